What follows belongs to an exercise in optimizing a design on an open flow for small area; a production flow would make more cautious choices.
At most, simulation tests tie the RTL to the original design; equivalence was not proved.
Order is by start time. A run may have started before the one above it ended, and the first run may already hold edits.
Not every run is shown, and edits may drop behaviour that the tests do not exercise.
Function not checked in run 8: the RTL went through the layout flow alone. No driver is modelled on the clock port, so clocking that relies on it looks cheaper here than on a real chip.

==> config.mk <==
export PLATFORM = sky130hd
export DESIGN_NAME = ws2812_top
export DESIGN_NICKNAME = ws2812_top
export VERILOG_FILES = /design/flow/design.v
export SDC_FILE = /design/flow/constraint.sdc
export NUM_CORES = 4
export LEC_CHECK = 0
export CAP_MARGIN = 20
export CORE_MARGIN = 2
export CORE_UTILIZATION = 45
export PLACE_DENSITY = 0.6
export SLEW_MARGIN = 20
==> constraint.sdc <==
create_clock -name core_clock -period 48.9 [get_ports {clk}]
set_input_delay 9.7800 -clock core_clock [delete_from_list [all_inputs] [get_ports {clk}]]
set_output_delay 9.7800 -clock core_clock [all_outputs]
set_load 0.01 [all_outputs]
==> design.v <==
module bit_fifo #(parameter DEPTH = 768) (
	input clk,
	input reset,
	input din,
	input wr_en,
	input rd_en,
	output reg q,
	output empty,
	output full
);
	localparam AW = $clog2(DEPTH);
	localparam CW = $clog2(DEPTH+1);
	reg mem [0:DEPTH-1];
	reg [AW-1:0] wr_ptr;
	reg [AW-1:0] rd_ptr;
	reg [CW-1:0] count;
	wire do_wr = wr_en & ~full;
	wire do_rd = rd_en & ~empty;
	assign empty = (count == 0);
	assign full = (count == DEPTH);
	always @(posedge clk) begin
		if (do_wr)
			mem[wr_ptr] <= din;
	end
	always @(posedge clk) begin
		if (reset) begin
			wr_ptr <= 0;
			rd_ptr <= 0;
			count <= 0;
			q <= 0;
		end else begin
			if (do_wr)
				wr_ptr <= (wr_ptr == DEPTH-1) ? {AW{1'b0}} : wr_ptr + 1'b1;
			if (do_rd) begin
				q <= mem[rd_ptr];
				rd_ptr <= (rd_ptr == DEPTH-1) ? {AW{1'b0}} : rd_ptr + 1'b1;
			end
			if (do_wr & ~do_rd)
				count <= count + 1'b1;
			else if (do_rd & ~do_wr)
				count <= count - 1'b1;
		end
	end
endmodule
module ledDriver(input clk, input reset, output reg led, input data, input lastBit, input start, output finish, output reg read);
	reg running;
	reg resCounting;
	reg[4:0] count;
	always @(posedge clk) begin
		if (reset || ~running) begin
			count<=0;
		end else begin
			if (count!=24) begin
				count <= count + 1;
			end else begin
			 count <=0;
			end
		end
	end
  reg firstbit;
	always @(posedge clk) begin
	  if (reset) begin
	    running <= 0;
	    firstbit <= 1;	   
		read <= 0;
		resCounting <= 0;
	  end else begin
	    if (~running & start) begin
	      running <= 1;
	      firstbit <= 1;
	    end else if (running) begin
	      firstbit<=0;
	      if (lastBit && count==24) begin
	        running <= 0;
	        resCounting <= 1;	 
			read <= 0;
	      end else if (count==0 && ~firstbit) begin
			read <= 1;
	      end else read <= 0;
	    end else if (resCounting && finish) begin
	      resCounting <= 0;
	    end
	  end
	end
	always @(posedge clk) begin
		if (reset || ~running) begin
			led <= 0;
		end else begin
			if (count==0) begin
				led <= 1;
			end else if ( (count==8 && ~data) || (count==16 && data)) begin
				led<=0;
			end
		end
	end
	reg [10:0] resCounter;
	always @(posedge clk) begin
	  if (reset || ~resCounting) begin
	    resCounter<=0;
	  end else begin
	    resCounter <= resCounter+1;
	  end
	end
	assign finish = resCounter==11'h7FF;
endmodule
module ws2812_top(input clk, input reset, input spi_valid, input spi_data, output led);
	parameter NUM_LEDS = 32;
	localparam NUM_BITS = NUM_LEDS*24;
	reg switch;
	wire q1,q2;
	reg[12:0] writeCount;
	wire read;	
	wire write ;		   	   
	wire empty1, empty2;
	reg justSwitched;
	bit_fifo #(.DEPTH(NUM_BITS)) fifo1(
		.clk(clk),
		.reset(reset),
		.din(spi_data),
		.wr_en(spi_valid & ~switch & write),
		.rd_en(read & switch),
		.q(q1),
		.empty(empty1),
		.full()
	);	   
	bit_fifo #(.DEPTH(NUM_BITS)) fifo2(
		.clk(clk),
		.reset(reset),
		.din(spi_data),
		.wr_en(spi_valid & switch & write),
		.rd_en(read & ~switch),
		.q(q2),
		.empty(empty2),
		.full()
	);		  
	wire readData;
	assign readData = switch ? q1 : q2;
	wire empty;
	assign empty = switch ? empty1 : empty2;
	wire ledFinished;  
	wire readDriver;
	assign read = readDriver | justSwitched;
	ledDriver ledDriver_inst(
		.clk(clk),
		.reset(reset),
		.led(led),
		.data(readData),   
		.lastBit(empty),
		.start(justSwitched),
		.finish(ledFinished),
		.read(readDriver)				  
	);
	reg ledRealFinished;
	reg firstRun;
	always @(posedge clk) begin
		if (reset) begin
			firstRun <= 1;		 
			ledRealFinished <= 1;
		end else begin
			if (justSwitched) begin
				firstRun <= 0;				
			end
			if (ledFinished)
				ledRealFinished <= 1;
			else if (justSwitched)
				ledRealFinished <= 0;
		end
	end
	reg spiFinished;
	reg seenSwitch;
	assign write = ~spiFinished | (seenSwitch!=switch);	
	wire spiRealFinished;
	assign spiRealFinished = spiFinished & (seenSwitch==switch);
	always @(posedge clk) begin
		if (reset) begin 
			writeCount <= 0;
			spiFinished <= 0;
			seenSwitch <= 0;
		end else if (spi_valid) begin
			if (writeCount==NUM_BITS-1) begin   
				if (seenSwitch!=switch) begin
					writeCount <= 1;  
					spiFinished <= 0;
				end else begin
					spiFinished <= 1;
				end
			end else begin
				writeCount <= writeCount + 1;
				spiFinished <= 0;		 
				seenSwitch <= switch;
			end
		end
	end			 
	always @(posedge clk) begin
		if (reset) begin
			switch <= 0;			  
			justSwitched <= 0;
		end else begin	
			if ((firstRun | ledRealFinished) & spiRealFinished) begin
				switch <= ~switch;
				justSwitched <= 1;
			end else
				justSwitched <= 0;
		end
	end	
endmodule
==> run.sh <==
#!/bin/bash
# synth_recipe.tcl (not shown) runs the flow's synth.tcl, then flattens the netlist and writes it again
# the make line also repeats each setting of config.mk as NAME=value (left out here)
make -C /OpenROAD-flow-scripts/flow DESIGN_CONFIG=/design/flow/config.mk WORK_HOME=/design/flow/orfs CLKGATE_MAP_FILE= SYNTH_SCRIPT=/design/flow/synth_recipe.tcl finish
==> impl_metrics.csv, run 1 <==
group,metric,value,unit
run_status,status,"no timing/DRC/antenna violations",
worst_setup_path,ff2ff_setup_slack,44050,ps
yosys,mappedNetlistNets,5219,
grt,grt_antenna_before_repair,3,
die,start_util,0.452,
timing,hold_viol,0,
yosys,synthFlopType,"edfxtp_1",
placed_design,gp_congestion,0.843,
clocking,cts.sinks,1638,
yosys,synth-async-reset-ratio,0,
timing,slew_viol_final,0,
worst_setup_path,crit_family,"compound AO/OA/AOI/OAI gates",
detailed_routing,routed_wl,182000,um
timing,hold_ws,444,ps
timing,max_freq,74.4,MHz
detailed_routing,ant_nets,0,
die,dieArea,0.162,sq mm
clocking,max-clock-path-buffers,3,
yosys,ys_types,70,
worst_setup_path,max_stage_delay,730,ps
clocking,clk_latency,830,ps
timing,finalSetupViolCount,0,
timing,relSlewSlack,0.190,
run,maxCapViolCount,0,
timing,rsz0062_at_grt,"no",
detailed_routing,wl_per_cell,25.2,um
grt,grt_pass1_vias,41200,
cells_and_area,fillers,13500,
worst_setup_path,critPathRequiredTime,49630,ps
worst_setup_path,cp_data_arrival_time,14170,ps
worst_setup_path,end_kind,"register",
die,die_h,402,um
clocking,clk_pin_slew_worst_paths,60,ps
yosys,synth_edf_count,1536,
clocking,ctsRootBufferMaster,"clkbuf_16",
yosys,yosys_warnings,3,
die,die_w,402,um
yosys,ys_ff_latch,1638,
detailed_routing,drtPass1Iterations,5,
worst_setup_path,worstPathCellList,"clkdlybuf4s50_1, o21ai_0, nor3_2, ha_1, inv_1, ha_1, nor2b_1, o21ai_0, a21boi_0, o21ai_0, a21boi_0, o21a_1, o21ai_0, or3b_2, a21oi_1",
die,io-pin-count,5,
timing,min_period,13440,ps
grt,grt_pass1_wl,269000,um
timing,tns,0,ps
detailed_routing,drt_iter0_markers,4968,
cells_and_area,nets,5090,
detailed_routing,vias_per_cell,5.87,
die,core_area,0.158,sq mm
clocking,h-tree-depth,4,
worst_setup_path,path_max_fanout,10,
cells_and_area,drive_above_1_share,0.148,
yosys,syn_area,0.0715,sq mm
worst_setup_path,critPathMostFrequentCell,"o21ai_0",
grt,grt_max_degree,276,
placed_design,dp_hpwl,103000,um
yosys,yosysSeqAreaShare,0.674,
worst_setup_path,cp-start-kind,"input port",
cells_and_area,finish.utilization,0.498,
yosys,syn_area_per_cell,13.8,sq um
timing,tightest_slew,1210,ps
grt,overflow,0,
clocking,ctsHoldBuffers,0,
detailed_routing,vias,42600,
clocking,cts_tree,"done",
cells_and_area,antenna_cells,0,
cells_and_area,area.growth.synth_to_final,10.1,%
yosys,netlist_instances,5181,
detailed_routing,drc,0,
worst_setup_path,cpMaxStageDelayCell,"nor3_2",
worst_setup_path,critical_path_class,"input port to register",
grt,grt_use_total,0.224,
placed_design,io_buffer_count,4,
die,rows,146,
worst_hold_path,hp-class,"register to register",
worst_setup_path,cp_num_buf_inv,2,
clocking,post_cts_resize_count,0,
clocking,cts_setup_buffers,0,
timing,post-route-period-util,0.275,
clocking,cts_made_buffers,172,
timing,finClkSkew,69.0,ps
==> cell usage after synthesis, drive strengths merged (8+ instances only) <==
cell type	instances	area share
nor2	1679	0.088
edfxtp	1536	0.65
clkbuf	356	0.019
mux4	352	0.11
nand2	232	0.012
mux2i	152	0.021
dfxtp	102	0.029
buf	99	0.0094
a21oi	79	0.0055
o21ai	61	0.0043
nor3	45	0.0032
nand3	43	0.0030
inv	37	0.0019
ha	32	0.0056
xnor2	29	0.0036
a221oi	26	0.0032
xor2	26	0.0032
a211oi	22	0.0023
and2	18	0.0016
o221ai	18	0.0022
a22o	16	0.0020
and3	16	0.0014
nor2b	15	0.0013
o22ai	15	0.0013
nor3b	14	0.0015
a22oi	13	0.0014
nor4	13	0.0011
a221o	11	0.0015
o211ai	10	0.0011
and3b	9	0.0011
nand2b	8	0.00070
nand4	8	0.00070
or2	8	0.00070
or3	8	0.00070
==> metal layers <==
| layer | vias to the layer above | GRT usage | wire [um] |
|---|---|---|---|
| met4 | 2 | 0.0763 | 6160 |
| met3 | 330 | 0.0416 | 13700 |
| met5 | - | 0 | 20 |
| met1 | 22100 | 0.308 | 75500 |
| li1 | 18600 | - | - |
| met2 | 1566 | 0.358 | 87100 |
==> final timing paths <==
path                                 from                      endpoint  cells after the start
min reg2reg  ledDriver_inst.resCounter[0]  ledDriver_inst.resCounter[0]                      1
min          ledDriver_inst.resCounter[0]  ledDriver_inst.resCounter[0]                      1
max reg2reg               fifo2.rd_ptr[1]                       fifo2.q                     11
max                             spi_valid                fifo1.count[8]                     15
==> cell families after synthesis <==
family / share of synthesized area
and+or+nand+nor: 0.119
DFF: 0.674
muxes: 0.133
buffers and inverters: 0.0301
AOI/OAI and AO/OA: 0.0308
xor gates and xnor gates: 0.00674
adders and majority gates: 0.00616
==> worst register-to-register path: stages, from the launching register on <==
cell and delay (ps):
dfxtp_4 930, buf_4 710, buf_4 660, mux4_2 430, a22o_1 260, a221oi_1 430
o22ai_1 260, or4_1 510, o311ai_1 120, o311ai_1 150, o311ai_1 110, a41oi_1 160
==> flip-flops by register name, indices dropped and copies added (netlist names), 5 cells and up <==
register	count
fifo1.mem	768
fifo2.rd_ptr	10
writeCount	13
ledDriver_inst.count	5
fifo1.wr_ptr	10
fifo2.count	10
ledDriver_inst.resCounter	11
fifo2.mem	768
fifo1.count	10
fifo1.rd_ptr	10
fifo2.wr_ptr	10
==> cell usage in the layout (no fill, tap or decap), types with 43 or more instances in the layout <==
master	instances
clkbuf_1	54
mux2i_1	152
nand2_1	213
dfxtp_1	95
buf_4	138
a21oi_1	79
edfxtp_1	1536
mux4_2	352
clkbuf_16	173
nor3_1	44
o21ai_0	59
nor2_1	1679
nand3_1	43
==> metrics by stage <==
step	setup slack, ps	instance area, sq um	cells
3_5_place_dp	34670	73300	6949
5_1_grt	35060	78700	7254
6_report	35460	78700	7254
2_1_floorplan	35840	71500	5181
4_1_cts	35520	78600	7253
3_3_place_gp	34610	73200	6947
==> cell type report <==
| cell class | count | area (sq um) | share of cell area |
|---|---|---|---|
| clock buffer | 230 | 4570 | 0.0581 |
| clock inverter | 74 | 769 | 0.00978 |
| inverter | 37 | 139 | 0.00176 |
| multi-input combinational | 3051 | 21200 | 0.269 |
| sequential | 1638 | 48200 | 0.612 |
| tap | 2072 | 2590 | 0.0329 |
| timing repair buffer | 152 | 1260 | 0.0160 |
Power of run 1 is not shown: the default activity estimate is doubtful for this run.
==> run 2, diff against run 1 <==
==> design.v (replaced) <==
module ws2812_top(input clk, input reset, input spi_valid, input spi_data, output reg led);
	localparam D = 24;           
	localparam NL = 63;          
	localparam QD = 23;          
	reg [4:0] ph;
	always @(posedge clk)
		if (reset || ph == D-1) ph <= 0;
		else ph <= ph + 1'b1;
	reg [9:0] writeCount;
	reg spiFinished;
	reg pend;                    
	reg ledRealFinished;
	reg justSwitched;
	wire swcond = ledRealFinished & spiFinished & ~pend;
	wire accept = spi_valid & (~spiFinished | pend);
	wire wcLast = (writeCount == 10'd767);
	always @(posedge clk) begin
		if (reset) begin
			writeCount <= 0;
			spiFinished <= 0;
			pend <= 0;
		end else begin
			if (spi_valid) begin
				if (wcLast) begin
					if (pend) begin
						writeCount <= 1;
						spiFinished <= 0;
					end else
						spiFinished <= 1;
				end else begin
					writeCount <= writeCount + 1'b1;
					spiFinished <= 0;
				end
			end
			if (swcond)
				pend <= 1;
			else if (spi_valid & ~wcLast)
				pend <= 0;
		end
	end
	reg [QD-1:0] q;
	reg [4:0] qc;
	reg [4:0] cs;
	reg [5:0] cl;
	wire atc = (ph == cs);
	wire qne = (qc != 0);
	wire commit = atc & (qne | accept);
	wire shin = accept & ~(atc & ~qne);
	wire pop = atc & qne;
	wire cdata = qne ? q[qc-1'b1] : spi_data;
	always @(posedge clk)
		if (shin) q <= {q[QD-2:0], spi_data};
	always @(posedge clk) begin
		if (reset) begin
			qc <= 0;
			cs <= 0;
			cl <= 0;
		end else begin
			if (shin & ~pop) qc <= qc + 1'b1;
			else if (pop & ~shin) qc <= qc - 1'b1;
			if (commit) begin
				if (cs == D-1) begin
					cs <= 0;
					cl <= (cl == NL-1) ? 6'd0 : cl + 1'b1;
				end else
					cs <= cs + 1'b1;
			end
		end
	end
	reg [NL-1:0] ring [0:D-1];
	wire [NL-1:0] tap = ring[D-1];
	integer i;
	always @(posedge clk) begin
		for (i = D-1; i > 0; i = i - 1)
			ring[i] <= ring[i-1];
	end
	genvar g;
	generate for (g = 0; g < NL; g = g + 1) begin : lane
		always @(posedge clk)
			ring[0][g] <= (commit && cl == g) ? cdata : tap[g];
	end endgenerate
	reg running;
	reg resCounting;
	reg [4:0] count;
	reg [10:0] resCounter;
	wire finish = (resCounter == 11'h7FF);
	reg [4:0] rs;
	reg [5:0] rl;
	reg [4:0] rk;
	reg got;
	reg d;
	wire atr = (ph == rs);
	wire fetch = atr & (~running | ~got);
	wire use8 = running & (count == 8);
	wire lastBit = (rs == 0) & (rk == 0);
	always @(posedge clk)
		if (fetch) d <= tap[rl];
	always @(posedge clk) begin
		if (reset) begin
			rs <= 0;
			rl <= 0;
			rk <= 0;
			got <= 0;
		end else begin
			if (use8) begin
				got <= 0;
				if (rs == D-1) begin
					rs <= 0;
					rk <= rk + 1'b1;
					rl <= (rl == NL-1) ? 6'd0 : rl + 1'b1;
				end else
					rs <= rs + 1'b1;
			end else if (fetch)
				got <= 1;
		end
	end
	always @(posedge clk) begin
		if (reset || ~running)
			count <= 0;
		else if (count != 24)
			count <= count + 1'b1;
		else
			count <= 0;
	end
	always @(posedge clk) begin
		if (reset) begin
			running <= 0;
			resCounting <= 0;
		end else begin
			if (~running & justSwitched)
				running <= 1;
			else if (running) begin
				if (lastBit && count == 24) begin
					running <= 0;
					resCounting <= 1;
				end
			end else if (resCounting && finish)
				resCounting <= 0;
		end
	end
	always @(posedge clk) begin
		if (reset || ~running)
			led <= 0;
		else if (count == 0)
			led <= 1;
		else if ((count == 8 && ~d) || count == 16)
			led <= 0;
	end
	always @(posedge clk) begin
		if (reset || ~resCounting)
			resCounter <= 0;
		else
			resCounter <= resCounter + 1'b1;
	end
	always @(posedge clk) begin
		if (reset) begin
			ledRealFinished <= 1;
			justSwitched <= 0;
		end else begin
			if (finish)
				ledRealFinished <= 1;
			else if (justSwitched)
				ledRealFinished <= 0;
			justSwitched <= swcond;
		end
	end
endmodule
==> impl_metrics.csv, run 2 <==
group,metric,value,unit
worst_setup_path,cp_data_arrival_time,1600,ps
grt,grt_pass1_wl,79100,um
clocking,ctsRootBufferMaster,"clkbuf_16",
worst_setup_path,worstPathCellList,"clkdlybuf4s50_1",
die,dieArea,0.0839,sq mm
run_status,status,"no timing/DRC/antenna violations",
cells_and_area,mostFrequentLayoutCells,"1583 x dfxtp_1, 145 x clkbuf_16, 63 x a21oi_1",
timing,tightest_slew,769,ps
yosys,synthMuxAreaShare,0.0196,
detailed_routing,wl_met3,2310,um
cells_and_area,layout_commonest_cell,"dfxtp_1",
yosys,yosysMostFrequentCell,"dfxtp_1",
clocking,ctsHoldBuffers,0,
detailed_routing,wl_per_cell,13.9,um
yosys,synth.area.top_cells,"dfxtp_1 86%, edfxtp_1 2.0%, a21oi_1 0.86%",
die,rows,104,
yosys,syn_area_per_cell,16.3,sq um
detailed_routing,m1WireLength,24200,um
clocking,cts.sinks,1607,
grt,grt_use_total,0.121,
cells_and_area,reg.largest.list,"ring (1512), q (23), resCounter (11)",
timing,hold_ws,313,ps
detailed_routing,drtPass1Iterations,7,
yosys,ys_types,70,
yosys,yosys_warnings,2,
run,maxCapViolCount,0,
detailed_routing,highest_layer,"met4",
worst_setup_path,crit_family,"buffers and inverters",
die,die_w,290,um
clocking,cts_tree,"done",
grt,overflow,0,
yosys,synthXorXnorAreaFrac,0.00835,
worst_setup_path,end_kind,"primary output",
yosys,synth_fa_ha_area_frac,0.00613,
detailed_routing,drt_iter0_markers,866,
cells_and_area,fillers,6403,
timing,min_period,11380,ps
cells_and_area,finish.utilization,0.529,
detailed_routing,ant_nets,0,
yosys,ys_ff_latch,1607,
detailed_routing,routed-wl-met2,20900,um
detailed_routing,vias_per_cell,4.36,
timing,hold_viol,0,
yosys,synth-async-reset-ratio,0,
placed_design,dpl.cell_count,3261,
clocking,cts_made_buffers,144,
yosys,yosys.area.top_type,"dfxtp_1",
yosys,synth_top_area_frac,0.863,
cells_and_area,drive_above_1_share,0.112,
yosys,mappedNetlistNets,2275,
detailed_routing,vias,15400,
clocking,cts_setup_buffers,0,
timing,finClkSkew,27.6,ps
yosys,synth-simple-area-share,0.0374,
yosys,synth_top_family_by_area,"simple AND/OR/NAND/NOR gates",
die,core_area,0.0807,sq mm
grt,grt_max_degree,64,
timing,slew_viol_final,0,
clocking,clk_latency,720,ps
cells_and_area,fin_cells,3529,
timing,finalSetupViolCount,0,
clocking,clk_pin_slew_worst_paths,60,ps
clocking,h-tree-depth,4,
yosys,syn_area,0.0367,sq mm
yosys,netlist_top_cells_count,"1583 x dfxtp_1, 63 x a21oi_1, 54 x nor2_1, 49 x a31oi_1, 47 x nand3_1",
placed_design,dp_hpwl,28300,um
clocking,max-clock-path-buffers,3,
timing,relSlewSlack,0.486,
yosys,synth_edf_count,24,
worst_setup_path,max_stage_delay,550,ps
yosys,yosysSeqAreaShare,0.882,
worst_setup_path,critPathRequiredTime,39120,ps
worst_setup_path,cpMaxStageDelayCell,"clkdlybuf4s50_1",
die,io-pin-count,5,
detailed_routing,routed_wl,49200,um
worst_hold_path,hp-class,"register to register",
worst_setup_path,cp_num_buf_inv,1,
timing,max_freq,87.9,MHz
clocking,post_cts_resize_count,0,
yosys,synth_compound_area_frac,0.0315,
cells_and_area,nets,2369,
timing,tns,0,ps
timing,rsz0062_at_grt,"no",
worst_setup_path,cp-start-kind,"register",
yosys,synthFlopType,"dfxtp_1",
cells_and_area,area.growth.synth_to_final,16.1,%
timing,post-route-period-util,0.233,
worst_setup_path,critical_path_class,"register to primary output",
placed_design,io_buffer_count,4,
grt,grt_pass1_vias,15500,
die,die_h,290,um
worst_setup_path,path_max_fanout,2,
cells_and_area,largest_reg_flops,1512,
placed_design,gp_congestion,0.785,
grt,grt_antenna_before_repair,3,
die,start_util,0.455,
yosys,netlist_instances,2253,
cells_and_area,largest_register,"ring",
detailed_routing,drc,0,
==> run 2: through the flow <==
stage	setup slack, ps	instance area [sq um]
final	37520	42700
after global routing	37430	42600
after CTS	37370	42600
after detailed placement	36600	37800
after global placement	36780	37800
after floorplan	36220	36700
==> run 2: cell families after synthesis <==
family	count (synthesis)
buffers and inverters	112
multiplexers	50
AND/OR/NAND/NOR	253
flip-flops	1607
AO/OA/AOI/OAI	178
XOR/XNOR	35
adder cells (fa/ha/maj)	18
==> run 2: cell type report <==
class	instances	area, sq um	share of cell area
diodes	2	5.00	0.000117
clock buffers	210	4160	0.0976
clock inverters	56	643	0.0151
inverters	45	169	0.00396
multi-input cells	534	3820	0.0895
flip-flops and latches	1607	32400	0.760
well taps	1060	1330	0.0311
repair buffers	15	118	0.00276
==> run 2: worst paths after layout <==
check	from	endpoint	slack (ps)	cells after the start
setup reg to reg	qc[0]	ring[0][50]	45380	8
setup / recovery	led	led	37520	1
hold reg to reg	ring[17][11]	ring[18][11]	310	0
hold / removal	ring[17][11]	ring[18][11]	310	0
==> run 2: metal layers <==
layer / up-vias / GRT usage
li1: 7598 / -
met1: 7309 / 0.163
met2: 323 / 0.177
met3: 142 / 0.0337
met4: 0 / 0.0671
met5: - / 0
Power of run 2 is not shown: the default activity estimate is doubtful for this run.
==> run 3, diff against run 2 <==
--- a/config.mk
+++ b/config.mk
@@ -6,7 +6,10 @@
 export NUM_CORES = 4
 export LEC_CHECK = 0
+export ABC_AREA = 1
 export CAP_MARGIN = 20
 export CORE_MARGIN = 2
-export CORE_UTILIZATION = 45
-export PLACE_DENSITY = 0.6
+export CORE_UTILIZATION = 60
+export CTS_BUF_LIST = sky130_fd_sc_hd__clkbuf_8
+export CTS_CLUSTER_SIZE = 30
+export PLACE_DENSITY = 0.75
 export SLEW_MARGIN = 20
==> impl_metrics.csv, run 3 <==
group,metric,value,unit
worst_setup_path,cp-start-kind,"input port",
worst_setup_path,critical_path_class,"input port to register",
yosys,syn_area,0.0371,sq mm
die,die_h,253,um
detailed_routing,routed_wl,54300,um
die,die_w,253,um
detailed_routing,vias,17300,
yosys,netlist_instances,2653,
yosys,synth-async-reset-ratio,0,
detailed_routing,drt_iter0_markers,1012,
yosys,syn_area_per_cell,14.0,sq um
die,rows,91,
yosys,yosysSeqAreaShare,0.872,
timing,max_freq,85.2,MHz
grt,grt_max_degree,133,
timing,slew_viol_final,0,
worst_setup_path,end_kind,"register",
yosys,ys_types,38,
grt,grt_use_total,0.177,
detailed_routing,vias_per_cell,4.59,
timing,finClkSkew,35.7,ps
clocking,ctsHoldBuffers,0,
cells_and_area,layout_commonest_cell,"dfxtp_1",
clocking,clk_latency,820,ps
grt,grt_antenna_before_repair,2,
worst_setup_path,cp_data_arrival_time,12470,ps
cells_and_area,largest_reg_flops,1512,
run_status,status,"no timing/DRC/antenna violations",
die,dieArea,0.0639,sq mm
placed_design,placed_cell_area,0.0379,sq mm
timing,rsz0062_at_grt,"no",
timing,hold_viol,0,
clocking,cts_made_buffers,211,
die,core_area,0.0615,sq mm
cells_and_area,drive_above_1_share,0.111,
cells_and_area,nets,2851,
cells_and_area,reg.largest.list,"ring (1512), q (23), resCounter (11)",
clocking,max-clock-path-buffers,3,
yosys,synth_edf_count,24,
placed_design,gp_congestion,0.895,
cells_and_area,seq_area,0.0324,sq mm
grt,grt_pass1_vias,17900,
worst_hold_path,hp-class,"register to register",
yosys,yosys.area.top_type,"dfxtp_1",
placed_design,dp_hpwl,31200,um
cells_and_area,largest_register,"ring",
worst_setup_path,path_max_fanout,29,
cells_and_area,final_cell_area,0.0423,sq mm
clocking,cts_tree,"done",
cells_and_area,area.growth.synth_to_final,14.0,%
cells_and_area,fillers,3879,
yosys,netlist_top_cells_count,"1583 x dfxtp_1, 383 x nand2_1, 177 x nor2_1, 121 x inv_1, 89 x o21ai_0",
detailed_routing,drc,0,
yosys,synth.area.top_cells,"dfxtp_1 85%, nand2_1 3.9%, edfxtp_1 1.9%",
worst_setup_path,critPathRequiredTime,49640,ps
die,io-pin-count,5,
timing,tns,0,ps
detailed_routing,ant_nets,0,
detailed_routing,drtPass1Iterations,8,
clocking,clk_pin_slew_worst_paths,60,ps
clocking,h-tree-depth,4,
yosys,ys_ff_latch,1607,
grt,grt_pass1_wl,88000,um
yosys,synthFlopType,"dfxtp_1",
clocking,ctsRootBufferMaster,"clkbuf_8",
yosys,yosysMostFrequentCell,"dfxtp_1",
cells_and_area,mostFrequentLayoutCells,"1583 x dfxtp_1, 383 x nand2_1, 268 x clkbuf_8",
run,maxCapViolCount,0,
yosys,yosys_warnings,2,
clocking,cts.sinks,1607,
placed_design,io_buffer_count,4,
timing,relSlewSlack,0.372,
timing,finalSetupViolCount,0,
timing,tightest_slew,940,ps
grt,overflow,0,
yosys,synth_top_area_frac,0.853,
die,start_util,0.604,
clocking,post_cts_resize_count,0,
cells_and_area,multi_input_area,0.00401,sq mm
clocking,cts_setup_buffers,0,
timing,min_period,11740,ps
detailed_routing,wl_per_cell,14.4,um
timing,post-route-period-util,0.240,
yosys,mappedNetlistNets,2675,
## run 3: worst paths after layout
path              slack, ps             to         from  cells past startpoint
hold reg to reg         300   ring[10][36]  ring[9][36]                      0
setup reg to reg      45750    ring[0][11]        qc[0]                     11
hold / removal          300   ring[10][36]  ring[9][36]                      0
setup / recovery      37160  resCounter[3]        reset                      6
## run 3: per-stage QoR
step	cells	hold WS, ps	setup slack (ps)	utilization
after floorplan	2653	310	36890	-
after detailed placement	3406	312	36400	0.617
after CTS	3778	299	37280	0.688
after global routing	3779	303	36950	0.689
final	3781	302	37160	0.689
after global placement	3406	310	36490	0.617
## run 3: layout make-up
type	count	area share
repair buffers	7	0.00148
clock inverters	104	0.0166
multi-input cells	876	0.0946
well taps	790	0.0233
inverters	126	0.0112
clock buffers	268	0.0871
flip-flops and latches	1607	0.765
diodes	3	0.000177
## run 3: layer usage
layer	track usage	up-vias	wire length, um
li1	-	8696	-
met1	0.229	8085	25400
met2	0.274	431	24600
met3	0.0466	136	2480
met4	0.0943	0	1870
met5	0	-	0
## run 3: worst max-delay path: stages
cell	delay, ps
clkdlybuf4s50_1	890
inv_1	950
nand2_1	350
inv_1	240
o21ai_0	130
a21oi_1	120
## run 3: cell families (layout without fill, tap and decap cells)
group                    Yosys count  in the layout  share of synthesized area
AO/OA/AOI/OAI                    155            155                     0.0220
XOR/XNOR                          15             15                    0.00354
adder cells (fa/ha/maj)           18             18                    0.00606
buffers and inverters            170            505                     0.0203
flip-flops                      1607           1607                      0.872
other                              0              3                          0
AND/OR/NAND/NOR                  688            688                     0.0756
Power of run 3 is not shown: the default activity estimate is doubtful for this run.
==> run 4, diff against run 3 <==
--- a/design.v
+++ b/design.v
@@ -10,7 +10,7 @@
 	reg spiFinished;
 	reg pend;                    
-	reg ledRealFinished;
-	reg justSwitched;
-	wire swcond = ledRealFinished & spiFinished & ~pend;
+	reg running;
+	reg resCounting;
+	wire swcond = ~running & ~resCounting & spiFinished & ~pend;
 	wire accept = spi_valid & (~spiFinished | pend);
 	wire wcLast = (writeCount == 10'd767);
@@ -80,46 +80,49 @@
 			ring[0][g] <= (commit && cl == g) ? cdata : tap[g];
 	end endgenerate
-	reg running;
-	reg resCounting;
 	reg [4:0] count;
-	reg [10:0] resCounter;
-	wire finish = (resCounter == 11'h7FF);
 	reg [4:0] rs;
 	reg [5:0] rl;
 	reg [4:0] rk;
-	reg got;
+	reg x;
 	reg d;
-	wire atr = (ph == rs);
-	wire fetch = atr & (~running | ~got);
 	wire use8 = running & (count == 8);
+	wire rwrap = use8 & (rs == D-1);
 	wire lastBit = (rs == 0) & (rk == 0);
+	wire gapCarry = resCounting & (count == 5'd31);
+	wire finish = gapCarry & x & (rk == 5'd31);
 	always @(posedge clk)
-		if (fetch) d <= tap[rl];
+		if (ph == rs) d <= tap[rl];
 	always @(posedge clk) begin
 		if (reset) begin
 			rs <= 0;
 			rl <= 0;
-			rk <= 0;
-			got <= 0;
-		end else begin
-			if (use8) begin
-				got <= 0;
-				if (rs == D-1) begin
-					rs <= 0;
-					rk <= rk + 1'b1;
-					rl <= (rl == NL-1) ? 6'd0 : rl + 1'b1;
-				end else
-					rs <= rs + 1'b1;
-			end else if (fetch)
-				got <= 1;
+		end else if (use8) begin
+			if (rs == D-1) begin
+				rs <= 0;
+				rl <= (rl == NL-1) ? 6'd0 : rl + 1'b1;
+			end else
+				rs <= rs + 1'b1;
 		end
 	end
 	always @(posedge clk) begin
-		if (reset || ~running)
+		if (reset) begin
+			rk <= 0;
+			x <= 0;
+		end else begin
+			if (rwrap | gapCarry)
+				rk <= rk + 1'b1;
+			if (gapCarry & (rk == 5'd31))
+				x <= ~x;
+		end
+	end
+	always @(posedge clk) begin
+		if (reset)
 			count <= 0;
-		else if (count != 24)
+		else if (swcond)
+			count <= 5'd31;
+		else if (running & (count == 24))
+			count <= 0;
+		else if (running | resCounting)
 			count <= count + 1'b1;
-		else
-			count <= 0;
 	end
 	always @(posedge clk) begin
@@ -128,5 +131,5 @@
 			resCounting <= 0;
 		end else begin
-			if (~running & justSwitched)
+			if (swcond)
 				running <= 1;
 			else if (running) begin
@@ -135,5 +138,5 @@
 					resCounting <= 1;
 				end
-			end else if (resCounting && finish)
+			end else if (finish)
 				resCounting <= 0;
 		end
@@ -147,21 +150,3 @@
 			led <= 0;
 	end
-	always @(posedge clk) begin
-		if (reset || ~resCounting)
-			resCounter <= 0;
-		else
-			resCounter <= resCounter + 1'b1;
-	end
-	always @(posedge clk) begin
-		if (reset) begin
-			ledRealFinished <= 1;
-			justSwitched <= 0;
-		end else begin
-			if (finish)
-				ledRealFinished <= 1;
-			else if (justSwitched)
-				ledRealFinished <= 0;
-			justSwitched <= swcond;
-		end
-	end
 endmodule
--- a/config.mk
+++ b/config.mk
@@ -6,10 +6,9 @@
 export NUM_CORES = 4
 export LEC_CHECK = 0
-export ABC_AREA = 1
 export CAP_MARGIN = 20
 export CORE_MARGIN = 2
 export CORE_UTILIZATION = 60
-export CTS_BUF_LIST = sky130_fd_sc_hd__clkbuf_8
-export CTS_CLUSTER_SIZE = 30
+export CTS_CLUSTER_DIAMETER = 70
+export CTS_CLUSTER_SIZE = 36
 export PLACE_DENSITY = 0.75
 export SLEW_MARGIN = 20
==> impl_metrics.csv, run 4 <==
group,metric,value,unit
yosys,synth_top_family_by_area,"multiplexers",
worst_setup_path,max_stage_delay,900,ps
die,die_w,250,um
yosys,yosysSeqAreaShare,0.885,
cells_and_area,multi_input_area,0.00389,sq mm
yosys,syn_area,0.0363,sq mm
timing,max_freq,81.6,MHz
yosys,ys_ff_latch,1594,
yosys,synthXorXnorAreaFrac,0.00748,
cells_and_area,seq_area,0.0322,sq mm
yosys,synthFlopType,"dfxtp_1",
yosys,synthMuxAreaShare,0.0429,
worst_setup_path,end_kind,"register",
clocking,ctsRootBufferMaster,"clkbuf_16",
grt,grt_max_degree,64,
yosys,synth_compound_area_frac,0.0151,
worst_setup_path,path_max_fanout,16,
clocking,ctsHoldBuffers,0,
clocking,post_cts_resize_count,0,
yosys,yosys_warnings,2,
clocking,clk_pin_slew_worst_paths,120,ps
worst_setup_path,cp_num_buf_inv,2,
grt,grt_use_total,0.147,
timing,rsz0062_at_grt,"no",
yosys,synth.area.top_cells,"dfxtp_1 87%, mux2_4 2.5%, edfxtp_1 2.0%",
cells_and_area,reg.largest.list,"ring (1512), q (23), writeCount (10)",
timing,finClkSkew,19.9,ps
timing,post-route-period-util,0.251,
grt,grt_pass1_wl,72200,um
timing,hold_viol,0,
detailed_routing,vias_per_cell,4.64,
detailed_routing,m1WireLength,23300,um
timing,tns,0,ps
die,core_area,0.0601,sq mm
clocking,max-clock-path-buffers,3,
yosys,synth-async-reset-ratio,0,
cells_and_area,largest_register,"ring",
timing,tightest_slew,1140,ps
yosys,netlist_top_cells_count,"1570 x dfxtp_1, 116 x nor2_1, 60 x mux2_4, 41 x nand2_1, 26 x inv_1",
grt,grt_pass1_vias,13600,
clocking,cts.sinks,1594,
detailed_routing,ant_nets,0,
die,dieArea,0.0625,sq mm
detailed_routing,drtPass1Iterations,5,
die,die_h,250,um
detailed_routing,highest_layer,"met4",
worst_setup_path,critPathRequiredTime,49440,ps
cells_and_area,layout_commonest_cell,"dfxtp_1",
die,start_util,0.604,
grt,overflow,0,
cells_and_area,area.growth.synth_to_final,6.51,%
detailed_routing,wl_per_cell,15.5,um
worst_setup_path,cpMaxStageDelayCell,"nand4_1",
cells_and_area,finish.utilization,0.643,
run_status,status,"no timing/DRC/antenna violations",
timing,relSlewSlack,0.241,
timing,finalSetupViolCount,0,
timing,min_period,12250,ps
detailed_routing,drt_iter0_markers,782,
yosys,synth_fa_ha_area_frac,0.00655,
yosys,synth_edf_count,24,
worst_setup_path,cp_data_arrival_time,12800,ps
die,io-pin-count,5,
placed_design,io_buffer_count,4,
timing,slew_viol_final,0,
worst_setup_path,crit_family,"simple AND/OR/NAND/NOR gates",
yosys,ys_types,63,
yosys,mappedNetlistNets,2162,
detailed_routing,drc,0,
clocking,cts_setup_buffers,0,
grt,grt_antenna_before_repair,4,
yosys,syn_area_per_cell,17.0,sq um
detailed_routing,wl_met3,1560,um
clocking,h-tree-depth,2,
worst_setup_path,cp-start-kind,"input port",
detailed_routing,routed_wl,46000,um
worst_setup_path,worstPathCellList,"clkdlybuf4s50_1, inv_1, o21ai_1, nand4_1, nor2_1, mux2_4",
yosys,synth_top_area_frac,0.865,
cells_and_area,largest_reg_flops,1512,
cells_and_area,fillers,4037,
run,maxCapViolCount,0,
yosys,netlist_instances,2139,
detailed_routing,routed-wl-met2,20000,um
yosys,yosys.area.top_type,"dfxtp_1",
placed_design,gp_congestion,0.801,
placed_design,dp_hpwl,28000,um
yosys,yosysMostFrequentCell,"dfxtp_1",
clocking,cts_tree,"done",
detailed_routing,vias,13700,
worst_hold_path,hp-class,"register to register",
cells_and_area,nets,2189,
worst_setup_path,critical_path_class,"input port to register",
clocking,cts_made_buffers,52,
die,rows,90,
cells_and_area,mostFrequentLayoutCells,"1570 x dfxtp_1, 116 x nor2_1, 60 x mux2_4",
yosys,synth-simple-area-share,0.0344,
cells_and_area,drive_above_1_share,0.0753,
clocking,clk_latency,650,ps
[run 4: metal layers]
layer  vias up  global-route usage
li1       6897                   -
met1      6549               0.214
met5         -                   0
met4         0              0.0489
met2       217               0.228
met3        83              0.0229
[run 4: final timing paths]
kind	cells past startpoint	startpoint	slack, ps	endpoint
min reg2reg	0	ring[12][5]	330	ring[13][5]
max	6	spi_valid	36650	ring[0][1]
min	0	ring[12][5]	330	ring[13][5]
max reg2reg	8	qc[0]	45310	ring[0][58]
[run 4: metrics by stage]
stage	worst slack (ps)	hold WS, ps	instance area [sq um]	cells
global route	36540	325	38700	2961
CTS	36720	325	38700	2961
global placement	36110	310	37200	2894
floorplan	37200	310	36300	2139
detailed placement	36040	312	37200	2894
finish	36650	327	38700	2963
[run 4: layout make-up]
class                           count  share of cell area
Antenna cell                        2            0.000129
Clock inverter                     10             0.00330
Tap cell                          782              0.0253
Timing Repair Buffer                7             0.00162
Sequential cell                  1594               0.831
Multi-Input combinational cell    485               0.101
Clock buffer                       57              0.0355
Inverter                           26             0.00252
[run 4: logic make-up (layout without fill, tap and decap cells)]
kind of cell | Yosys count | after routing
DFF | 1594 | 1594
adders and majority gates | 19 | 19
xor gates and xnor gates | 31 | 31
AOI/OAI and AO/OA | 77 | 77
other | 0 | 2
buffers and inverters | 60 | 100
and+or+nand+nor | 260 | 260
muxes | 98 | 98
Power of run 4 is not shown: the default activity estimate is doubtful for this run.
==> run 5, diff against run 4 <==
--- a/config.mk
+++ b/config.mk
@@ -8,7 +8,7 @@
 export CAP_MARGIN = 20
 export CORE_MARGIN = 2
-export CORE_UTILIZATION = 60
-export CTS_CLUSTER_DIAMETER = 70
-export CTS_CLUSTER_SIZE = 36
-export PLACE_DENSITY = 0.75
+export CORE_UTILIZATION = 45
+export CTS_CLUSTER_DIAMETER = 100
+export CTS_CLUSTER_SIZE = 30
+export PLACE_DENSITY = 0.6
 export SLEW_MARGIN = 20
==> impl_metrics.csv, run 5 <==
group,metric,value,unit
yosys,synth.area.top_cells,"dfxtp_1 87%, mux2_4 2.5%, edfxtp_1 2.0%",
detailed_routing,drt_iter0_markers,707,
grt,grt_pass1_wl,71000,um
cells_and_area,area.growth.synth_to_final,7.69,%
timing,rsz0062_at_grt,"no",
yosys,synth-async-reset-ratio,0,
worst_setup_path,path_max_fanout,16,
yosys,yosys_warnings,2,
detailed_routing,vias_per_cell,4.26,
clocking,cts_tree,"done",
clocking,ctsHoldBuffers,0,
detailed_routing,wl_met3,1660,um
cells_and_area,layout_commonest_cell,"dfxtp_1",
worst_setup_path,worstReg2RegEnd,"ring[0][60]",
clocking,cts_setup_buffers,0,
grt,grt_antenna_before_repair,5,
die,die_w,288,um
worst_setup_path,ff2ff_setup_slack,45260,ps
cells_and_area,multi_input_area,0.00389,sq mm
yosys,synthMuxAreaShare,0.0429,
grt,grt_max_degree,64,
detailed_routing,drc,0,
yosys,synth-simple-area-share,0.0344,
detailed_routing,m1WireLength,23600,um
cells_and_area,largest_reg_flops,1512,
timing,post-route-period-util,0.250,
placed_design,dpl.cell_count,3172,
yosys,synth_edf_count,24,
yosys,mappedNetlistNets,2162,
yosys,synth_fa_ha_area_frac,0.00655,
clocking,max-clock-path-buffers,3,
worst_hold_path,hold_path_depth,0,
cells_and_area,nets,2196,
cells_and_area,mostFrequentLayoutCells,"1570 x dfxtp_1, 116 x nor2_1, 61 x clkbuf_16",
detailed_routing,routed-wl-met2,18200,um
yosys,synthFlopType,"dfxtp_1",
worst_setup_path,cp_data_arrival_time,12750,ps
cells_and_area,fin_cells,3242,
timing,max_freq,81.9,MHz
placed_design,dp_hpwl,27800,um
die,start_util,0.453,
grt,grt_pass1_vias,13600,
detailed_routing,highest_layer,"met4",
timing,relSlewSlack,0.251,
die,io-pin-count,5,
yosys,yosys.area.top_type,"dfxtp_1",
timing,finClkSkew,25.4,ps
die,core_area,0.0802,sq mm
timing,finalSetupViolCount,0,
yosys,syn_area_per_cell,17.0,sq um
yosys,synth_compound_area_frac,0.0151,
detailed_routing,ant_nets,0,
cells_and_area,largest_register,"ring",
yosys,syn_area,0.0363,sq mm
worst_hold_path,hp-class,"register to register",
clocking,clk_pin_slew_worst_paths,120,ps
worst_setup_path,r2r_cells,8,
grt,overflow,0,
clocking,h-tree-depth,2,
worst_setup_path,end_kind,"register",
yosys,synth_top_area_frac,0.865,
cells_and_area,drive_above_1_share,0.0743,
yosys,synth_top_family_by_area,"multiplexers",
worst_setup_path,critical_path_class,"input port to register",
yosys,yosysMostFrequentCell,"dfxtp_1",
clocking,cts.sinks,1594,
yosys,yosysSeqAreaShare,0.885,
yosys,ys_ff_latch,1594,
detailed_routing,routed_wl,44900,um
worst_setup_path,cp-start-kind,"input port",
detailed_routing,wl_per_cell,13.9,um
yosys,netlist_instances,2139,
detailed_routing,drtPass1Iterations,5,
timing,tightest_slew,1120,ps
detailed_routing,vias,13800,
timing,hold_viol,0,
placed_design,io_buffer_count,4,
die,die_h,288,um
die,rows,104,
worst_hold_path,worstHoldStart,"ring[21][14]",
clocking,ctsRootBufferMaster,"clkbuf_16",
worst_setup_path,r2r_start,"qc[0]",
timing,min_period,12220,ps
clocking,clk_latency,650,ps
yosys,netlist_top_cells_count,"1570 x dfxtp_1, 116 x nor2_1, 60 x mux2_4, 41 x nand2_1, 26 x inv_1",
cells_and_area,fillers,6712,
worst_hold_path,worstHoldEndpoint,"ring[22][14]",
yosys,synthXorXnorAreaFrac,0.00748,
cells_and_area,reg.largest.list,"ring (1512), q (23), writeCount (10)",
cells_and_area,seq_area,0.0322,sq mm
clocking,cts_made_buffers,59,
grt,grt_use_total,0.109,
run,maxCapViolCount,0,
timing,tns,0,ps
die,dieArea,0.0830,sq mm
worst_setup_path,critPathRequiredTime,49430,ps
clocking,post_cts_resize_count,0,
run_status,status,"no timing/DRC/antenna violations",
yosys,ys_types,63,
placed_design,gp_congestion,0.780,
timing,slew_viol_final,0,
[run 5: worst max-delay path by stage]
stage,start,to,slack [ps],cells past startpoint
2_1_floorplan,spi_valid,q[0],37200,3
3_3_place_gp,spi_valid,ring[0][1],36100,6
3_5_place_dp,spi_valid,ring[0][49],36040,6
4_1_cts,spi_valid,ring[0][49],36770,6
5_1_grt,spi_valid,ring[0][5],36530,6
6_report,spi_valid,ring[0][49],36680,6
[run 5: cells by family after synthesis]
group                    after synthesis
XOR/XNOR                              31
multiplexers                          98
buffers and inverters                 60
AND/OR/NAND/NOR                      260
adder cells (fa/ha/maj)               19
flip-flops                          1594
AO/OA/AOI/OAI                         77
[run 5: routing by layer]
layer / GRT usage / up-vias
li1: - / 6918
met2: 0.158 / 239
met4: 0.0446 / 0
met3: 0.0199 / 99
met1: 0.162 / 6570
met5: 0 / -
[run 5: critical path, stage by stage]
cell and delay, ps:
clkdlybuf4s50_1 690, inv_1 210, o21ai_1 500, nand4_1 840, nor2_1 400, mux2_4 320
[run 5: area by class of cell]
type                    count  area share
multi-input cells         485      0.0996
repair buffers              7     0.00160
flip-flops and latches   1594       0.822
diodes                      3    0.000192
clock inverters             2    0.000736
inverters                  26     0.00250
clock buffers              65      0.0394
well taps                1060      0.0339
[run 5: per-stage QoR]
step	instance area (sq um)	hold slack, ps	util	worst slack, ps
global placement	37500	310	0.468	36100
detailed placement	37500	312	0.468	36040
global route	39100	334	0.488	36530
finish	39100	323	0.488	36680
floorplan	36300	310	-	37200
CTS	39100	326	0.488	36770
Power of run 5 is not shown: the default activity estimate is doubtful for this run.
==> run 6, diff against run 5 <==
--- a/config.mk
+++ b/config.mk
@@ -8,7 +8,8 @@
 export CAP_MARGIN = 20
 export CORE_MARGIN = 2
-export CORE_UTILIZATION = 45
-export CTS_CLUSTER_DIAMETER = 100
-export CTS_CLUSTER_SIZE = 30
-export PLACE_DENSITY = 0.6
+export CORE_UTILIZATION = 65
+export CTS_BUF_LIST = sky130_fd_sc_hd__clkbuf_8
+export CTS_CLUSTER_DIAMETER = 40
+export CTS_CLUSTER_SIZE = 20
+export PLACE_DENSITY = 0.8
 export SLEW_MARGIN = 20
==> impl_metrics.csv, run 6 <==
group,metric,value,unit
timing,hold_viol,0,
worst_setup_path,cp_data_arrival_time,12960,ps
yosys,netlist_instances,2139,
cells_and_area,reg.largest.list,"ring (1512), q (23), writeCount (10)",
cells_and_area,fillers,3091,
die,io-pin-count,5,
cells_and_area,layout_commonest_cell,"dfxtp_1",
worst_setup_path,critPathRequiredTime,49540,ps
grt,grt_max_degree,64,
grt,grt_pass1_wl,81300,um
run,maxCapViolCount,0,
die,dieArea,0.0578,sq mm
cells_and_area,nets,2255,
clocking,clk_pin_slew_worst_paths,110,ps
grt,overflow,0,
placed_design,gp_congestion,0.819,
worst_setup_path,worstPathCellList,"clkdlybuf4s50_1, inv_1, o21ai_1, nand4_1, nor2_1, mux2_4",
clocking,ctsRootBufferMaster,"clkbuf_8",
yosys,netlist_top_cells_count,"1570 x dfxtp_1, 116 x nor2_1, 60 x mux2_4, 41 x nand2_1, 26 x inv_1",
clocking,ctsHoldBuffers,0,
die,rows,86,
detailed_routing,drtPass1Iterations,5,
timing,rsz0062_at_grt,"no",
grt,grt_use_total,0.186,
worst_setup_path,cpMaxStageDelayCell,"nand4_1",
detailed_routing,vias_per_cell,4.69,
detailed_routing,drc,0,
worst_setup_path,max_stage_delay,920,ps
yosys,syn_area_per_cell,17.0,sq um
detailed_routing,ant_nets,0,
worst_setup_path,path_max_fanout,16,
timing,post-route-period-util,0.252,
clocking,cts_tree,"done",
cells_and_area,mostFrequentLayoutCells,"1569 x dfxtp_1, 132 x clkbuf_8, 116 x nor2_1",
grt,grt_pass1_vias,15100,
cells_and_area,drive_above_1_share,0.135,
die,core_area,0.0552,sq mm
yosys,synth-async-reset-ratio,0,
detailed_routing,drt_iter0_markers,851,
yosys,mappedNetlistNets,2162,
yosys,ys_ff_latch,1594,
worst_hold_path,hp-class,"register to register",
placed_design,dp_hpwl,29900,um
yosys,synth.area.top_cells,"dfxtp_1 87%, mux2_4 2.5%, edfxtp_1 2.0%",
clocking,max-clock-path-buffers,3,
worst_setup_path,end_kind,"register",
placed_design,io_buffer_count,4,
yosys,synth_edf_count,24,
timing,slew_viol_final,0,
timing,finalSetupViolCount,0,
clocking,clk_latency,740,ps
timing,tns,0,ps
yosys,yosysSeqAreaShare,0.885,
yosys,syn_area,0.0363,sq mm
worst_setup_path,cp-start-kind,"input port",
yosys,yosys_warnings,2,
yosys,synth_top_area_frac,0.865,
worst_setup_path,critical_path_class,"input port to register",
worst_setup_path,ff2ff_setup_slack,45370,ps
clocking,cts_setup_buffers,0,
clocking,cts_made_buffers,118,
die,start_util,0.658,
clocking,post_cts_resize_count,0,
timing,relSlewSlack,0.228,
clocking,h-tree-depth,3,
yosys,yosys.area.top_type,"dfxtp_1",
die,die_w,240,um
detailed_routing,routed_wl,52300,um
timing,min_period,12320,ps
run_status,status,"no timing/DRC/antenna violations",
cells_and_area,largest_register,"ring",
clocking,cts.sinks,1594,
yosys,synthFlopType,"dfxtp_1",
grt,grt_antenna_before_repair,2,
timing,tightest_slew,1150,ps
yosys,ys_types,63,
yosys,yosysMostFrequentCell,"dfxtp_1",
timing,finClkSkew,33.5,ps
cells_and_area,largest_reg_flops,1512,
timing,max_freq,81.1,MHz
die,die_h,240,um
cells_and_area,area.growth.synth_to_final,10.2,%
detailed_routing,vias,14500,
detailed_routing,wl_per_cell,17.0,um
run 6: cell count changes in the layout (fill, tap and decap cells not counted), sizes merged:
cell,previous run,this run
bufinv,0,11
clkbuf,65,132
clkinv,0,34
clkinvlp,0,21
diode,3,2
inv,28,50
run 6: cell families after synthesis:
kind of cell,after synthesis,synth area share
xor gates and xnor gates,31,0.00748
muxes,98,0.0429
adders and majority gates,19,0.00655
buffers and inverters,60,0.00834
and+or+nand+nor,260,0.0344
DFF,1594,0.885
AOI/OAI and AO/OA,77,0.0151
run 6: cell type report:
class                           instances  area, sq um  area share
Clock buffer                          132         1820      0.0454
Timing Repair Buffer                    7         62.6     0.00156
Antenna cell                            2         5.00    0.000125
Inverter                               26         97.6     0.00244
Clock inverter                         90         1060      0.0266
Tap cell                              748          936      0.0234
Multi-Input combinational cell        485         3880      0.0969
Sequential cell                      1594        32200       0.804
run 6: path summary, 6_finish.rpt:
check,depth (start not counted),startpoint,end
worst max-delay path,6,spi_valid,ring[0][29]
worst min-delay path,0,ring[17][28],ring[18][28]
worst max register to register,7,qc[0],ring[0][29]
worst min register to register,0,ring[17][28],ring[18][28]
run 6: per-stage QoR:
stage	instances	area (sq um)	util	setup slack [ps]	hold WS (ps)
after floorplan	2139	36300	-	37200	310
after global placement	2860	37100	0.672	36140	310
after detailed placement	2860	37100	0.673	36020	312
after CTS	3082	40000	0.725	36730	317
after global routing	3083	40000	0.725	36580	316
final	3084	40000	0.725	36580	316
run 6: critical path, delay by kind of cell:
family	cells	cell delay (ps)
mux	1	340
compound gates	1	500
buf+inv	2	930
simple gates	2	1410
run 6: metal layers:
| layer | routed length (um) | up-vias | share of wire | GRT usage |
|---|---|---|---|---|
| met5 | 0 | - | 0 | 0 |
| met4 | 1410 | 0 | 0.027 | 0.0653 |
| met3 | 1940 | 120 | 0.037 | 0.0359 |
| met2 | 24700 | 299 | 0.47 | 0.310 |
| met1 | 24200 | 6938 | 0.46 | 0.246 |
| li1 | - | 7115 | - | - |
Power of run 6 is not shown: the default activity estimate is doubtful for this run.
==> run 7, diff against run 6 <==
==> config.mk (replaced) <==
export PLATFORM = sky130hd
export DESIGN_NAME = ws2812_top
export DESIGN_NICKNAME = ws2812_top
export VERILOG_FILES = /design/flow/design.v
export SDC_FILE = /design/flow/constraint.sdc
export NUM_CORES = 4
export LEC_CHECK = 0
export ABC_CLOCK_PERIOD_IN_PS = 48900
export CAP_MARGIN = 20
export CORE_MARGIN = 2
export CORE_UTILIZATION = 45
export CTS_CLUSTER_DIAMETER = 100
export CTS_CLUSTER_SIZE = 30
export PLACE_DENSITY = 0.6
export SLEW_MARGIN = 20
==> impl_metrics.csv, run 7 <==
group,metric,value,unit
worst_setup_path,worstPathCellList,"clkdlybuf4s50_1, inv_1, o21ai_1, nand4_1, nor2_1, mux2_4",
cells_and_area,area.growth.synth_to_final,7.69,%
cells_and_area,largest_reg_flops,1512,
timing,hold_ws,323,ps
timing,tns,0,ps
die,die_w,288,um
yosys,yosysSeqAreaShare,0.885,
clocking,max-clock-path-buffers,3,
die,die_h,288,um
clocking,cts_setup_buffers,0,
clocking,ctsHoldBuffers,0,
cells_and_area,largest_register,"ring",
timing,finClkSkew,25.4,ps
worst_setup_path,cp-start-kind,"input port",
run_status,status,"no timing/DRC/antenna violations",
die,start_util,0.453,
worst_setup_path,end_kind,"register",
timing,slew_viol_final,0,
cells_and_area,finish.utilization,0.488,
timing,min_period,12220,ps
detailed_routing,vias,13800,
worst_setup_path,cpMaxStageDelayCell,"nand4_1",
clocking,h-tree-depth,2,
grt,grt_pass1_vias,13600,
grt,grt_pass1_wl,71000,um
clocking,post_cts_resize_count,0,
yosys,synth_top_area_frac,0.865,
cells_and_area,layout_commonest_cell,"dfxtp_1",
cells_and_area,nets,2196,
detailed_routing,wl_met3,1660,um
worst_setup_path,cp_num_buf_inv,2,
timing,relSlewSlack,0.251,
placed_design,io_buffer_count,4,
die,io-pin-count,5,
detailed_routing,drt_iter0_markers,707,
detailed_routing,routed_wl,44900,um
clocking,ctsRootBufferMaster,"clkbuf_16",
clocking,clk_latency,650,ps
cells_and_area,seq_area,0.0322,sq mm
yosys,netlist_instances,2139,
cells_and_area,multi_input_area,0.00389,sq mm
yosys,synth-async-reset-ratio,0,
worst_setup_path,critPathRequiredTime,49430,ps
worst_setup_path,critical_path_class,"input port to register",
run,maxCapViolCount,0,
cells_and_area,fillers,6712,
detailed_routing,wl_per_cell,13.9,um
timing,max_freq,81.9,MHz
clocking,cts.sinks,1594,
yosys,yosys_warnings,2,
worst_setup_path,cp_data_arrival_time,12750,ps
yosys,yosysMostFrequentCell,"dfxtp_1",
timing,post-route-period-util,0.250,
die,rows,104,
worst_setup_path,max_stage_delay,840,ps
yosys,synth_edf_count,24,
die,core_area,0.0802,sq mm
clocking,cts_tree,"done",
yosys,syn_area,0.0363,sq mm
grt,grt_max_degree,64,
cells_and_area,final_cell_area,0.0391,sq mm
placed_design,gp_congestion,0.780,
timing,tightest_slew,1120,ps
placed_design,dp_hpwl,27800,um
detailed_routing,m1WireLength,23600,um
die,dieArea,0.0830,sq mm
placed_design,placed_cell_area,0.0375,sq mm
yosys,netlist_top_cells_count,"1570 x dfxtp_1, 116 x nor2_1, 60 x mux2_4, 41 x nand2_1, 26 x inv_1",
yosys,synth.area.top_cells,"dfxtp_1 87%, mux2_4 2.5%, edfxtp_1 2.0%",
clocking,cts_made_buffers,59,
detailed_routing,highest_layer,"met4",
yosys,mappedNetlistNets,2162,
detailed_routing,ant_nets,0,
yosys,ys_types,63,
yosys,ys_ff_latch,1594,
clocking,clk_pin_slew_worst_paths,120,ps
detailed_routing,drtPass1Iterations,5,
worst_setup_path,path_max_fanout,16,
timing,hold_viol,0,
detailed_routing,vias_per_cell,4.26,
cells_and_area,drive_above_1_share,0.0743,
grt,grt_use_total,0.109,
worst_setup_path,crit_family,"simple AND/OR/NAND/NOR gates",
cells_and_area,reg.largest.list,"ring (1512), q (23), writeCount (10)",
yosys,synthFlopType,"dfxtp_1",
detailed_routing,routed-wl-met2,18200,um
grt,grt_antenna_before_repair,5,
grt,overflow,0,
timing,rsz0062_at_grt,"no",
cells_and_area,mostFrequentLayoutCells,"1570 x dfxtp_1, 116 x nor2_1, 61 x clkbuf_16",
yosys,syn_area_per_cell,17.0,sq um
yosys,yosys.area.top_type,"dfxtp_1",
detailed_routing,drc,0,
timing,finalSetupViolCount,0,
worst_hold_path,hp-class,"register to register",
-- run 7: layer usage --
layer | vias to the layer above | GRT usage
met4 | 0 | 0.0446
met5 | - | 0
met1 | 6570 | 0.162
met3 | 99 | 0.0199
met2 | 239 | 0.158
li1 | 6918 | -
-- run 7: final cells by class --
class	count	area share
sequential	1594	0.822
multi-input combinational	485	0.0996
clock buffer	65	0.0394
tap	1060	0.0339
inverter	26	0.00250
timing repair buffer	7	0.00160
clock inverter	2	0.000736
antenna	3	0.000192
-- run 7: logic make-up after synthesis --
logic type / count (synthesis) / synth area share
mux: 98 / 0.0429
flops: 1594 / 0.885
compound gates: 77 / 0.0151
buf+inv: 60 / 0.00834
fa+ha+maj: 19 / 0.00655
simple gates: 260 / 0.0344
xor+xnor: 31 / 0.00748
-- run 7: path summary, 6_finish.rpt --
path / start / end / slack, ps / depth (start not counted)
hold reg to reg: ring[21][14] / ring[22][14] / 320 / 0
setup / recovery: spi_valid / ring[0][49] / 36680 / 6
hold / removal: ring[21][14] / ring[22][14] / 320 / 0
setup reg to reg: qc[0] / ring[0][60] / 45260 / 8
-- run 7: metrics by stage --
stage | instances | worst slack, ps
global route | 3239 | 36530
detailed placement | 3172 | 36040
floorplan | 2139 | 37200
CTS | 3239 | 36770
finish | 3242 | 36680
global placement | 3172 | 36100
Power of run 7 is not shown: the default activity estimate is doubtful for this run.
==> run 8, diff against run 7 <==
--- a/design.v
+++ b/design.v
@@ -2,72 +2,49 @@
 	localparam D = 24;           
 	localparam NL = 63;          
-	localparam QD = 23;          
 	reg [4:0] ph;
 	always @(posedge clk)
 		if (reset || ph == D-1) ph <= 0;
 		else ph <= ph + 1'b1;
-	reg [9:0] writeCount;
+	reg [4:0] ms;
+	reg [4:0] mk;
+	reg [5:0] ml;
 	reg spiFinished;
-	reg pend;                    
+	reg pend;
 	reg running;
 	reg resCounting;
 	wire swcond = ~running & ~resCounting & spiFinished & ~pend;
 	wire accept = spi_valid & (~spiFinished | pend);
-	wire wcLast = (writeCount == 10'd767);
+	wire msLast = (ms == D-1);
 	always @(posedge clk) begin
 		if (reset) begin
-			writeCount <= 0;
+			ms <= 0;
+			mk <= 0;
+			ml <= 0;
 			spiFinished <= 0;
 			pend <= 0;
 		end else begin
-			if (spi_valid) begin
-				if (wcLast) begin
-					if (pend) begin
-						writeCount <= 1;
-						spiFinished <= 0;
-					end else
-						spiFinished <= 1;
-				end else begin
-					writeCount <= writeCount + 1'b1;
-					spiFinished <= 0;
-				end
+			if (accept) begin
+				spiFinished <= msLast & (mk == 5'd31);
+				if (msLast) begin
+					ms <= 0;
+					mk <= mk + 1'b1;
+					ml <= (ml == NL-1) ? 6'd0 : ml + 1'b1;
+				end else
+					ms <= ms + 1'b1;
 			end
 			if (swcond)
 				pend <= 1;
-			else if (spi_valid & ~wcLast)
+			else if (spi_valid & ~spiFinished)
 				pend <= 0;
 		end
 	end
-	reg [QD-1:0] q;
-	reg [4:0] qc;
-	reg [4:0] cs;
-	reg [5:0] cl;
-	wire atc = (ph == cs);
-	wire qne = (qc != 0);
-	wire commit = atc & (qne | accept);
-	wire shin = accept & ~(atc & ~qne);
-	wire pop = atc & qne;
-	wire cdata = qne ? q[qc-1'b1] : spi_data;
+	reg [D-1:0] w;
 	always @(posedge clk)
-		if (shin) q <= {q[QD-2:0], spi_data};
-	always @(posedge clk) begin
-		if (reset) begin
-			qc <= 0;
-			cs <= 0;
-			cl <= 0;
-		end else begin
-			if (shin & ~pop) qc <= qc + 1'b1;
-			else if (pop & ~shin) qc <= qc - 1'b1;
-			if (commit) begin
-				if (cs == D-1) begin
-					cs <= 0;
-					cl <= (cl == NL-1) ? 6'd0 : cl + 1'b1;
-				end else
-					cs <= cs + 1'b1;
-			end
-		end
-	end
+		if (accept) w[ms] <= spi_data;
 	reg [NL-1:0] ring [0:D-1];
 	wire [NL-1:0] tap = ring[D-1];
+	wire [5:0] mlp = (ml == 0) ? NL-1 : ml - 1'b1;
+	wire [5:0] cl = (ph < ms) ? ml : mlp;
+	wire cdata = w[ph];
 	integer i;
 	always @(posedge clk) begin
@@ -78,5 +55,5 @@
 	generate for (g = 0; g < NL; g = g + 1) begin : lane
 		always @(posedge clk)
-			ring[0][g] <= (commit && cl == g) ? cdata : tap[g];
+			ring[0][g] <= (cl == g) ? cdata : tap[g];
 	end endgenerate
 	reg [4:0] count;
==> impl_metrics.csv, run 8 <==
group,metric,value,unit
run_status,status,"no timing/DRC/antenna violations",
cells_and_area,largest_reg_flops,1512,
yosys,synthMuxAreaShare,0.0444,
yosys,synthXorXnorAreaFrac,0.00819,
clocking,cts_made_buffers,59,
clocking,max-clock-path-buffers,3,
timing,finalSetupViolCount,0,
worst_setup_path,critical_path_class,"input port to register",
cells_and_area,mostFrequentLayoutCells,"1560 x dfxtp_1, 101 x nand2_1, 75 x mux2_2",
timing,min_period,11700,ps
cells_and_area,largest_register,"ring",
yosys,netlist_instances,2168,
clocking,clk_pin_slew_worst_paths,110,ps
die,io-pin-count,5,
timing,tightest_slew,1060,ps
cells_and_area,area.growth.synth_to_final,7.68,%
yosys,mappedNetlistNets,2197,
yosys,synth-simple-area-share,0.0344,
yosys,ys_types,65,
yosys,synth_top_area_frac,0.859,
worst_setup_path,critPathRequiredTime,49440,ps
worst_setup_path,cp-start-kind,"input port",
worst_setup_path,path_max_fanout,30,
timing,finClkSkew,24.1,ps
yosys,yosysMostFrequentCell,"dfxtp_1",
yosys,syn_area_per_cell,16.8,sq um
detailed_routing,ant_nets,0,
timing,tns,0,ps
yosys,yosys_warnings,2,
clocking,clk_latency,650,ps
die,rows,104,
clocking,h-tree-depth,2,
cells_and_area,fillers,6611,
yosys,synth.area.top_cells,"dfxtp_1 86%, mux2_2 2.3%, edfxtp_1 2.1%",
die,die_w,288,um
run,maxCapViolCount,0,
detailed_routing,routed_wl,46000,um
yosys,syn_area,0.0364,sq mm
yosys,synth_fa_ha_area_frac,0.00860,
grt,grt_max_degree,64,
yosys,yosys.area.top_type,"dfxtp_1",
cells_and_area,drive_above_1_share,0.0884,
worst_setup_path,cp_data_arrival_time,12240,ps
timing,relSlewSlack,0.289,
die,dieArea,0.0831,sq mm
worst_setup_path,end_kind,"register",
yosys,synthFlopType,"dfxtp_1",
yosys,netlist_top_cells_count,"1560 x dfxtp_1, 101 x nand2_1, 75 x mux2_2, 62 x nor2_1, 26 x nor3_1",
grt,grt_pass1_vias,13800,
detailed_routing,drt_iter0_markers,632,
cells_and_area,reg.largest.list,"ring (1512), w (24)",
grt,grt_antenna_before_repair,2,
clocking,cts.sinks,1585,
clocking,ctsRootBufferMaster,"clkbuf_16",
die,die_h,288,um
cells_and_area,fin_cells,3270,
detailed_routing,drc,0,
cells_and_area,seq_area,0.0320,sq mm
yosys,synth_top_family_by_area,"multiplexers",
die,start_util,0.453,
grt,grt_pass1_wl,74000,um
timing,max_freq,85.4,MHz
timing,slew_viol_final,0,
die,core_area,0.0803,sq mm
grt,grt_use_total,0.113,
placed_design,io_buffer_count,4,
clocking,cts_setup_buffers,0,
cells_and_area,multi_input_area,0.00406,sq mm
clocking,ctsHoldBuffers,0,
yosys,synth-async-reset-ratio,0,
yosys,synth_compound_area_frac,0.0159,
worst_hold_path,hp-class,"register to register",
yosys,ys_ff_latch,1585,
timing,post-route-period-util,0.239,
clocking,post_cts_resize_count,0,
placed_design,dp_hpwl,28000,um
placed_design,gp_congestion,0.772,
detailed_routing,vias_per_cell,4.26,
placed_design,dpl.cell_count,3198,
timing,rsz0062_at_grt,"no",
detailed_routing,vias,13900,
yosys,yosysSeqAreaShare,0.879,
yosys,synth_edf_count,25,
grt,overflow,0,
detailed_routing,wl_per_cell,14.1,um
detailed_routing,drtPass1Iterations,5,
timing,hold_viol,0,
cells_and_area,layout_commonest_cell,"dfxtp_1",
clocking,cts_tree,"done",
cells_and_area,nets,2229,
## run 8: cell count changes in the layout (fill, tap and decap cells not counted), sizes merged, moves of 6 or more
cell and delta:
dfxtp -10, nand2 +60, mux2 +14, a22oi -6
nor3 +13, nor2b -7, ha +6, nand3 -6
nor2 -54, o21ai +8, o2bb2ai +6
## run 8: critical path: stages
cell	delay (ps)
clkdlybuf4s50_1	490
nand2_1	100
inv_2	500
nand3_1	240
nor3_2	420
buf_4	270
nand4_1	150
xnor2_1	200
nor2_1	70
## run 8: routing by layer
metal,global-route usage,vias to the layer above,share of wire
met2,0.168,166,0.42
met3,0.0199,85,0.031
met4,0.0399,0,0.030
li1,-,7014,-
met5,0,-,0
met1,0.165,6657,0.52
## run 8: final timing paths
kind / from / to / slack (ps) / cells past startpoint
worst max-delay path: spi_valid / ml[4] / 37200 / 9
worst min-delay path: ring[19][53] / ring[20][53] / 310 / 0
worst max register to register: ms[4] / ring[0][45] / 45190 / 9
worst min register to register: ring[19][53] / ring[20][53] / 310 / 0
## run 8: final cells by class
type / instances / share of cell area
Inverter: 24 / 0.00230
Timing Repair Buffer: 10 / 0.00217
Sequential cell: 1585 / 0.816
Multi-Input combinational cell: 520 / 0.104
Clock inverter: 5 / 0.00214
Antenna cell: 3 / 0.000192
Clock buffer: 63 / 0.0392
Tap cell: 1060 / 0.0339
## run 8: cell families (layout without fill, tap and decap cells)
| kind of cell | after synthesis | after routing |
|---|---|---|
| flops | 1585 | 1585 |
| simple gates | 262 | 262 |
| mux | 118 | 118 |
| compound gates | 81 | 81 |
| buf+inv | 63 | 102 |
| xor+xnor | 34 | 34 |
| fa+ha+maj | 25 | 25 |
| other cells | 0 | 3 |
## run 8: stage by stage
step	hold WS [ps]	worst slack [ps]	area (sq um)	util
after floorplan	310	37270	36400	-
after global placement	310	36250	37500	0.468
after detailed placement	312	36100	37500	0.468
after CTS	320	36810	39200	0.488
after global routing	321	37010	39200	0.488
final	315	37200	39200	0.488
Power of run 8 is not shown: the default activity estimate is doubtful for this run.
==> run 9, diff against run 8 <==
--- a/design.v
+++ b/design.v
@@ -2,49 +2,72 @@
 	localparam D = 24;           
 	localparam NL = 63;          
+	localparam QD = 23;          
 	reg [4:0] ph;
 	always @(posedge clk)
 		if (reset || ph == D-1) ph <= 0;
-		else ph <= ph + 1'b1;
-	reg [4:0] ms;
-	reg [4:0] mk;
-	reg [5:0] ml;
+		else ph <= (ph ^ {&ph[3:0], &ph[2:0], &ph[1:0], ph[0], 1'b1});
+	reg [9:0] writeCount;
 	reg spiFinished;
-	reg pend;
+	reg pend;                    
 	reg running;
 	reg resCounting;
 	wire swcond = ~running & ~resCounting & spiFinished & ~pend;
 	wire accept = spi_valid & (~spiFinished | pend);
-	wire msLast = (ms == D-1);
+	wire wcLast = (writeCount == 10'd767);
 	always @(posedge clk) begin
 		if (reset) begin
-			ms <= 0;
-			mk <= 0;
-			ml <= 0;
+			writeCount <= 0;
 			spiFinished <= 0;
 			pend <= 0;
 		end else begin
-			if (accept) begin
-				spiFinished <= msLast & (mk == 5'd31);
-				if (msLast) begin
-					ms <= 0;
-					mk <= mk + 1'b1;
-					ml <= (ml == NL-1) ? 6'd0 : ml + 1'b1;
-				end else
-					ms <= ms + 1'b1;
+			if (spi_valid) begin
+				if (wcLast) begin
+					if (pend) begin
+						writeCount <= 1;
+						spiFinished <= 0;
+					end else
+						spiFinished <= 1;
+				end else begin
+					writeCount <= (writeCount ^ {&writeCount[8:0], &writeCount[7:0], &writeCount[6:0], &writeCount[5:0], &writeCount[4:0], &writeCount[3:0], &writeCount[2:0], &writeCount[1:0], writeCount[0], 1'b1});
+					spiFinished <= 0;
+				end
 			end
 			if (swcond)
 				pend <= 1;
-			else if (spi_valid & ~spiFinished)
+			else if (spi_valid & ~wcLast)
 				pend <= 0;
 		end
 	end
-	reg [D-1:0] w;
+	reg [QD-1:0] q;
+	reg [4:0] qc;
+	reg [4:0] cs;
+	reg [5:0] cl;
+	wire atc = (ph == cs);
+	wire qne = (qc != 0);
+	wire commit = atc & (qne | accept);
+	wire shin = accept & ~(atc & ~qne);
+	wire pop = atc & qne;
+	wire cdata = qne ? q[(qc ^ {~|qc[3:0], ~|qc[2:0], ~|qc[1:0], ~qc[0], 1'b1})] : spi_data;
 	always @(posedge clk)
-		if (accept) w[ms] <= spi_data;
+		if (shin) q <= {q[QD-2:0], spi_data};
+	always @(posedge clk) begin
+		if (reset) begin
+			qc <= 0;
+			cs <= 0;
+			cl <= 0;
+		end else begin
+			if (shin & ~pop) qc <= (qc ^ {&qc[3:0], &qc[2:0], &qc[1:0], qc[0], 1'b1});
+			else if (pop & ~shin) qc <= (qc ^ {~|qc[3:0], ~|qc[2:0], ~|qc[1:0], ~qc[0], 1'b1});
+			if (commit) begin
+				if (cs == D-1) begin
+					cs <= 0;
+					cl <= (cl == NL-1) ? 6'd0 : (cl ^ {&cl[4:0], &cl[3:0], &cl[2:0], &cl[1:0], cl[0], 1'b1});
+				end else
+					cs <= (cs ^ {&cs[3:0], &cs[2:0], &cs[1:0], cs[0], 1'b1});
+			end
+		end
+	end
 	reg [NL-1:0] ring [0:D-1];
 	wire [NL-1:0] tap = ring[D-1];
-	wire [5:0] mlp = (ml == 0) ? NL-1 : ml - 1'b1;
-	wire [5:0] cl = (ph < ms) ? ml : mlp;
-	wire cdata = w[ph];
 	integer i;
 	always @(posedge clk) begin
@@ -55,5 +78,5 @@
 	generate for (g = 0; g < NL; g = g + 1) begin : lane
 		always @(posedge clk)
-			ring[0][g] <= (cl == g) ? cdata : tap[g];
+			ring[0][g] <= (commit && cl == g) ? cdata : tap[g];
 	end endgenerate
 	reg [4:0] count;
@@ -77,7 +100,7 @@
 			if (rs == D-1) begin
 				rs <= 0;
-				rl <= (rl == NL-1) ? 6'd0 : rl + 1'b1;
+				rl <= (rl == NL-1) ? 6'd0 : (rl ^ {&rl[4:0], &rl[3:0], &rl[2:0], &rl[1:0], rl[0], 1'b1});
 			end else
-				rs <= rs + 1'b1;
+				rs <= (rs ^ {&rs[3:0], &rs[2:0], &rs[1:0], rs[0], 1'b1});
 		end
 	end
@@ -88,5 +111,5 @@
 		end else begin
 			if (rwrap | gapCarry)
-				rk <= rk + 1'b1;
+				rk <= (rk ^ {&rk[3:0], &rk[2:0], &rk[1:0], rk[0], 1'b1});
 			if (gapCarry & (rk == 5'd31))
 				x <= ~x;
@@ -101,5 +124,5 @@
 			count <= 0;
 		else if (running | resCounting)
-			count <= count + 1'b1;
+			count <= (count ^ {&count[3:0], &count[2:0], &count[1:0], count[0], 1'b1});
 	end
 	always @(posedge clk) begin
--- a/config.mk
+++ b/config.mk
@@ -6,5 +6,4 @@
 export NUM_CORES = 4
 export LEC_CHECK = 0
-export ABC_CLOCK_PERIOD_IN_PS = 48900
 export CAP_MARGIN = 20
 export CORE_MARGIN = 2
==> impl_metrics.csv, run 9 <==
group,metric,value,unit
worst_hold_path,hp-class,"register to register",
worst_setup_path,worstReg2RegEnd,"ring[0][13]",
grt,grt_max_degree,40,
cells_and_area,layout_commonest_cell,"dfxtp_1",
worst_setup_path,path_max_fanout,18,
clocking,cts_setup_buffers,0,
worst_hold_path,worstHoldStart,"ring[22][37]",
timing,finClkSkew,49.6,ps
clocking,ctsHoldBuffers,0,
detailed_routing,drc,0,
worst_setup_path,cp_num_cells,6,
timing,tns,0,ps
cells_and_area,mostFrequentLayoutCells,"1568 x dfxtp_1, 107 x o21ai_0, 59 x clkbuf_16",
yosys,ys_types,62,
detailed_routing,drt_iter0_markers,762,
timing,post-route-period-util,0.253,
clocking,max-clock-path-buffers,3,
die,die_w,287,um
worst_setup_path,ff2ff_setup_slack,45440,ps
worst_setup_path,cp_num_buf_inv,2,
worst_setup_path,end_kind,"register",
clocking,cts.sinks,1594,
die,rows,103,
detailed_routing,wl_per_cell,14.1,um
worst_setup_path,crit_family,"compound AO/OA/AOI/OAI gates",
detailed_routing,drtPass1Iterations,5,
grt,grt_use_total,0.112,
clocking,cts_tree,"done",
grt,grt_pass1_wl,72100,um
yosys,ys_ff_latch,1594,
die,die_h,287,um
cells_and_area,largest_register,"ring",
yosys,yosysMostFrequentCell,"dfxtp_1",
yosys,yosysSeqAreaShare,0.893,
cells_and_area,nets,2228,
timing,max_freq,80.9,MHz
yosys,synth_top_area_frac,0.873,
yosys,yosys_warnings,2,
cells_and_area,final_cell_area,0.0388,sq mm
worst_setup_path,max_stage_delay,870,ps
grt,grt_antenna_before_repair,5,
grt,overflow,0,
worst_setup_path,r2r_start,"qc[0]",
placed_design,gp_congestion,0.812,
cells_and_area,finish.utilization,0.490,
timing,min_period,12360,ps
worst_hold_path,worstHoldEndpoint,"ring[23][37]",
yosys,mappedNetlistNets,2193,
cells_and_area,area.growth.synth_to_final,7.80,%
yosys,synthFlopType,"dfxtp_1",
clocking,h-tree-depth,2,
yosys,syn_area,0.0360,sq mm
yosys,syn_area_per_cell,16.7,sq um
timing,hold_ws,304,ps
yosys,synth_edf_count,24,
cells_and_area,fillers,6639,
timing,finalSetupViolCount,0,
timing,tightest_slew,858,ps
detailed_routing,vias_per_cell,4.30,
clocking,post_cts_resize_count,0,
timing,rsz0062_at_grt,"no",
cells_and_area,reg.largest.list,"ring (1512), q (23), writeCount (10)",
worst_hold_path,hold_path_depth,0,
placed_design,io_buffer_count,4,
cells_and_area,largest_reg_flops,1512,
detailed_routing,routed_wl,45700,um
placed_design,placed_cell_area,0.0372,sq mm
timing,hold_viol,0,
cells_and_area,drive_above_1_share,0.0547,
yosys,synth.area.top_cells,"dfxtp_1 87%, edfxtp_1 2.0%, o21ai_0 1.5%",
grt,grt_pass1_vias,13400,
detailed_routing,vias,14000,
yosys,netlist_top_cells_count,"1570 x dfxtp_1, 107 x o21ai_0, 57 x nand2_1, 38 x nor2_1, 37 x a21oi_1",
run,maxCapViolCount,0,
die,io-pin-count,5,
run_status,status,"no timing/DRC/antenna violations",
clocking,cts_made_buffers,59,
timing,slew_viol_final,0,
worst_setup_path,r2r_cells,8,
worst_setup_path,worstPathCellList,"clkdlybuf4s50_1, inv_1, o21ai_1, nand4_1, o21bai_2, o21ai_0",
clocking,clk_latency,690,ps
clocking,clk_pin_slew_worst_paths,110,ps
placed_design,dp_hpwl,28600,um
worst_setup_path,cp_data_arrival_time,12950,ps
detailed_routing,ant_nets,0,
worst_setup_path,cp-start-kind,"input port",
worst_setup_path,cpMaxStageDelayCell,"clkdlybuf4s50_1",
yosys,synth-async-reset-ratio,0,
yosys,netlist_instances,2155,
die,core_area,0.0791,sq mm
clocking,ctsRootBufferMaster,"clkbuf_16",
worst_setup_path,critPathRequiredTime,49480,ps
die,start_util,0.455,
die,dieArea,0.0823,sq mm
timing,relSlewSlack,0.428,
yosys,yosys.area.top_type,"dfxtp_1",
worst_setup_path,critical_path_class,"input port to register",
==> run 9: cell type report <==
type / count / area (sq um) / share of cell area
flip-flops and latches: 1594 / 32200 / 0.829
multi-input cells: 493 / 3550 / 0.0915
clock buffers: 62 / 1500 / 0.0386
well taps: 1050 / 1310 / 0.0339
inverters: 36 / 135 / 0.00348
clock inverters: 4 / 82.6 / 0.00213
repair buffers: 6 / 55.1 / 0.00142
diodes: 4 / 10.0 / 0.000258
==> run 9: worst max path at each step <==
stage               from           to  slack (ps)
6_report       spi_valid  ring[0][13]       36540
5_1_grt        spi_valid  ring[0][13]       36310
4_1_cts        spi_valid  ring[0][13]       36560
3_5_place_dp   spi_valid  ring[0][13]       35860
3_3_place_gp   spi_valid  ring[0][15]       36040
2_1_floorplan  spi_valid         q[0]       37230
==> run 9: per-layer routing <==
metal,up-vias,track usage,part of all wire
met1,6647,0.168,0.53
met4,0,0.0432,0.030
li1,7023,-,-
met3,91,0.0187,0.038
met5,-,0,0
met2,200,0.161,0.40
==> run 9: cells by family (layout without fill, tap and decap cells) <==
kind of cell    count (synthesis)  count (layout)  share of synthesized area
mux                            34              34                     0.0171
other cells                     0               4                          0
buf+inv                        68             108                    0.00862
compound gates                217             217                     0.0380
fa+ha+maj                      34              34                     0.0118
flops                        1594            1594                      0.893
xor+xnor                       21              21                    0.00511
simple gates                  187             187                     0.0259
==> run 9: worst reg2reg max path, stage by stage, from the launching register on <==
cell and delay, ps:
dfxtp_1 610, inv_1 160, ha_1 240, nor3b_1 140, ha_1 300, o21ai_1 250
nand4_1 720, o21bai_2 680, o21ai_0 270
==> run 9: metrics by stage <==
| step | cells | setup WS (ps) |
|---|---|---|
| floorplan | 2155 | 37230 |
| global placement | 3179 | 36040 |
| detailed placement | 3179 | 35860 |
| CTS | 3245 | 36560 |
| global route | 3245 | 36310 |
| finish | 3249 | 36540 |
Power of run 9 is not shown: the default activity estimate is doubtful for this run.
==> run 10, diff against run 9 <==
==> flow/run.sh (new file) <==
#!/bin/bash
# The standard layout (standard.sh, all ORFS steps to finish) with one change:
# ABC maps the logic with an area-oriented script (flow/abc.script) in place
# of ORFS's abc_speed.script. Everything else, including the register mapping,
# is ORFS's own, from an unmodified copy of its scripts folder.
set -euo pipefail
here=$(pwd)
rm -rf "$here/scripts"
cp -r "$FLOW_HOME/scripts" "$here/scripts"
cp "$here/flow/abc.script" "$here/scripts/abc_speed.script"
bash standard.sh SCRIPTS_DIR="$here/scripts" finish > "$here/orfs_flow.log" 2>&1
==> flow/abc.script (new file) <==
strash
dch
amap
topo
==> standard.sh (new file) <==
#!/bin/bash
# synth_recipe.tcl (not shown) runs the flow's synth.tcl, then flattens the netlist and writes it again
# the make line also repeats each setting of config.mk as NAME=value (left out here)
make -C /OpenROAD-flow-scripts/flow DESIGN_CONFIG=/design/flow/config.mk WORK_HOME=/design/flow/orfs CLKGATE_MAP_FILE= SYNTH_SCRIPT=/design/flow/synth_recipe.tcl "${@:-finish}"
removed: run.sh
==> impl_metrics.csv, run 10 <==
group,metric,value,unit
run_status,status,"no timing/DRC/antenna violations",
die,die_h,285,um
cells_and_area,final_cell_area,0.0384,sq mm
worst_setup_path,path_max_fanout,35,
clocking,ctsRootBufferMaster,"clkbuf_16",
detailed_routing,vias,14300,
timing,rsz0062_at_grt,"no",
grt,grt_antenna_before_repair,5,
clocking,h-tree-depth,2,
yosys,ys_ff_latch,1594,
worst_hold_path,hp-class,"register to register",
detailed_routing,drtPass1Iterations,5,
timing,finClkSkew,17.1,ps
yosys,synth_fa_ha_area_frac,0.0120,
yosys,yosysMostFrequentCell,"dfxtp_1",
placed_design,io_buffer_count,4,
detailed_routing,wl_per_cell,13.6,um
placed_design,placed_cell_area,0.0368,sq mm
die,dieArea,0.0810,sq mm
yosys,synth_top_family_by_area,"compound AO/OA/AOI/OAI gates",
grt,grt_pass1_wl,72000,um
yosys,synth_edf_count,24,
timing,min_period,12400,ps
yosys,yosys.area.top_type,"dfxtp_1",
die,start_util,0.456,
yosys,netlist_top_cells_count,"1570 x dfxtp_1, 150 x nor2_1, 87 x a21oi_1, 58 x clkinv_1, 45 x nor3_1",
worst_setup_path,worstPathCellList,"clkdlybuf4s50_1, nand2_1, a21oi_1, inv_2, nor3_1, nand2_1, clkinv_1, nor2_1, clkinv_1, o21ai_0, o311a_1",
timing,tightest_slew,857,ps
yosys,synth_top_area_frac,0.887,
yosys,ys_types,36,
worst_setup_path,critPathRequiredTime,49450,ps
timing,hold_viol,0,
clocking,cts.sinks,1594,
timing,finalSetupViolCount,0,
worst_setup_path,cp-startpoint,"spi_valid",
yosys,syn_area,0.0354,sq mm
placed_design,gp_congestion,0.855,
cells_and_area,area.growth.synth_to_final,8.38,%
worst_setup_path,cpMaxStageDelayCell,"a21oi_1",
yosys,synthFlopType,"dfxtp_1",
yosys,synthMuxAreaShare,0,
worst_setup_path,r2r_cells,13,
clocking,cts_made_buffers,59,
timing,fin_ws,36500,ps
yosys,mappedNetlistNets,2220,
grt,overflow,0,
worst_setup_path,cp_num_buf_inv,4,
detailed_routing,routed_wl,45000,um
cells_and_area,reg.largest.list,"ring (1512), q (23), writeCount (10)",
clocking,cts_setup_buffers,0,
cells_and_area,mostFrequentLayoutCells,"1570 x dfxtp_1, 150 x nor2_1, 86 x a21oi_1",
die,io-pin-count,5,
worst_setup_path,end_kind,"register",
placed_design,dp_hpwl,27800,um
worst_setup_path,r2r_start,"qc[0]",
grt,grt_pass1_vias,13800,
detailed_routing,ant_nets,0,
yosys,synth_compound_area_frac,0.0424,
clocking,clk_latency,660,ps
cells_and_area,largest_register,"ring",
worst_setup_path,cp-start-kind,"input port",
yosys,yosysSeqAreaShare,0.907,
detailed_routing,drc,0,
grt,grt_max_degree,64,
worst_setup_path,critical_path_class,"input port to register",
worst_setup_path,cp_data_arrival_time,12940,ps
yosys,synth.area.top_cells,"dfxtp_1 89%, edfxtp_1 2.0%, nor2_1 1.6%",
clocking,clk_pin_slew_worst_paths,110,ps
cells_and_area,nets,2289,
clocking,max-clock-path-buffers,3,
worst_setup_path,max_stage_delay,680,ps
timing,hold_ws,317,ps
cells_and_area,largest_reg_flops,1512,
yosys,synth-async-reset-ratio,0,
cells_and_area,drive_above_1_share,0.0319,
clocking,post_cts_resize_count,0,
die,die_w,285,um
yosys,netlist_instances,2182,
timing,tns,0,ps
detailed_routing,vias_per_cell,4.32,
placed_design,dp_worst_setup_slack,35090,ps
die,rows,102,
grt,grt_use_total,0.112,
worst_setup_path,cp_num_cells,11,
timing,relSlewSlack,0.423,
worst_hold_path,worstHoldStart,"ring[22][49]",
timing,slew_viol_final,0,
run,maxCapViolCount,0,
timing,max_freq,80.7,MHz
worst_hold_path,hold_path_depth,0,
cells_and_area,layout_commonest_cell,"dfxtp_1",
yosys,syn_area_per_cell,16.2,sq um
yosys,yosys_warnings,2,
clocking,ctsHoldBuffers,0,
detailed_routing,drt_iter0_markers,779,
die,core_area,0.0777,sq mm
worst_setup_path,crit_family,"buffers and inverters",
timing,post-route-period-util,0.253,
yosys,synth-simple-area-share,0.0323,
clocking,cts_tree,"done",
yosys,synthXorXnorAreaFrac,0,
run 10: changes by cell type after synthesis, moves of 27 or more:
cell,delta
nor2_1,+112
o21ai_0,-90
clkinv_1,+58
a21oi_1,+50
a22oi_1,+37
inv_1,-36
nor3_1,+36
nand2_1,-34
o22ai_1,+27
run 10: layout make-up:
class,instances,area [sq um]
clock inverter,5,60.1
fill,6446,39300
timing repair buffer,8,70.1
tap,1040,1300
antenna,2,5.00
multi-input combinational,530,3100
sequential,1594,32200
inverter,58,218
clock buffer,63,1510
run 10: through the flow:
step	util	instances
after floorplan	-	2182
after global placement	0.474	3230
after detailed placement	0.474	3230
after CTS	0.494	3298
after global routing	0.494	3298
final	0.494	3300
run 10: path summary, 6_finish.rpt:
| check | endpoint | slack, ps |
|---|---|---|
| worst min register to register | ring[23][49] | 320 |
| worst max-delay path | cl[5] | 36500 |
| worst min-delay path | ring[23][49] | 320 |
| worst max register to register | cl[5] | 44370 |
run 10: logic make-up (layout without fill, tap and decap cells):
group / Yosys count / in the layout
DFF: 1594 / 1594
and+or+nand+nor: 265 / 265
adders and majority gates: 34 / 34
buffers and inverters: 58 / 134
AOI/OAI and AO/OA: 231 / 231
other: 0 / 2
run 10: worst register-to-register path: cells and delay by family, from the launching register on:
kind / cells / cell delay (ps)
AND/OR/NAND/NOR: 4 / 780
buffers and inverters: 4 / 1270
flip-flops: 1 / 670
AO/OA/AOI/OAI: 3 / 1040
adder cells (fa/ha/maj): 2 / 670
run 10: per-layer routing:
layer  GRT usage  share of wire  vias up
li1            -              -     7241
met1       0.161           0.52     6699
met2       0.162           0.40      212
met3      0.0222          0.040       98
met4      0.0505          0.041        0
met5           0              0        -
Power of run 10 is not shown: the default activity estimate is doubtful for this run.
==> run 11, diff against run 10 <==
--- a/config.mk
+++ b/config.mk
@@ -10,5 +10,5 @@
 export CORE_UTILIZATION = 45
 export CTS_CLUSTER_DIAMETER = 100
-export CTS_CLUSTER_SIZE = 30
+export CTS_CLUSTER_SIZE = 34
 export PLACE_DENSITY = 0.6
 export SLEW_MARGIN = 20
==> impl_metrics.csv, run 11 <==
group,metric,value,unit
timing,hold_viol,0,
yosys,netlist_instances,2182,
grt,grt_antenna_before_repair,2,
die,rows,102,
cells_and_area,nets,2283,
worst_setup_path,worstPathCellList,"clkdlybuf4s50_1, nand2_1, a21oi_1, inv_2, nor3_1, nand2_1, clkinv_1, nor2_1, clkinv_1, o21ai_0, o311a_1",
cells_and_area,drive_above_1_share,0.0293,
grt,grtUsageMet3,0.0231,
timing,relSlewSlack,0.421,
clocking,h-tree-depth,2,
yosys,synth_top_family_by_area,"compound AO/OA/AOI/OAI gates",
placed_design,dpl.cell_count,3230,
die,core_area,0.0777,sq mm
clocking,max-clock-path-buffers,3,
yosys,synth_edf_count,24,
detailed_routing,drtPass1Iterations,6,
timing,tightest_slew,860,ps
detailed_routing,drc,0,
detailed_routing,wl_per_cell,13.6,um
yosys,synth.area.top_cells,"dfxtp_1 89%, edfxtp_1 2.0%, nor2_1 1.6%",
yosys,synth_compound_area_frac,0.0424,
yosys,synthMuxAreaShare,0,
worst_setup_path,end_kind,"register",
die,die_h,285,um
yosys,synth-async-reset-ratio,0,
run,maxCapViolCount,0,
clocking,ctsRootBufferMaster,"clkbuf_16",
run_status,status,"no timing/DRC/antenna violations",
clocking,cts_setup_buffers,0,
detailed_routing,routed_wl,44900,um
cells_and_area,layout_commonest_cell,"dfxtp_1",
yosys,ys_ff_latch,1594,
grt,grt_pass1_wl,71700,um
grt,grt_use_met1,0.161,
yosys,syn_area,0.0354,sq mm
cells_and_area,largest_register,"ring",
yosys,ys_types,36,
die,die_w,285,um
die,start_util,0.456,
worst_setup_path,crit_family,"buffers and inverters",
grt,overflow,0,
detailed_routing,drt_iter0_markers,806,
detailed_routing,ant_nets,0,
clocking,cts_tree,"done",
yosys,yosys.area.top_type,"dfxtp_1",
worst_setup_path,path_max_fanout,35,
grt,grt_max_degree,64,
yosys,yosysSeqAreaShare,0.907,
timing,min_period,12380,ps
worst_hold_path,hp-class,"register to register",
grt,grt_use_total,0.111,
worst_setup_path,critPathRequiredTime,49450,ps
worst_setup_path,max_stage_delay,670,ps
timing,tns,0,ps
yosys,synth-simple-area-share,0.0323,
yosys,synth_top_area_frac,0.887,
yosys,mappedNetlistNets,2220,
grt,grt_pass1_vias,13800,
die,dieArea,0.0810,sq mm
worst_setup_path,cp_num_buf_inv,4,
die,io-pin-count,5,
cells_and_area,fin_cells,3294,
worst_setup_path,critical_path_class,"input port to register",
placed_design,gp_congestion,0.855,
timing,rsz0062_at_grt,"no",
timing,finClkSkew,32.1,ps
cells_and_area,seq_area,0.0322,sq mm
timing,max_freq,80.8,MHz
placed_design,dp_hpwl,27800,um
cells_and_area,area.growth.synth_to_final,8.04,%
clocking,cts.sinks,1594,
worst_setup_path,cp_data_arrival_time,12930,ps
cells_and_area,largest_reg_flops,1512,
cells_and_area,reg.largest.list,"ring (1512), q (23), writeCount (10)",
clocking,cts_made_buffers,53,
clocking,clk_latency,660,ps
timing,finalSetupViolCount,0,
cells_and_area,mostFrequentLayoutCells,"1570 x dfxtp_1, 150 x nor2_1, 86 x a21oi_1",
yosys,synthXorXnorAreaFrac,0,
yosys,yosysMostFrequentCell,"dfxtp_1",
yosys,yosys_warnings,2,
cells_and_area,multi_input_area,0.00310,sq mm
clocking,ctsHoldBuffers,0,
worst_setup_path,cp-start-kind,"input port",
placed_design,io_buffer_count,4,
timing,slew_viol_final,0,
cells_and_area,fillers,6442,
grt,use_met2,0.162,
yosys,synth_fa_ha_area_frac,0.0120,
worst_setup_path,cpMaxStageDelayCell,"a21oi_1",
detailed_routing,vias_per_cell,4.31,
yosys,syn_area_per_cell,16.2,sq um
clocking,post_cts_resize_count,0,
detailed_routing,vias,14200,
clocking,clk_pin_slew_worst_paths,120,ps
timing,post-route-period-util,0.253,
yosys,netlist_top_cells_count,"1570 x dfxtp_1, 150 x nor2_1, 87 x a21oi_1, 58 x clkinv_1, 45 x nor3_1",
grt,grt_busiest_layer,"met2",
yosys,synthFlopType,"dfxtp_1",
-- run 11: path summary, 6_finish.rpt --
kind,startpoint,to,slack (ps),cells after the start
hold reg to reg,ring[20][29],ring[21][29],310,0
hold / removal,ring[20][29],ring[21][29],310,0
setup reg to reg,qc[0],cl[5],44380,13
setup / recovery,spi_valid,cl[5],36520,11
-- run 11: through the flow --
step	hold WS, ps	utilization	worst slack (ps)	instance area, sq um
final	307	0.493	36520	38300
after global placement	310	0.474	35360	36800
after global routing	304	0.493	36250	38300
after detailed placement	312	0.474	35090	36800
after floorplan	310	-	36500	35400
after CTS	306	0.492	35780	38300
-- run 11: cells by family after synthesis --
logic type,after synthesis
AND/OR/NAND/NOR,265
buffers and inverters,58
AO/OA/AOI/OAI,231
adder cells (fa/ha/maj),34
flip-flops,1594
-- run 11: cell type report --
| class | count | area share |
|---|---|---|
| well taps | 1040 | 0.0340 |
| clock buffers | 55 | 0.0348 |
| clock inverters | 6 | 0.00297 |
| diodes | 3 | 0.000196 |
| multi-input cells | 530 | 0.0808 |
| inverters | 58 | 0.00569 |
| flip-flops and latches | 1594 | 0.840 |
| repair buffers | 8 | 0.00183 |
-- run 11: worst reg2reg max path, cell delays in order (launching register included) --
cell and delay, ps:
dfxtp_1 680, clkinv_1 490, ha_1 370, nor3b_1 150, ha_1 300, a21oi_1 660
inv_2 520, nor3_1 340, nand2_1 230, clkinv_1 130, nor2_1 60, clkinv_1 150
o21ai_0 180, o311a_1 180
-- run 11: layer usage --
| layer | vias up | part of all wire |
|---|---|---|
| met3 | 76 | 0.038 |
| met4 | 0 | 0.035 |
| met2 | 215 | 0.40 |
| li1 | 7223 | - |
| met5 | - | 0 |
| met1 | 6669 | 0.52 |
Power of run 11 is not shown: the default activity estimate is doubtful for this run.
==> run 12, diff against run 11 <==
--- a/config.mk
+++ b/config.mk
@@ -8,7 +8,7 @@
 export CAP_MARGIN = 20
 export CORE_MARGIN = 2
-export CORE_UTILIZATION = 45
-export CTS_CLUSTER_DIAMETER = 100
-export CTS_CLUSTER_SIZE = 34
-export PLACE_DENSITY = 0.6
+export CORE_UTILIZATION = 55
+export CTS_CLUSTER_DIAMETER = 80
+export CTS_CLUSTER_SIZE = 36
+export PLACE_DENSITY = 0.7
 export SLEW_MARGIN = 20
==> impl_metrics.csv, run 12 <==
group,metric,value,unit
detailed_routing,drc,0,
clocking,clk_latency,650,ps
grt,grt_max_degree,64,
timing,tightest_slew,887,ps
timing,slew_viol_final,0,
yosys,syn_area,0.0354,sq mm
worst_setup_path,worstPathCellList,"clkdlybuf4s50_1, nand2_1, a21oi_1, clkinv_1, buf_8, nor3_1, nand2_1, clkinv_1, nor2_1, clkinv_1, o21ai_0, o221a_1",
yosys,yosys_warnings,2,
worst_setup_path,path_max_fanout,18,
die,core_area,0.0641,sq mm
timing,hold_viol,0,
clocking,cts_setup_buffers,0,
worst_setup_path,r2r_cells,14,
clocking,max-clock-path-buffers,3,
grt,grt_antenna_before_repair,2,
timing,rsz0062_at_grt,"no",
grt,grt_pass1_wl,73100,um
worst_setup_path,cpMaxStageDelayCell,"clkinv_1",
yosys,yosysSeqAreaShare,0.907,
yosys,netlist_instances,2182,
worst_setup_path,cp-start-kind,"input port",
clocking,h-tree-depth,2,
detailed_routing,routed_wl,46000,um
detailed_routing,vias,14300,
cells_and_area,finish.utilization,0.593,
yosys,ys_ff_latch,1594,
worst_setup_path,end_kind,"register",
detailed_routing,drtPass1Iterations,5,
die,start_util,0.553,
clocking,post_cts_resize_count,0,
detailed_routing,highest_layer,"met4",
detailed_routing,vias_per_cell,4.59,
cells_and_area,largest_reg_flops,1512,
yosys,synthFlopType,"dfxtp_1",
yosys,synth_top_area_frac,0.887,
detailed_routing,wl_per_cell,14.8,um
timing,finClkSkew,26.6,ps
run_status,status,"no timing/DRC/antenna violations",
worst_setup_path,critPathMostFrequentCell,"clkinv_1",
timing,hold_ws,322,ps
worst_setup_path,critPathRequiredTime,49440,ps
run,maxCapViolCount,0,
worst_hold_path,hp-class,"register to register",
die,die_w,258,um
cells_and_area,largest_register,"ring",
detailed_routing,drt_iter0_markers,1037,
cells_and_area,nets,2282,
yosys,ys_types,36,
worst_setup_path,cp_num_cells,12,
worst_hold_path,hold_path_depth,0,
detailed_routing,wl_met3,1610,um
grt,overflow,0,
clocking,clk_pin_slew_worst_paths,120,ps
yosys,mappedNetlistNets,2220,
timing,tns,0,ps
cells_and_area,area.growth.synth_to_final,7.31,%
yosys,synth-async-reset-ratio,0,
die,rows,93,
cells_and_area,reg.largest.list,"ring (1512), q (23), writeCount (10)",
clocking,cts_tree,"done",
clocking,ctsRootBufferMaster,"clkbuf_16",
die,io-pin-count,5,
worst_setup_path,cp_num_buf_inv,5,
clocking,cts.sinks,1594,
yosys,netlist_top_cells_count,"1570 x dfxtp_1, 150 x nor2_1, 87 x a21oi_1, 58 x clkinv_1, 45 x nor3_1",
cells_and_area,fillers,4676,
yosys,synth_edf_count,24,
timing,finalSetupViolCount,0,
worst_setup_path,critical_path_class,"input port to register",
timing,min_period,12820,ps
grt,grt_pass1_vias,14100,
worst_setup_path,max_stage_delay,740,ps
clocking,cts_made_buffers,51,
yosys,syn_area_per_cell,16.2,sq um
detailed_routing,ant_nets,0,
detailed_routing,m1WireLength,23400,um
detailed_routing,routed-wl-met2,19200,um
die,die_h,258,um
grt,grt_use_total,0.139,
placed_design,gp_congestion,0.861,
timing,post-route-period-util,0.262,
die,dieArea,0.0665,sq mm
cells_and_area,drive_above_1_share,0.0297,
yosys,yosysMostFrequentCell,"dfxtp_1",
cells_and_area,mostFrequentLayoutCells,"1570 x dfxtp_1, 150 x nor2_1, 86 x a21oi_1",
cells_and_area,layout_commonest_cell,"dfxtp_1",
yosys,yosys.area.top_type,"dfxtp_1",
worst_setup_path,crit_family,"buffers and inverters",
yosys,synth.area.top_cells,"dfxtp_1 89%, edfxtp_1 2.0%, nor2_1 1.6%",
timing,relSlewSlack,0.402,
timing,max_freq,78.0,MHz
placed_design,dp_hpwl,28300,um
worst_setup_path,cp_data_arrival_time,13360,ps
clocking,ctsHoldBuffers,0,
placed_design,io_buffer_count,4,
## run 12: cell counts after synthesis
Identical to the previous run, type by type.
## run 12: layer usage
metal | up-vias | track usage
met5 | - | 0
met4 | 0 | 0.0592
met3 | 100 | 0.0264
met2 | 232 | 0.208
met1 | 6723 | 0.201
li1 | 7234 | -
## run 12: metrics by stage
stage | std cells | setup WS [ps] | cell area [sq um]
after floorplan | 2182 | 36500 | 35400
after global placement | 3045 | 35450 | 36600
after detailed placement | 3045 | 35250 | 36600
after CTS | 3107 | 35930 | 38000
after global routing | 3108 | 35880 | 38000
final | 3110 | 36080 | 38000
## run 12: cell type report
class	instances	area, sq um	share of cell area
inverters	58	218	0.00572
diodes	2	5.00	0.000132
clock buffers	54	1310	0.0344
flip-flops and latches	1594	32200	0.845
repair buffers	9	85.1	0.00224
multi-input cells	530	3100	0.0814
well taps	855	1070	0.0281
clock inverters	8	100	0.00263
## run 12: worst register-to-register path, stage by stage, from the launching register on
cell and delay, ps:
dfxtp_1 680, clkinv_1 480, ha_1 360, nor3b_1 150, ha_1 300, a21oi_1 620
clkinv_1 740, buf_8 380, nor3_1 200, nand2_1 210, clkinv_1 120, nor2_1 60
clkinv_1 140, o21ai_0 190, o221a_1 190
## run 12: final timing paths
path,from,end,slack (ps)
setup reg to reg,qc[0],cl[0],43980
hold / removal,ring[21][16],ring[22][16],320
hold reg to reg,ring[21][16],ring[22][16],320
setup / recovery,spi_valid,cl[0],36080
## run 12: cell families after synthesis
kind of cell    after synthesis  synth area share
flops                      1594             0.907
simple gates                265            0.0323
compound gates              231            0.0424
buf+inv                      58           0.00614
fa+ha+maj                    34            0.0120
Power of run 12 is not shown: the default activity estimate is doubtful for this run.
==> run 13, diff against run 12 <==
--- a/design.v
+++ b/design.v
@@ -42,5 +42,4 @@
 	reg [4:0] qc;
 	reg [4:0] cs;
-	reg [5:0] cl;
 	wire atc = (ph == cs);
 	wire qne = (qc != 0);
@@ -55,15 +54,9 @@
 			qc <= 0;
 			cs <= 0;
-			cl <= 0;
 		end else begin
 			if (shin & ~pop) qc <= (qc ^ {&qc[3:0], &qc[2:0], &qc[1:0], qc[0], 1'b1});
 			else if (pop & ~shin) qc <= (qc ^ {~|qc[3:0], ~|qc[2:0], ~|qc[1:0], ~qc[0], 1'b1});
-			if (commit) begin
-				if (cs == D-1) begin
-					cs <= 0;
-					cl <= (cl == NL-1) ? 6'd0 : (cl ^ {&cl[4:0], &cl[3:0], &cl[2:0], &cl[1:0], cl[0], 1'b1});
-				end else
-					cs <= (cs ^ {&cs[3:0], &cs[2:0], &cs[1:0], cs[0], 1'b1});
-			end
+			if (commit)
+				cs <= (cs == D-1) ? 5'd0 : (cs ^ {&cs[3:0], &cs[2:0], &cs[1:0], cs[0], 1'b1});
 		end
 	end
@@ -74,10 +67,6 @@
 		for (i = D-1; i > 0; i = i - 1)
 			ring[i] <= ring[i-1];
+		ring[0] <= commit ? {tap[NL-2:0], cdata} : tap;
 	end
-	genvar g;
-	generate for (g = 0; g < NL; g = g + 1) begin : lane
-		always @(posedge clk)
-			ring[0][g] <= (commit && cl == g) ? cdata : tap[g];
-	end endgenerate
 	reg [4:0] count;
 	reg [4:0] rs;
@@ -93,14 +82,16 @@
 	always @(posedge clk)
 		if (ph == rs) d <= tap[rl];
+	wire [4:0] rsn = (rs == D-1) ? 5'd0 : (rs ^ {&rs[3:0], &rs[2:0], &rs[1:0], rs[0], 1'b1});
 	always @(posedge clk) begin
 		if (reset) begin
 			rs <= 0;
-			rl <= 0;
-		end else if (use8) begin
-			if (rs == D-1) begin
-				rs <= 0;
-				rl <= (rl == NL-1) ? 6'd0 : (rl ^ {&rl[4:0], &rl[3:0], &rl[2:0], &rl[1:0], rl[0], 1'b1});
-			end else
-				rs <= (rs ^ {&rs[3:0], &rs[2:0], &rs[1:0], rs[0], 1'b1});
+			rl <= 6'h3F;
+		end else begin
+			if (use8)
+				rs <= rsn;
+			if (commit & ~use8 & (cs == rs))
+				rl <= (rl ^ {&rl[4:0], &rl[3:0], &rl[2:0], &rl[1:0], rl[0], 1'b1});
+			else if (use8 & ~commit & (rsn == cs))
+				rl <= (rl ^ {~|rl[4:0], ~|rl[3:0], ~|rl[2:0], ~|rl[1:0], ~rl[0], 1'b1});
 		end
 	end
==> flow/abc.script (replaced) <==
strash
&get -n
&st
&syn3
&dch
&put
amap
topo
--- a/config.mk
+++ b/config.mk
@@ -10,5 +10,5 @@
 export CORE_UTILIZATION = 55
 export CTS_CLUSTER_DIAMETER = 80
-export CTS_CLUSTER_SIZE = 36
+export CTS_CLUSTER_SIZE = 32
 export PLACE_DENSITY = 0.7
 export SLEW_MARGIN = 20
==> impl_metrics.csv, run 13 <==
group,metric,value,unit
run_status,status,"no timing/DRC/antenna violations",
clocking,cts.sinks,1588,
cells_and_area,area.growth.synth_to_final,7.68,%
worst_setup_path,ff2ff_setup_slack,44570,ps
detailed_routing,ant_nets,0,
yosys,yosys_warnings,2,
timing,post-route-period-util,0.264,
worst_setup_path,cpMaxStageDelayCell,"o41ai_1",
worst_setup_path,cp_num_cells,10,
clocking,post_cts_resize_count,0,
yosys,syn_area,0.0349,sq mm
timing,tightest_slew,919,ps
detailed_routing,wl_per_cell,14.6,um
yosys,synth_edf_count,24,
yosys,synth.area.top_cells,"dfxtp_1 90%, edfxtp_1 2.1%, o22ai_1 1.8%",
cells_and_area,layout_commonest_cell,"dfxtp_1",
worst_setup_path,critPathRequiredTime,49430,ps
worst_setup_path,critical_path_class,"input port to register",
timing,min_period,12900,ps
clocking,cts_tree,"done",
clocking,ctsHoldBuffers,0,
yosys,mappedNetlistNets,2106,
timing,tns,0,ps
cells_and_area,fillers,4634,
worst_setup_path,path_max_fanout,69,
detailed_routing,vias_per_cell,4.62,
die,io-pin-count,5,
worst_setup_path,r2r_start,"qc[0]",
detailed_routing,vias,13900,
die,die_w,256,um
worst_setup_path,crit_family,"compound AO/OA/AOI/OAI gates",
timing,hold_viol,0,
yosys,ys_types,38,
timing,relSlewSlack,0.380,
clocking,ctsRootBufferMaster,"clkbuf_16",
clocking,cts_made_buffers,56,
worst_setup_path,end_kind,"register",
yosys,yosys.area.top_type,"dfxtp_1",
worst_setup_path,worstPathCellList,"clkdlybuf4s50_1, nand2_1, nand2_1, nand2_2, buf_4, inv_2, o41ai_1, o221ai_1, a21oi_1, o21ai_0",
yosys,syn_area_per_cell,16.8,sq um
die,start_util,0.555,
worst_setup_path,max_stage_delay,940,ps
timing,slew_viol_final,0,
cells_and_area,drive_above_1_share,0.0339,
yosys,netlist_top_cells_count,"1564 x dfxtp_1, 116 x clkinv_1, 101 x o22ai_1, 43 x nor2_1, 26 x a21oi_1",
grt,grt_max_degree,70,
cells_and_area,mostFrequentLayoutCells,"1564 x dfxtp_1, 115 x clkinv_1, 101 x o22ai_1",
clocking,clk_latency,660,ps
detailed_routing,routed_wl,43800,um
worst_hold_path,worstHoldStart,"ring[6][23]",
clocking,cts_setup_buffers,0,
die,rows,92,
timing,finalSetupViolCount,0,
worst_hold_path,hold_path_depth,0,
yosys,synth_top_area_frac,0.897,
cells_and_area,nets,2176,
worst_setup_path,r2r_cells,12,
timing,rsz0062_at_grt,"no",
yosys,yosysSeqAreaShare,0.918,
die,core_area,0.0629,sq mm
yosys,netlist_instances,2078,
worst_setup_path,cp_num_buf_inv,3,
grt,overflow,0,
cells_and_area,largest_reg_flops,1512,
run,maxCapViolCount,0,
grt,grt_use_total,0.134,
grt,grt_pass1_wl,70800,um
placed_design,gp_congestion,0.806,
worst_hold_path,hp-class,"register to register",
placed_design,io_buffer_count,4,
clocking,clk_pin_slew_worst_paths,120,ps
die,dieArea,0.0655,sq mm
cells_and_area,largest_register,"ring",
worst_setup_path,cp_data_arrival_time,13440,ps
yosys,yosysMostFrequentCell,"dfxtp_1",
clocking,max-clock-path-buffers,3,
timing,max_freq,77.5,MHz
grt,grt_antenna_before_repair,1,
worst_setup_path,worstReg2RegEnd,"rl[5]",
timing,finClkSkew,29.1,ps
worst_setup_path,cp-start-kind,"input port",
detailed_routing,drt_iter0_markers,995,
worst_setup_path,critPathMostFrequentCell,"nand2_1",
grt,grt_pass1_vias,13800,
worst_hold_path,worstHoldEndpoint,"ring[7][23]",
detailed_routing,drc,0,
detailed_routing,drtPass1Iterations,6,
die,die_h,256,um
clocking,h-tree-depth,2,
cells_and_area,reg.largest.list,"ring (1512), q (23), writeCount (10)",
yosys,ys_ff_latch,1588,
placed_design,dp_hpwl,25000,um
yosys,synthFlopType,"dfxtp_1",
yosys,synth-async-reset-ratio,0,
[run 13: cells by family (layout without fill, tap and decap cells)]
logic type | count (synthesis) | count (layout) | share of synthesized area
other | 0 | 7 | 0
adders and majority gates | 24 | 24 | 0.00861
and+or+nand+nor | 111 | 111 | 0.0147
AOI/OAI and AO/OA | 239 | 239 | 0.0463
buffers and inverters | 116 | 193 | 0.0125
DFF | 1588 | 1588 | 0.918
[run 13: through the flow]
stage	std cells	hold slack [ps]	worst slack, ps	util	instance area, sq um
after floorplan	2078	310	34800	-	34900
after global placement	2936	310	35860	0.574	36100
after detailed placement	2936	312	35520	0.574	36100
after CTS	3001	318	36240	0.598	37600
after global routing	3001	329	35840	0.598	37600
final	3008	318	36000	0.598	37600
[run 13: area by class of cell]
type	instances	area, sq um	area share
Inverter	116	435	0.0116
Sequential cell	1588	32000	0.853
Tap cell	846	1060	0.0282
Clock inverter	6	67.6	0.00180
Multi-Input combinational cell	374	2430	0.0646
Timing Repair Buffer	12	100	0.00266
Antenna cell	7	17.5	0.000466
Clock buffer	59	1430	0.0382
[run 13: worst max-delay path by stage]
stage,from,end
finish,spi_valid,rl[5]
global route,spi_valid,rl[5]
CTS,spi_valid,rl[5]
detailed placement,spi_valid,rl[5]
global placement,spi_valid,rl[5]
floorplan,spi_valid,rl[5]
[run 13: metal layers]
metal	track usage	wire length, um	up-vias
met5	0	0	-
met1	0.193	22300	6644
met2	0.204	18700	247
li1	-	-	6913
met3	0.0269	1730	80
met4	0.0429	1140	0
Power of run 13 is not shown: the default activity estimate is doubtful for this run.
==> run 14, diff against run 13 <==
--- a/design.v
+++ b/design.v
@@ -47,5 +47,6 @@
 	wire shin = accept & ~(atc & ~qne);
 	wire pop = atc & qne;
-	wire cdata = qne ? q[(qc ^ {~|qc[3:0], ~|qc[2:0], ~|qc[1:0], ~qc[0], 1'b1})] : spi_data;
+	wire [31:0] qx = {{(32-QD){1'b0}}, q};     
+	wire cdata = qne ? qx[(qc ^ {~|qc[3:0], ~|qc[2:0], ~|qc[1:0], ~qc[0], 1'b1})] : spi_data;
 	always @(posedge clk)
 		if (shin) q <= {q[QD-2:0], spi_data};
@@ -63,9 +64,14 @@
 	reg [NL-1:0] ring [0:D-1];
 	wire [NL-1:0] tap = ring[D-1];
+	wire [63:0] tapx = {{(64-NL){1'b0}}, tap};   
+	reg rpar;
+	always @(posedge clk)
+		if (reset) rpar <= 0;
+		else if (ph == D-1) rpar <= ~rpar;
 	integer i;
 	always @(posedge clk) begin
 		for (i = D-1; i > 0; i = i - 1)
 			ring[i] <= ring[i-1];
-		ring[0] <= commit ? {tap[NL-2:0], cdata} : tap;
+		ring[0] <= ~(commit ? {tap[NL-2:0], cdata ^ rpar} : tap);
 	end
 	reg [4:0] count;
@@ -81,5 +87,5 @@
 	wire finish = gapCarry & x & (rk == 5'd31);
 	always @(posedge clk)
-		if (ph == rs) d <= tap[rl];
+		if (ph == rs) d <= tapx[rl] ^ rpar;
 	wire [4:0] rsn = (rs == D-1) ? 5'd0 : (rs ^ {&rs[3:0], &rs[2:0], &rs[1:0], rs[0], 1'b1});
 	always @(posedge clk) begin
==> impl_metrics.csv, run 14 <==
group,metric,value,unit
detailed_routing,routed_wl,43300,um
detailed_routing,drt_iter0_markers,846,
clocking,h-tree-depth,2,
placed_design,gp_congestion,0.766,
die,dieArea,0.0651,sq mm
yosys,yosysMostFrequentCell,"dfxtp_1",
die,core_area,0.0627,sq mm
worst_setup_path,critPathRequiredTime,49460,ps
die,rows,92,
timing,slew_viol_final,0,
cells_and_area,layout_commonest_cell,"dfxtp_1",
detailed_routing,drc,0,
worst_hold_path,hp-class,"register to register",
run_status,status,"no timing/DRC/antenna violations",
grt,grt_use_total,0.135,
worst_setup_path,cp_data_arrival_time,13260,ps
detailed_routing,wl_per_cell,14.6,um
detailed_routing,ant_nets,0,
cells_and_area,drive_above_1_share,0.0342,
clocking,ctsRootBufferMaster,"clkbuf_16",
grt,grt_max_degree,70,
run,maxCapViolCount,0,
clocking,post_cts_resize_count,0,
cells_and_area,largest_reg_flops,1512,
detailed_routing,vias,13600,
yosys,mappedNetlistNets,2058,
die,io-pin-count,5,
grt,grt_antenna_before_repair,1,
clocking,cts_tree,"done",
yosys,synth_top_area_frac,0.903,
worst_setup_path,path_max_fanout,69,
placed_design,io_buffer_count,4,
die,start_util,0.553,
grt,grt_pass1_vias,13500,
die,die_h,255,um
timing,hold_viol,0,
timing,max_freq,78.7,MHz
yosys,synth-async-reset-ratio,0,
grt,grt_pass1_wl,69600,um
yosys,synth_edf_count,24,
yosys,syn_area_per_cell,17.1,sq um
timing,tns,0,ps
clocking,cts_setup_buffers,0,
clocking,clk_pin_slew_worst_paths,110,ps
detailed_routing,drtPass1Iterations,6,
timing,min_period,12700,ps
yosys,ys_ff_latch,1589,
worst_setup_path,critical_path_class,"input port to register",
timing,rsz0062_at_grt,"no",
cells_and_area,reg.largest.list,"ring (1512), q (23), writeCount (10)",
yosys,syn_area,0.0347,sq mm
clocking,ctsHoldBuffers,0,
cells_and_area,mostFrequentLayoutCells,"1565 x dfxtp_1, 93 x o22ai_1, 57 x nor2_1, 57 x clkbuf_16, 56 x clkinv_1",
yosys,synthFlopType,"dfxtp_1",
grt,overflow,0,
cells_and_area,largest_register,"ring",
cells_and_area,area.growth.synth_to_final,7.80,%
detailed_routing,vias_per_cell,4.60,
clocking,clk_latency,650,ps
worst_setup_path,cp-start-kind,"input port",
timing,finClkSkew,26.0,ps
die,die_w,255,um
yosys,netlist_instances,2030,
timing,relSlewSlack,0.408,
timing,post-route-period-util,0.260,
clocking,max-clock-path-buffers,3,
timing,tightest_slew,882,ps
worst_setup_path,ff2ff_setup_slack,44400,ps
timing,finalSetupViolCount,0,
clocking,cts_made_buffers,56,
yosys,yosys.area.top_type,"dfxtp_1",
worst_setup_path,end_kind,"register",
yosys,yosysSeqAreaShare,0.923,
yosys,netlist_top_cells_count,"1565 x dfxtp_1, 93 x o22ai_1, 57 x clkinv_1, 57 x nor2_1",
yosys,yosys_warnings,2,
cells_and_area,nets,2126,
clocking,cts.sinks,1589,
placed_design,dp_hpwl,24800,um
yosys,ys_types,36,
yosys,synth.area.top_cells,"dfxtp_1 90%, edfxtp_1 2.1%, o22ai_1 1.7%",
[run 14: cell type report]
type | instances | area [sq um]
tap | 846 | 1060
clock inverter | 6 | 92.6
multi-input combinational | 384 | 2470
antenna | 4 | 10.0
fill | 4486 | 25300
clock buffer | 60 | 1440
timing repair buffer | 10 | 85.1
sequential | 1589 | 32100
inverter | 57 | 214
[run 14: kinds of logic (layout without fill, tap and decap cells)]
| group | Yosys count | after routing | synth area share |
|---|---|---|---|
| buffers and inverters | 57 | 133 | 0.00616 |
| and+or+nand+nor | 124 | 124 | 0.0160 |
| AOI/OAI and AO/OA | 236 | 236 | 0.0458 |
| other | 0 | 4 | 0 |
| DFF | 1589 | 1589 | 0.923 |
| adders and majority gates | 24 | 24 | 0.00865 |
[run 14: worst max-delay path, stage by stage]
cell and delay, ps:
clkdlybuf4s50_1 530, nand2_1 170, clkinv_1 130, o21ai_4 50, buf_4 350, inv_2 130, buf_4 610, nand3_1 340
o41ai_1 260, clkinv_1 270, a211oi_1 330, clkinv_1 120, o221ai_1 180
[run 14: worst paths after layout]
check | depth (start not counted) | end | start
setup / recovery | 13 | rl[1] | spi_valid
hold / removal | 0 | ring[3][14] | ring[2][14]
setup reg to reg | 15 | rl[1] | qc[0]
hold reg to reg | 0 | ring[3][14] | ring[2][14]
[run 14: metrics by stage]
stage / hold WS (ps) / setup WS, ps / std cells / utilization / area, sq um
floorplan: 310 / 30870 / 2030 / - / 34700
global placement: 310 / 35780 / 2886 / 0.572 / 35900
detailed placement: 312 / 35630 / 2886 / 0.572 / 35900
CTS: 306 / 36310 / 2952 / 0.596 / 37400
global route: 300 / 35990 / 2952 / 0.596 / 37400
finish: 305 / 36200 / 2956 / 0.596 / 37400
[run 14: metal layers]
layer,routed length [um],up-vias,share of wire,GRT usage
met1,22400,6481,0.52,0.199
met5,0,-,0,0
li1,-,6809,-,-
met4,921,0,0.021,0.0414
met3,1670,74,0.039,0.0242
met2,18300,245,0.42,0.204
Power of run 14 is not shown: the default activity estimate is doubtful for this run.
==> run 15, diff against run 14 <==
--- a/config.mk
+++ b/config.mk
@@ -10,5 +10,5 @@
 export CORE_UTILIZATION = 55
 export CTS_CLUSTER_DIAMETER = 80
-export CTS_CLUSTER_SIZE = 32
+export CTS_CLUSTER_SIZE = 35
 export PLACE_DENSITY = 0.7
 export SLEW_MARGIN = 20
==> impl_metrics.csv, run 15 <==
group,metric,value,unit
run_status,status,"no timing/DRC/antenna violations",
cells_and_area,mostFrequentLayoutCells,"1565 x dfxtp_1, 93 x o22ai_1, 57 x nor2_1",
yosys,yosysMostFrequentCell,"dfxtp_1",
run,maxCapViolCount,0,
worst_setup_path,critPathRequiredTime,49460,ps
yosys,netlist_instances,2030,
clocking,cts_made_buffers,53,
yosys,synth_edf_count,24,
clocking,ctsHoldBuffers,0,
die,dieArea,0.0651,sq mm
clocking,clk_latency,650,ps
timing,hold_viol,0,
clocking,h-tree-depth,2,
worst_setup_path,critical_path_class,"input port to register",
die,rows,92,
timing,tightest_slew,886,ps
yosys,synth-async-reset-ratio,0,
worst_setup_path,ff2ff_setup_slack,44410,ps
worst_setup_path,end_kind,"register",
yosys,syn_area,0.0347,sq mm
timing,tns,0,ps
clocking,cts.sinks,1589,
cells_and_area,drive_above_1_share,0.0347,
timing,slew_viol_final,0,
placed_design,dp_hpwl,24800,um
worst_hold_path,hp-class,"register to register",
cells_and_area,nets,2123,
timing,post-route-period-util,0.260,
grt,grt_use_total,0.134,
cells_and_area,largest_reg_flops,1512,
yosys,syn_area_per_cell,17.1,sq um
cells_and_area,layout_commonest_cell,"dfxtp_1",
yosys,yosys.area.top_type,"dfxtp_1",
grt,grt_pass1_vias,13400,
die,die_h,255,um
clocking,max-clock-path-buffers,3,
die,io-pin-count,5,
clocking,post_cts_resize_count,0,
grt,grt_max_degree,70,
yosys,mappedNetlistNets,2058,
clocking,clk_pin_slew_worst_paths,120,ps
yosys,synthFlopType,"dfxtp_1",
cells_and_area,fillers,4509,
yosys,yosys_warnings,2,
placed_design,placed_cell_area,0.0359,sq mm
yosys,synth.area.top_cells,"dfxtp_1 90%, edfxtp_1 2.1%, o22ai_1 1.7%",
worst_setup_path,path_max_fanout,69,
placed_design,io_buffer_count,4,
yosys,netlist_top_cells_count,"1565 x dfxtp_1, 93 x o22ai_1, 57 x clkinv_1, 57 x nor2_1",
detailed_routing,drc,0,
cells_and_area,largest_register,"ring",
die,start_util,0.553,
grt,grt_antenna_before_repair,3,
detailed_routing,drt_iter0_markers,919,
detailed_routing,ant_nets,0,
cells_and_area,reg.largest.list,"ring (1512), q (23), writeCount (10)",
detailed_routing,vias_per_cell,4.59,
detailed_routing,wl_per_cell,14.6,um
clocking,ctsRootBufferMaster,"clkbuf_16",
timing,max_freq,78.6,MHz
die,die_w,255,um
worst_setup_path,cp_data_arrival_time,13280,ps
timing,min_period,12720,ps
yosys,synth_top_area_frac,0.903,
die,core_area,0.0627,sq mm
grt,overflow,0,
detailed_routing,routed_wl,43200,um
grt,grt_pass1_wl,69300,um
detailed_routing,drtPass1Iterations,5,
yosys,yosysSeqAreaShare,0.923,
cells_and_area,area.growth.synth_to_final,7.84,%
yosys,ys_types,36,
timing,rsz0062_at_grt,"no",
timing,finalSetupViolCount,0,
timing,relSlewSlack,0.406,
worst_setup_path,cp-start-kind,"input port",
yosys,ys_ff_latch,1589,
detailed_routing,vias,13600,
timing,finClkSkew,40.4,ps
cells_and_area,final_cell_area,0.0374,sq mm
placed_design,gp_congestion,0.766,
clocking,cts_setup_buffers,0,
clocking,cts_tree,"done",
[run 15: cell count changes in the layout (fill, tap and decap cells not counted)]
cell,before,now
clkbuf_16,57,55
inv_8,0,1
clkinv_8,0,4
clkbuf_1,3,1
clkinv_4,1,0
inv_16,2,1
inv_4,1,0
inv_6,0,1
bufinv_16,0,1
clkinvlp_4,1,0
[run 15: kinds of logic after synthesis]
| kind of cell | count (synthesis) | synth area share |
|---|---|---|
| adder cells (fa/ha/maj) | 24 | 0.00865 |
| buffers and inverters | 57 | 0.00616 |
| flip-flops | 1589 | 0.923 |
| AND/OR/NAND/NOR | 124 | 0.0160 |
| AO/OA/AOI/OAI | 236 | 0.0458 |
[run 15: path summary, 6_finish.rpt]
check,from,endpoint,cells past startpoint
worst max-delay path,spi_valid,rl[1],13
worst min-delay path,ring[3][15],ring[4][15],0
worst max register to register,qc[0],rl[1],15
worst min register to register,ring[3][15],ring[4][15],0
[run 15: worst max-delay path, stage by stage]
cell             delay, ps
clkdlybuf4s50_1        530
nand2_1                170
clkinv_1               130
o21ai_4                 50
buf_4                  350
inv_2                  130
buf_4                  610
nand3_1                340
o41ai_1                260
clkinv_1               280
a211oi_1               330
clkinv_1               120
o221ai_1               180
[run 15: final cells by class]
cell class	count	area [sq um]	area share
sequential	1589	32100	0.856
tap	846	1060	0.0283
multi-input combinational	384	2470	0.0659
clock buffer	56	1380	0.0369
clock inverter	9	165	0.00441
inverter	57	214	0.00572
antenna	4	10.0	0.000267
timing repair buffer	10	85.1	0.00227
[run 15: layer usage]
layer	GRT usage	up-vias	wire length, um
li1	-	6808	-
met1	0.197	6429	22200
met2	0.202	264	18100
met3	0.0304	77	1930
met4	0.0363	0	853
met5	0	-	0
[run 15: through the flow]
stage | setup slack, ps | cells | hold WS, ps | utilization
3_3_place_gp | 35780 | 2886 | 310 | 0.572
3_5_place_dp | 35630 | 2886 | 312 | 0.572
4_1_cts | 36310 | 2951 | 285 | 0.596
2_1_floorplan | 30870 | 2030 | 310 | -
6_report | 36180 | 2955 | 284 | 0.597
5_1_grt | 35980 | 2951 | 280 | 0.597
Power of run 15 is not shown: the default activity estimate is doubtful for this run.
==> run 16, diff against run 15 <==
--- a/config.mk
+++ b/config.mk
@@ -9,6 +9,7 @@
 export CORE_MARGIN = 2
 export CORE_UTILIZATION = 55
-export CTS_CLUSTER_DIAMETER = 80
-export CTS_CLUSTER_SIZE = 35
+export CTS_BUF_LIST = sky130_fd_sc_hd__clkbuf_8
+export CTS_CLUSTER_DIAMETER = 60
+export CTS_CLUSTER_SIZE = 20
 export PLACE_DENSITY = 0.7
 export SLEW_MARGIN = 20
==> impl_metrics.csv, run 16 <==
group,metric,value,unit
run_status,status,"no timing/DRC/antenna violations",
clocking,cts_made_buffers,91,
yosys,synth.area.top_cells,"dfxtp_1 90%, edfxtp_1 2.1%, o22ai_1 1.7%",
yosys,syn_area_per_cell,17.1,sq um
worst_setup_path,cp_data_arrival_time,13300,ps
yosys,yosysMostFrequentCell,"dfxtp_1",
timing,finClkSkew,35.7,ps
cells_and_area,layout_commonest_cell,"dfxtp_1",
timing,min_period,12680,ps
worst_setup_path,end_kind,"register",
placed_design,gp_congestion,0.766,
timing,post-route-period-util,0.259,
die,core_area,0.0627,sq mm
clocking,max-clock-path-buffers,3,
yosys,mappedNetlistNets,2058,
cells_and_area,fillers,4511,
timing,relSlewSlack,0.403,
placed_design,io_buffer_count,4,
cells_and_area,reg.largest.list,"ring (1512), q (23), writeCount (10)",
timing,hold_viol,0,
worst_setup_path,critPathMostFrequentCell,"clkinv_1",
cells_and_area,seq_area,0.0321,sq mm
clocking,cts_setup_buffers,0,
worst_setup_path,cp-startpoint,"spi_valid",
yosys,synth_top_area_frac,0.903,
die,rows,92,
detailed_routing,drtPass1Iterations,5,
clocking,cts.sinks,1589,
timing,rsz0062_at_grt,"no",
detailed_routing,drc,0,
run,maxCapViolCount,0,
worst_setup_path,path_max_fanout,69,
worst_setup_path,ff2ff_setup_slack,44410,ps
yosys,yosysSeqAreaShare,0.923,
yosys,yosys.area.top_type,"dfxtp_1",
cells_and_area,nets,2161,
die,die_h,255,um
worst_setup_path,worstReg2RegEnd,"rl[1]",
cells_and_area,largest_reg_flops,1512,
worst_setup_path,critPathRequiredTime,49520,ps
clocking,post_cts_resize_count,0,
timing,slew_viol_final,0,
yosys,netlist_top_cells_count,"1565 x dfxtp_1, 93 x o22ai_1, 57 x clkinv_1, 57 x nor2_1",
yosys,ys_ff_latch,1589,
timing,max_freq,78.9,MHz
yosys,synth_edf_count,24,
detailed_routing,routed_wl,43100,um
die,io-pin-count,5,
worst_setup_path,cp-start-kind,"input port",
worst_setup_path,r2r_start,"qc[0]",
worst_hold_path,worstHoldEndpoint,"ring[9][45]",
grt,grt_max_degree,70,
cells_and_area,largest_register,"ring",
detailed_routing,drt_iter0_markers,854,
yosys,ys_types,36,
cells_and_area,multi_input_area,0.00247,sq mm
detailed_routing,vias_per_cell,4.62,
worst_setup_path,cpMaxStageDelayCell,"buf_4",
detailed_routing,vias,13900,
die,die_w,255,um
yosys,yosys_warnings,2,
timing,tns,0,ps
clocking,cts_tree,"done",
cells_and_area,area.growth.synth_to_final,7.53,%
grt,grt_antenna_before_repair,3,
clocking,h-tree-depth,3,
yosys,syn_area,0.0347,sq mm
timing,tightest_slew,890,ps
worst_hold_path,hold_path_depth,0,
grt,grt_pass1_vias,13800,
detailed_routing,ant_nets,0,
clocking,clk_latency,700,ps
grt,grt_use_total,0.135,
grt,overflow,0,
worst_hold_path,hp-class,"register to register",
yosys,netlist_instances,2030,
worst_setup_path,worstPathCellList,"clkdlybuf4s50_1, nand2_1, clkinv_1, o21ai_4, buf_4, inv_2, buf_4, nand3_1, o41ai_1, clkinv_1, a211oi_1, clkinv_1, o221ai_1",
grt,grt_pass1_wl,69600,um
clocking,ctsHoldBuffers,0,
timing,finalSetupViolCount,0,
worst_setup_path,max_stage_delay,610,ps
die,start_util,0.553,
clocking,clk_pin_slew_worst_paths,120,ps
clocking,ctsRootBufferMaster,"clkbuf_8",
cells_and_area,drive_above_1_share,0.0531,
die,dieArea,0.0651,sq mm
worst_hold_path,worstHoldStart,"ring[8][45]",
detailed_routing,wl_per_cell,14.4,um
worst_setup_path,r2r_cells,15,
placed_design,dp_hpwl,24800,um
cells_and_area,mostFrequentLayoutCells,"1565 x dfxtp_1, 95 x clkbuf_8, 93 x o22ai_1",
worst_setup_path,critical_path_class,"input port to register",
yosys,synth-async-reset-ratio,0,
yosys,synthFlopType,"dfxtp_1",
run 16: cell counts after synthesis:
Identical to the previous run, type by type.
run 16: worst max-delay path by stage:
stage,to,slack [ps]
finish,rl[1],36220
global route,rl[5],36040
CTS,rl[1],36390
detailed placement,rl[1],35630
global placement,rl[1],35780
floorplan,rl[1],30870
run 16: final cells by class:
cell class | instances | share of cell area
diodes | 4 | 0.000268
clock buffers | 95 | 0.0350
clock inverters | 13 | 0.00349
inverters | 57 | 0.00573
multi-input cells | 384 | 0.0661
flip-flops and latches | 1589 | 0.859
well taps | 846 | 0.0284
repair buffers | 10 | 0.00228
run 16: worst max-delay path: cells and delay by family:
kind                   cells  cell delay (ps)
AOI/OAI and AO/OA          4              830
buffers and inverters      7             2140
and+or+nand+nor            2              510
run 16: layer usage:
layer | vias up | global-route usage | wire (um)
met5 | - | 0 | 0
li1 | 6880 | - | -
met4 | 0 | 0.0468 | 1190
met2 | 290 | 0.201 | 18000
met3 | 106 | 0.0327 | 1840
met1 | 6586 | 0.196 | 22100
run 16: kinds of logic (layout without fill, tap and decap cells):
group,count (synthesis),after routing,share of synthesized area
adder cells (fa/ha/maj),24,24,0.00865
buffers and inverters,57,175,0.00616
flip-flops,1589,1589,0.923
other,0,4,0
AO/OA/AOI/OAI,236,236,0.0458
AND/OR/NAND/NOR,124,124,0.0160
run 16: per-stage QoR:
step	utilization	hold slack [ps]	cells	setup slack (ps)	cell area (sq um)
6_report	0.595	309	2998	36220	37300
5_1_grt	0.595	310	2994	36040	37300
4_1_cts	0.595	307	2994	36390	37300
3_5_place_dp	0.572	312	2886	35630	35900
3_3_place_gp	0.572	310	2886	35780	35900
2_1_floorplan	-	310	2030	30870	34700
Power of run 16 is not shown: the default activity estimate is doubtful for this run.
==> run 17, diff against run 16 <==
--- a/config.mk
+++ b/config.mk
@@ -8,8 +8,8 @@
 export CAP_MARGIN = 20
 export CORE_MARGIN = 2
-export CORE_UTILIZATION = 55
+export CORE_UTILIZATION = 60
 export CTS_BUF_LIST = sky130_fd_sc_hd__clkbuf_8
-export CTS_CLUSTER_DIAMETER = 60
-export CTS_CLUSTER_SIZE = 20
-export PLACE_DENSITY = 0.7
+export CTS_CLUSTER_DIAMETER = 50
+export CTS_CLUSTER_SIZE = 18
+export PLACE_DENSITY = 0.75
 export SLEW_MARGIN = 20
==> impl_metrics.csv, run 17 <==
group,metric,value,unit
detailed_routing,drc,0,
yosys,yosys_warnings,2,
run,maxCapViolCount,0,
detailed_routing,drtPass1Iterations,5,
yosys,synth_top_area_frac,0.903,
timing,finalSetupViolCount,0,
yosys,netlist_top_cells_count,"1565 x dfxtp_1, 93 x o22ai_1, 57 x clkinv_1, 57 x nor2_1",
placed_design,dp_hpwl,25600,um
timing,finClkSkew,38.6,ps
worst_setup_path,critPathRequiredTime,49520,ps
detailed_routing,wl_met3,1920,um
die,start_util,0.604,
yosys,synth_edf_count,24,
placed_design,placed_cell_area,0.0358,sq mm
cells_and_area,final_cell_area,0.0375,sq mm
yosys,synthFlopType,"dfxtp_1",
timing,relSlewSlack,0.405,
yosys,synth-async-reset-ratio,0,
grt,grt_pass1_vias,13800,
timing,max_freq,76.3,MHz
timing,tightest_slew,881,ps
detailed_routing,routed_wl,44100,um
yosys,ys_types,36,
worst_setup_path,end_kind,"register",
yosys,yosysMostFrequentCell,"dfxtp_1",
yosys,netlist_instances,2030,
cells_and_area,fillers,3800,
detailed_routing,drt_iter0_markers,821,
detailed_routing,m1WireLength,22300,um
yosys,yosysSeqAreaShare,0.923,
cells_and_area,mostFrequentLayoutCells,"1565 x dfxtp_1, 107 x clkbuf_8, 93 x o22ai_1",
worst_setup_path,critical_path_class,"input port to register",
die,core_area,0.0575,sq mm
yosys,synth.area.top_cells,"dfxtp_1 90%, edfxtp_1 2.1%, o22ai_1 1.7%",
yosys,ys_ff_latch,1589,
timing,post-route-period-util,0.268,
cells_and_area,reg.largest.list,"ring (1512), q (23), writeCount (10)",
grt,grt_pass1_wl,71400,um
clocking,post_cts_resize_count,0,
clocking,cts_made_buffers,104,
timing,tns,0,ps
cells_and_area,layout_commonest_cell,"dfxtp_1",
placed_design,gp_congestion,0.770,
timing,slew_viol_final,0,
clocking,clk_latency,730,ps
detailed_routing,vias,13900,
cells_and_area,nets,2173,
yosys,mappedNetlistNets,2058,
die,die_h,245,um
run_status,status,"no timing/DRC/antenna violations",
clocking,cts_tree,"done",
grt,overflow,0,
cells_and_area,largest_register,"ring",
worst_hold_path,hp-class,"register to register",
yosys,syn_area_per_cell,17.1,sq um
detailed_routing,routed-wl-met2,18900,um
clocking,max-clock-path-buffers,3,
detailed_routing,wl_per_cell,15.0,um
die,rows,88,
timing,rsz0062_at_grt,"no",
clocking,cts_setup_buffers,0,
clocking,ctsHoldBuffers,0,
yosys,yosys.area.top_type,"dfxtp_1",
clocking,h-tree-depth,3,
cells_and_area,drive_above_1_share,0.0635,
clocking,clk_pin_slew_worst_paths,100,ps
die,dieArea,0.0598,sq mm
worst_setup_path,path_max_fanout,69,
clocking,ctsRootBufferMaster,"clkbuf_8",
cells_and_area,area.growth.synth_to_final,8.06,%
die,io-pin-count,5,
detailed_routing,highest_layer,"met4",
die,die_w,245,um
grt,grt_antenna_before_repair,2,
clocking,cts.sinks,1589,
cells_and_area,largest_reg_flops,1512,
timing,min_period,13100,ps
yosys,syn_area,0.0347,sq mm
grt,grt_use_total,0.151,
placed_design,io_buffer_count,4,
worst_setup_path,cp_data_arrival_time,13720,ps
worst_setup_path,cp-start-kind,"input port",
detailed_routing,ant_nets,0,
timing,hold_viol,0,
detailed_routing,vias_per_cell,4.73,
grt,grt_max_degree,70,
-- run 17: final cells by class --
class | instances | area (sq um) | share of cell area
Tap cell | 765 | 957 | 0.0255
Clock inverter | 27 | 249 | 0.00664
Antenna cell | 2 | 5.00 | 0.000133
Multi-Input combinational cell | 384 | 2470 | 0.0658
Sequential cell | 1589 | 32100 | 0.855
Inverter | 57 | 214 | 0.00570
Timing Repair Buffer | 9 | 90.1 | 0.00240
Clock buffer | 107 | 1470 | 0.0393
-- run 17: metal layers --
metal | track usage | up-vias
met2 | 0.223 | 279
met5 | 0 | -
met4 | 0.0513 | 0
met1 | 0.221 | 6612
li1 | - | 6912
met3 | 0.0353 | 90
-- run 17: final timing paths --
| kind | from | depth (start not counted) | endpoint | slack [ps] |
|---|---|---|---|---|
| max | spi_valid | 11 | rl[1] | 35800 |
| min | ring[16][20] | 0 | ring[17][20] | 300 |
| max reg2reg | qc[0] | 13 | rl[1] | 44210 |
| min reg2reg | ring[16][20] | 0 | ring[17][20] | 300 |
-- run 17: critical path: stages --
cell and delay [ps]:
clkdlybuf4s50_1 470, nand2_1 200, clkinv_1 160, o21ai_4 140
buf_4 570, inv_2 480, o41ai_1 930, clkinv_1 300
a211oi_1 350, clkinv_1 120, o221ai_1 180
-- run 17: logic make-up (layout without fill, tap and decap cells) --
logic type | Yosys count | count (layout) | synth area share
other | 0 | 2 | 0
AOI/OAI and AO/OA | 236 | 236 | 0.0458
DFF | 1589 | 1589 | 0.923
adders and majority gates | 24 | 24 | 0.00865
and+or+nand+nor | 124 | 124 | 0.0160
buffers and inverters | 57 | 200 | 0.00616
-- run 17: metrics by stage --
stage / utilization / setup WS [ps] / instances / hold slack (ps)
floorplan: - / 30870 / 2030 / 310
global placement: 0.622 / 35170 / 2803 / 310
detailed placement: 0.622 / 35110 / 2804 / 312
CTS: 0.652 / 35890 / 2938 / 300
global route: 0.652 / 35540 / 2938 / 308
finish: 0.653 / 35800 / 2940 / 300
Power of run 17 is not shown: the default activity estimate is doubtful for this run.
==> run 18, diff against run 17 <==
==> config.mk (replaced) <==
export PLATFORM = sky130hd
export DESIGN_NAME = ws2812_top
export DESIGN_NICKNAME = ws2812_top
export VERILOG_FILES = /design/flow/design.v
export SDC_FILE = /design/flow/constraint.sdc
export NUM_CORES = 4
export LEC_CHECK = 0
export CAP_MARGIN = 20
export CORE_MARGIN = 2
export CORE_UTILIZATION = 55
export CTS_BUF_LIST = sky130_fd_sc_hd__clkbuf_8 sky130_fd_sc_hd__clkbuf_16
export CTS_CLUSTER_DIAMETER = 60
export CTS_CLUSTER_SIZE = 21
export PLACE_DENSITY = 0.7
export SLEW_MARGIN = 20
==> impl_metrics.csv, run 18 <==
group,metric,value,unit
worst_setup_path,r2r_start,"qc[0]",
cells_and_area,drive_above_1_share,0.0517,
detailed_routing,highest_layer,"met4",
yosys,synthXorXnorAreaFrac,0,
grt,grt_pass1_wl,72000,um
detailed_routing,ant_nets,0,
clocking,max-clock-path-buffers,3,
worst_setup_path,ff2ff_setup_slack,44410,ps
detailed_routing,drtPass1Iterations,5,
timing,finClkSkew,25.9,ps
timing,relSlewSlack,0.416,
yosys,ys_ff_latch,1589,
worst_setup_path,cp-start-kind,"input port",
worst_setup_path,cp_data_arrival_time,13300,ps
timing,hold_ws,307,ps
timing,tns,0,ps
cells_and_area,fillers,4395,
timing,rsz0062_at_grt,"no",
die,core_area,0.0627,sq mm
run_status,status,"no timing/DRC/antenna violations",
yosys,synth_compound_area_frac,0.0458,
grt,grt_max_degree,70,
yosys,synth_edf_count,24,
yosys,synth_top_area_frac,0.903,
yosys,netlist_instances,2030,
die,io-pin-count,5,
worst_setup_path,critical_path_class,"input port to register",
detailed_routing,wl_met3,1890,um
detailed_routing,m1WireLength,22400,um
yosys,syn_area,0.0347,sq mm
yosys,synthMuxAreaShare,0,
worst_setup_path,end_kind,"register",
clocking,clk_pin_slew_worst_paths,80,ps
die,die_w,255,um
die,die_h,255,um
clocking,cts_tree,"done",
placed_design,dpl.cell_count,2886,
cells_and_area,final_cell_area,0.0383,sq mm
clocking,ctsHoldBuffers,0,
cells_and_area,layout_commonest_cell,"dfxtp_1",
worst_setup_path,path_max_fanout,69,
grt,grt_antenna_before_repair,3,
yosys,yosys_warnings,2,
cells_and_area,fin_cells,2996,
detailed_routing,wl_per_cell,14.9,um
placed_design,dp_hpwl,24800,um
timing,min_period,12750,ps
clocking,cts_setup_buffers,0,
grt,overflow,0,
run,maxCapViolCount,0,
cells_and_area,largest_reg_flops,1512,
detailed_routing,drt_iter0_markers,844,
worst_setup_path,r2r_cells,15,
timing,slew_viol_final,0,
yosys,synth_top_family_by_area,"compound AO/OA/AOI/OAI gates",
timing,post-route-period-util,0.261,
clocking,post_cts_resize_count,0,
yosys,yosys.area.top_type,"dfxtp_1",
detailed_routing,vias_per_cell,4.64,
clocking,clk_latency,650,ps
clocking,cts_made_buffers,87,
timing,hold_viol,0,
yosys,synth-async-reset-ratio,0,
placed_design,io_buffer_count,4,
cells_and_area,reg.largest.list,"ring (1512), q (23), writeCount (10)",
cells_and_area,mostFrequentLayoutCells,"1565 x dfxtp_1, 93 x o22ai_1, 88 x clkbuf_16",
die,dieArea,0.0651,sq mm
clocking,h-tree-depth,3,
timing,tightest_slew,871,ps
yosys,yosysMostFrequentCell,"dfxtp_1",
worst_setup_path,critPathRequiredTime,49460,ps
cells_and_area,nets,2157,
worst_hold_path,hold_path_depth,0,
die,rows,92,
yosys,syn_area_per_cell,17.1,sq um
cells_and_area,largest_register,"ring",
placed_design,gp_congestion,0.766,
timing,max_freq,78.5,MHz
detailed_routing,drc,0,
clocking,cts.sinks,1589,
worst_hold_path,hp-class,"register to register",
yosys,netlist_top_cells_count,"1565 x dfxtp_1, 93 x o22ai_1, 57 x clkinv_1, 57 x nor2_1",
yosys,synth-simple-area-share,0.0160,
placed_design,placed_cell_area,0.0359,sq mm
cells_and_area,area.growth.synth_to_final,10.3,%
die,start_util,0.553,
detailed_routing,routed-wl-met2,18900,um
yosys,yosysSeqAreaShare,0.923,
timing,finalSetupViolCount,0,
detailed_routing,routed_wl,44500,um
grt,grt_use_total,0.141,
worst_setup_path,cp-startpoint,"spi_valid",
clocking,ctsRootBufferMaster,"clkbuf_16",
yosys,synthFlopType,"dfxtp_1",
yosys,ys_types,36,
detailed_routing,vias,13900,
grt,grt_pass1_vias,14100,
worst_hold_path,worstHoldStart,"ring[12][48]",
worst_setup_path,worstReg2RegEnd,"rl[1]",
worst_hold_path,worstHoldEndpoint,"ring[13][48]",
yosys,synth.area.top_cells,"dfxtp_1 90%, edfxtp_1 2.1%, o22ai_1 1.7%",
yosys,mappedNetlistNets,2058,
yosys,synth_fa_ha_area_frac,0.00865,
-- run 18: cell families after synthesis --
| group | Yosys count |
|---|---|
| flops | 1589 |
| compound gates | 236 |
| simple gates | 124 |
| buf+inv | 57 |
| fa+ha+maj | 24 |
-- run 18: how the worst max path moves through the flow --
stage | end | depth (start not counted)
final | rl[1] | 13
after global routing | rl[5] | 13
after CTS | rl[1] | 13
after detailed placement | rl[1] | 13
after global placement | rl[1] | 13
after floorplan | rl[1] | 9
-- run 18: layout make-up --
class	instances	area [sq um]	share of cell area
antenna	5	12.5	0.000327
clock buffer	88	2200	0.0575
clock inverter	17	186	0.00487
inverter	57	214	0.00559
multi-input combinational	384	2470	0.0645
sequential	1589	32100	0.837
tap	846	1060	0.0277
timing repair buffer	10	85.1	0.00222
-- run 18: worst max-delay path: stages --
cell             delay (ps)
clkdlybuf4s50_1         530
nand2_1                 180
clkinv_1                130
o21ai_4                  50
buf_4                   350
inv_2                   130
buf_4                   620
nand3_1                 330
o41ai_1                 250
clkinv_1                270
a211oi_1                340
clkinv_1                130
o221ai_1                180
-- run 18: metal layers --
metal  track usage  vias to the layer above
met1         0.201                     6615
met3        0.0322                      106
met5             0                        -
met4        0.0523                        0
li1              -                     6883
met2         0.212                      297
-- run 18: metrics by stage --
stage / setup WS [ps] / utilization
global route: 35940 / 0.610
finish: 36150 / 0.610
detailed placement: 35630 / 0.572
global placement: 35780 / 0.572
floorplan: 30870 / -
CTS: 36310 / 0.610
Power of run 18 is not shown: the default activity estimate is doubtful for this run.
==> run 19, diff against run 18 <==
==> flow/run.sh (replaced) <==
#!/bin/bash
# The standard layout (standard.sh, all ORFS steps to finish) with two changes:
# - ABC maps the logic with an area-oriented script (flow/abc.script) in place
#   of ORFS's abc_speed.script. Everything else, including the register
#   mapping, is ORFS's own, from an unmodified copy of its scripts folder.
# - clock tree synthesis clusters at most 20 sinks within 60 um per
#   clkbuf_8 and inserts no dummy loads (CTS_ARGS replaces ORFS's defaults).
set -euo pipefail
here=$(pwd)
rm -rf "$here/scripts"
cp -r "$FLOW_HOME/scripts" "$here/scripts"
cp "$here/flow/abc.script" "$here/scripts/abc_speed.script"
cts="-sink_clustering_enable -repair_clock_nets -sink_clustering_size 20 -sink_clustering_max_diameter 60 -buf_list sky130_fd_sc_hd__clkbuf_8 -dont_use_dummy_load"
bash standard.sh SCRIPTS_DIR="$here/scripts" "CTS_ARGS=$cts" finish > "$here/orfs_flow.log" 2>&1
--- a/config.mk
+++ b/config.mk
@@ -9,7 +9,4 @@
 export CORE_MARGIN = 2
 export CORE_UTILIZATION = 55
-export CTS_BUF_LIST = sky130_fd_sc_hd__clkbuf_8 sky130_fd_sc_hd__clkbuf_16
-export CTS_CLUSTER_DIAMETER = 60
-export CTS_CLUSTER_SIZE = 21
 export PLACE_DENSITY = 0.7
 export SLEW_MARGIN = 20
==> impl_metrics.csv, run 19 <==
group,metric,value,unit
yosys,synthFlopType,"dfxtp_1",
worst_setup_path,path_max_fanout,69,
cells_and_area,largest_reg_flops,1512,
clocking,cts.sinks,1589,
yosys,ys_ff_latch,1589,
cells_and_area,largest_register,"ring",
die,die_h,255,um
detailed_routing,drtPass1Iterations,5,
grt,grt_pass1_wl,69500,um
detailed_routing,drc,0,
clocking,cts_tree,"done",
grt,grt_use_total,0.135,
detailed_routing,vias_per_cell,4.63,
clocking,cts_made_buffers,91,
timing,tightest_slew,883,ps
grt,grt_max_degree,70,
timing,rsz0062_at_grt,"no",
yosys,synth_top_family_by_area,"compound AO/OA/AOI/OAI gates",
timing,finClkSkew,78.6,ps
cells_and_area,seq_area,0.0321,sq mm
worst_hold_path,hp-class,"register to register",
cells_and_area,multi_input_area,0.00247,sq mm
yosys,yosys.area.top_type,"dfxtp_1",
yosys,syn_area,0.0347,sq mm
cells_and_area,drive_above_1_share,0.0469,
clocking,max-clock-path-buffers,3,
run,maxCapViolCount,0,
clocking,cts_setup_buffers,0,
detailed_routing,vias,13800,
cells_and_area,finish.utilization,0.592,
worst_setup_path,cp_data_arrival_time,13300,ps
die,dieArea,0.0651,sq mm
detailed_routing,ant_nets,0,
clocking,ctsRootBufferMaster,"clkbuf_8",
placed_design,dpl.cell_count,2886,
timing,min_period,12710,ps
yosys,synth_top_area_frac,0.903,
yosys,synth_compound_area_frac,0.0458,
grt,grt_antenna_before_repair,3,
grt,overflow,0,
yosys,syn_area_per_cell,17.1,sq um
cells_and_area,area.growth.synth_to_final,7.00,%
cells_and_area,fin_cells,2981,
yosys,yosysSeqAreaShare,0.923,
timing,post-route-period-util,0.260,
grt,grt_use_met1,0.195,
yosys,synth_fa_ha_area_frac,0.00865,
clocking,clk_latency,690,ps
cells_and_area,layout_commonest_cell,"dfxtp_1",
die,rows,92,
cells_and_area,reg.largest.list,"ring (1512), q (23), writeCount (10)",
yosys,mappedNetlistNets,2058,
run_status,status,"no timing/DRC/antenna violations",
timing,finalSetupViolCount,0,
yosys,ys_types,36,
yosys,yosys_warnings,2,
yosys,synth.area.top_cells,"dfxtp_1 90%, edfxtp_1 2.1%, o22ai_1 1.7%",
timing,hold_viol,0,
yosys,synthXorXnorAreaFrac,0,
die,start_util,0.553,
cells_and_area,nets,2161,
worst_setup_path,critical_path_class,"input port to register",
placed_design,io_buffer_count,4,
worst_setup_path,critPathRequiredTime,49490,ps
worst_setup_path,end_kind,"register",
yosys,netlist_top_cells_count,"1565 x dfxtp_1, 93 x o22ai_1, 57 x clkinv_1, 57 x nor2_1",
clocking,h-tree-depth,3,
timing,max_freq,78.7,MHz
placed_design,placed_cell_area,0.0359,sq mm
detailed_routing,routed_wl,43100,um
worst_setup_path,cp-start-kind,"input port",
yosys,synth-async-reset-ratio,0,
grt,grt_pass1_vias,13800,
yosys,yosysMostFrequentCell,"dfxtp_1",
timing,tns,0,ps
die,core_area,0.0627,sq mm
timing,slew_viol_final,0,
clocking,ctsHoldBuffers,0,
yosys,netlist_instances,2030,
grt,grt_busiest_layer,"met2",
cells_and_area,fillers,4527,
grt,grtUsageMet3,0.0330,
yosys,synth-simple-area-share,0.0160,
yosys,synthMuxAreaShare,0,
cells_and_area,mostFrequentLayoutCells,"1565 x dfxtp_1, 93 x o22ai_1, 91 x clkbuf_8",
detailed_routing,drt_iter0_markers,825,
die,io-pin-count,5,
clocking,clk_pin_slew_worst_paths,110,ps
cells_and_area,final_cell_area,0.0371,sq mm
placed_design,gp_congestion,0.766,
die,die_w,255,um
detailed_routing,wl_per_cell,14.5,um
placed_design,dp_hpwl,24800,um
timing,relSlewSlack,0.408,
yosys,synth_edf_count,24,
clocking,post_cts_resize_count,0,
grt,use_met2,0.201,
## run 19: path summary, 6_finish.rpt
check | from | end | slack, ps | cells after the start
setup / recovery | spi_valid | rl[1] | 36190 | 13
hold / removal | ring[8][45] | ring[9][45] | 260 | 0
setup reg to reg | qc[0] | rl[1] | 44420 | 15
hold reg to reg | ring[8][45] | ring[9][45] | 260 | 0
## run 19: per-layer routing
metal	routed length, um	vias to the layer above
met5	0	-
met4	1130	0
met3	1850	102
met2	18000	267
met1	22200	6576
li1	-	6858
## run 19: final cells by class
class,instances,share of cell area
antenna,4,0.000270
clock buffer,91,0.0337
inverter,57,0.00576
multi-input combinational,384,0.0665
sequential,1589,0.863
tap,846,0.0285
timing repair buffer,10,0.00229
## run 19: cells by family (layout without fill, tap and decap cells)
family,Yosys count,in the layout
flops,1589,1589
compound gates,236,236
simple gates,124,124
buf+inv,57,158
fa+ha+maj,24,24
other cells,0,4
## run 19: worst max-delay path, stage by stage
cell and delay (ps):
clkdlybuf4s50_1 530, nand2_1 170, clkinv_1 130, o21ai_4 50, buf_4 340, inv_2 130
buf_4 620, nand3_1 350, o41ai_1 260, clkinv_1 270, a211oi_1 330, clkinv_1 120
o221ai_1 180
## run 19: through the flow
stage,hold WS (ps),setup WS [ps]
final,263,36190
after global routing,262,36010
after CTS,260,36360
after detailed placement,312,35630
after global placement,310,35780
after floorplan,310,30870
Power of run 19 is not shown: the default activity estimate is doubtful for this run.
==> run 20, diff against run 19 <==
--- a/flow/run.sh
+++ b/flow/run.sh
@@ -11,4 +11,4 @@
 cp -r "$FLOW_HOME/scripts" "$here/scripts"
 cp "$here/flow/abc.script" "$here/scripts/abc_speed.script"
-cts="-sink_clustering_enable -repair_clock_nets -sink_clustering_size 20 -sink_clustering_max_diameter 60 -buf_list sky130_fd_sc_hd__clkbuf_8 -dont_use_dummy_load"
+cts="-sink_clustering_enable -repair_clock_nets -sink_clustering_size 22 -sink_clustering_max_diameter 55 -buf_list sky130_fd_sc_hd__clkbuf_8 -dont_use_dummy_load"
 bash standard.sh SCRIPTS_DIR="$here/scripts" "CTS_ARGS=$cts" finish > "$here/orfs_flow.log" 2>&1
==> impl_metrics.csv, run 20 <==
group,metric,value,unit
die,start_util,0.553,
worst_setup_path,max_stage_delay,620,ps
yosys,ys_types,36,
cells_and_area,reg.largest.list,"ring (1512), q (23), writeCount (10)",
worst_setup_path,cpMaxStageDelayCell,"buf_4",
die,die_w,255,um
worst_setup_path,worstPathCellList,"clkdlybuf4s50_1, nand2_1, clkinv_1, o21ai_4, buf_4, inv_2, buf_4, nand3_1, o41ai_1, clkinv_1, a211oi_1, clkinv_1, o221ai_1",
clocking,clk_latency,680,ps
placed_design,gp_congestion,0.766,
timing,max_freq,78.6,MHz
run,maxCapViolCount,0,
grt,grt_pass1_wl,69700,um
detailed_routing,drtPass1Iterations,5,
grt,overflow,0,
worst_setup_path,cp_num_cells,13,
clocking,cts_tree,"done",
placed_design,dpl.cell_count,2886,
yosys,syn_area,0.0347,sq mm
cells_and_area,layout_commonest_cell,"dfxtp_1",
worst_hold_path,hp-class,"register to register",
timing,hold_viol,0,
clocking,cts_made_buffers,86,
detailed_routing,drt_iter0_markers,833,
yosys,mappedNetlistNets,2058,
timing,tightest_slew,880,ps
timing,tns,0,ps
detailed_routing,drc,0,
worst_setup_path,critical_path_class,"input port to register",
cells_and_area,largest_reg_flops,1512,
worst_setup_path,cp-startpoint,"spi_valid",
cells_and_area,area.growth.synth_to_final,6.78,%
die,io-pin-count,5,
clocking,max-clock-path-buffers,3,
grt,grt_antenna_before_repair,2,
cells_and_area,nets,2156,
detailed_routing,ant_nets,0,
clocking,h-tree-depth,3,
worst_setup_path,end_kind,"register",
worst_setup_path,path_max_fanout,69,
timing,slew_viol_final,0,
worst_setup_path,crit_family,"buffers and inverters",
placed_design,dp_hpwl,24800,um
yosys,netlist_top_cells_count,"1565 x dfxtp_1, 93 x o22ai_1, 57 x clkinv_1, 57 x nor2_1",
clocking,cts.sinks,1589,
worst_setup_path,cp-start-kind,"input port",
detailed_routing,wl_per_cell,14.5,um
worst_setup_path,r2r_start,"qc[0]",
yosys,synthFlopType,"dfxtp_1",
clocking,post_cts_resize_count,0,
cells_and_area,fin_cells,2974,
timing,finalSetupViolCount,0,
timing,relSlewSlack,0.410,
cells_and_area,mostFrequentLayoutCells,"1565 x dfxtp_1, 93 x o22ai_1, 86 x clkbuf_8",
worst_setup_path,r2r_cells,15,
worst_setup_path,cp_num_buf_inv,7,
yosys,ys_ff_latch,1589,
worst_setup_path,crit_end,"rl[1]",
clocking,ctsHoldBuffers,0,
run_status,status,"no timing/DRC/antenna violations",
clocking,cts_setup_buffers,0,
timing,rsz0062_at_grt,"no",
worst_setup_path,worstReg2RegEnd,"rl[1]",
clocking,clk_pin_slew_worst_paths,120,ps
grt,grt_use_total,0.136,
clocking,ctsRootBufferMaster,"clkbuf_8",
die,core_area,0.0627,sq mm
die,rows,92,
yosys,synth_edf_count,24,
placed_design,io_buffer_count,4,
worst_setup_path,ff2ff_setup_slack,44420,ps
detailed_routing,vias,13700,
detailed_routing,vias_per_cell,4.61,
timing,post-route-period-util,0.260,
worst_setup_path,critPathMostFrequentCell,"clkinv_1",
yosys,yosys_warnings,2,
cells_and_area,largest_register,"ring",
yosys,netlist_instances,2030,
worst_setup_path,cp_data_arrival_time,13310,ps
yosys,synth_top_area_frac,0.903,
timing,min_period,12720,ps
die,dieArea,0.0651,sq mm
yosys,yosys.area.top_type,"dfxtp_1",
cells_and_area,drive_above_1_share,0.0447,
yosys,synth.area.top_cells,"dfxtp_1 90%, edfxtp_1 2.1%, o22ai_1 1.7%",
grt,grt_pass1_vias,13700,
yosys,yosysMostFrequentCell,"dfxtp_1",
timing,finClkSkew,66.2,ps
die,die_h,255,um
yosys,yosysSeqAreaShare,0.923,
yosys,synth-async-reset-ratio,0,
worst_setup_path,critPathRequiredTime,49490,ps
detailed_routing,routed_wl,43200,um
yosys,syn_area_per_cell,17.1,sq um
grt,grt_max_degree,70,
-- run 20: changes by cell type in the layout (fill, tap and decap cells not counted) --
cell and change:
diode_2 -2, clkbuf_8 -5
-- run 20: worst reg2reg max path, delay by kind of cell, from the launching register on --
kind | cells | cell delay (ps)
adders and majority gates | 2 | 570
AOI/OAI and AO/OA | 4 | 850
and+or+nand+nor | 2 | 530
buffers and inverters | 7 | 1960
DFF | 1 | 530
-- run 20: per-layer routing --
metal	up-vias	part of all wire	track usage
met5	-	0	0
met4	0	0.024	0.0463
met3	97	0.041	0.0316
met2	273	0.42	0.201
met1	6484	0.52	0.197
li1	6843	-	-
-- run 20: cells by family (layout without fill, tap and decap cells) --
family          after synthesis  in the layout  share of synthesized area
flops                      1589           1589                      0.923
simple gates                124            124                     0.0160
compound gates              236            236                     0.0458
buf+inv                      57            153                    0.00616
other cells                   0              2                          0
fa+ha+maj                    24             24                    0.00865
-- run 20: worst min-delay path by stage --
stage / start / to / slack, ps / depth (start not counted)
after detailed placement: ring[17][55] / ring[18][55] / 310 / 0
after global placement: ring[22][30] / ring[23][30] / 310 / 0
after global routing: ring[2][14] / ring[3][14] / 250 / 0
after floorplan: ring[9][0] / ring[10][0] / 310 / 0
final: ring[2][14] / ring[3][14] / 250 / 0
after CTS: ring[2][14] / ring[3][14] / 260 / 0
-- run 20: cell type report --
type | count | area, sq um
diodes | 2 | 5.00
clock buffers | 86 | 1180
fillers | 4559 | 25700
inverters | 57 | 214
multi-input cells | 384 | 2470
flip-flops and latches | 1589 | 32100
well taps | 846 | 1060
repair buffers | 10 | 85.1
-- run 20: stage by stage --
stage	utilization	hold slack, ps	cell area, sq um	worst slack (ps)
3_3_place_gp	0.572	310	35900	35780
6_report	0.591	255	37100	36180
5_1_grt	0.591	250	37100	36030
2_1_floorplan	-	310	34700	30870
4_1_cts	0.591	257	37100	36350
3_5_place_dp	0.572	312	35900	35630
Power of run 20 is not shown: the default activity estimate is doubtful for this run.
==> run 21, diff against run 20 <==
--- a/flow/run.sh
+++ b/flow/run.sh
@@ -11,4 +11,4 @@
 cp -r "$FLOW_HOME/scripts" "$here/scripts"
 cp "$here/flow/abc.script" "$here/scripts/abc_speed.script"
-cts="-sink_clustering_enable -repair_clock_nets -sink_clustering_size 22 -sink_clustering_max_diameter 55 -buf_list sky130_fd_sc_hd__clkbuf_8 -dont_use_dummy_load"
+cts="-sink_clustering_enable -repair_clock_nets -sink_clustering_size 21 -sink_clustering_max_diameter 80 -buf_list sky130_fd_sc_hd__clkbuf_8 -dont_use_dummy_load"
 bash standard.sh SCRIPTS_DIR="$here/scripts" "CTS_ARGS=$cts" finish > "$here/orfs_flow.log" 2>&1
==> impl_metrics.csv, run 21 <==
group,metric,value,unit
run_status,status,"no timing/DRC/antenna violations",
cells_and_area,nets,2156,
placed_design,io_buffer_count,4,
cells_and_area,fillers,4548,
cells_and_area,largest_register,"ring",
worst_setup_path,cp-start-kind,"input port",
detailed_routing,wl_per_cell,14.4,um
clocking,clk_pin_slew_worst_paths,120,ps
yosys,synth-async-reset-ratio,0,
worst_setup_path,r2r_cells,15,
die,core_area,0.0627,sq mm
worst_setup_path,cpMaxStageDelayCell,"buf_4",
worst_setup_path,critical_path_class,"input port to register",
die,start_util,0.553,
worst_hold_path,hold_path_depth,0,
clocking,max-clock-path-buffers,3,
worst_setup_path,cp_data_arrival_time,13310,ps
yosys,netlist_instances,2030,
detailed_routing,drt_iter0_markers,897,
detailed_routing,routed_wl,42900,um
yosys,ys_ff_latch,1589,
detailed_routing,vias_per_cell,4.60,
timing,tightest_slew,881,ps
cells_and_area,reg.largest.list,"ring (1512), q (23), writeCount (10)",
yosys,synthFlopType,"dfxtp_1",
clocking,cts_setup_buffers,0,
yosys,synth_top_area_frac,0.903,
yosys,syn_area,0.0347,sq mm
worst_setup_path,ff2ff_setup_slack,44390,ps
die,io-pin-count,5,
timing,tns,0,ps
worst_setup_path,path_max_fanout,69,
yosys,syn_area_per_cell,17.1,sq um
cells_and_area,seq_area,0.0321,sq mm
die,rows,92,
grt,overflow,0,
timing,relSlewSlack,0.409,
timing,max_freq,78.6,MHz
clocking,ctsRootBufferMaster,"clkbuf_8",
timing,finalSetupViolCount,0,
die,die_w,255,um
die,dieArea,0.0651,sq mm
timing,finClkSkew,61.4,ps
worst_setup_path,end_kind,"register",
placed_design,dp_hpwl,24800,um
yosys,mappedNetlistNets,2058,
clocking,cts.sinks,1589,
worst_setup_path,worstReg2RegEnd,"rl[1]",
worst_hold_path,hp-class,"register to register",
worst_hold_path,worstHoldEndpoint,"ring[3][14]",
timing,post-route-period-util,0.260,
yosys,yosysSeqAreaShare,0.923,
yosys,synth.area.top_cells,"dfxtp_1 90%, edfxtp_1 2.1%, o22ai_1 1.7%",
yosys,yosysMostFrequentCell,"dfxtp_1",
detailed_routing,drc,0,
worst_setup_path,critPathMostFrequentCell,"clkinv_1",
yosys,yosys.area.top_type,"dfxtp_1",
worst_setup_path,worstPathCellList,"clkdlybuf4s50_1, nand2_1, clkinv_1, o21ai_4, buf_4, inv_2, buf_4, nand3_1, o41ai_1, clkinv_1, a211oi_1, clkinv_1, o221ai_1",
timing,slew_viol_final,0,
yosys,synth_edf_count,24,
detailed_routing,drtPass1Iterations,5,
die,die_h,255,um
clocking,ctsHoldBuffers,0,
grt,grt_max_degree,70,
cells_and_area,multi_input_area,0.00247,sq mm
clocking,cts_made_buffers,86,
worst_setup_path,max_stage_delay,620,ps
detailed_routing,ant_nets,0,
cells_and_area,mostFrequentLayoutCells,"1565 x dfxtp_1, 93 x o22ai_1, 86 x clkbuf_8",
worst_hold_path,worstHoldStart,"ring[2][14]",
detailed_routing,vias,13700,
yosys,yosys_warnings,2,
cells_and_area,drive_above_1_share,0.0447,
clocking,cts_tree,"done",
worst_setup_path,critPathRequiredTime,49490,ps
worst_setup_path,r2r_start,"qc[0]",
grt,grt_antenna_before_repair,3,
grt,grt_pass1_vias,13700,
timing,rsz0062_at_grt,"no",
worst_setup_path,crit_family,"buffers and inverters",
run,maxCapViolCount,0,
worst_setup_path,cp_num_buf_inv,7,
timing,hold_viol,0,
cells_and_area,largest_reg_flops,1512,
grt,grt_pass1_wl,69400,um
timing,min_period,12730,ps
yosys,ys_types,36,
yosys,netlist_top_cells_count,"1565 x dfxtp_1, 93 x o22ai_1, 57 x clkinv_1, 57 x nor2_1",
clocking,post_cts_resize_count,0,
clocking,h-tree-depth,3,
grt,grt_use_total,0.135,
cells_and_area,layout_commonest_cell,"dfxtp_1",
placed_design,gp_congestion,0.766,
cells_and_area,area.growth.synth_to_final,6.78,%
clocking,clk_latency,700,ps
-- run 21: cell counts in the layout (fill, tap and decap cells not counted) --
Identical to the previous run, type by type.
-- run 21: final cells by class --
type / instances / share of cell area
antenna: 2 / 0.000135
clock buffer: 86 / 0.0319
inverter: 57 / 0.00577
multi-input combinational: 384 / 0.0666
sequential: 1589 / 0.865
tap: 846 / 0.0286
timing repair buffer: 10 / 0.00230
-- run 21: how the worst max path moves through the flow --
stage	depth (start not counted)	slack (ps)	start	end
after floorplan	9	30870	spi_valid	rl[1]
after global placement	13	35780	spi_valid	rl[1]
after detailed placement	13	35630	spi_valid	rl[1]
after CTS	13	36370	spi_valid	rl[1]
after global routing	13	36010	spi_valid	rl[5]
final	13	36170	spi_valid	rl[1]
-- run 21: metrics by stage --
step,instance area (sq um),utilization,std cells,hold slack (ps),worst slack (ps)
2_1_floorplan,34700,-,2030,310,30870
3_3_place_gp,35900,0.572,2886,310,35780
3_5_place_dp,35900,0.572,2886,312,35630
4_1_cts,37100,0.591,2972,254,36370
5_1_grt,37100,0.591,2972,251,36010
6_report,37100,0.591,2974,257,36170
-- run 21: cells by family (layout without fill, tap and decap cells) --
logic type	count (synthesis)	in the layout	synth area share
compound gates	236	236	0.0458
fa+ha+maj	24	24	0.00865
buf+inv	57	153	0.00616
flops	1589	1589	0.923
other cells	0	2	0
simple gates	124	124	0.0160
-- run 21: layer usage --
metal	share of wire	global-route usage	wire (um)
met1	0.52	0.195	22100
met2	0.42	0.201	17900
met3	0.044	0.0325	1870
met4	0.024	0.0449	1050
met5	0	0	0
Power of run 21 is not shown: the default activity estimate is doubtful for this run.
==> run 22, diff against run 21 <==
--- a/design.v
+++ b/design.v
@@ -7,33 +7,27 @@
 		if (reset || ph == D-1) ph <= 0;
 		else ph <= (ph ^ {&ph[3:0], &ph[2:0], &ph[1:0], ph[0], 1'b1});
-	reg [9:0] writeCount;
+	reg [4:0] mk;
 	reg spiFinished;
-	reg pend;                    
+	reg pend;
 	reg running;
 	reg resCounting;
+	wire [4:0] ms;
+	wire msLast = (ms == D-1);
 	wire swcond = ~running & ~resCounting & spiFinished & ~pend;
 	wire accept = spi_valid & (~spiFinished | pend);
-	wire wcLast = (writeCount == 10'd767);
 	always @(posedge clk) begin
 		if (reset) begin
-			writeCount <= 0;
+			mk <= 0;
 			spiFinished <= 0;
 			pend <= 0;
 		end else begin
-			if (spi_valid) begin
-				if (wcLast) begin
-					if (pend) begin
-						writeCount <= 1;
-						spiFinished <= 0;
-					end else
-						spiFinished <= 1;
-				end else begin
-					writeCount <= (writeCount ^ {&writeCount[8:0], &writeCount[7:0], &writeCount[6:0], &writeCount[5:0], &writeCount[4:0], &writeCount[3:0], &writeCount[2:0], &writeCount[1:0], writeCount[0], 1'b1});
-					spiFinished <= 0;
-				end
+			if (accept) begin
+				spiFinished <= msLast & (mk == 5'd31);
+				if (msLast)
+					mk <= (mk ^ {&mk[3:0], &mk[2:0], &mk[1:0], mk[0], 1'b1});
 			end
 			if (swcond)
 				pend <= 1;
-			else if (spi_valid & ~wcLast)
+			else if (spi_valid & ~spiFinished)
 				pend <= 0;
 		end
@@ -43,4 +37,6 @@
 	reg [4:0] cs;
 	wire atc = (ph == cs);
+	wire [5:0] msum = cs + qc;
+	assign ms = (msum >= D) ? msum - D : msum;
 	wire qne = (qc != 0);
 	wire commit = atc & (qne | accept);
--- a/flow/run.sh
+++ b/flow/run.sh
@@ -4,5 +4,5 @@
 #   of ORFS's abc_speed.script. Everything else, including the register
 #   mapping, is ORFS's own, from an unmodified copy of its scripts folder.
-# - clock tree synthesis clusters at most 20 sinks within 60 um per
+# - clock tree synthesis clusters at most 21 sinks within 80 um per
 #   clkbuf_8 and inserts no dummy loads (CTS_ARGS replaces ORFS's defaults).
 set -euo pipefail
==> impl_metrics.csv, run 22 <==
group,metric,value,unit
clocking,cts_tree,"done",
worst_setup_path,path_max_fanout,69,
yosys,netlist_instances,2021,
cells_and_area,seq_area,0.0320,sq mm
clocking,max-clock-path-buffers,3,
placed_design,dpl.cell_count,2877,
cells_and_area,reg.largest.list,"ring (1512), q (23), rl (6)",
worst_hold_path,hp-class,"register to register",
die,dieArea,0.0651,sq mm
detailed_routing,drtPass1Iterations,5,
worst_setup_path,cp-start-kind,"input port",
run,maxCapViolCount,0,
timing,slew_viol_final,0,
yosys,netlist_top_cells_count,"1560 x dfxtp_1, 88 x o22ai_1, 56 x clkinv_1, 50 x nor2_1, 28 x ha_1",
yosys,syn_area,0.0347,sq mm
timing,finalSetupViolCount,0,
clocking,h-tree-depth,3,
yosys,ys_types,36,
detailed_routing,drc,0,
clocking,clk_latency,710,ps
clocking,cts_setup_buffers,0,
placed_design,dp_worst_setup_slack,34790,ps
timing,tightest_slew,1110,ps
yosys,yosys_warnings,2,
cells_and_area,multi_input_area,0.00254,sq mm
clocking,cts_made_buffers,85,
cells_and_area,mostFrequentLayoutCells,"1560 x dfxtp_1, 88 x o22ai_1, 85 x clkbuf_8",
detailed_routing,vias_per_cell,4.57,
yosys,synth_edf_count,24,
die,die_w,255,um
yosys,synth_fa_ha_area_frac,0.0107,
yosys,yosysSeqAreaShare,0.921,
worst_setup_path,r2r_cells,11,
grt,overflow,0,
yosys,synth-async-reset-ratio,0,
cells_and_area,fin_cells,2968,
die,start_util,0.553,
yosys,syn_area_per_cell,17.2,sq um
worst_setup_path,critPathRequiredTime,49510,ps
grt,grt_pass1_vias,13500,
die,die_h,255,um
placed_design,io_buffer_count,4,
placed_design,dp_hpwl,24800,um
clocking,ctsRootBufferMaster,"clkbuf_8",
clocking,post_cts_resize_count,0,
detailed_routing,drt_iter0_markers,769,
yosys,yosys.area.top_type,"dfxtp_1",
yosys,synthXorXnorAreaFrac,0,
run_status,status,"no timing/DRC/antenna violations",
timing,rsz0062_at_grt,"no",
yosys,yosysMostFrequentCell,"dfxtp_1",
cells_and_area,fillers,4583,
clocking,clk_pin_slew_worst_paths,120,ps
worst_setup_path,critical_path_class,"input port to register",
cells_and_area,layout_commonest_cell,"dfxtp_1",
placed_design,gp_congestion,0.719,
worst_setup_path,ff2ff_setup_slack,44010,ps
worst_hold_path,worstHoldEndpoint,"ring[2][33]",
worst_setup_path,r2r_start,"spiFinished",
cells_and_area,largest_reg_flops,1512,
timing,hold_viol,0,
yosys,synth_compound_area_frac,0.0465,
timing,tns,0,ps
yosys,synthFlopType,"dfxtp_1",
yosys,ys_ff_latch,1584,
detailed_routing,vias,13600,
yosys,synth_top_family_by_area,"compound AO/OA/AOI/OAI gates",
timing,max_freq,73.9,MHz
worst_setup_path,end_kind,"register",
yosys,mappedNetlistNets,2054,
yosys,synthMuxAreaShare,0,
worst_hold_path,hold_path_depth,0,
detailed_routing,ant_nets,0,
timing,relSlewSlack,0.253,
cells_and_area,largest_register,"ring",
grt,grt_antenna_before_repair,2,
clocking,cts.sinks,1584,
yosys,synth.area.top_cells,"dfxtp_1 90%, edfxtp_1 2.1%, o22ai_1 1.6%",
die,rows,92,
timing,finClkSkew,60.3,ps
cells_and_area,final_cell_area,0.0371,sq mm
yosys,synth_top_area_frac,0.901,
timing,post-route-period-util,0.277,
clocking,ctsHoldBuffers,0,
detailed_routing,routed_wl,42900,um
grt,grt_use_total,0.136,
timing,min_period,13540,ps
cells_and_area,drive_above_1_share,0.0449,
die,io-pin-count,5,
worst_hold_path,worstHoldStart,"ring[1][33]",
worst_setup_path,worstReg2RegEnd,"rl[5]",
worst_setup_path,cp_data_arrival_time,14150,ps
grt,grt_pass1_wl,69400,um
cells_and_area,area.growth.synth_to_final,6.85,%
die,core_area,0.0627,sq mm
cells_and_area,nets,2152,
yosys,synth-simple-area-share,0.0154,
detailed_routing,wl_per_cell,14.5,um
placed_design,placed_cell_area,0.0358,sq mm
grt,grt_max_degree,70,
timing,fin_ws,35360,ps
## run 22: cell types whose count changed after synthesis, moves of 5 or more
| cell | before | now |
|---|---|---|
| nand3_1 | 3 | 11 |
| o22ai_1 | 93 | 88 |
| dfxtp_1 | 1565 | 1560 |
| nor3_1 | 24 | 17 |
| nor2_1 | 57 | 50 |
| o21ai_0 | 28 | 21 |
| o221ai_1 | 13 | 23 |
## run 22: cell type report
type                    count  share of cell area
clock buffers              85              0.0316
flip-flops and latches   1584               0.862
multi-input cells         381              0.0685
repair buffers             11             0.00304
diodes                      5            0.000338
inverters                  56             0.00567
well taps                 846              0.0286
## run 22: per-layer routing
| layer | global-route usage | share of wire | vias to the layer above |
|---|---|---|---|
| li1 | - | - | 6847 |
| met1 | 0.197 | 0.52 | 6454 |
| met2 | 0.200 | 0.42 | 176 |
| met3 | 0.0341 | 0.041 | 94 |
| met4 | 0.0496 | 0.028 | 0 |
| met5 | 0 | 0 | - |
## run 22: cells by family (layout without fill, tap and decap cells)
| kind of cell | count (synthesis) | after routing |
|---|---|---|
| and+or+nand+nor | 118 | 118 |
| adders and majority gates | 29 | 29 |
| AOI/OAI and AO/OA | 234 | 234 |
| other | 0 | 5 |
| DFF | 1584 | 1584 |
| buffers and inverters | 56 | 152 |
## run 22: metrics by stage
| step | hold slack [ps] | utilization |
|---|---|---|
| 6_report | 290 | 0.591 |
| 3_5_place_dp | 312 | 0.571 |
| 3_3_place_gp | 310 | 0.571 |
| 4_1_cts | 277 | 0.590 |
| 5_1_grt | 292 | 0.590 |
| 2_1_floorplan | 310 | - |
## run 22: critical path, stage by stage
cell	delay, ps
clkdlybuf4s50_1	410
o21ai_0	380
clkinv_1	320
o21ai_4	190
buf_4	630
inv_2	400
buf_4	400
o41ai_1	920
o221ai_1	330
a21oi_1	230
o21ai_0	100
## run 22: how the worst max path moves through the flow
stage / start / to / slack (ps) / cells past startpoint
2_1_floorplan: spi_valid / rl[5] / 30770 / 8
3_3_place_gp: spi_valid / rl[5] / 35070 / 11
3_5_place_dp: spi_valid / rl[5] / 34790 / 11
4_1_cts: spi_valid / rl[5] / 35590 / 11
5_1_grt: spi_valid / rl[5] / 35010 / 11
6_report: spi_valid / rl[5] / 35360 / 11
Power of run 22 is not shown: the default activity estimate is doubtful for this run.
==> run 23, diff against run 22 <==
==> flow/run.sh (replaced) <==
#!/bin/bash
# The standard layout (standard.sh, all ORFS steps to finish) with two changes:
# - ABC maps the logic with an area-oriented script (flow/abc.script) in place
#   of ORFS's abc_speed.script. Everything else, including the register
#   mapping, is ORFS's own, from an unmodified copy of its scripts folder.
# - clock tree synthesis clusters at most 20 sinks within 60 um per
#   clkbuf_8 and inserts no dummy loads (CTS_ARGS replaces ORFS's defaults).
set -euo pipefail
here=$(pwd)
rm -rf "$here/scripts"
cp -r "$FLOW_HOME/scripts" "$here/scripts"
cp "$here/flow/abc.script" "$here/scripts/abc_speed.script"
cts="-sink_clustering_enable -repair_clock_nets -sink_clustering_size 20 -sink_clustering_max_diameter 60 -buf_list sky130_fd_sc_hd__clkbuf_8 -dont_use_dummy_load"
bash standard.sh SCRIPTS_DIR="$here/scripts" "CTS_ARGS=$cts" finish > "$here/orfs_flow.log" 2>&1
==> impl_metrics.csv, run 23 <==
group,metric,value,unit
yosys,synth_top_family_by_area,"compound AO/OA/AOI/OAI gates",
timing,finClkSkew,63.9,ps
yosys,syn_area,0.0347,sq mm
die,die_h,255,um
detailed_routing,drtPass1Iterations,5,
timing,finalSetupViolCount,0,
detailed_routing,wl_per_cell,14.6,um
clocking,cts.sinks,1584,
worst_setup_path,cp-start-kind,"input port",
yosys,syn_area_per_cell,17.2,sq um
yosys,netlist_top_cells_count,"1560 x dfxtp_1, 88 x o22ai_1, 56 x clkinv_1, 50 x nor2_1, 28 x ha_1",
grt,grt_pass1_vias,13700,
cells_and_area,fin_cells,2973,
cells_and_area,reg.largest.list,"ring (1512), q (23), rl (6)",
detailed_routing,drc,0,
cells_and_area,multi_input_area,0.00254,sq mm
cells_and_area,mostFrequentLayoutCells,"1560 x dfxtp_1, 91 x clkbuf_8, 88 x o22ai_1",
worst_setup_path,critical_path_class,"input port to register",
clocking,ctsRootBufferMaster,"clkbuf_8",
worst_setup_path,critPathRequiredTime,49500,ps
yosys,synth_edf_count,24,
cells_and_area,fillers,4578,
timing,rsz0062_at_grt,"no",
placed_design,dpl.cell_count,2877,
die,die_w,255,um
yosys,yosysSeqAreaShare,0.921,
cells_and_area,nets,2158,
yosys,synthMuxAreaShare,0,
timing,slew_viol_final,0,
clocking,max-clock-path-buffers,3,
grt,grt_max_degree,70,
die,rows,92,
die,io-pin-count,5,
timing,max_freq,73.7,MHz
detailed_routing,vias_per_cell,4.59,
cells_and_area,largest_reg_flops,1512,
yosys,synthXorXnorAreaFrac,0,
grt,overflow,0,
detailed_routing,vias,13700,
clocking,clk_pin_slew_worst_paths,110,ps
yosys,netlist_instances,2021,
grt,grt_antenna_before_repair,2,
placed_design,gp_congestion,0.719,
clocking,ctsHoldBuffers,0,
yosys,synth_compound_area_frac,0.0465,
timing,tns,0,ps
timing,min_period,13560,ps
clocking,clk_latency,700,ps
cells_and_area,layout_commonest_cell,"dfxtp_1",
clocking,cts_setup_buffers,0,
yosys,ys_types,36,
clocking,cts_made_buffers,91,
yosys,synth-simple-area-share,0.0154,
worst_setup_path,path_max_fanout,69,
yosys,yosys_warnings,2,
detailed_routing,routed_wl,43300,um
yosys,synth.area.top_cells,"dfxtp_1 90%, edfxtp_1 2.1%, o22ai_1 1.6%",
clocking,h-tree-depth,3,
run,maxCapViolCount,0,
cells_and_area,seq_area,0.0320,sq mm
clocking,post_cts_resize_count,0,
placed_design,dp_hpwl,24800,um
die,start_util,0.553,
placed_design,io_buffer_count,4,
cells_and_area,area.growth.synth_to_final,7.08,%
yosys,yosysMostFrequentCell,"dfxtp_1",
clocking,cts_tree,"done",
yosys,ys_ff_latch,1584,
run_status,status,"no timing/DRC/antenna violations",
die,dieArea,0.0651,sq mm
worst_setup_path,end_kind,"register",
yosys,synthFlopType,"dfxtp_1",
worst_hold_path,hp-class,"register to register",
worst_setup_path,cp_data_arrival_time,14160,ps
detailed_routing,ant_nets,0,
yosys,synth_fa_ha_area_frac,0.0107,
yosys,mappedNetlistNets,2054,
cells_and_area,drive_above_1_share,0.0476,
die,core_area,0.0627,sq mm
grt,grt_pass1_wl,70600,um
timing,relSlewSlack,0.254,
yosys,synth_top_area_frac,0.901,
grt,grt_use_total,0.139,
yosys,yosys.area.top_type,"dfxtp_1",
detailed_routing,drt_iter0_markers,784,
timing,post-route-period-util,0.277,
yosys,synth-async-reset-ratio,0,
timing,tightest_slew,1110,ps
timing,hold_viol,0,
cells_and_area,largest_register,"ring",
[run 23: cell types whose count changed in the layout (fill, tap and decap cells not counted)]
cell      before  now
diode_2        5    4
clkbuf_8      85   91
[run 23: path summary, 6_finish.rpt]
kind	cells after the start	start	to	slack, ps
worst max-delay path	11	spi_valid	rl[5]	35340
worst max register to register	11	spiFinished	rl[5]	44020
worst min register to register	0	ring[9][3]	ring[10][3]	290
worst min-delay path	0	ring[9][3]	ring[10][3]	290
[run 23: kinds of logic (layout without fill, tap and decap cells)]
family	after synthesis	after routing
buffers and inverters	56	158
adder cells (fa/ha/maj)	29	29
other	0	4
flip-flops	1584	1584
AO/OA/AOI/OAI	234	234
AND/OR/NAND/NOR	118	118
[run 23: per-stage QoR]
stage / area, sq um / util / setup slack, ps / hold WS, ps
finish: 37100 / 0.592 / 35340 / 293
global route: 37100 / 0.592 / 35010 / 293
CTS: 37100 / 0.591 / 35580 / 295
detailed placement: 35800 / 0.571 / 34790 / 312
global placement: 35800 / 0.571 / 35070 / 310
floorplan: 34700 / - / 30770 / 310
[run 23: area by class of cell]
cell class,instances,share of cell area
antenna,4,0.000270
multi-input combinational,381,0.0684
clock buffer,91,0.0337
tap,846,0.0285
inverter,56,0.00566
timing repair buffer,11,0.00303
sequential,1584,0.860
[run 23: worst max-delay path, cell delays in order]
cell	delay [ps]
clkdlybuf4s50_1	410
o21ai_0	380
clkinv_1	320
o21ai_4	190
buf_4	630
inv_2	410
buf_4	400
o41ai_1	920
o221ai_1	330
a21oi_1	230
o21ai_0	100
[run 23: layer usage]
layer,share of wire,up-vias,routed length (um),track usage
li1,-,6861,-,-
met1,0.51,6512,22100,0.197
met2,0.42,204,18200,0.206
met3,0.043,82,1870,0.0352
met4,0.026,0,1140,0.0508
met5,0,-,0,0
Power of run 23 is not shown: the default activity estimate is doubtful for this run.

[port drivers added, routing unchanged]
The flow's constraints put no driver on any port. The routed layouts listed below were extracted and timed again, unchanged, in two steps.
Step 1 sets driving cells, clkbuf_16 on the clock port and buf_2 on the other inputs (assumed; they add their load-dependent delay and slew).
Step 2 also shifts input and output timing later by t, the mid clock arrival at the registers, as if the neighbouring blocks saw the same clock.
a / b / c = ideal ports / drivers / drivers and shift; a / b = the first two.
| run | shift t [ns] | slack for setup (ns) | pins driven straight from the clock port |
|---|---|---|---|
| run 1 | 0.859 | 35.464 / 35.511 / 34.652 | 1 |
| run 2 | 0.764 | 37.520 / 37.461 / 36.837 | 1 |
| run 3 | 0.861 | 37.165 / 37.200 / 36.339 | 1 |
| run 4 | 0.693 | 36.646 / 36.684 / 35.991 | 1 |
| run 5 | 0.703 | 36.684 / 36.723 / 36.020 | 1 |
| run 6 | 0.782 | 36.576 / 36.609 / 35.828 | 1 |
| run 7 | 0.703 | 36.684 / 36.723 / 36.020 | 1 |
| run 8 | 0.705 | 37.196 / 37.235 / 36.530 | 1 |
| run 9 | 0.726 | 36.536 / 36.576 / 35.850 | 1 |
| run 10 | 0.704 | 36.504 / 36.541 / 35.837 | 1 |
| run 11 | 0.700 | 36.522 / 36.560 / 35.860 | 1 |
| run 12 | 0.699 | 36.079 / 36.115 / 35.416 | 1 |
| run 13 | 0.699 | 35.996 / 36.026 / 35.328 | 1 |
| run 14 | 0.701 | 36.200 / 36.230 / 35.529 | 1 |
| run 15 | 0.700 | 36.184 / 36.216 / 35.517 | 1 |
| run 16 | 0.737 | 36.221 / 36.247 / 35.510 | 1 |
| run 17 | 0.760 | 35.801 / 35.831 / 35.071 | 1 |
| run 18 | 0.698 | 36.154 / 36.186 / 35.488 | 1 |
| run 19 | 0.709 | 36.187 / 36.214 / 35.505 | 1 |
| run 20 | 0.701 | 36.180 / 36.207 / 35.506 | 1 |
| run 21 | 0.703 | 36.174 / 36.200 / 35.497 | 1 |
| run 22 | 0.735 | 35.363 / 35.392 / 34.657 | 1 |
| run 23 | 0.728 | 35.336 / 35.367 / 34.640 | 1 |
After both steps setup and hold are still met in every run listed. For run 3, which loses most, drivers alone change the setup slack by +0.035 ns; drivers and shift together by -0.826 ns.
